This is an optimization exercise on Yosys and OpenROAD, whose aim is small area and a short achievable clock period, not a production implementation. RTL that was checked went through simulation tests only; none was proved equivalent to the original. Runs are listed by start time; runs that overlapped did not see each other's results, and the first one shown may already differ from the original design. Some runs may be left out. An edit can pass the tests and still lose a function that they never use. No functional check of the RTL was part of runs 1 to 6.

### constraint.sdc
create_clock -name core_clock -period 14.0 [get_ports {clock}]
set_input_delay 2.8000 -clock core_clock [delete_from_list [all_inputs] [get_ports {clock}]]
set_output_delay 2.8000 -clock core_clock [all_outputs]
set_load 0.01 [all_outputs]
### run.sh
#!/bin/bash
# synth_recipe.tcl (not shown) runs the flow's synth.tcl, then flattens the netlist and writes it again
# the make line also repeats each setting of config.mk as NAME=value (left out here)
make -C /OpenROAD-flow-scripts/flow DESIGN_CONFIG=/design/flow/config.mk WORK_HOME=/design/flow/orfs CLKGATE_MAP_FILE= SYNTH_SCRIPT=/design/flow/synth_recipe.tcl finish
### design.v
module g_poker_core (
	clock,
	reset_c,
	bet_c,
	betup_c,
	betdw_c,
	start_c,
	hold_c0,
	hold_c1,
	hold_c2,
	hold_c3,
	hold_c4,
	draw_c,
	double_c,
	high_c,
	low_c,
	suit_c,
	hand_c,
	select,
	hold_o0,
	hold_o1,
	hold_o2,
	hold_o3,
	hold_o4,
	Pnum0,
	Pnum1,
	Pnum2,
	Pnum3,
	Pnum4,
	suit0,
	suit1,
	suit2,
	suit3,
	suit4,
	nnum0,
	nnum1,
	nnum2,
	nnum3,
	nnum4,
	nsuit0,
	nsuit1,
	nsuit2,
	nsuit3,
	nsuit4,
	hand_r,
	Dnum0,
	Dnum1,
	highlow,
	highlow_ro,
	wager_b,
	mih_b
);
input wire clock;
input wire reset_c;
input wire bet_c;
input wire betup_c;
input wire betdw_c;
input wire start_c;
input wire hold_c0;
input wire hold_c1;
input wire hold_c2;
input wire hold_c3;
input wire hold_c4;
input wire draw_c;
input wire double_c;
input wire high_c;
input wire low_c;
input wire suit_c;
input wire hand_c;
output wire [3:0] select;
output wire  hold_o0;
output wire  hold_o1;
output wire  hold_o2;
output wire  hold_o3;
output wire  hold_o4;
output wire [3:0] Pnum0;
output wire [3:0] Pnum1;
output wire [3:0] Pnum2;
output wire [3:0] Pnum3;
output wire [3:0] Pnum4;
output wire [2:0] suit0;
output wire [2:0] suit1;
output wire [2:0] suit2;
output wire [2:0] suit3;
output wire [2:0] suit4;
output wire [3:0] nnum0;
output wire [3:0] nnum1;
output wire [3:0] nnum2;
output wire [3:0] nnum3;
output wire [3:0] nnum4;
output wire [2:0] nsuit0;
output wire [2:0] nsuit1;
output wire [2:0] nsuit2;
output wire [2:0] nsuit3;
output wire [2:0] nsuit4;
output wire [3:0] hand_r;
output wire [3:0] Dnum0;
output wire [3:0] Dnum1;
output wire [1:0] highlow;
output wire [1:0] highlow_ro;
output wire [15:0] wager_b;
output wire [15:0] mih_b;
localparam [2:0] S0 = 3'b000, S1 = 3'b100, S2 = 3'b001,
                 S3 = 3'b101, S4 = 3'b010, S5 = 3'b011;
reg [2:0] cur, cur_n;
reg [3:0] sel_r, sel_n;
reg [4:0] hold_r, hold_n;
reg [1:0] hl_r, hl_n;
reg [1:0] updown, updown_n;
wire [1:0] game_s = cur[1:0];
wire bet_s  = (cur == S1);
wire draw_s = (cur == S3);
reg dchance1;
reg dchance2;
always @* begin
	cur_n = cur;
	sel_n = sel_r;
	hold_n = hold_r;
	hl_n = hl_r;
	updown_n = 2'b00;
	case (cur)
		S0: begin
			if (~bet_c) begin cur_n = S1; sel_n = 4'b0001; end
			else sel_n = 4'b0000;
		end
		S1: begin
			sel_n = 4'b0001;
			if (~betup_c) updown_n = 2'b01;
			else if (~betdw_c) updown_n = 2'b10;
			else if (~start_c) begin cur_n = S2; sel_n = 4'b0010; end
		end
		S2: begin
			sel_n = 4'b0010;
			if (~hold_c0) hold_n[0] = ~hold_r[0];
			else if (~hold_c1) hold_n[1] = ~hold_r[1];
			else if (~hold_c2) hold_n[2] = ~hold_r[2];
			else if (~hold_c3) hold_n[3] = ~hold_r[3];
			else if (~hold_c4) hold_n[4] = ~hold_r[4];
			else if (~suit_c) sel_n = 4'b0011;
			else if (~draw_c) begin cur_n = S3; sel_n = 4'b0100; end
		end
		S3: begin
			if (dchance1 & ~double_c) begin cur_n = S4; sel_n = 4'b0101; end
			else if (~suit_c) sel_n = 4'b1011;
			else if (~hand_c) sel_n = 4'b0110;
			else if (~bet_c) begin cur_n = S1; hold_n = 5'b0; sel_n = 4'b0001; end
			else sel_n = 4'b0100;
		end
		S4: begin
			if (~high_c) begin cur_n = S5; hl_n = 2'b01; sel_n = 4'b1101; end
			else if (~low_c) begin cur_n = S5; hl_n = 2'b10; sel_n = 4'b1101; end
			else begin hl_n = 2'b00; sel_n = 4'b0101; end
		end
		S5: begin
			if (~double_c & dchance2) begin cur_n = S4; hl_n = 2'b00; sel_n = 4'b0101; end
			else if (~double_c | ~bet_c) begin cur_n = S1; hold_n = 5'b0; hl_n = 2'b00; sel_n = 4'b0001; end
			else if (~hand_c) sel_n = 4'b0111;
			else begin hl_n = 2'b00; sel_n = 4'b1101; end
		end
		default: ;
	endcase
end
always @(posedge clock or negedge reset_c) begin
	if (~reset_c) begin
		cur <= S0;
		sel_r <= 4'b0;
		hold_r <= 5'b0;
		hl_r <= 2'b0;
		updown <= 2'b0;
	end
	else begin
		cur <= cur_n;
		sel_r <= sel_n;
		hold_r <= hold_n;
		hl_r <= hl_n;
		updown <= updown_n;
	end
end
assign select = sel_r;
assign {hold_o4, hold_o3, hold_o2, hold_o1, hold_o0} = hold_r;
assign highlow = hl_r;
reg [15:0] wager_o, mih_o;
reg [15:0] money_r;
reg [15:0] wager1;
wire        w_ge = (wager_o >= money_r);
wire [15:0] w_c  = w_ge ? money_r : wager_o;
reg  [15:0] wager_n;
always @* begin
	if (updown == 2'b01) wager_n = w_ge ? money_r : wager_o + 16'd10;
	else if (updown == 2'b10) wager_n = (w_c > 16'd10) ? w_c - 16'd10 : w_c;
	else wager_n = w_c;
end
always @(posedge clock or negedge reset_c) begin
	if (~reset_c) begin
		wager_o <= 16'd10;
		mih_o <= 16'd1000;
	end
	else if (bet_s) begin
		wager_o <= wager_n;
		mih_o <= money_r;
	end
end
reg  [3:0] hand_q;
reg  [1:0] hlr_v;        
wire [15:0] diff = mih_o - wager_o;
reg  [15:0] kw;
reg         pay, nopay;
always @* begin
	pay = 1'b1;
	nopay = 1'b0;
	case (hand_q)
		4'b0010, 4'b0011: kw = wager_o;
		4'b0100: kw = {wager_o[14:0], 1'b0};
		4'b0101: kw = {wager_o[13:0], 2'b0};
		4'b0110: kw = wager_o * 16'd5;
		4'b0111: kw = wager_o * 16'd10;
		4'b1000: kw = wager_o * 16'd15;
		4'b1010: kw = wager_o * 16'd100;
		default: begin kw = 16'd0; pay = 1'b0; nopay = (hand_q[3:1] == 3'b000); end
	endcase
end
reg [15:0] money_n, wager1_n;
always @* begin
	money_n = money_r;
	wager1_n = wager1;
	if (game_s == 2'b01) begin
		if (pay) begin wager1_n = kw; money_n = diff + kw; end
		else if (nopay) money_n = diff;
	end
	else if (game_s == 2'b11) begin
		if (hlr_v == 2'b01) begin wager1_n = {wager1[14:0], 1'b0}; money_n = diff + {wager1[14:0], 1'b0}; end
		else if (hlr_v == 2'b10) money_n = diff + wager1;
		else if (hlr_v == 2'b11) money_n = diff;
	end
end
always @(posedge clock or negedge reset_c) begin
	if (~reset_c) begin
		money_r <= 16'd1000;
		wager1 <= 16'd0;
	end
	else begin
		money_r <= money_n;
		wager1 <= wager1_n;
	end
end
function [15:0] bcd;
	input [15:0] v;
	reg [15:0] b1000, b100, b10, b1;
	begin
		b1000 = v / 16'd1000;
		b100 = v % 16'd1000 / 16'd100;
		b10 = v % 16'd100 / 16'd10;
		b1 = v % 16'd10;
		bcd = {b1000[3:0], b100[3:0], b10[3:0], b1[3:0]};
	end
endfunction
function [15:0] inc10;
	input [15:0] d;
	reg c1, c2;
	begin
		c1 = (d[7:4] == 4'd9);
		c2 = c1 & (d[11:8] == 4'd9);
		inc10[3:0] = d[3:0];
		inc10[7:4] = c1 ? 4'd0 : d[7:4] + 4'd1;
		inc10[11:8] = c2 ? 4'd0 : (c1 ? d[11:8] + 4'd1 : d[11:8]);
		inc10[15:12] = d[15:12] + {3'd0, c2};
	end
endfunction
function [15:0] dec10;
	input [15:0] d;
	reg b1, b2;
	begin
		b1 = (d[7:4] == 4'd0);
		b2 = b1 & (d[11:8] == 4'd0);
		dec10[3:0] = d[3:0];
		dec10[7:4] = b1 ? 4'd9 : d[7:4] - 4'd1;
		dec10[11:8] = b2 ? 4'd9 : (b1 ? d[11:8] - 4'd1 : d[11:8]);
		dec10[15:12] = d[15:12] - {3'd0, b2};
	end
endfunction
reg [15:0] wb_r, hb_r, wb_n;
wire [15:0] money_b = bcd(money_r);
wire [16:0] w_up = {1'b0, wager_o} + 17'd10;
wire [15:0] w_cb = w_ge ? hb_r : wb_r;
always @* begin
	if (updown == 2'b01) wb_n = w_ge ? hb_r : (w_up[16] ? {12'd0, w_up[3:0]} : inc10(wb_r));
	else if (updown == 2'b10) wb_n = (w_c > 16'd10) ? dec10(w_cb) : w_cb;
	else wb_n = w_ge ? money_b : wb_r;
end
always @(posedge clock or negedge reset_c) begin
	if (~reset_c) begin
		wb_r <= 16'h0010;
		hb_r <= 16'h1000;
	end
	else if (bet_s) begin
		wb_r <= wb_n;
		hb_r <= money_b;
	end
end
assign wager_b = wb_r;
assign mih_b = hb_r;
localparam [255:0] DIV2 = 256'h2aaaaaaaaaaaaaaaaaaaaaaaaaaaaaaaaaaaaaaaaaaaaaaaaaaaaaaaaaaaaaaa;
localparam [255:0] DIV3 = 256'h4924924924924924924924924924924924924924924924924924924924924924;
localparam [255:0] DIV5 = 256'h4210842108421084210842108421084210842108421084210842108421084210;
localparam [255:0] DIV7 = 256'h0810204081020408102040810204081020408102040810204081020408102040;
localparam [255:0] DIV11 = 256'h1002004008010020040080100200400801002004008010020040080100200400;
localparam [255:0] DIV13 = 256'h0040020010008004002001000800400200100080040020010008004002001000;
localparam [255:0] DIV17 = 256'h4000200010000800040002000100008000400020001000080004000200010000;
localparam [255:0] DIV19 = 256'h0040000800010000200004000080001000020000400008000100002000040000;
localparam [255:0] DIV23 = 256'h1000002000004000008000010000020000040000080000100000200000400000;
reg [7:0] count;
reg [39:0] rn;           
reg [19:0] rs;           
reg [19:0] Pn;           
reg [14:0] Ps;           
reg [3:0] Dn0, Dn1;
reg [1:0] d_count;
wire [9:0] adv = {DIV23[count], DIV19[count], DIV17[count], DIV13[count], DIV11[count],
                  DIV7[count], DIV5[count], DIV3[count], DIV2[count], 1'b1};
wire ld_d0 = (game_s == 2'b10) & (d_count == 2'd0) & dchance1;
wire ld_d1 = (game_s == 2'b10) & (d_count == 2'd1) & dchance2;
wire ld_d2 = (game_s == 2'b10) & (d_count == 2'd2) & dchance2;
wire tick  = (game_s != 2'b01) & ~ld_d0 & ~ld_d1 & ~ld_d2;
function [2:0] suitv;
	input [1:0] s;
	suitv = {1'b0, s} + 3'd1;
endfunction
function [3:0] inc13;
	input [3:0] n;
	inc13 = (n == 4'd13) ? 4'd1 : n + 4'd1;
endfunction
reg [39:0] rn_n;
reg [19:0] rs_n;
reg [19:0] Pn_n;
reg [14:0] Ps_n;
integer i;
always @* begin
	rn_n = rn;
	rs_n = rs;
	for (i = 0; i < 10; i = i + 1)
		if (adv[i]) begin
			rn_n[4*i +: 4] = inc13(rn[4*i +: 4]);
			rs_n[2*i +: 2] = rs[2*i +: 2] + 2'd1;
		end
	for (i = 0; i < 5; i = i + 1) begin
		Pn_n[4*i +: 4] = rn[4*i +: 4];
		Ps_n[3*i +: 3] = suitv(rs[2*i +: 2]);
	end
end
always @(posedge clock or negedge reset_c) begin
	if (~reset_c) begin
		count <= 8'd0;
		rn <= {10{4'd1}};
		rs <= 20'd0;
		Pn <= 20'd0;
		Ps <= 15'd0;
		Dn0 <= 4'd0;
		Dn1 <= 4'd0;
	end
	else begin
		if (game_s == 2'b01) begin
			Pn <= Pn_n;
			Ps <= Ps_n;
		end
		if (ld_d0) begin Dn0 <= rn[3:0]; Dn1 <= rn[7:4]; end
		if (ld_d1) begin Dn0 <= rn[11:8]; Dn1 <= rn[15:12]; end
		if (ld_d2) begin Dn0 <= rn[19:16]; Dn1 <= rn[23:20]; end
		if (tick) begin
			count <= (count == 8'd255) ? 8'd1 : count + 8'd1;
			rn <= rn_n;
			rs <= rs_n;
		end
	end
end
assign {Pnum4, Pnum3, Pnum2, Pnum1, Pnum0} = Pn;
assign {suit4, suit3, suit2, suit1, suit0} = Ps;
assign Dnum0 = Dn0;
assign Dnum1 = Dn1;
reg [19:0] nn;
reg [14:0] ns;
reg [19:0] nn_n;
reg [14:0] ns_n;
reg pjudge;
always @* begin
	for (i = 0; i < 5; i = i + 1) begin
		nn_n[4*i +: 4] = hold_r[i] ? Pn[4*i +: 4] : rn[4*(i+5) +: 4];
		ns_n[3*i +: 3] = hold_r[i] ? Ps[3*i +: 3] : suitv(rs[2*(i+5) +: 2]);
	end
end
always @(posedge clock or negedge reset_c) begin
	if (~reset_c) begin
		nn <= 20'd0;
		ns <= 15'd0;
		pjudge <= 1'b0;
	end
	else begin
		pjudge <= draw_s;
		if (draw_s) begin
			nn <= nn_n;
			ns <= ns_n;
		end
	end
end
assign {nnum4, nnum3, nnum2, nnum1, nnum0} = nn;
assign {nsuit4, nsuit3, nsuit2, nsuit1, nsuit0} = ns;
function [19:0] sort5;
	input [19:0] v;
	reg [3:0] x0, x1, x2, x3, x4, t;
	begin
		{x4, x3, x2, x1, x0} = v;
		if (x0 > x1) begin t = x0; x0 = x1; x1 = t; end
		if (x3 > x4) begin t = x3; x3 = x4; x4 = t; end
		if (x2 > x4) begin t = x2; x2 = x4; x4 = t; end
		if (x2 > x3) begin t = x2; x2 = x3; x3 = t; end
		if (x0 > x3) begin t = x0; x0 = x3; x3 = t; end
		if (x0 > x2) begin t = x0; x0 = x2; x2 = t; end
		if (x1 > x4) begin t = x1; x1 = x4; x4 = t; end
		if (x1 > x3) begin t = x1; x1 = x3; x3 = t; end
		if (x1 > x2) begin t = x1; x1 = x2; x2 = t; end
		sort5 = {x4, x3, x2, x1, x0};
	end
endfunction
wire [19:0] srt = sort5(nn);
wire [3:0] a0 = srt[3:0], a1 = srt[7:4], a2 = srt[11:8], a3 = srt[15:12], a4 = srt[19:16];
wire e01 = (a0 == a1);
wire e12 = (a1 == a2);
wire e23 = (a2 == a3);
wire e34 = (a3 == a4);
wire flush = (ns[2:0] == ns[5:3]) & (ns[2:0] == ns[8:6]) & (ns[2:0] == ns[11:9]) &
             (ns[2:0] == ns[14:12]);
wire [3:0] d20 = a2 - a0;
wire [3:0] d42 = a4 - a2;
wire [3:0] d40 = a4 - a0;
wire [3:0] d31 = a3 - a1;
wire straight = ((d20 == 4'd2) | (d42 == 4'd2)) & ((d40 == 4'd4) | (d40 == 4'd12)) &
                ((d31 == 4'd2) | (d31 == 4'd10));
wire royal = ((a0 == 4'd1) & (a1 == 4'd10)) | ((a0 == 4'd7) & (a1 == 4'd9));
reg [3:0] hand_n;
always @* begin
	if (flush) begin
		if ((e01 & e12 & e23) | (e12 & e23 & e34)) hand_n = 4'b0111;
		else if (straight) hand_n = royal ? 4'b1010 : 4'b1000;
		else hand_n = 4'b0101;
	end
	else begin
		case ({e01, e12, e23, e34})
			4'b0000: hand_n = straight ? 4'b0100 : 4'b0000;
			4'b0001, 4'b0010, 4'b0100, 4'b1000: hand_n = 4'b0001;
			4'b0101, 4'b1001, 4'b1010: hand_n = 4'b0010;
			4'b0011, 4'b0110, 4'b1100: hand_n = 4'b0011;
			4'b1011, 4'b1101: hand_n = 4'b0110;
			default: hand_n = 4'b0111;
		endcase
	end
end
always @(posedge clock or negedge reset_c) begin
	if (~reset_c) begin
		hand_q <= 4'b1111;
		dchance1 <= 1'b0;
	end
	else if (pjudge) begin
		hand_q <= hand_n;
		dchance1 <= (hand_n[3:1] != 3'b000);
	end
	else hand_q <= 4'b1111;
end
assign hand_r = hand_q;
reg [1:0] hl_ro;
reg hl_v;
wire hl_act  = (hl_r == 2'b01) | (hl_r == 2'b10);
wire hl_lose = (hl_r == 2'b01) ? (Dn0 > Dn1) : (Dn0 < Dn1);
wire hl_eq   = (Dn0 == Dn1);
wire [1:0] dc_inc = d_count + 2'd1;
always @(posedge clock or negedge reset_c) begin
	if (~reset_c) begin
		hl_ro <= 2'b00;
		hl_v <= 1'b0;
		dchance2 <= 1'b0;
		d_count <= 2'b00;
	end
	else if (~bet_c) begin
		hl_ro <= 2'b00;
		hl_v <= 1'b0;
		dchance2 <= 1'b0;
		d_count <= 2'b00;
	end
	else begin
		hl_v <= hl_act;
		if (hl_act) begin
			if (hl_lose) begin
				hl_ro <= 2'b11;
				dchance2 <= 1'b0;
				d_count <= 2'b00;
			end
			else begin
				hl_ro <= hl_eq ? 2'b10 : 2'b01;
				dchance2 <= (dc_inc != 2'b11);
				d_count <= (dc_inc == 2'b11) ? 2'b00 : dc_inc;
			end
		end
		else if (d_count == 2'b11) begin
			d_count <= 2'b00;
			dchance2 <= 1'b0;
		end
	end
end
always @* hlr_v = hl_v ? hl_ro : 2'b00;
assign highlow_ro = hl_ro;
endmodule
### config.mk
export PLATFORM = sky130hd
export DESIGN_NAME = g_poker_core
export DESIGN_NICKNAME = g_poker_core
export VERILOG_FILES = /design/flow/design.v
export SDC_FILE = /design/flow/constraint.sdc
export NUM_CORES = 8
export LEC_CHECK = 0
export ABC_AREA = 1
export CAP_MARGIN = 20
export CORE_MARGIN = 2
export CORE_UTILIZATION = 50
export SLEW_MARGIN = 20
==> impl_metrics.toml, run 1 <==
[run_status]
run_status = "complete, no violations"

[floorplan]
core_area_um2 = 57900
total_die_area_um2 = 60800
die_height_um = 247
die_w_um = 247
ios = 144
initial_utilization_pct = 50.8
floorplan.rows = 88

[placement]
detailed_placement_hpwl_um = 68800
place.detailed.instances = 5162
weighted_congestion_reported_at_the_end_of_routability_driven_placement = 0.930
port_buffers = 143

[timing]
grt_setup_unrepaired = "false"
fin_tns_setup_ns = 0
finalWorstPathRequiredPeriod_ns = 10.91
worst_slew_margin_rel_pct = 17.0
clock-skew-final_ns = 0.0307
worst-slew-pin-transition_ns = 1.23
timing_hold_violations_final = 0
hold_slack_ns = 0.486
maxClockFrequency_ghz = 0.0917
min_period_over_period_pct = 77.9
report.final.setup_viol = 0
timing_max_transition_violations_final = 0

[worst_setup_path]
setup.worst_path.start_class = "flop"
cp_num_buf_inv = 8
endpoint_kind = "flop"
critical_path.max_fanout = 22
path_common_cell = "sky130_fd_sc_hd__nand2_1"
cpPeakStageDelay_ns = 0.65
crit_path_leading_delay_family = "simple AND/OR/NAND/NOR gates"
cp_max_delay_cell = "sky130_fd_sc_hd__dfrtp_1"
arrival_ns = 11.37
critPathRequiredTime_ns = 14.46
timing_worst_setup_path_type = "reg -> reg"

[global_routing]
gr-usage-all-layers_pct = 29.2
grt_max_degree = 73
grt_pass1_wl_um = 143000
grt.overflow.total = 0
antenna_found_initial = 0
grt_pass1_vias = 26800

[drt]
drt_first_iter_violations = 2041
number_of_vias_per_cell = 5.49
drtAntennaViolNets = 0
drt_pre_antenna_iters = 8
vias = 28700
totalWireLength_um = 88500
post_drt_wl_per_cell_um = 16.9
remaining_drc_errors = 0

[layout]
post_route_cells_drive_above_1_share_pct = 8.25
antennaDiodeCount = 0
fin_util_pct = 56.2
syn_to_final_growth_pct = 10.6
final_net_count = 4718
final_cell_count_no_fill = 5225

[clock_tree]
h-tree-depth = 2
tritoncts = "built"
cts.hold.buffers_added = 0
cts_clock_pin_slew_for_the_worst_setup_and_hold_paths_ns = 0.06
setup_buffers_after_cts = 0
cts_num_sinks = 269
max_clock_buf_depth = 3
clock_latency_late_sink_ns = 0.59
clock_buffer_count_from_cts = 36
post_cts_resized = 0
clk_root_buffer_cell = "sky130_fd_sc_hd__clkbuf_16"

[synth]
synth_area_um2 = 29400
yosys_warnings = 1
async_reset_ff_share_pct = 100
yosys_register_bits = 269
synthDominantAreaCellType = "sky130_fd_sc_hd__dfrtp_1"
synth-edff-count = 0
post_synth_num_cell_types = 91
syn_nets = 4632
post-synth-top-count-cell = "sky130_fd_sc_hd__nand2_1"
synth_flop_cell = "sky130_fd_sc_hd__dfrtp_1"
post_synth.cell_area_avg_um2 = 6.76
synth.cells.most_frequent = "892 x sky130_fd_sc_hd__nand2_1, 603 x sky130_fd_sc_hd__inv_1, 474 x sky130_fd_sc_hd__o21ai_0, 436 x sky130_fd_sc_hd__nor2_1, 239 x sky130_fd_sc_hd__dfrtp_1"
yosysSeqAreaShare_pct = 23.0
netlist_top_cells_area = "sky130_fd_sc_hd__dfrtp_1 20%, sky130_fd_sc_hd__nand2_1 11%, sky130_fd_sc_hd__ha_1 9.7%"
syn-instance-count = 4349
yosysTopAreaCellShare_pct = 20.3

[job]
max_cap_viols = 0

[hold_path]
hold_class = "reg -> reg"
## routing by layer
| layer | up-vias | routed length (µm) | GRT usage (%) |
|---|---|---|---|
| li1 | 14600 | - | - |
| met1 | 13200 | 41200 | 40.4 |
| met2 | 785 | 40000 | 47.7 |
| met3 | 111 | 5400 | 4.42 |
| met4 | 0 | 1940 | 7.16 |
| met5 | - | 0 | 0 |
## per-stage QoR
stage	area (µm²)	setup slack [ns]
after global routing	32500	1.38
after floorplan	29400	4.55
after global placement	31300	3.13
final	32500	3.09
after CTS	32500	3.08
after detailed placement	31300	3.11
## worst min-delay path: stages, from the launching register on
cell and delay (ns):
sky130_fd_sc_hd__dfrtp_1 0.35, sky130_fd_sc_hd__nand2_1 0.06, sky130_fd_sc_hd__nand2_1 0.05
## cell type report
| cell class | count | area [µm²] |
|---|---|---|
| inverters | 655 | 2490 |
| clock buffers | 47 | 1010 |
| fillers | 5762 | 25400 |
| clock inverters | 16 | 185 |
| well taps | 765 | 957 |
| multi-input cells | 3312 | 19600 |
| flip-flops and latches | 269 | 6770 |
| repair buffers | 161 | 1570 |
## cell usage in the layout, fill, tap and decap left out, types with 27 or more instances in the layout
master and n:
sky130_fd_sc_hd__dfrtp_1 239, sky130_fd_sc_hd__a21oi_1 238, sky130_fd_sc_hd__ha_1 228, sky130_fd_sc_hd__inv_2 30
sky130_fd_sc_hd__o211ai_1 59, sky130_fd_sc_hd__nand2_4 29, sky130_fd_sc_hd__o21ai_0 474, sky130_fd_sc_hd__nand2_2 76
sky130_fd_sc_hd__fa_1 38, sky130_fd_sc_hd__nor3_1 72, sky130_fd_sc_hd__nor2_1 434, sky130_fd_sc_hd__nand2_1 892
sky130_fd_sc_hd__nand3_1 198, sky130_fd_sc_hd__o22ai_1 38, sky130_fd_sc_hd__inv_1 601, sky130_fd_sc_hd__dfstp_2 30
sky130_fd_sc_hd__xor2_1 94, sky130_fd_sc_hd__o31ai_1 27, sky130_fd_sc_hd__clkdlybuf4s50_1 142, sky130_fd_sc_hd__clkbuf_16 36
sky130_fd_sc_hd__xnor2_1 53, sky130_fd_sc_hd__nand4_1 44
## worst paths after layout
path                       cells past startpoint  slack (ns)        end        start
min reg2reg                                    2        0.49      rs[1]        rs[1]
max in group asynchronous                      4        8.76   count[3]      reset_c
min                                            2        0.49      rs[1]        rs[1]
max reg2reg                                   80        3.09    hb_r[4]  money_r[12]
min in group asynchronous                      1        2.21  wager1[7]      reset_c
max                                           80        3.09    hb_r[4]  money_r[12]
## state kept, by name, summed over array words and instances (netlist names), 15 cells and up
register	cells
Pn	20
nn	20
rn	40
wager_o	16
wb_r	16
mih_o	16
rs	20
ns	15
Ps	15
hb_r	15
wager1	16
money_r	16
## cell families (layout without fill, tap and decap cells)
group | count (synthesis) | count (layout) | share of synthesized area, %
AOI/OAI and AO/OA | 1011 | 1011 | 19.8
xor gates and xnor gates | 154 | 154 | 4.84
adders and majority gates | 266 | 266 | 12.3
buffers and inverters | 768 | 879 | 10.6
DFF | 269 | 269 | 23.0
muxes | 2 | 2 | 0.0681
and+or+nand+nor | 1879 | 1879 | 29.5
Power of run 1 is not shown: default switching activity piles up to over one toggle a cycle in this logic, so the estimate is an artifact.
==> run 2: changes to the inputs <==
--- a/config.mk
+++ b/config.mk
@@ -7,3 +7,2 @@
 export LEC_CHECK = 0
-export ABC_AREA = 1
 export CAP_MARGIN = 20
==> run 2 against run 1 <==
  * Clock-buffer cell count increased by 3
  * Maximum frequency decreased by 9.7%
  * Still clean on timing, DRC and antenna
  * Wire length increased by 9.0%
  * Global-route usage increased by 1.7 points
  * Register-to-register slack got worse by 1.2 ns
  * Die area increased by 1.2%
  * Area after synthesis increased by 1.3%
  * First-iteration DRC count increased by 24%
  * Highest routed layer is now met5
  * Critical endpoint is now hand_q[0]
  * Sequential share of layout area decreased by 0.20 points
  * Clock skew decreased by 0.0073 ns
  * Cell count decreased by 12%
  * Utilization decreased by 0.41 points
==> impl_metrics.toml, run 2 <==
[drt]
vias = 29000
remaining_drc_errors = 0
totalWireLength_um = 96500
drt_first_iter_violations = 2535
drt_pre_antenna_iters = 6
post_drt_wl_per_cell_um = 20.9
number_of_vias_per_cell = 6.28
drtAntennaViolNets = 0

[layout]
syn_to_final_growth_pct = 10.3
multi_input_area_um2 = 21300
max_flop_register = "rn"
antennaDiodeCount = 0
largest_register_ff_count = 40
final_net_count = 4106
sequential_cell_area_um2 = 6770
layout_commonest_cell = "sky130_fd_sc_hd__nand2_1"
post_route_cells_drive_above_1_share_pct = 7.22
layout.cells.most_common_list = "478 x sky130_fd_sc_hd__nand2_1, 320 x sky130_fd_sc_hd__o21ai_0, 312 x sky130_fd_sc_hd__a21oi_1, 294 x sky130_fd_sc_hd__nor2_1, 239 x sky130_fd_sc_hd__dfrtp_1"
layout.filler_cells = 5534

[worst_setup_path]
cp_num_buf_inv = 2
path_common_cell = "sky130_fd_sc_hd__o21ai_0"
arrival_ns = 12.56
crit_path_leading_delay_family = "compound AO/OA/AOI/OAI gates"
worst-r2r-cell-count = 54
cp_max_delay_cell = "sky130_fd_sc_hd__o21ai_1"
worst_path_depth = 54
timing_worst_setup_path_type = "reg -> reg"
cpPeakStageDelay_ns = 0.64
setup.worst_path.start_class = "flop"
critPathRequiredTime_ns = 14.47
critical_path.max_fanout = 14
endpoint_kind = "flop"

[floorplan]
ios = 144
die_height_um = 248
die_w_um = 248
core_area_um2 = 58900
initial_utilization_pct = 50.6
total_die_area_um2 = 61500
floorplan.rows = 89

[timing]
grt_setup_unrepaired = "false"
timing_hold_violations_final = 0
finalWorstPathRequiredPeriod_ns = 12.09
worst-slew-pin-transition_ns = 1.09
maxClockFrequency_ghz = 0.0827
worst_slew_margin_rel_pct = 27.1
fin_tns_setup_ns = 0
clock-skew-final_ns = 0.0234
timing_max_transition_violations_final = 0
min_period_over_period_pct = 86.3
report.final.setup_viol = 0

[clock_tree]
cts_num_sinks = 269
max_clock_buf_depth = 3
clock_buffer_count_from_cts = 36
tritoncts = "built"
clock_latency_late_sink_ns = 0.58
cts_clock_pin_slew_for_the_worst_setup_and_hold_paths_ns = 0.06
setup_buffers_after_cts = 0
clk_root_buffer_cell = "sky130_fd_sc_hd__clkbuf_16"
h-tree-depth = 2
cts.hold.buffers_added = 0
post_cts_resized = 0

[synth]
synth_top_family_by_area = "compound AO/OA/AOI/OAI gates"
yosysSeqAreaShare_pct = 22.7
post_synth_num_cell_types = 132
post_synthesis_adder_cell_area_fraction_pct = 12.3
synth-edff-count = 0
synth_xor_xnor_area_share_pct = 5.50
yosys_warnings = 1
syn-instance-count = 3824
yosys-mux-area-fraction_pct = 5.78
synth_compound_gate_area_share_pct = 28.9
synthDominantAreaCellType = "sky130_fd_sc_hd__dfrtp_1"
post_synth_and_or_nand_nor_area_fraction_pct = 18.9
synth_area_um2 = 29800
synth_flop_cell = "sky130_fd_sc_hd__dfrtp_1"
async_reset_ff_share_pct = 100
syn_nets = 4107
yosysTopAreaCellShare_pct = 20.1
post-synth-top-count-cell = "sky130_fd_sc_hd__nand2_1"
post_synth.cell_area_avg_um2 = 7.79
yosys_register_bits = 269
netlist_top_cells_area = "sky130_fd_sc_hd__dfrtp_1 20%, sky130_fd_sc_hd__ha_1 9.6%, sky130_fd_sc_hd__nand2_1 6.0%"
synth.cells.most_frequent = "480 x sky130_fd_sc_hd__nand2_1, 320 x sky130_fd_sc_hd__o21ai_0, 314 x sky130_fd_sc_hd__a21oi_1, 297 x sky130_fd_sc_hd__nor2_1, 239 x sky130_fd_sc_hd__dfrtp_1"

[global_routing]
antenna_found_initial = 1
grt.overflow.total = 0
gr-usage-all-layers_pct = 30.9
grt_pass1_vias = 27900
grt_max_degree = 187
grt_pass1_wl_um = 153000

[placement]
weighted_congestion_reported_at_the_end_of_routability_driven_placement = 0.894
port_buffers = 143
detailed_placement_hpwl_um = 71700

[hold_path]
hold_class = "reg -> reg"
timing.hold.worst_path_depth = 1

[run_status]
run_status = "complete, no violations"

[job]
max_cap_viols = 0
==> run 2: final timing paths <==
path,slack [ns],start,endpoint
setup / recovery,1.91,nn[13],hand_q[0]
hold / removal,0.48,wb_r[1],wb_r[1]
setup reg to reg,1.91,nn[13],hand_q[0]
hold reg to reg,0.48,wb_r[1],wb_r[1]
max in group asynchronous,10.17,reset_c,hb_r[11]
min in group asynchronous,2.24,reset_c,wager1[12]
==> run 2: per-layer routing <==
metal	global-route usage, %	part of all wire, %	up-vias	wire, µm
li1	-	-	13900	-
met2	52.3	47	919	45800
met4	11.3	3.8	2	3640
met5	0	0.013	-	13
met1	39.6	43	14000	41600
met3	5.05	5.7	183	5470
==> run 2: area by class of cell <==
class	count	share of cell area (%)
clock buffers	50	3.05
clock inverters	15	0.727
inverters	205	2.34
multi-input cells	3123	64.8
flip-flops and latches	269	20.6
well taps	773	2.94
repair buffers	188	5.50
==> run 2: logic make-up (layout without fill, tap and decap cells) <==
kind of cell | after synthesis | after routing
flops | 269 | 269
compound gates | 1277 | 1277
xor+xnor | 186 | 186
simple gates | 1225 | 1225
fa+ha+maj | 271 | 271
buf+inv | 432 | 458
mux | 164 | 164
==> run 2: stage by stage <==
stage                     worst slack, ns  area, µm²  util [%]  instances  hold slack [ns]
after floorplan                      3.37      29800         -       3824            0.425
after global placement               2.08      31600      53.6       4557            0.466
after detailed placement             1.96      31600      53.6       4557            0.467
after CTS                            1.95      32800      55.7       4622            0.480
after global routing                0.701      32900      55.8       4623            0.498
final                                1.91      32900      55.8       4623            0.476
Power of run 2 is left out for the same reason.
==> run 3: changes to the inputs <==
--- a/design.v
+++ b/design.v
@@ -245,11 +245,28 @@
 end
+function [3:0] add3;
+	input [3:0] x;
+	case (x)
+		4'd5: add3 = 4'd8;
+		4'd6: add3 = 4'd9;
+		4'd7: add3 = 4'd10;
+		4'd8: add3 = 4'd11;
+		4'd9: add3 = 4'd12;
+		default: add3 = x;
+	endcase
+endfunction
 function [15:0] bcd;
 	input [15:0] v;
-	reg [15:0] b1000, b100, b10, b1;
+	reg [35:0] s;
+	integer k;
 	begin
-		b1000 = v / 16'd1000;
-		b100 = v % 16'd1000 / 16'd100;
-		b10 = v % 16'd100 / 16'd10;
-		b1 = v % 16'd10;
-		bcd = {b1000[3:0], b100[3:0], b10[3:0], b1[3:0]};
+		s = {20'd0, v};
+		for (k = 0; k < 16; k = k + 1) begin
+			s[19:16] = add3(s[19:16]);
+			s[23:20] = add3(s[23:20]);
+			s[27:24] = add3(s[27:24]);
+			s[31:28] = add3(s[31:28]);
+			s = s << 1;
+		end
+		bcd[11:0] = s[27:16];
+		bcd[15:12] = ({s[34:32], 1'b0} ^ {s[32], 3'b000}) + s[31:28];
 	end
--- a/config.mk
+++ b/config.mk
@@ -7,2 +7,3 @@
 export LEC_CHECK = 0
+export ABC_AREA = 1
 export CAP_MARGIN = 20
==> run 3 against run 2 <==
  * Still clean on timing, DRC and antenna
  * Sequential share of layout area is 2.9 points higher
  * Hold slack better by 0.0051 ns
  * Area after synthesis is 14% lower
  * Cell area is 12% lower
  * Wire length is 14% lower
  * Utilization is 1.6 points higher
  * Worst setup slack better by 0.43 ns
  * Non-clock buffer count is 27 lower
  * Via count is 10% lower
  * Clock-buffer cell count is 1 higher
  * Largest cell class unchanged
  * Highest routed layer unchanged
==> impl_metrics.toml, run 3 <==
[worst_setup_path]
arrival_ns = 12.11
cp_max_delay_cell = "sky130_fd_sc_hd__a32oi_1"
critical_path.max_fanout = 16
critPathRequiredTime_ns = 14.46
endpoint_kind = "flop"
timing_worst_setup_path_type = "reg -> reg"
cpPeakStageDelay_ns = 0.79
setup.worst_path.start_class = "flop"
path_common_cell = "sky130_fd_sc_hd__inv_1"

[drt]
number_of_vias_per_cell = 5.78
vias = 26000
drt_first_iter_violations = 2040
post_drt_wl_per_cell_um = 18.4
drt_pre_antenna_iters = 6
drtAntennaViolNets = 0
remaining_drc_errors = 0
totalWireLength_um = 83000

[timing]
report.final.setup_viol = 0
worst_slew_margin_rel_pct = 27.9
fin_tns_setup_ns = 0
timing_max_transition_violations_final = 0
clock-skew-final_ns = 0.0334
hold_slack_ns = 0.481
timing_hold_violations_final = 0
grt_setup_unrepaired = "false"
min_period_over_period_pct = 83.3
maxClockFrequency_ghz = 0.0858
finalWorstPathRequiredPeriod_ns = 11.66
worst-slew-pin-transition_ns = 1.07

[global_routing]
grt_max_degree = 96
grt_pass1_vias = 25100
gr-usage-all-layers_pct = 30.9
grt.overflow.total = 0
grt_pass1_wl_um = 132000
antenna_found_initial = 7

[placement]
place.detailed.instances = 4436
port_buffers = 143
weighted_congestion_reported_at_the_end_of_routability_driven_placement = 0.946
detailed_placement_hpwl_um = 64000

[layout]
syn_to_final_growth_pct = 12.9
layout.cells.most_common_list = "767 x sky130_fd_sc_hd__nand2_1, 501 x sky130_fd_sc_hd__inv_1, 438 x sky130_fd_sc_hd__o21ai_0, 314 x sky130_fd_sc_hd__nor2_1, 239 x sky130_fd_sc_hd__dfrtp_1"
post_route_cells_drive_above_1_share_pct = 6.40
largest_register_ff_count = 40
max_flop_register = "rn"
antennaDiodeCount = 0
final_net_count = 4086
layout_commonest_cell = "sky130_fd_sc_hd__nand2_1"
final_cell_count_no_fill = 4501

[synth]
async_reset_ff_share_pct = 100
yosys_register_bits = 269
post-synth-top-count-cell = "sky130_fd_sc_hd__nand2_1"
synth-edff-count = 0
syn_nets = 3975
synth.cells.most_frequent = "767 x sky130_fd_sc_hd__nand2_1, 502 x sky130_fd_sc_hd__inv_1, 438 x sky130_fd_sc_hd__o21ai_0, 319 x sky130_fd_sc_hd__nor2_1, 239 x sky130_fd_sc_hd__dfrtp_1"
netlist_top_cells_area = "sky130_fd_sc_hd__dfrtp_1 23%, sky130_fd_sc_hd__nand2_1 11%, sky130_fd_sc_hd__ha_1 11%"
synth_flop_cell = "sky130_fd_sc_hd__dfrtp_1"
post_synth_num_cell_types = 70
yosys_warnings = 1
synthDominantAreaCellType = "sky130_fd_sc_hd__dfrtp_1"
synth_area_um2 = 25500
syn-instance-count = 3691
yosysTopAreaCellShare_pct = 23.4
yosysSeqAreaShare_pct = 26.5
post_synth.cell_area_avg_um2 = 6.92

[clock_tree]
tritoncts = "built"
clk_root_buffer_cell = "sky130_fd_sc_hd__clkbuf_16"
clock_latency_late_sink_ns = 0.56
h-tree-depth = 2
setup_buffers_after_cts = 0
cts_clock_pin_slew_for_the_worst_setup_and_hold_paths_ns = 0.06
max_clock_buf_depth = 3
cts_num_sinks = 269
post_cts_resized = 0
cts.hold.buffers_added = 0
clock_buffer_count_from_cts = 35

[floorplan]
initial_utilization_pct = 50.8
ios = 144
total_die_area_um2 = 52900
core_area_um2 = 50300
floorplan.rows = 82
die_w_um = 230
die_height_um = 230

[job]
max_cap_viols = 0

[hold_path]
hold_class = "reg -> reg"

[run_status]
run_status = "complete, no violations"
-- run 3: cell types whose count changed in the layout (fill, tap and decap cells not counted), sizes merged, moves of 43 or more --
cell	delta
a211oi	-53
a21o	-62
a21oi	-90
inv	+337
mux2i	-123
nand2	+325
nand2b	-43
nand3	+93
o21ai	+138
xnor2	-91
-- run 3: worst max-delay path, delay by kind of cell (launching register included) --
kind	cells	cell delay [ns]
AO/OA/AOI/OAI	22	5.37
flip-flops	1	0.40
adder cells (fa/ha/maj)	7	2.16
AND/OR/NAND/NOR	16	1.44
buffers and inverters	14	1.82
XOR/XNOR	2	0.38
-- run 3: worst paths after layout --
kind | start | to | slack, ns | depth (start not counted)
max in group asynchronous | reset_c | rn[7] | 9.69 | 3
worst min register to register | wb_r[0] | wb_r[0] | 0.48 | 2
worst max-delay path | nn[19] | dchance1 | 2.34 | 61
worst max register to register | nn[19] | dchance1 | 2.34 | 61
min in group asynchronous | reset_c | wager1[5] | 2.30 | 1
worst min-delay path | wb_r[0] | wb_r[0] | 0.48 | 2
-- run 3: cell type report --
class | instances | area (µm²)
fillers | 4799 | 21400
repair buffers | 161 | 1580
clock buffers | 51 | 1020
clock inverters | 13 | 159
flip-flops and latches | 269 | 6770
well taps | 672 | 841
inverters | 555 | 2080
multi-input cells | 2780 | 16400
-- run 3: cell families (layout without fill, tap and decap cells) --
family	Yosys count	in the layout	synth area share, %
AND/OR/NAND/NOR	1424	1424	23.7
AO/OA/AOI/OAI	988	988	22.7
buffers and inverters	642	780	9.46
flip-flops	269	269	26.5
adder cells (fa/ha/maj)	267	267	14.2
XOR/XNOR	99	99	3.39
multiplexers	2	2	0.0784
-- run 3: per-stage QoR --
stage,util (%),setup slack [ns],cell area (µm²)
6_report,57.4,2.34,28800
5_1_grt,57.4,0.981,28800
4_1_cts,57.3,2.58,28800
3_5_place_dp,55.0,2.66,27600
3_3_place_gp,55.0,3.26,27600
2_1_floorplan,-,4.39,25500
-- run 3: per-layer routing --
layer / track usage [%] / share of wire (%) / up-vias
met3: 5.54 / 7.3 / 166
li1: - / - / 12600
met1: 40.6 / 43 / 12300
met2: 51.3 / 46 / 915
met5: 0 / 0.11 / -
met4: 10.1 / 3.0 / 14
Power of run 3 is left out for the same reason.
==> run 4: changes to the inputs <==
--- a/design.v
+++ b/design.v
@@ -181,12 +181,35 @@
 assign highlow = hl_r;
-reg [15:0] wager_o, mih_o;
+reg [15:0] wager_o;
+reg [15:0] mih_d;
 reg [15:0] money_r;
 reg [15:0] wager1;
-wire        w_ge = (wager_o >= money_r);
-wire [15:0] w_c  = w_ge ? money_r : wager_o;
-reg  [15:0] wager_n;
+wire        w_ge  = (wager_o >= money_r);
+wire        w_gt10 = (wager_o > 16'd10);
+wire        m_gt10 = (money_r > 16'd10);
+wire [15:0] w_p10 = wager_o + 16'd10;
+wire [15:0] w_m10 = wager_o - 16'd10;
+wire [15:0] m_m10 = money_r - 16'd10;
+wire [15:0] x0    = money_r - wager_o;
+wire [15:0] x_m10 = money_r - wager_o - 16'd10;
+wire [15:0] x_p10 = money_r - wager_o + 16'd10;
+reg  [15:0] wager_n, mih_d_n;
 always @* begin
-	if (updown == 2'b01) wager_n = w_ge ? money_r : wager_o + 16'd10;
-	else if (updown == 2'b10) wager_n = (w_c > 16'd10) ? w_c - 16'd10 : w_c;
-	else wager_n = w_c;
+	if (updown == 2'b01) begin
+		wager_n = w_ge ? money_r : w_p10;
+		mih_d_n = w_ge ? 16'd0 : x_m10;
+	end
+	else if (updown == 2'b10) begin
+		if (w_ge) begin
+			wager_n = m_gt10 ? m_m10 : money_r;
+			mih_d_n = m_gt10 ? 16'd10 : 16'd0;
+		end
+		else begin
+			wager_n = w_gt10 ? w_m10 : wager_o;
+			mih_d_n = w_gt10 ? x_p10 : x0;
+		end
+	end
+	else begin
+		wager_n = w_ge ? money_r : wager_o;
+		mih_d_n = w_ge ? 16'd0 : x0;
+	end
 end
@@ -195,3 +218,3 @@
 		wager_o <= 16'd10;
-		mih_o <= 16'd1000;
+		mih_d <= 16'd990;
 	end
@@ -199,3 +222,3 @@
 		wager_o <= wager_n;
-		mih_o <= money_r;
+		mih_d <= mih_d_n;
 	end
@@ -204,6 +227,10 @@
 reg  [1:0] hlr_v;        
-wire [15:0] diff = mih_o - wager_o;
-reg  [15:0] kw;
-reg         pay, nopay;
+reg  [15:0] t1, t2, t3;
+reg         cin, pay, nopay;
+wire [15:0] w = wager_o;
 always @* begin
+	t1 = 16'd0;
+	t2 = 16'd0;
+	t3 = 16'd0;
+	cin = 1'b0;
 	pay = 1'b1;
@@ -211,26 +238,26 @@
 	case (hand_q)
-		4'b0010, 4'b0011: kw = wager_o;
-		4'b0100: kw = {wager_o[14:0], 1'b0};
-		4'b0101: kw = {wager_o[13:0], 2'b0};
-		4'b0110: kw = wager_o * 16'd5;
-		4'b0111: kw = wager_o * 16'd10;
-		4'b1000: kw = wager_o * 16'd15;
-		4'b1010: kw = wager_o * 16'd100;
-		default: begin kw = 16'd0; pay = 1'b0; nopay = (hand_q[3:1] == 3'b000); end
+		4'b0010, 4'b0011: t1 = w;
+		4'b0100: t1 = {w[14:0], 1'b0};
+		4'b0101: t1 = {w[13:0], 2'b0};
+		4'b0110: begin t1 = {w[13:0], 2'b0}; t2 = w; end
+		4'b0111: begin t1 = {w[12:0], 3'b0}; t2 = {w[14:0], 1'b0}; end
+		4'b1000: begin t1 = {w[11:0], 4'b0}; t2 = ~w; cin = 1'b1; end
+		4'b1010: begin t1 = {w[9:0], 6'b0}; t2 = {w[10:0], 5'b0}; t3 = {w[13:0], 2'b0}; end
+		default: begin pay = 1'b0; nopay = (hand_q[3:1] == 3'b000); end
 	endcase
-end
-reg [15:0] money_n, wager1_n;
-always @* begin
-	money_n = money_r;
-	wager1_n = wager1;
-	if (game_s == 2'b01) begin
-		if (pay) begin wager1_n = kw; money_n = diff + kw; end
-		else if (nopay) money_n = diff;
-	end
-	else if (game_s == 2'b11) begin
-		if (hlr_v == 2'b01) begin wager1_n = {wager1[14:0], 1'b0}; money_n = diff + {wager1[14:0], 1'b0}; end
-		else if (hlr_v == 2'b10) money_n = diff + wager1;
-		else if (hlr_v == 2'b11) money_n = diff;
+	if (game_s == 2'b11) begin
+		t1 = (hlr_v == 2'b01) ? {wager1[14:0], 1'b0} : (hlr_v == 2'b10) ? wager1 : 16'd0;
+		t2 = 16'd0;
+		t3 = 16'd0;
+		cin = 1'b0;
 	end
 end
+wire [15:0] ks = t1 ^ t2 ^ t3;
+wire [15:0] kc = (t1 & t2) | (t1 & t3) | (t2 & t3);
+wire [15:0] ms = mih_d ^ ks ^ {kc[14:0], cin};
+wire [15:0] mc = (mih_d & ks) | (mih_d & {kc[14:0], cin}) | (ks & {kc[14:0], cin});
+wire [15:0] kw = ks + {kc[14:0], cin};
+wire [15:0] msum = ms + {mc[14:0], 1'b0};
+wire m_en = ((game_s == 2'b01) & (pay | nopay)) | ((game_s == 2'b11) & (hlr_v != 2'b00));
+wire w1_en = ((game_s == 2'b01) & pay) | ((game_s == 2'b11) & (hlr_v == 2'b01));
 always @(posedge clock or negedge reset_c) begin
@@ -241,4 +268,4 @@
 	else begin
-		money_r <= money_n;
-		wager1 <= wager1_n;
+		if (m_en) money_r <= msum;
+		if (w1_en) wager1 <= kw;
 	end
@@ -303,3 +330,3 @@
 	if (updown == 2'b01) wb_n = w_ge ? hb_r : (w_up[16] ? {12'd0, w_up[3:0]} : inc10(wb_r));
-	else if (updown == 2'b10) wb_n = (w_c > 16'd10) ? dec10(w_cb) : w_cb;
+	else if (updown == 2'b10) wb_n = (w_ge ? m_gt10 : w_gt10) ? dec10(w_cb) : w_cb;
 	else wb_n = w_ge ? money_b : wb_r;
@@ -422,20 +449,37 @@
 assign {nsuit4, nsuit3, nsuit2, nsuit1, nsuit0} = ns;
-function [19:0] sort5;
-	input [19:0] v;
-	reg [3:0] x0, x1, x2, x3, x4, t;
+function lt4;
+	input [3:0] x;
+	input [3:0] y;
+	lt4 = (~x[3] & y[3]) |
+	      (~(x[3] ^ y[3]) & ((~x[2] & y[2]) |
+	       (~(x[2] ^ y[2]) & ((~x[1] & y[1]) |
+	        (~(x[1] ^ y[1]) & ~x[0] & y[0])))));
+endfunction
+wire [3:0] c0 = nn[3:0], c1 = nn[7:4], c2 = nn[11:8], c3 = nn[15:12], c4 = nn[19:16];
+wire b10 = ~lt4(c1, c0), b20 = ~lt4(c2, c0), b30 = ~lt4(c3, c0), b40 = ~lt4(c4, c0);
+wire b21 = ~lt4(c2, c1), b31 = ~lt4(c3, c1), b41 = ~lt4(c4, c1);
+wire b32 = ~lt4(c3, c2), b42 = ~lt4(c4, c2);
+wire b43 = ~lt4(c4, c3);
+wire [3:0] bf0 = {~b40, ~b30, ~b20, ~b10};
+wire [3:0] bf1 = {~b41, ~b31, ~b21, b10};
+wire [3:0] bf2 = {~b42, ~b32, b21, b20};
+wire [3:0] bf3 = {~b43, b32, b31, b30};
+wire [3:0] bf4 = {b43, b42, b41, b40};
+function [4:0] onehot_count;
+	input [3:0] x;
+	reg [2:0] n;
 	begin
-		{x4, x3, x2, x1, x0} = v;
-		if (x0 > x1) begin t = x0; x0 = x1; x1 = t; end
-		if (x3 > x4) begin t = x3; x3 = x4; x4 = t; end
-		if (x2 > x4) begin t = x2; x2 = x4; x4 = t; end
-		if (x2 > x3) begin t = x2; x2 = x3; x3 = t; end
-		if (x0 > x3) begin t = x0; x0 = x3; x3 = t; end
-		if (x0 > x2) begin t = x0; x0 = x2; x2 = t; end
-		if (x1 > x4) begin t = x1; x1 = x4; x4 = t; end
-		if (x1 > x3) begin t = x1; x1 = x3; x3 = t; end
-		if (x1 > x2) begin t = x1; x1 = x2; x2 = t; end
-		sort5 = {x4, x3, x2, x1, x0};
+		n = x[0] + x[1] + x[2] + x[3];
+		onehot_count = 5'd1 << n;
 	end
 endfunction
-wire [19:0] srt = sort5(nn);
+wire [4:0] r0 = onehot_count(bf0), r1 = onehot_count(bf1), r2 = onehot_count(bf2),
+           r3 = onehot_count(bf3), r4 = onehot_count(bf4);
+reg [19:0] srt;
+integer k;
+always @* begin
+	for (k = 0; k < 5; k = k + 1)
+		srt[4*k +: 4] = ({4{r0[k]}} & c0) | ({4{r1[k]}} & c1) | ({4{r2[k]}} & c2) |
+		                ({4{r3[k]}} & c3) | ({4{r4[k]}} & c4);
+end
 wire [3:0] a0 = srt[3:0], a1 = srt[7:4], a2 = srt[11:8], a3 = srt[15:12], a4 = srt[19:16];
--- a/config.mk
+++ b/config.mk
@@ -7,3 +7,4 @@
 export LEC_CHECK = 0
-export ABC_AREA = 1
+export ABC_AREA = 0
+export ABC_CLOCK_PERIOD_IN_PS = 4000
 export CAP_MARGIN = 20
==> run 4 against run 3 <==
  * Still clean
  * Synthesized cell count down 9.6%
  * Register-to-register slack better by 3.8 ns
  * Global-route usage down 0.099 points
  * Utilization down 1.1 points
  * Via count down 0.87%
  * Critical path depth down 38
  * Non-clock buffer count up 19
  * Wire length up 1.6%
  * Area after synthesis up 1.6%
  * Critical endpoint is now wb_r[15]
==> impl_metrics.toml, run 4 <==
[run_status]
run_status = "complete, no violations"

[timing]
timing_hold_violations_final = 0
min_period_over_period_pct = 56.3
finalWorstPathRequiredPeriod_ns = 7.88
worst_slew_margin_rel_pct = 25.2
grt_setup_unrepaired = "false"
clock-skew-final_ns = 0.0308
hold_slack_ns = 0.481
maxClockFrequency_ghz = 0.127
worst-slew-pin-transition_ns = 1.12
fin_tns_setup_ns = 0
timing_max_transition_violations_final = 0
report.final.setup_viol = 0

[clock_tree]
h-tree-depth = 2
setup_buffers_after_cts = 0
cts.hold.buffers_added = 0
clock_latency_late_sink_ns = 0.58
cts_clock_pin_slew_for_the_worst_setup_and_hold_paths_ns = 0.05
cts_num_sinks = 270
post_cts_resized = 0
tritoncts = "built"
clk_root_buffer_cell = "sky130_fd_sc_hd__clkbuf_16"
max_clock_buf_depth = 3
clock_buffer_count_from_cts = 36

[layout]
final_net_count = 3522
layout.cells.most_common_list = "502 x sky130_fd_sc_hd__nand2_1, 307 x sky130_fd_sc_hd__o21ai_0, 238 x sky130_fd_sc_hd__dfrtp_1, 231 x sky130_fd_sc_hd__nor2_1, 210 x sky130_fd_sc_hd__a21oi_1"
finish.instance_area_um2 = 28900
sequential_cell_area_um2 = 6800
largest_register_ff_count = 40
antennaDiodeCount = 0
multi_input_area_um2 = 17600
syn_to_final_growth_pct = 11.3
max_flop_register = "rn"
layout.filler_cells = 4779
layout_commonest_cell = "sky130_fd_sc_hd__nand2_1"
post_route_cells_drive_above_1_share_pct = 6.96

[synth]
post-synth-top-count-cell = "sky130_fd_sc_hd__nand2_1"
yosysTopAreaCellShare_pct = 22.9
syn-instance-count = 3338
synth-edff-count = 0
post_synth_num_cell_types = 121
async_reset_ff_share_pct = 100
yosys_warnings = 1
netlist_top_cells_area = "sky130_fd_sc_hd__dfrtp_1 23%, sky130_fd_sc_hd__nand2_1 7.3%, sky130_fd_sc_hd__ha_1 6.5%"
synth_area_um2 = 26000
yosys_register_bits = 270
syn_nets = 3526
synth_flop_cell = "sky130_fd_sc_hd__dfrtp_1"
synthDominantAreaCellType = "sky130_fd_sc_hd__dfrtp_1"
yosysSeqAreaShare_pct = 26.2
post_synth.cell_area_avg_um2 = 7.77
synth.cells.most_frequent = "504 x sky130_fd_sc_hd__nand2_1, 308 x sky130_fd_sc_hd__o21ai_0, 238 x sky130_fd_sc_hd__dfrtp_1, 233 x sky130_fd_sc_hd__nor2_1, 210 x sky130_fd_sc_hd__a21oi_1"

[placement]
weighted_congestion_reported_at_the_end_of_routability_driven_placement = 0.927
port_buffers = 143
placed_area_um2 = 27600
detailed_placement_hpwl_um = 61200

[drt]
drt_first_iter_violations = 2800
remaining_drc_errors = 0
post_drt_wl_per_cell_um = 20.9
vias = 25800
totalWireLength_um = 84300
number_of_vias_per_cell = 6.38
drtAntennaViolNets = 0
drt_pre_antenna_iters = 13

[job]
max_cap_viols = 0

[global_routing]
gr-usage-all-layers_pct = 30.8
antenna_found_initial = 0
grt.overflow.total = 0
grt_max_degree = 110
grt_pass1_wl_um = 134000
grt_pass1_vias = 24100

[worst_setup_path]
worst_r2r_startpoint = "money_r[14]"
worst-r2r-cell-count = 23
cp_max_delay_cell = "sky130_fd_sc_hd__dfrtp_1"
path_common_cell = "sky130_fd_sc_hd__nor2_1"
endpoint_kind = "flop"
timing_worst_setup_path_type = "reg -> reg"
launch_point_of_the_critical_path = "money_r[14]"
critPathRequiredTime_ns = 14.46
cpPeakStageDelay_ns = 0.91
arrival_ns = 8.34
critical_path_cell_by_cell = "clkinv_1 -> nor4b_1 -> a311oi_1 -> a31oi_2 -> a2111oi_4 -> nor2_1 -> a21boi_1 -> nor2_1 -> o21ai_0 -> a41oi_1 -> nand4_1 -> o21ai_0 -> and2_1 -> nand3_2 -> a21oi_4 -> xnor2_1 -> nor2_1 -> o31a_1 -> ha_1 -> fa_1 -> xnor2_1 -> o31ai_1 -> a311oi_1"
setup.worst_path.start_class = "flop"
critical_path.max_fanout = 29

[floorplan]
die_w_um = 232
initial_utilization_pct = 50.6
core_area_um2 = 51300
floorplan.rows = 83
die_height_um = 232
total_die_area_um2 = 53700
ios = 144

[hold_path]
timing.hold.worst_path_depth = 1
hold_class = "reg -> reg"
timing.hold.worst.start = "pjudge"
## run 4: cell type report
type,count,share of cell area [%]
inverters,170,2.21
flip-flops and latches,270,23.5
multi-input cells,2676,61.1
repair buffers,180,5.94
well taps,680,2.95
clock inverters,15,0.810
clock buffers,51,3.45
## run 4: cells by family (layout without fill, tap and decap cells)
kind of cell | after synthesis | after routing | synth area share (%)
simple gates | 1182 | 1182 | 21.5
compound gates | 1060 | 1060 | 27.3
buf+inv | 392 | 416 | 6.06
flops | 270 | 270 | 26.2
fa+ha+maj | 178 | 178 | 9.60
xor+xnor | 144 | 144 | 4.86
mux | 112 | 112 | 4.57
## run 4: worst paths after layout
kind                            slack [ns]    endpoint
worst max-delay path                  6.12    wb_r[15]
worst min-delay path                  0.48   hand_q[1]
worst max register to register        6.12    wb_r[15]
worst min register to register        0.48   hand_q[1]
max in group asynchronous            10.15  d_count[0]
min in group asynchronous             2.22    wb_r[14]
## run 4: routing by layer
| layer | vias to the layer above | track usage [%] | wire length [µm] |
|---|---|---|---|
| met1 | 12500 | 40.6 | 36100 |
| li1 | 12200 | - | - |
| met4 | 0 | 10.9 | 2600 |
| met5 | - | 0 | 0 |
| met2 | 948 | 51.2 | 40200 |
| met3 | 140 | 4.70 | 5470 |
## run 4: worst max-delay path: cells and delay by family (launching register included)
family	cells	cell delay, ns
AOI/OAI and AO/OA	11	2.68
and+or+nand+nor	7	2.58
DFF	1	0.91
adders and majority gates	2	0.59
buffers and inverters	1	0.51
xor gates and xnor gates	2	0.48
## run 4: through the flow
step / util (%) / cells / worst slack, ns
floorplan: - / 3338 / 7.99
global placement: 53.9 / 3976 / 6.48
detailed placement: 53.9 / 3976 / 6.26
CTS: 56.3 / 4042 / 6.24
global route: 56.3 / 4042 / 5.42
finish: 56.3 / 4042 / 6.12
Power of run 4 is left out for the same reason.
==> run 5: changes to the inputs <==
--- a/config.mk
+++ b/config.mk
@@ -7,4 +7,3 @@
 export LEC_CHECK = 0
-export ABC_AREA = 0
-export ABC_CLOCK_PERIOD_IN_PS = 4000
+export ABC_AREA = 1
 export CAP_MARGIN = 20
==> run 5 against run 4 <==
  * Cell area down 6.5%
  * Synthesized cell count up 4.0%
  * Highest routed layer unchanged
  * Register-to-register slack better by 1.5 ns
  * Wire length down 3.4%
==> impl_metrics.toml, run 5 <==
[layout]
max_flop_register = "rn"
layout.filler_cells = 4533
largest_register_ff_count = 40
final_net_count = 3749
layout_commonest_cell = "sky130_fd_sc_hd__nand2_1"
post_route_cells_drive_above_1_share_pct = 6.91
syn_to_final_growth_pct = 12.8
layout.cells.most_common_list = "713 x sky130_fd_sc_hd__nand2_1, 444 x sky130_fd_sc_hd__inv_1, 330 x sky130_fd_sc_hd__nor2_1, 316 x sky130_fd_sc_hd__o21ai_0, 238 x sky130_fd_sc_hd__dfrtp_1"

[synth]
post_synth_num_cell_types = 72
synth_xor_xnor_area_share_pct = 4.25
synth.cells.most_frequent = "713 x sky130_fd_sc_hd__nand2_1, 444 x sky130_fd_sc_hd__inv_1, 334 x sky130_fd_sc_hd__nor2_1, 316 x sky130_fd_sc_hd__o21ai_0, 238 x sky130_fd_sc_hd__dfrtp_1"
syn_nets = 3661
yosys_register_bits = 270
netlist_top_cells_area = "sky130_fd_sc_hd__dfrtp_1 25%, sky130_fd_sc_hd__nand2_1 11%, sky130_fd_sc_hd__ha_1 7.0%"
synth_compound_gate_area_share_pct = 21.8
synth_area_um2 = 23900
post_synth.cell_area_avg_um2 = 6.89
synthDominantAreaCellType = "sky130_fd_sc_hd__dfrtp_1"
synth_flop_cell = "sky130_fd_sc_hd__dfrtp_1"
synth_top_family_by_area = "simple AND/OR/NAND/NOR gates"
yosysSeqAreaShare_pct = 28.4
yosysTopAreaCellShare_pct = 24.9
post_synthesis_adder_cell_area_fraction_pct = 10.1
async_reset_ff_share_pct = 100
yosys-mux-area-fraction_pct = 0
post_synth_and_or_nand_nor_area_fraction_pct = 25.7
yosys_warnings = 1
post-synth-top-count-cell = "sky130_fd_sc_hd__nand2_1"
synth-edff-count = 0
syn-instance-count = 3473

[global_routing]
grt_pass1_vias = 24000
grt_max_degree = 165
grt_pass1_wl_um = 129000
grt.overflow.total = 0
gr-usage-all-layers_pct = 32.5
antenna_found_initial = 1

[worst_setup_path]
critPathRequiredTime_ns = 14.48
crit_path_leading_delay_family = "compound AO/OA/AOI/OAI gates"
arrival_ns = 6.84
endpoint_kind = "flop"
cp_max_delay_cell = "sky130_fd_sc_hd__clkinv_1"
critical_path_cell_by_cell = "nand2_1 -> clkinv_1 -> a211oi_1 -> ha_1 -> inv_1 -> fa_1 -> inv_1 -> ha_1 -> inv_1 -> fa_1 -> o31ai_1 -> inv_1 -> o21ai_0 -> nand3_1 -> nand2_1 -> nand3_1 -> nand2_1 -> a21oi_1 -> o21bai_1 -> nand2_1 -> nand2_1 -> a21oi_1 -> xor2_1 -> o21ai_0"
setup.worst_path.start_class = "flop"
cp_num_buf_inv = 5
critical_path.max_fanout = 35
timing_worst_setup_path_type = "reg -> reg"
path_common_cell = "sky130_fd_sc_hd__nand2_1"
cpPeakStageDelay_ns = 1.04

[drt]
totalWireLength_um = 81500
number_of_vias_per_cell = 5.91
drt_pre_antenna_iters = 8
vias = 24900
drtAntennaViolNets = 0
remaining_drc_errors = 0
post_drt_wl_per_cell_um = 19.4
drt_first_iter_violations = 2434

[clock_tree]
cts_num_sinks = 270
cts_clock_pin_slew_for_the_worst_setup_and_hold_paths_ns = 0.06
h-tree-depth = 2
tritoncts = "built"
clk_root_buffer_cell = "sky130_fd_sc_hd__clkbuf_16"
setup_buffers_after_cts = 0
clock_buffer_count_from_cts = 34
cts.hold.buffers_added = 0
post_cts_resized = 0
max_clock_buf_depth = 3
clock_latency_late_sink_ns = 0.57

[job]
max_cap_viols = 0

[timing]
timing_hold_violations_final = 0
grt_setup_unrepaired = "false"
min_period_over_period_pct = 45.4
worst_slew_margin_rel_pct = 34.2
timing_max_transition_violations_final = 0
clock-skew-final_ns = 0.0225
finalWorstPathRequiredPeriod_ns = 6.36
report.final.setup_viol = 0
maxClockFrequency_ghz = 0.157
fin_tns_setup_ns = 0
worst-slew-pin-transition_ns = 0.984

[floorplan]
total_die_area_um2 = 49600
die_w_um = 223
ios = 144
floorplan.rows = 80
initial_utilization_pct = 50.4
core_area_um2 = 47400
die_height_um = 223

[hold_path]
hold_class = "reg -> reg"

[placement]
detailed_placement_hpwl_um = 62200
port_buffers = 143
weighted_congestion_reported_at_the_end_of_routability_driven_placement = 0.936

[run_status]
run_status = "complete, no violations"
==> run 5: layout make-up <==
cell class              count  area (µm²)  share of cell area [%]
diodes                      1        2.50                 0.00927
clock buffers              48         943                    3.50
clock inverters            14         176                   0.654
inverters                 507        1910                    7.06
multi-input cells        2586       14800                    54.9
flip-flops and latches    270        6800                    25.2
well taps                 615         769                    2.85
repair buffers            162        1590                    5.90
==> run 5: cell families (layout without fill, tap and decap cells) <==
logic type / Yosys count / count (layout)
and+or+nand+nor: 1435 / 1435
AOI/OAI and AO/OA: 864 / 864
buffers and inverters: 617 / 731
DFF: 270 / 270
adders and majority gates: 171 / 171
xor gates and xnor gates: 116 / 116
other: 0 / 1
==> run 5: metal layers <==
layer	part of all wire, %	vias up	global-route usage (%)	wire [µm]
met2	48	1008	55.2	39000
met4	5.0	0	16.0	4090
li1	-	11900	-	-
met1	41	11700	40.6	33400
met5	0	-	0	0
met3	6.1	231	4.42	4990
==> run 5: stage by stage <==
| step | area, µm² | setup WS (ns) | std cells | hold WS [ns] | util (%) |
|---|---|---|---|---|---|
| after floorplan | 23900 | 9.12 | 3473 | 0.445 | - |
| after global placement | 25900 | 7.86 | 4140 | 0.465 | 54.5 |
| after detailed placement | 25900 | 7.67 | 4140 | 0.479 | 54.5 |
| after CTS | 27000 | 7.66 | 4202 | 0.479 | 56.9 |
| after global routing | 27000 | 7.04 | 4202 | 0.501 | 56.9 |
| final | 27000 | 7.64 | 4203 | 0.483 | 56.9 |
==> run 5: path summary, 6_finish.rpt <==
| kind | startpoint | to | slack, ns | depth (start not counted) |
|---|---|---|---|---|
| worst max-delay path | cur[0] | money_r[15] | 7.64 | 24 |
| worst min-delay path | pjudge | hand_q[1] | 0.48 | 1 |
| worst max register to register | cur[0] | money_r[15] | 7.64 | 24 |
| worst min register to register | pjudge | hand_q[1] | 0.48 | 1 |
| max in group asynchronous | reset_c | Pn[5] | 10.35 | 2 |
| min in group asynchronous | reset_c | mih_d[14] | 2.24 | 1 |
Power of run 5 is left out for the same reason.
==> run 6: changes to the inputs <==
--- a/design.v
+++ b/design.v
@@ -185,11 +185,11 @@
 reg [15:0] wager1;
-wire        w_ge  = (wager_o >= money_r);
+wire        w_ge   = (wager_o >= money_r);
 wire        w_gt10 = (wager_o > 16'd10);
 wire        m_gt10 = (money_r > 16'd10);
-wire [15:0] w_p10 = wager_o + 16'd10;
-wire [15:0] w_m10 = wager_o - 16'd10;
-wire [15:0] m_m10 = money_r - 16'd10;
-wire [15:0] x0    = money_r - wager_o;
-wire [15:0] x_m10 = money_r - wager_o - 16'd10;
-wire [15:0] x_p10 = money_r - wager_o + 16'd10;
+wire [16:0] w_up   = {1'b0, wager_o} + 17'd10;
+wire [15:0] w_m10  = wager_o - 16'd10;
+wire [15:0] m_m10  = money_r - 16'd10;
+wire [15:0] x0     = money_r - wager_o;
+wire [15:0] x_m10  = money_r - wager_o - 16'd10;
+wire [15:0] x_p10  = money_r - wager_o + 16'd10;
 reg  [15:0] wager_n, mih_d_n;
@@ -197,3 +197,3 @@
 	if (updown == 2'b01) begin
-		wager_n = w_ge ? money_r : w_p10;
+		wager_n = w_ge ? money_r : w_up[15:0];
 		mih_d_n = w_ge ? 16'd0 : x_m10;
@@ -226,38 +226,30 @@
 reg  [3:0] hand_q;
+reg  [7:0] hs;
 reg  [1:0] hlr_v;        
-reg  [15:0] t1, t2, t3;
-reg         cin, pay, nopay;
 wire [15:0] w = wager_o;
-always @* begin
-	t1 = 16'd0;
-	t2 = 16'd0;
-	t3 = 16'd0;
-	cin = 1'b0;
-	pay = 1'b1;
-	nopay = 1'b0;
-	case (hand_q)
-		4'b0010, 4'b0011: t1 = w;
-		4'b0100: t1 = {w[14:0], 1'b0};
-		4'b0101: t1 = {w[13:0], 2'b0};
-		4'b0110: begin t1 = {w[13:0], 2'b0}; t2 = w; end
-		4'b0111: begin t1 = {w[12:0], 3'b0}; t2 = {w[14:0], 1'b0}; end
-		4'b1000: begin t1 = {w[11:0], 4'b0}; t2 = ~w; cin = 1'b1; end
-		4'b1010: begin t1 = {w[9:0], 6'b0}; t2 = {w[10:0], 5'b0}; t3 = {w[13:0], 2'b0}; end
-		default: begin pay = 1'b0; nopay = (hand_q[3:1] == 3'b000); end
-	endcase
-	if (game_s == 2'b11) begin
-		t1 = (hlr_v == 2'b01) ? {wager1[14:0], 1'b0} : (hlr_v == 2'b10) ? wager1 : 16'd0;
-		t2 = 16'd0;
-		t3 = 16'd0;
-		cin = 1'b0;
-	end
-end
+wire g01 = (game_s == 2'b01);
+wire g11 = (game_s == 2'b11);
+wire [15:0] t1 = ({16{g01 & hs[0]}} & w) |
+                 ({16{g01 & hs[1]}} & {w[14:0], 1'b0}) |
+                 ({16{g01 & (hs[2] | hs[3])}} & {w[13:0], 2'b0}) |
+                 ({16{g01 & hs[4]}} & {w[12:0], 3'b0}) |
+                 ({16{g01 & hs[5]}} & {w[11:0], 4'b0}) |
+                 ({16{g01 & hs[6]}} & {w[9:0], 6'b0}) |
+                 ({16{g11 & (hlr_v == 2'b01)}} & {wager1[14:0], 1'b0}) |
+                 ({16{g11 & (hlr_v == 2'b10)}} & wager1);
+wire [15:0] t2 = ({16{g01 & hs[3]}} & w) |
+                 ({16{g01 & hs[4]}} & {w[14:0], 1'b0}) |
+                 ({16{g01 & hs[5]}} & ~w) |
+                 ({16{g01 & hs[6]}} & {w[10:0], 5'b0});
+wire [15:0] t3 = {16{g01 & hs[6]}} & {w[13:0], 2'b0};
+wire        cin = g01 & hs[5];
 wire [15:0] ks = t1 ^ t2 ^ t3;
 wire [15:0] kc = (t1 & t2) | (t1 & t3) | (t2 & t3);
-wire [15:0] ms = mih_d ^ ks ^ {kc[14:0], cin};
-wire [15:0] mc = (mih_d & ks) | (mih_d & {kc[14:0], cin}) | (ks & {kc[14:0], cin});
-wire [15:0] kw = ks + {kc[14:0], cin};
+wire [15:0] kc1 = {kc[14:0], cin};
+wire [15:0] ms = mih_d ^ ks ^ kc1;
+wire [15:0] mc = (mih_d & ks) | (mih_d & kc1) | (ks & kc1);
+wire [15:0] kw = ks + kc1;
 wire [15:0] msum = ms + {mc[14:0], 1'b0};
-wire m_en = ((game_s == 2'b01) & (pay | nopay)) | ((game_s == 2'b11) & (hlr_v != 2'b00));
-wire w1_en = ((game_s == 2'b01) & pay) | ((game_s == 2'b11) & (hlr_v == 2'b01));
+wire m_en = (g01 & (hs != 8'd0)) | (g11 & (hlr_v != 2'b00));
+wire w1_en = (g01 & (hs[6:0] != 7'd0)) | (g11 & (hlr_v == 2'b01));
 always @(posedge clock or negedge reset_c) begin
@@ -283,8 +275,8 @@
 endfunction
-function [15:0] bcd;
+function [18:0] dec5;
 	input [15:0] v;
-	reg [35:0] s;
+	reg [34:0] s;
 	integer k;
 	begin
-		s = {20'd0, v};
+		s = {19'd0, v};
 		for (k = 0; k < 16; k = k + 1) begin
@@ -296,9 +288,8 @@
 		end
-		bcd[11:0] = s[27:16];
-		bcd[15:12] = ({s[34:32], 1'b0} ^ {s[32], 3'b000}) + s[31:28];
+		dec5 = s[34:16];
 	end
 endfunction
-function [15:0] inc10;
-	input [15:0] d;
-	reg c1, c2;
+function [18:0] inc10;
+	input [18:0] d;
+	reg c1, c2, c3;
 	begin
@@ -306,2 +297,3 @@
 		c2 = c1 & (d[11:8] == 4'd9);
+		c3 = c2 & (d[15:12] == 4'd9);
 		inc10[3:0] = d[3:0];
@@ -309,8 +301,9 @@
 		inc10[11:8] = c2 ? 4'd0 : (c1 ? d[11:8] + 4'd1 : d[11:8]);
-		inc10[15:12] = d[15:12] + {3'd0, c2};
+		inc10[15:12] = c3 ? 4'd0 : (c2 ? d[15:12] + 4'd1 : d[15:12]);
+		inc10[18:16] = d[18:16] + {2'd0, c3};
 	end
 endfunction
-function [15:0] dec10;
-	input [15:0] d;
-	reg b1, b2;
+function [18:0] dec10;
+	input [18:0] d;
+	reg b1, b2, b3;
 	begin
@@ -318,2 +311,3 @@
 		b2 = b1 & (d[11:8] == 4'd0);
+		b3 = b2 & (d[15:12] == 4'd0);
 		dec10[3:0] = d[3:0];
@@ -321,13 +315,17 @@
 		dec10[11:8] = b2 ? 4'd9 : (b1 ? d[11:8] - 4'd1 : d[11:8]);
-		dec10[15:12] = d[15:12] - {3'd0, b2};
+		dec10[15:12] = b3 ? 4'd9 : (b2 ? d[15:12] - 4'd1 : d[15:12]);
+		dec10[18:16] = d[18:16] - {2'd0, b3};
 	end
 endfunction
-reg [15:0] wb_r, hb_r, wb_n;
-wire [15:0] money_b = bcd(money_r);
-wire [16:0] w_up = {1'b0, wager_o} + 17'd10;
-wire [15:0] w_cb = w_ge ? hb_r : wb_r;
+function [15:0] display;
+	input [18:0] d;
+	display = {({d[18:16], 1'b0} ^ {d[16], 3'b000}) + d[15:12], d[11:0]};
+endfunction
+reg [18:0] wd_r, hd_r, wd_n;
+wire [18:0] money_d = dec5(money_r);
+wire [18:0] w_cd = w_ge ? hd_r : wd_r;
 always @* begin
-	if (updown == 2'b01) wb_n = w_ge ? hb_r : (w_up[16] ? {12'd0, w_up[3:0]} : inc10(wb_r));
-	else if (updown == 2'b10) wb_n = (w_ge ? m_gt10 : w_gt10) ? dec10(w_cb) : w_cb;
-	else wb_n = w_ge ? money_b : wb_r;
+	if (updown == 2'b01) wd_n = w_ge ? hd_r : (w_up[16] ? {15'd0, w_up[3:0]} : inc10(wd_r));
+	else if (updown == 2'b10) wd_n = (w_ge ? m_gt10 : w_gt10) ? dec10(w_cd) : w_cd;
+	else wd_n = w_ge ? money_d : wd_r;
 end
@@ -335,12 +333,12 @@
 	if (~reset_c) begin
-		wb_r <= 16'h0010;
-		hb_r <= 16'h1000;
+		wd_r <= 19'h00010;
+		hd_r <= 19'h01000;
 	end
 	else if (bet_s) begin
-		wb_r <= wb_n;
-		hb_r <= money_b;
+		wd_r <= wd_n;
+		hd_r <= money_d;
 	end
 end
-assign wager_b = wb_r;
-assign mih_b = hb_r;
+assign wager_b = display(wd_r);
+assign mih_b = display(hd_r);
 localparam [255:0] DIV2 = 256'h2aaaaaaaaaaaaaaaaaaaaaaaaaaaaaaaaaaaaaaaaaaaaaaaaaaaaaaaaaaaaaaa;
@@ -457,3 +455,13 @@
 endfunction
-wire [3:0] c0 = nn[3:0], c1 = nn[7:4], c2 = nn[11:8], c3 = nn[15:12], c4 = nn[19:16];
+function [4:0] place;
+	input [3:0] x;
+	case (x)
+		4'b0000: place = 5'b00001;
+		4'b0001, 4'b0010, 4'b0100, 4'b1000: place = 5'b00010;
+		4'b0011, 4'b0101, 4'b0110, 4'b1001, 4'b1010, 4'b1100: place = 5'b00100;
+		4'b0111, 4'b1011, 4'b1101, 4'b1110: place = 5'b01000;
+		default: place = 5'b10000;
+	endcase
+endfunction
+wire [3:0] c0 = nn_n[3:0], c1 = nn_n[7:4], c2 = nn_n[11:8], c3 = nn_n[15:12], c4 = nn_n[19:16];
 wire b10 = ~lt4(c1, c0), b20 = ~lt4(c2, c0), b30 = ~lt4(c3, c0), b40 = ~lt4(c4, c0);
@@ -462,17 +470,8 @@
 wire b43 = ~lt4(c4, c3);
-wire [3:0] bf0 = {~b40, ~b30, ~b20, ~b10};
-wire [3:0] bf1 = {~b41, ~b31, ~b21, b10};
-wire [3:0] bf2 = {~b42, ~b32, b21, b20};
-wire [3:0] bf3 = {~b43, b32, b31, b30};
-wire [3:0] bf4 = {b43, b42, b41, b40};
-function [4:0] onehot_count;
-	input [3:0] x;
-	reg [2:0] n;
-	begin
-		n = x[0] + x[1] + x[2] + x[3];
-		onehot_count = 5'd1 << n;
-	end
-endfunction
-wire [4:0] r0 = onehot_count(bf0), r1 = onehot_count(bf1), r2 = onehot_count(bf2),
-           r3 = onehot_count(bf3), r4 = onehot_count(bf4);
+wire [4:0] r0 = place({~b40, ~b30, ~b20, ~b10});
+wire [4:0] r1 = place({~b41, ~b31, ~b21, b10});
+wire [4:0] r2 = place({~b42, ~b32, b21, b20});
+wire [4:0] r3 = place({~b43, b32, b31, b30});
+wire [4:0] r4 = place({b43, b42, b41, b40});
+reg [19:0] srt_n;
 reg [19:0] srt;
@@ -481,5 +480,7 @@
 	for (k = 0; k < 5; k = k + 1)
-		srt[4*k +: 4] = ({4{r0[k]}} & c0) | ({4{r1[k]}} & c1) | ({4{r2[k]}} & c2) |
-		                ({4{r3[k]}} & c3) | ({4{r4[k]}} & c4);
+		srt_n[4*k +: 4] = ({4{r0[k]}} & c0) | ({4{r1[k]}} & c1) | ({4{r2[k]}} & c2) |
+		                  ({4{r3[k]}} & c3) | ({4{r4[k]}} & c4);
 end
+always @(posedge clock)
+	if (draw_s) srt <= srt_n;
 wire [3:0] a0 = srt[3:0], a1 = srt[7:4], a2 = srt[11:8], a3 = srt[15:12], a4 = srt[19:16];
@@ -516,2 +517,16 @@
 end
+function [7:0] factor;
+	input [3:0] h;
+	case (h)
+		4'b0000, 4'b0001: factor = 8'b10000000;
+		4'b0010, 4'b0011: factor = 8'b00000001;
+		4'b0100: factor = 8'b00000010;
+		4'b0101: factor = 8'b00000100;
+		4'b0110: factor = 8'b00001000;
+		4'b0111: factor = 8'b00010000;
+		4'b1000: factor = 8'b00100000;
+		4'b1010: factor = 8'b01000000;
+		default: factor = 8'b00000000;
+	endcase
+endfunction
 always @(posedge clock or negedge reset_c) begin
@@ -519,2 +534,3 @@
 		hand_q <= 4'b1111;
+		hs <= 8'd0;
 		dchance1 <= 1'b0;
@@ -523,5 +539,9 @@
 		hand_q <= hand_n;
+		hs <= factor(hand_n);
 		dchance1 <= (hand_n[3:1] != 3'b000);
 	end
-	else hand_q <= 4'b1111;
+	else begin
+		hand_q <= 4'b1111;
+		hs <= 8'd0;
+	end
 end
==> run 6 against run 5 <==
  * Clock-buffer cell count increased by 5
  * First-iteration DRC count fell by 3.5%
  * Critical endpoint is now wd_r[15]
  * Highest routed layer unchanged
  * Cell count increased by 3.9%
  * Cell area increased by 5.5%
  * Synthesized cell count is 3.3% higher
  * Utilization about the same
  * Non-clock buffer count grew 6
==> impl_metrics.toml, run 6 <==
[worst_setup_path]
timing_worst_setup_path_type = "reg -> reg"
launch_point_of_the_critical_path = "wager_o[1]"
arrival_ns = 6.67
cp_num_buf_inv = 6
worst_r2r_startpoint = "wager_o[1]"
endpoint_kind = "flop"
cpPeakStageDelay_ns = 0.59
setup.worst_path.start_class = "flop"
cp_max_delay_cell = "sky130_fd_sc_hd__dfstp_2"
crit_path_leading_delay_family = "simple AND/OR/NAND/NOR gates"
critical_path.max_fanout = 72
critPathRequiredTime_ns = 14.49

[timing]
min_period_over_period_pct = 44.2
maxClockFrequency_ghz = 0.162
finalWorstPathRequiredPeriod_ns = 6.18
timing_hold_violations_final = 0
worst_slew_margin_rel_pct = 26.8
clock-skew-final_ns = 0.0219
grt_setup_unrepaired = "false"
worst-slew-pin-transition_ns = 1.09
fin_tns_setup_ns = 0
timing_max_transition_violations_final = 0
report.final.setup_viol = 0

[clock_tree]
clock_buffer_count_from_cts = 38
clock_latency_late_sink_ns = 0.58
clk_root_buffer_cell = "sky130_fd_sc_hd__clkbuf_16"
setup_buffers_after_cts = 0
cts_num_sinks = 304
tritoncts = "built"
cts_clock_pin_slew_for_the_worst_setup_and_hold_paths_ns = 0.06
h-tree-depth = 2
max_clock_buf_depth = 3
post_cts_resized = 0
cts.hold.buffers_added = 0

[layout]
syn_to_final_growth_pct = 12.7
layout_commonest_cell = "sky130_fd_sc_hd__nand2_1"
largest_register_ff_count = 40
max_flop_register = "rn"
post_route_cells_drive_above_1_share_pct = 7.47
layout.cells.most_common_list = "785 x sky130_fd_sc_hd__nand2_1, 437 x sky130_fd_sc_hd__inv_1, 346 x sky130_fd_sc_hd__o21ai_0, 300 x sky130_fd_sc_hd__nor2_1, 252 x sky130_fd_sc_hd__dfrtp_1"
finish.instance_area_um2 = 28500
final_net_count = 3856
antennaDiodeCount = 0

[floorplan]
initial_utilization_pct = 50.5
core_area_um2 = 50100
ios = 144
floorplan.rows = 82
die_height_um = 229
total_die_area_um2 = 52400
die_w_um = 229

[synth]
synth.cells.most_frequent = "786 x sky130_fd_sc_hd__nand2_1, 437 x sky130_fd_sc_hd__inv_1, 347 x sky130_fd_sc_hd__o21ai_0, 304 x sky130_fd_sc_hd__nor2_1, 252 x sky130_fd_sc_hd__dfrtp_1"
yosysTopAreaCellShare_pct = 24.9
async_reset_ff_share_pct = 93.4
post-synth-top-count-cell = "sky130_fd_sc_hd__nand2_1"
synth-edff-count = 20
yosys_warnings = 1
yosysSeqAreaShare_pct = 30.6
post_synth_num_cell_types = 77
synth_flop_cell = "sky130_fd_sc_hd__dfrtp_1"
post_synth.cell_area_avg_um2 = 7.05
netlist_top_cells_area = "sky130_fd_sc_hd__dfrtp_1 25%, sky130_fd_sc_hd__nand2_1 12%, sky130_fd_sc_hd__ha_1 6.9%"
syn-instance-count = 3586
synth_area_um2 = 25300
syn_nets = 3775
yosys_register_bits = 304
synthDominantAreaCellType = "sky130_fd_sc_hd__dfrtp_1"

[placement]
port_buffers = 143
placed_area_um2 = 27200
weighted_congestion_reported_at_the_end_of_routability_driven_placement = 0.956
detailed_placement_hpwl_um = 64100

[hold_path]
hold_class = "reg -> reg"
timing.hold.worst.start = "nn[17]"

[drt]
drt_first_iter_violations = 2348
drt_pre_antenna_iters = 6
totalWireLength_um = 85200
vias = 25400
drtAntennaViolNets = 0
number_of_vias_per_cell = 5.82
post_drt_wl_per_cell_um = 19.5
remaining_drc_errors = 0

[global_routing]
grt.overflow.total = 0
antenna_found_initial = 1
grt_pass1_vias = 24700
grt_pass1_wl_um = 136000
gr-usage-all-layers_pct = 32.3
grt_max_degree = 80

[run_status]
run_status = "complete, no violations"

[job]
max_cap_viols = 0
run 6: worst reg2reg max path: cells and delay by family (launching register included):
kind | cells | cell delay, ns
adders and majority gates | 1 | 0.49
and+or+nand+nor | 12 | 2.06
buffers and inverters | 6 | 1.71
AOI/OAI and AO/OA | 10 | 1.23
DFF | 1 | 0.59
run 6: through the flow:
step / instances / utilization, % / setup slack (ns) / hold slack (ns)
after floorplan: 3586 / - / 9.13 / 0.446
after global placement: 4298 / 54.3 / 8.26 / 0.461
after detailed placement: 4298 / 54.3 / 8.14 / 0.466
after CTS: 4367 / 56.8 / 8.03 / 0.485
after global routing: 4368 / 56.9 / 7.39 / 0.509
final: 4368 / 56.9 / 7.82 / 0.478
run 6: final timing paths:
path                                  to  slack (ns)  depth (start not counted)
worst max-delay path            wd_r[15]        7.82                         29
max in group asynchronous          rn[7]        9.59                          3
min in group asynchronous         nn[16]        2.23                          1
worst min register to register    nn[17]        0.48                          2
worst max register to register  wd_r[15]        7.82                         29
worst min-delay path              nn[17]        0.48                          2
run 6: kinds of logic (layout without fill, tap and decap cells):
family          count (synthesis)  count (layout)  synth area share, %
compound gates                882             882                 21.0
xor+xnor                      108             108                 3.74
fa+ha+maj                     172             172                 9.49
buf+inv                       625             735                 9.75
flops                         304             304                 30.6
mux                             6               6                0.242
simple gates                 1489            1489                 25.1
run 6: cell type report:
| cell class | instances | area [µm²] |
|---|---|---|
| Clock buffer | 53 | 1050 |
| Clock inverter | 16 | 233 |
| Fill cell | 4854 | 21600 |
| Inverter | 498 | 1870 |
| Multi-Input combinational cell | 2657 | 15100 |
| Sequential cell | 304 | 7750 |
| Tap cell | 672 | 841 |
| Timing Repair Buffer | 168 | 1640 |
run 6: routing by layer:
| layer | part of all wire, % | GRT usage, % | wire length (µm) |
|---|---|---|---|
| met5 | 0 | 0 | 0 |
| met4 | 3.7 | 12.7 | 3190 |
| met3 | 6.9 | 4.38 | 5920 |
| met2 | 47 | 54.4 | 39700 |
| met1 | 43 | 42.0 | 36400 |
Power of run 6 is left out for the same reason.
==> run 7: changes to the inputs <==
--- a/design.v
+++ b/design.v
@@ -195,21 +195,11 @@
 reg  [15:0] wager_n, mih_d_n;
+wire up = (updown == 2'b01);
+wire dn = (updown == 2'b10);
+wire [15:0] wager_ge = (dn & m_gt10) ? m_m10 : money_r;
+wire [15:0] mih_d_ge = (dn & m_gt10) ? 16'd10 : 16'd0;
+wire [15:0] wager_lt = up ? w_up[15:0] : (dn & w_gt10) ? w_m10 : wager_o;
+wire [15:0] mih_d_lt = up ? x_m10 : (dn & w_gt10) ? x_p10 : x0;
 always @* begin
-	if (updown == 2'b01) begin
-		wager_n = w_ge ? money_r : w_up[15:0];
-		mih_d_n = w_ge ? 16'd0 : x_m10;
-	end
-	else if (updown == 2'b10) begin
-		if (w_ge) begin
-			wager_n = m_gt10 ? m_m10 : money_r;
-			mih_d_n = m_gt10 ? 16'd10 : 16'd0;
-		end
-		else begin
-			wager_n = w_gt10 ? w_m10 : wager_o;
-			mih_d_n = w_gt10 ? x_p10 : x0;
-		end
-	end
-	else begin
-		wager_n = w_ge ? money_r : wager_o;
-		mih_d_n = w_ge ? 16'd0 : x0;
-	end
+	wager_n = w_ge ? wager_ge : wager_lt;
+	mih_d_n = w_ge ? mih_d_ge : mih_d_lt;
 end
@@ -226,21 +216,19 @@
 reg  [3:0] hand_q;
-reg  [7:0] hs;
-reg  [1:0] hlr_v;        
+reg  [7:0] ps;
+reg  [2:0] dbl;
 wire [15:0] w = wager_o;
-wire g01 = (game_s == 2'b01);
-wire g11 = (game_s == 2'b11);
-wire [15:0] t1 = ({16{g01 & hs[0]}} & w) |
-                 ({16{g01 & hs[1]}} & {w[14:0], 1'b0}) |
-                 ({16{g01 & (hs[2] | hs[3])}} & {w[13:0], 2'b0}) |
-                 ({16{g01 & hs[4]}} & {w[12:0], 3'b0}) |
-                 ({16{g01 & hs[5]}} & {w[11:0], 4'b0}) |
-                 ({16{g01 & hs[6]}} & {w[9:0], 6'b0}) |
-                 ({16{g11 & (hlr_v == 2'b01)}} & {wager1[14:0], 1'b0}) |
-                 ({16{g11 & (hlr_v == 2'b10)}} & wager1);
-wire [15:0] t2 = ({16{g01 & hs[3]}} & w) |
-                 ({16{g01 & hs[4]}} & {w[14:0], 1'b0}) |
-                 ({16{g01 & hs[5]}} & ~w) |
-                 ({16{g01 & hs[6]}} & {w[10:0], 5'b0});
-wire [15:0] t3 = {16{g01 & hs[6]}} & {w[13:0], 2'b0};
-wire        cin = g01 & hs[5];
+wire [15:0] t1 = ({16{ps[0]}} & w) |
+                 ({16{ps[1]}} & {w[14:0], 1'b0}) |
+                 ({16{ps[2] | ps[3]}} & {w[13:0], 2'b0}) |
+                 ({16{ps[4]}} & {w[12:0], 3'b0}) |
+                 ({16{ps[5]}} & {w[11:0], 4'b0}) |
+                 ({16{ps[6]}} & {w[9:0], 6'b0}) |
+                 ({16{dbl[2]}} & {wager1[14:0], 1'b0}) |
+                 ({16{dbl[1]}} & wager1);
+wire [15:0] t2 = ({16{ps[3]}} & w) |
+                 ({16{ps[4]}} & {w[14:0], 1'b0}) |
+                 ({16{ps[5]}} & ~w) |
+                 ({16{ps[6]}} & {w[10:0], 5'b0});
+wire [15:0] t3 = {16{ps[6]}} & {w[13:0], 2'b0};
+wire        cin = ps[5];
 wire [15:0] ks = t1 ^ t2 ^ t3;
@@ -252,4 +240,4 @@
 wire [15:0] msum = ms + {mc[14:0], 1'b0};
-wire m_en = (g01 & (hs != 8'd0)) | (g11 & (hlr_v != 2'b00));
-wire w1_en = (g01 & (hs[6:0] != 7'd0)) | (g11 & (hlr_v == 2'b01));
+wire m_en = (ps != 8'd0) | (dbl != 3'd0);
+wire w1_en = (ps[6:0] != 7'd0) | dbl[2];
 always @(posedge clock or negedge reset_c) begin
@@ -325,8 +313,6 @@
 wire [18:0] money_d = dec5(money_r);
-wire [18:0] w_cd = w_ge ? hd_r : wd_r;
-always @* begin
-	if (updown == 2'b01) wd_n = w_ge ? hd_r : (w_up[16] ? {15'd0, w_up[3:0]} : inc10(wd_r));
-	else if (updown == 2'b10) wd_n = (w_ge ? m_gt10 : w_gt10) ? dec10(w_cd) : w_cd;
-	else wd_n = w_ge ? money_d : wd_r;
-end
+wire [18:0] wd_ge = up ? hd_r : dn ? (m_gt10 ? dec10(hd_r) : hd_r) : money_d;
+wire [18:0] wd_lt = up ? (w_up[16] ? {15'd0, w_up[3:0]} : inc10(wd_r)) :
+                    (dn & w_gt10) ? dec10(wd_r) : wd_r;
+always @* wd_n = w_ge ? wd_ge : wd_lt;
 always @(posedge clock or negedge reset_c) begin
@@ -484,3 +470,3 @@
 always @(posedge clock)
-	if (draw_s) srt <= srt_n;
+	srt <= srt_n;
 wire [3:0] a0 = srt[3:0], a1 = srt[7:4], a2 = srt[11:8], a3 = srt[15:12], a4 = srt[19:16];
@@ -534,3 +520,3 @@
 		hand_q <= 4'b1111;
-		hs <= 8'd0;
+		ps <= 8'd0;
 		dchance1 <= 1'b0;
@@ -539,3 +525,3 @@
 		hand_q <= hand_n;
-		hs <= factor(hand_n);
+		ps <= (cur_n[1:0] == 2'b01) ? factor(hand_n) : 8'd0;
 		dchance1 <= (hand_n[3:1] != 3'b000);
@@ -544,3 +530,3 @@
 		hand_q <= 4'b1111;
-		hs <= 8'd0;
+		ps <= 8'd0;
 	end
@@ -549,3 +535,2 @@
 reg [1:0] hl_ro;
-reg hl_v;
 wire hl_act  = (hl_r == 2'b01) | (hl_r == 2'b10);
@@ -557,3 +542,2 @@
 		hl_ro <= 2'b00;
-		hl_v <= 1'b0;
 		dchance2 <= 1'b0;
@@ -563,3 +547,2 @@
 		hl_ro <= 2'b00;
-		hl_v <= 1'b0;
 		dchance2 <= 1'b0;
@@ -568,3 +551,2 @@
 	else begin
-		hl_v <= hl_act;
 		if (hl_act) begin
@@ -587,3 +569,8 @@
 end
-always @* hlr_v = hl_v ? hl_ro : 2'b00;
+wire [1:0] hlr_n = (bet_c & hl_act) ? (hl_lose ? 2'b11 : hl_eq ? 2'b10 : 2'b01) : 2'b00;
+always @(posedge clock or negedge reset_c) begin
+	if (~reset_c) dbl <= 3'd0;
+	else if (cur_n == S5) dbl <= {hlr_n == 2'b01, hlr_n == 2'b10, hlr_n == 2'b11};
+	else dbl <= 3'd0;
+end
 assign highlow_ro = hl_ro;
==> run 7 against run 6 <==
  * Still clean
  * Cell area shrank 2.2%
  * Clock-buffer cell count is 5 higher
  * Synthesized cell count fell by 3.8%
  * Critical path depth fell by 6
  * Hold slack better by 0.0022 ns
  * Register-to-register slack improved by 0.70 ns
  * Utilization increased by 0.12 points
  * Flip-flop and latch count grew 2
  * Worst setup slack better by 0.70 ns
  * Highest routed layer is now met5
==> impl_metrics.toml, run 7 <==
[synth]
yosysSeqAreaShare_pct = 30.8
post_synth_num_cell_types = 73
post_synth.cell_area_avg_um2 = 7.14
syn_nets = 3644
yosysTopAreaCellShare_pct = 25.8
post-synth-top-count-cell = "sky130_fd_sc_hd__nand2_1"
syn-instance-count = 3451
synth_flop_cell = "sky130_fd_sc_hd__dfrtp_1"
synth_area_um2 = 24700
yosys_register_bits = 306
synth.cells.most_frequent = "695 x sky130_fd_sc_hd__nand2_1, 445 x sky130_fd_sc_hd__inv_1, 363 x sky130_fd_sc_hd__o21ai_0, 285 x sky130_fd_sc_hd__nor2_1, 254 x sky130_fd_sc_hd__dfrtp_1"
yosys_warnings = 1
async_reset_ff_share_pct = 93.5
netlist_top_cells_area = "sky130_fd_sc_hd__dfrtp_1 26%, sky130_fd_sc_hd__nand2_1 11%, sky130_fd_sc_hd__o21ai_0 7.4%"
synth-edff-count = 0
synthDominantAreaCellType = "sky130_fd_sc_hd__dfrtp_1"

[floorplan]
die_w_um = 226
ios = 144
die_height_um = 226
core_area_um2 = 48800
floorplan.rows = 81
initial_utilization_pct = 50.5
total_die_area_um2 = 51100

[clock_tree]
post_cts_resized = 0
setup_buffers_after_cts = 0
max_clock_buf_depth = 3
clock_latency_late_sink_ns = 0.58
h-tree-depth = 2
clock_buffer_count_from_cts = 38
cts_clock_pin_slew_for_the_worst_setup_and_hold_paths_ns = 0.06
cts.hold.buffers_added = 0
cts_num_sinks = 306
tritoncts = "built"
clk_root_buffer_cell = "sky130_fd_sc_hd__clkbuf_16"

[run_status]
run_status = "complete, no violations"

[drt]
number_of_vias_per_cell = 5.78
drt_first_iter_violations = 2421
vias = 24400
remaining_drc_errors = 0
drtAntennaViolNets = 0
totalWireLength_um = 81200
drt_pre_antenna_iters = 7
post_drt_wl_per_cell_um = 19.2

[hold_path]
hold_class = "reg -> reg"

[timing]
grt_setup_unrepaired = "false"
worst-slew-pin-transition_ns = 0.977
clock-skew-final_ns = 0.0303
report.final.setup_viol = 0
min_period_over_period_pct = 39.2
maxClockFrequency_ghz = 0.182
fin_tns_setup_ns = 0
timing_hold_violations_final = 0
worst_slew_margin_rel_pct = 34.6
finalWorstPathRequiredPeriod_ns = 5.48
hold_slack_ns = 0.480
timing_max_transition_violations_final = 0

[worst_setup_path]
critical_path_cell_by_cell = "nor2_1 -> clkinv_1 -> a221oi_1 -> fa_1 -> inv_1 -> fa_1 -> ha_1 -> nand3_1 -> and2_1 -> o21ai_0 -> inv_1 -> nor2_1 -> o21ai_0 -> nand2_1 -> nand3_1 -> nand2_1 -> a21oi_1 -> o21bai_1 -> nand2_1 -> nand2_1 -> a21oi_1 -> or2_2 -> a31oi_1"
critPathRequiredTime_ns = 14.49
endpoint_kind = "flop"
setup.worst_path.start_class = "flop"
cp_num_buf_inv = 3
rrSetupSlack_ns = 8.52
critical_path.max_fanout = 16
crit_path_leading_delay_family = "simple AND/OR/NAND/NOR gates"
cpPeakStageDelay_ns = 0.59
arrival_ns = 5.97
timing_worst_setup_path_type = "reg -> reg"
path_common_cell = "sky130_fd_sc_hd__nand2_1"
cp_max_delay_cell = "sky130_fd_sc_hd__dfrtp_1"

[layout]
fin_util_pct = 57.0
layout.filler_cells = 4635
post_route_cells_drive_above_1_share_pct = 7.52
multi_input_area_um2 = 14600
final_net_count = 3727
max_flop_register = "rn"
sequential_cell_area_um2 = 7600
layout_commonest_cell = "sky130_fd_sc_hd__nand2_1"
final_cell_count_no_fill = 4228
layout.cells.most_common_list = "695 x sky130_fd_sc_hd__nand2_1, 445 x sky130_fd_sc_hd__inv_1, 362 x sky130_fd_sc_hd__o21ai_0, 284 x sky130_fd_sc_hd__nor2_1, 254 x sky130_fd_sc_hd__dfrtp_1"
largest_register_ff_count = 40
antennaDiodeCount = 0
syn_to_final_growth_pct = 13.0

[global_routing]
grt_max_degree = 85
gr-usage-all-layers_pct = 31.5
grt.overflow.total = 0
grt_pass1_vias = 23600
grt_pass1_wl_um = 127000
antenna_found_initial = 6

[placement]
place.detailed.instances = 4158
port_buffers = 143
detailed_placement_hpwl_um = 61900
weighted_congestion_reported_at_the_end_of_routability_driven_placement = 0.968

[job]
max_cap_viols = 0
## run 7: worst min-delay path, cell delays in order, from the launching register on
cell and delay (ns):
sky130_fd_sc_hd__dfrtp_1 0.34, sky130_fd_sc_hd__nand2_1 0.05, sky130_fd_sc_hd__nand2_1 0.05
## run 7: metal layers
| layer | part of all wire [%] | GRT usage, % |
|---|---|---|
| met2 | 47 | 52.5 |
| met4 | 3.3 | 11.0 |
| met1 | 42 | 41.1 |
| met3 | 8.0 | 5.70 |
| met5 | 0.081 | 0 |
## run 7: area by class of cell
type	instances	share of cell area [%]
multi-input cells	2531	52.5
repair buffers	169	5.86
inverters	488	6.59
clock inverters	12	0.588
clock buffers	58	4.20
well taps	664	2.98
flip-flops and latches	306	27.3
## run 7: cell families after synthesis
| family | count (synthesis) | share of synthesized area [%] |
|---|---|---|
| and+or+nand+nor | 1332 | 23.2 |
| AOI/OAI and AO/OA | 897 | 21.6 |
| buffers and inverters | 614 | 9.91 |
| DFF | 306 | 30.8 |
| adders and majority gates | 176 | 9.94 |
| xor gates and xnor gates | 119 | 4.23 |
| muxes | 7 | 0.294 |
## run 7: worst paths after layout
check / from / endpoint / depth (start not counted)
max: ps[3] / money_r[14] / 23
min: hl_ro[1] / hl_ro[1] / 2
max reg2reg: ps[3] / money_r[14] / 23
min reg2reg: hl_ro[1] / hl_ro[1] / 2
max in group asynchronous: reset_c / wd_r[15] / 2
min in group asynchronous: reset_c / rs[19] / 1
## run 7: stage by stage
stage / area (µm²) / worst slack [ns]
floorplan: 24700 / 9.55
global placement: 26500 / 8.67
detailed placement: 26500 / 8.54
CTS: 27900 / 8.54
global route: 27900 / 8.01
finish: 27900 / 8.52
Power of run 7 is not shown: the default activity estimate is doubtful for this run.
==> run 8: changes to the inputs <==
--- a/design.v
+++ b/design.v
@@ -252,11 +252,153 @@
 end
-function [3:0] add3;
-	input [3:0] x;
-	case (x)
-		4'd5: add3 = 4'd8;
-		4'd6: add3 = 4'd9;
-		4'd7: add3 = 4'd10;
-		4'd8: add3 = 4'd11;
-		4'd9: add3 = 4'd12;
-		default: add3 = x;
+function [7:0] dw0;
+	input [3:0] n;
+	case (n)
+		4'd0: dw0 = 8'h00;
+		4'd1: dw0 = 8'h01;
+		4'd2: dw0 = 8'h02;
+		4'd3: dw0 = 8'h03;
+		4'd4: dw0 = 8'h04;
+		4'd5: dw0 = 8'h05;
+		4'd6: dw0 = 8'h06;
+		4'd7: dw0 = 8'h07;
+		4'd8: dw0 = 8'h08;
+		4'd9: dw0 = 8'h09;
+		4'd10: dw0 = 8'h10;
+		4'd11: dw0 = 8'h11;
+		4'd12: dw0 = 8'h12;
+		4'd13: dw0 = 8'h13;
+		4'd14: dw0 = 8'h14;
+		4'd15: dw0 = 8'h15;
+	endcase
+endfunction
+function [11:0] dw1;
+	input [3:0] n;
+	case (n)
+		4'd0: dw1 = 12'h000;
+		4'd1: dw1 = 12'h016;
+		4'd2: dw1 = 12'h032;
+		4'd3: dw1 = 12'h048;
+		4'd4: dw1 = 12'h064;
+		4'd5: dw1 = 12'h080;
+		4'd6: dw1 = 12'h096;
+		4'd7: dw1 = 12'h112;
+		4'd8: dw1 = 12'h128;
+		4'd9: dw1 = 12'h144;
+		4'd10: dw1 = 12'h160;
+		4'd11: dw1 = 12'h176;
+		4'd12: dw1 = 12'h192;
+		4'd13: dw1 = 12'h208;
+		4'd14: dw1 = 12'h224;
+		4'd15: dw1 = 12'h240;
+	endcase
+endfunction
+function [15:0] dw2;
+	input [3:0] n;
+	case (n)
+		4'd0: dw2 = 16'h0000;
+		4'd1: dw2 = 16'h0256;
+		4'd2: dw2 = 16'h0512;
+		4'd3: dw2 = 16'h0768;
+		4'd4: dw2 = 16'h1024;
+		4'd5: dw2 = 16'h1280;
+		4'd6: dw2 = 16'h1536;
+		4'd7: dw2 = 16'h1792;
+		4'd8: dw2 = 16'h2048;
+		4'd9: dw2 = 16'h2304;
+		4'd10: dw2 = 16'h2560;
+		4'd11: dw2 = 16'h2816;
+		4'd12: dw2 = 16'h3072;
+		4'd13: dw2 = 16'h3328;
+		4'd14: dw2 = 16'h3584;
+		4'd15: dw2 = 16'h3840;
+	endcase
+endfunction
+function [19:0] dw3;
+	input [3:0] n;
+	case (n)
+		4'd0: dw3 = 20'h00000;
+		4'd1: dw3 = 20'h04096;
+		4'd2: dw3 = 20'h08192;
+		4'd3: dw3 = 20'h12288;
+		4'd4: dw3 = 20'h16384;
+		4'd5: dw3 = 20'h20480;
+		4'd6: dw3 = 20'h24576;
+		4'd7: dw3 = 20'h28672;
+		4'd8: dw3 = 20'h32768;
+		4'd9: dw3 = 20'h36864;
+		4'd10: dw3 = 20'h40960;
+		4'd11: dw3 = 20'h45056;
+		4'd12: dw3 = 20'h49152;
+		4'd13: dw3 = 20'h53248;
+		4'd14: dw3 = 20'h57344;
+		4'd15: dw3 = 20'h61440;
+	endcase
+endfunction
+function [5:0] dsplit;
+	input [5:0] s;
+	case (s)
+		6'd0: dsplit = {2'd0, 4'd0};
+		6'd1: dsplit = {2'd0, 4'd1};
+		6'd2: dsplit = {2'd0, 4'd2};
+		6'd3: dsplit = {2'd0, 4'd3};
+		6'd4: dsplit = {2'd0, 4'd4};
+		6'd5: dsplit = {2'd0, 4'd5};
+		6'd6: dsplit = {2'd0, 4'd6};
+		6'd7: dsplit = {2'd0, 4'd7};
+		6'd8: dsplit = {2'd0, 4'd8};
+		6'd9: dsplit = {2'd0, 4'd9};
+		6'd10: dsplit = {2'd1, 4'd0};
+		6'd11: dsplit = {2'd1, 4'd1};
+		6'd12: dsplit = {2'd1, 4'd2};
+		6'd13: dsplit = {2'd1, 4'd3};
+		6'd14: dsplit = {2'd1, 4'd4};
+		6'd15: dsplit = {2'd1, 4'd5};
+		6'd16: dsplit = {2'd1, 4'd6};
+		6'd17: dsplit = {2'd1, 4'd7};
+		6'd18: dsplit = {2'd1, 4'd8};
+		6'd19: dsplit = {2'd1, 4'd9};
+		6'd20: dsplit = {2'd2, 4'd0};
+		6'd21: dsplit = {2'd2, 4'd1};
+		6'd22: dsplit = {2'd2, 4'd2};
+		6'd23: dsplit = {2'd2, 4'd3};
+		6'd24: dsplit = {2'd2, 4'd4};
+		6'd25: dsplit = {2'd2, 4'd5};
+		6'd26: dsplit = {2'd2, 4'd6};
+		6'd27: dsplit = {2'd2, 4'd7};
+		6'd28: dsplit = {2'd2, 4'd8};
+		6'd29: dsplit = {2'd2, 4'd9};
+		6'd30: dsplit = {2'd3, 4'd0};
+		6'd31: dsplit = {2'd3, 4'd1};
+		6'd32: dsplit = {2'd3, 4'd2};
+		6'd33: dsplit = {2'd3, 4'd3};
+		6'd34: dsplit = {2'd3, 4'd4};
+		6'd35: dsplit = {2'd3, 4'd5};
+		6'd36: dsplit = {2'd3, 4'd6};
+		6'd37: dsplit = {2'd3, 4'd7};
+		6'd38: dsplit = {2'd3, 4'd8};
+		6'd39: dsplit = {2'd3, 4'd9};
+		6'd40: dsplit = {2'd3, 4'd0};
+		6'd41: dsplit = {2'd3, 4'd0};
+		6'd42: dsplit = {2'd3, 4'd0};
+		6'd43: dsplit = {2'd3, 4'd0};
+		6'd44: dsplit = {2'd3, 4'd0};
+		6'd45: dsplit = {2'd3, 4'd0};
+		6'd46: dsplit = {2'd3, 4'd0};
+		6'd47: dsplit = {2'd3, 4'd0};
+		6'd48: dsplit = {2'd3, 4'd0};
+		6'd49: dsplit = {2'd3, 4'd0};
+		6'd50: dsplit = {2'd3, 4'd0};
+		6'd51: dsplit = {2'd3, 4'd0};
+		6'd52: dsplit = {2'd3, 4'd0};
+		6'd53: dsplit = {2'd3, 4'd0};
+		6'd54: dsplit = {2'd3, 4'd0};
+		6'd55: dsplit = {2'd3, 4'd0};
+		6'd56: dsplit = {2'd3, 4'd0};
+		6'd57: dsplit = {2'd3, 4'd0};
+		6'd58: dsplit = {2'd3, 4'd0};
+		6'd59: dsplit = {2'd3, 4'd0};
+		6'd60: dsplit = {2'd3, 4'd0};
+		6'd61: dsplit = {2'd3, 4'd0};
+		6'd62: dsplit = {2'd3, 4'd0};
+		6'd63: dsplit = {2'd3, 4'd0};
 	endcase
@@ -265,14 +407,36 @@
 	input [15:0] v;
-	reg [34:0] s;
-	integer k;
+	reg [19:0] t3;
+	reg [15:0] t2;
+	reg [11:0] t1;
+	reg [7:0] t0;
+	reg [5:0] s0, s1, s2, s3;
+	reg [5:0] p0, p1, p2, p3;
+	reg [3:0] a1, a2, a3, a4;
+	reg c2, c3, c4;
+	reg [3:0] d1, d2, d3, d4;
 	begin
-		s = {19'd0, v};
-		for (k = 0; k < 16; k = k + 1) begin
-			s[19:16] = add3(s[19:16]);
-			s[23:20] = add3(s[23:20]);
-			s[27:24] = add3(s[27:24]);
-			s[31:28] = add3(s[31:28]);
-			s = s << 1;
-		end
-		dec5 = s[34:16];
+		t0 = dw0(v[3:0]);
+		t1 = dw1(v[7:4]);
+		t2 = dw2(v[11:8]);
+		t3 = dw3(v[15:12]);
+		s0 = t0[3:0] + t1[3:0] + t2[3:0] + t3[3:0];
+		s1 = t0[7:4] + t1[7:4] + t2[7:4] + t3[7:4];
+		s2 = t1[11:8] + t2[11:8] + t3[11:8];
+		s3 = t2[15:12] + t3[15:12];
+		p0 = dsplit(s0);
+		p1 = dsplit(s1);
+		p2 = dsplit(s2);
+		p3 = dsplit(s3);
+		a1 = p1[3:0] + p0[5:4];
+		a2 = p2[3:0] + p1[5:4];
+		a3 = p3[3:0] + p2[5:4];
+		a4 = t3[19:16] + p3[5:4];
+		c2 = (a1 >= 4'd10);
+		c3 = (a2 >= 4'd10) | ((a2 == 4'd9) & c2);
+		c4 = (a3 >= 4'd10) | ((a3 == 4'd9) & c3);
+		d1 = (a1 >= 4'd10) ? a1 - 4'd10 : a1;
+		d2 = (a2 + c2 >= 4'd10) ? a2 + c2 - 4'd10 : a2 + c2;
+		d3 = (a3 + c3 >= 4'd10) ? a3 + c3 - 4'd10 : a3 + c3;
+		d4 = a4 + c4;
+		dec5 = {d4[2:0], d3, d2, d1, p0[3:0]};
 	end
@@ -307,5 +471,138 @@
 endfunction
+function [3:0] top16;
+	input [6:0] x;     
+	case (x)
+		7'h00: top16 = 4'd0;
+		7'h01: top16 = 4'd1;
+		7'h02: top16 = 4'd2;
+		7'h03: top16 = 4'd3;
+		7'h04: top16 = 4'd4;
+		7'h05: top16 = 4'd5;
+		7'h06: top16 = 4'd6;
+		7'h07: top16 = 4'd7;
+		7'h08: top16 = 4'd8;
+		7'h09: top16 = 4'd9;
+		7'h0a: top16 = 4'd10;
+		7'h0b: top16 = 4'd11;
+		7'h0c: top16 = 4'd12;
+		7'h0d: top16 = 4'd13;
+		7'h0e: top16 = 4'd14;
+		7'h0f: top16 = 4'd15;
+		7'h10: top16 = 4'd10;
+		7'h11: top16 = 4'd11;
+		7'h12: top16 = 4'd12;
+		7'h13: top16 = 4'd13;
+		7'h14: top16 = 4'd14;
+		7'h15: top16 = 4'd15;
+		7'h16: top16 = 4'd0;
+		7'h17: top16 = 4'd1;
+		7'h18: top16 = 4'd2;
+		7'h19: top16 = 4'd3;
+		7'h1a: top16 = 4'd4;
+		7'h1b: top16 = 4'd5;
+		7'h1c: top16 = 4'd6;
+		7'h1d: top16 = 4'd7;
+		7'h1e: top16 = 4'd8;
+		7'h1f: top16 = 4'd9;
+		7'h20: top16 = 4'd4;
+		7'h21: top16 = 4'd5;
+		7'h22: top16 = 4'd6;
+		7'h23: top16 = 4'd7;
+		7'h24: top16 = 4'd8;
+		7'h25: top16 = 4'd9;
+		7'h26: top16 = 4'd10;
+		7'h27: top16 = 4'd11;
+		7'h28: top16 = 4'd12;
+		7'h29: top16 = 4'd13;
+		7'h2a: top16 = 4'd14;
+		7'h2b: top16 = 4'd15;
+		7'h2c: top16 = 4'd0;
+		7'h2d: top16 = 4'd1;
+		7'h2e: top16 = 4'd2;
+		7'h2f: top16 = 4'd3;
+		7'h30: top16 = 4'd14;
+		7'h31: top16 = 4'd15;
+		7'h32: top16 = 4'd0;
+		7'h33: top16 = 4'd1;
+		7'h34: top16 = 4'd2;
+		7'h35: top16 = 4'd3;
+		7'h36: top16 = 4'd4;
+		7'h37: top16 = 4'd5;
+		7'h38: top16 = 4'd6;
+		7'h39: top16 = 4'd7;
+		7'h3a: top16 = 4'd8;
+		7'h3b: top16 = 4'd9;
+		7'h3c: top16 = 4'd10;
+		7'h3d: top16 = 4'd11;
+		7'h3e: top16 = 4'd12;
+		7'h3f: top16 = 4'd13;
+		7'h40: top16 = 4'd8;
+		7'h41: top16 = 4'd9;
+		7'h42: top16 = 4'd10;
+		7'h43: top16 = 4'd11;
+		7'h44: top16 = 4'd12;
+		7'h45: top16 = 4'd13;
+		7'h46: top16 = 4'd14;
+		7'h47: top16 = 4'd15;
+		7'h48: top16 = 4'd0;
+		7'h49: top16 = 4'd1;
+		7'h4a: top16 = 4'd2;
+		7'h4b: top16 = 4'd3;
+		7'h4c: top16 = 4'd4;
+		7'h4d: top16 = 4'd5;
+		7'h4e: top16 = 4'd6;
+		7'h4f: top16 = 4'd7;
+		7'h50: top16 = 4'd2;
+		7'h51: top16 = 4'd3;
+		7'h52: top16 = 4'd4;
+		7'h53: top16 = 4'd5;
+		7'h54: top16 = 4'd6;
+		7'h55: top16 = 4'd7;
+		7'h56: top16 = 4'd8;
+		7'h57: top16 = 4'd9;
+		7'h58: top16 = 4'd10;
+		7'h59: top16 = 4'd11;
+		7'h5a: top16 = 4'd12;
+		7'h5b: top16 = 4'd13;
+		7'h5c: top16 = 4'd14;
+		7'h5d: top16 = 4'd15;
+		7'h5e: top16 = 4'd0;
+		7'h5f: top16 = 4'd1;
+		7'h60: top16 = 4'd12;
+		7'h61: top16 = 4'd13;
+		7'h62: top16 = 4'd14;
+		7'h63: top16 = 4'd15;
+		7'h64: top16 = 4'd0;
+		7'h65: top16 = 4'd1;
+		7'h66: top16 = 4'd2;
+		7'h67: top16 = 4'd3;
+		7'h68: top16 = 4'd4;
+		7'h69: top16 = 4'd5;
+		7'h6a: top16 = 4'd6;
+		7'h6b: top16 = 4'd7;
+		7'h6c: top16 = 4'd8;
+		7'h6d: top16 = 4'd9;
+		7'h6e: top16 = 4'd10;
+		7'h6f: top16 = 4'd11;
+		7'h70: top16 = 4'd6;
+		7'h71: top16 = 4'd7;
+		7'h72: top16 = 4'd8;
+		7'h73: top16 = 4'd9;
+		7'h74: top16 = 4'd10;
+		7'h75: top16 = 4'd11;
+		7'h76: top16 = 4'd12;
+		7'h77: top16 = 4'd13;
+		7'h78: top16 = 4'd14;
+		7'h79: top16 = 4'd15;
+		7'h7a: top16 = 4'd0;
+		7'h7b: top16 = 4'd1;
+		7'h7c: top16 = 4'd2;
+		7'h7d: top16 = 4'd3;
+		7'h7e: top16 = 4'd4;
+		7'h7f: top16 = 4'd5;
+	endcase
+endfunction
 function [15:0] display;
 	input [18:0] d;
-	display = {({d[18:16], 1'b0} ^ {d[16], 3'b000}) + d[15:12], d[11:0]};
+	display = {top16(d[18:12]), d[11:0]};
 endfunction
==> flow/run.sh (new file) <==
#!/bin/bash
set -euo pipefail
bash standard.sh ADDER_MAP_FILE= SETUP_SLACK_MARGIN=9.3 finish > standard.log 2>&1
==> standard.sh (new file) <==
#!/bin/bash
# synth_recipe.tcl (not shown) runs the flow's synth.tcl, then flattens the netlist and writes it again
# the make line also repeats each setting of config.mk as NAME=value (left out here)
make -C /OpenROAD-flow-scripts/flow DESIGN_CONFIG=/design/flow/config.mk WORK_HOME=/design/flow/orfs CLKGATE_MAP_FILE= SYNTH_SCRIPT=/design/flow/synth_recipe.tcl "${@:-finish}"
removed: run.sh
==> run 8 against run 7 <==
  * Die area decreased by 1.0%
  * Worst setup slack better by 0.83 ns
  * Sequential share of layout area is 0.44 points higher
  * Cell area down 1.4%
  * Non-clock buffer count rose by 7
  * Cell count is 5.3% higher
  * Critical path depth fell by 20
==> impl_metrics.toml, run 8 <==
[layout]
layout_commonest_cell = "sky130_fd_sc_hd__nand2_1"
final_net_count = 3826
final_cell_count_no_fill = 4454
syn_to_final_growth_pct = 12.6
layout.filler_cells = 4670
layout.cells.most_common_list = "938 x sky130_fd_sc_hd__nand2_1, 456 x sky130_fd_sc_hd__inv_1, 398 x sky130_fd_sc_hd__nor2_1, 351 x sky130_fd_sc_hd__o21ai_0, 244 x sky130_fd_sc_hd__dfrtp_1"
largest_register_ff_count = 40
max_flop_register = "rn"
post_route_cells_drive_above_1_share_pct = 8.18

[synth]
synth_top_family_by_area = "simple AND/OR/NAND/NOR gates"
syn_nets = 3750
synth_flop_cell = "sky130_fd_sc_hd__dfrtp_1"
post_synth.cell_area_avg_um2 = 6.54
synth.cells.most_frequent = "938 x sky130_fd_sc_hd__nand2_1, 460 x sky130_fd_sc_hd__inv_1, 404 x sky130_fd_sc_hd__nor2_1, 354 x sky130_fd_sc_hd__o21ai_0, 254 x sky130_fd_sc_hd__dfrtp_1"
post_synth_and_or_nand_nor_area_fraction_pct = 31.0
netlist_top_cells_area = "sky130_fd_sc_hd__dfrtp_1 26%, sky130_fd_sc_hd__nand2_1 14%, sky130_fd_sc_hd__o21ai_0 7.3%"
post_synth_num_cell_types = 74
synth_xor_xnor_area_share_pct = 5.60
yosysTopAreaCellShare_pct = 26.1
syn-instance-count = 3733
synth-edff-count = 0
synthDominantAreaCellType = "sky130_fd_sc_hd__dfrtp_1"
synth_compound_gate_area_share_pct = 21.5
synth_area_um2 = 24400
yosys_warnings = 1
yosys_register_bits = 306
post-synth-top-count-cell = "sky130_fd_sc_hd__nand2_1"
post_synthesis_adder_cell_area_fraction_pct = 0
yosys-mux-area-fraction_pct = 0.0410
yosysSeqAreaShare_pct = 31.1
async_reset_ff_share_pct = 93.5

[drt]
post_drt_wl_per_cell_um = 18.7
totalWireLength_um = 83400
number_of_vias_per_cell = 5.80
drt_pre_antenna_iters = 6
drt_first_iter_violations = 2402
vias = 25800
drtAntennaViolNets = 0
remaining_drc_errors = 0

[clock_tree]
cts_clock_pin_slew_for_the_worst_setup_and_hold_paths_ns = 0.06
tritoncts = "built"
max_clock_buf_depth = 3
clk_root_buffer_cell = "sky130_fd_sc_hd__clkbuf_16"
clock_latency_late_sink_ns = 0.57
cts_num_sinks = 306
h-tree-depth = 2
clock_buffer_count_from_cts = 38
cts.hold.buffers_added = 0

[placement]
weighted_congestion_reported_at_the_end_of_routability_driven_placement = 0.992
port_buffers = 143
place.detailed.instances = 4376
detailed_placement_hpwl_um = 63100

[global_routing]
grt.overflow.total = 0
grt_pass1_vias = 24900
grt_max_degree = 78
antenna_found_initial = 4
gr-usage-all-layers_pct = 32.7
grt_pass1_wl_um = 132000

[timing]
grt_setup_unrepaired = "true"
clock-skew-final_ns = 0.0203
maxClockFrequency_ghz = 0.215
report.final.setup_viol = 0
timing_max_transition_violations_final = 0
worst-slew-pin-transition_ns = 1.07
worst_slew_margin_rel_pct = 28.1
fin_tns_setup_ns = 0
finalWorstPathRequiredPeriod_ns = 4.65
min_period_over_period_pct = 33.2
timing_hold_violations_final = 0

[worst_setup_path]
arrival_ns = 1.85
setup.worst_path.start_class = "flop"
endpoint_kind = "primary output"
timing_worst_setup_path_type = "reg -> out"
critical_path.max_fanout = 5
critPathRequiredTime_ns = 11.20

[floorplan]
ios = 144
total_die_area_um2 = 50600
floorplan.rows = 80
core_area_um2 = 47900
initial_utilization_pct = 50.9
die_height_um = 225
die_w_um = 225

[run_status]
run_status = "complete, no violations"

[hold_path]
hold_class = "reg -> reg"

[job]
max_cap_viols = 0
[run 8: cell types whose count changed after synthesis, sizes merged, moves of 33 or more]
cell,delta
a21oi,-33
ha,-143
nand2,+252
nand3,+66
fa,-33
nor2,+118
[run 8: final timing paths]
path                           from           to  slack [ns]  cells after the start
min                           nn[4]        nn[4]        0.48                      2
max in group asynchronous   reset_c     hd_r[14]       10.34                      2
max reg2reg                   ps[3]  money_r[11]        9.61                     22
min reg2reg                   nn[4]        nn[4]        0.48                      2
min in group asynchronous   reset_c  money_r[12]        2.20                      1
max                        hd_r[13]    mih_b[13]        9.35                      3
[run 8: cell families (layout without fill, tap and decap cells)]
| logic type | count (synthesis) | in the layout |
|---|---|---|
| xor gates and xnor gates | 155 | 155 |
| muxes | 1 | 1 |
| and+or+nand+nor | 1756 | 1756 |
| buffers and inverters | 640 | 744 |
| other | 0 | 2 |
| DFF | 306 | 306 |
| AOI/OAI and AO/OA | 875 | 875 |
[run 8: final cells by class]
cell class / count / area [µm²] / area share [%]
tap: 615 / 769 / 2.80
timing repair inverter: 1 / 7.51 / 0.0273
timing repair buffer: 176 / 1700 / 6.17
clock buffer: 52 / 1080 / 3.95
clock inverter: 16 / 151 / 0.551
sequential: 306 / 7610 / 27.7
inverter: 499 / 1890 / 6.89
multi-input combinational: 2787 / 14200 / 51.9
antenna: 2 / 5.00 / 0.0182
[run 8: metrics by stage]
step	hold slack (ns)	util (%)	area, µm²	setup WS (ns)
final	0.484	57.3	27500	9.35
after detailed placement	0.472	54.4	26100	8.72
after floorplan	0.460	-	24400	9.76
after global placement	0.470	54.4	26100	8.78
after CTS	0.487	57.0	27300	9.17
after global routing	0.513	57.3	27500	9.25
[run 8: critical path, cell delays in order, from the launching register on]
cell and delay (ns):
sky130_fd_sc_hd__dfrtp_2 0.45, sky130_fd_sc_hd__buf_4 0.15, sky130_fd_sc_hd__xor2_1 0.15, sky130_fd_sc_hd__clkdlybuf4s50_1 0.55
[run 8: layer usage]
metal / part of all wire, % / GRT usage (%)
met1: 41 / 40.9
met2: 47 / 54.8
met3: 7.1 / 6.08
met4: 5.1 / 15.1
met5: 0.038 / 0
[run 8: repair_timing]
action / 4_1_cts / 5_1_grt
resized for setup: 17 / 27
pin swaps: 1 / 5
buffers inserted: 1 / 6
cloned: 0 / 1
endpoints found under the setup margin: 26 / 47
Power of run 8 is not shown: the default activity estimate is doubtful for this run.
==> run 9: changes to the inputs <==
--- a/design.v
+++ b/design.v
@@ -185,11 +185,75 @@
 reg [15:0] wager1;
-wire        w_ge   = (wager_o >= money_r);
+function [16:0] add16;
+	input [15:0] x;
+	input [15:0] y;
+	input ci;
+	reg [15:0] g, p, gg, pp, g2, p2;
+	reg [16:0] c;
+	integer ai, al, aj;
+	begin
+		g = x & y;
+		p = x ^ y;
+		gg = g;
+		pp = p;
+		for (al = 0; al < 4; al = al + 1) begin
+			g2 = gg;
+			p2 = pp;
+			for (ai = 0; ai < 16; ai = ai + 1)
+				if ((ai >> al) & 1) begin
+					aj = ((ai >> al) << al) - 1;
+					g2[ai] = gg[ai] | (pp[ai] & gg[aj]);
+					p2[ai] = pp[ai] & pp[aj];
+				end
+			gg = g2;
+			pp = p2;
+		end
+		c[0] = ci;
+		for (ai = 0; ai < 16; ai = ai + 1)
+			c[ai+1] = gg[ai] | (pp[ai] & ci);
+		add16 = {c[16], p ^ c[15:0]};
+	end
+endfunction
+function ge16;
+	input [15:0] x;
+	input [15:0] y;
+	reg [15:0] g, e, g2, e2;
+	integer ci2, cl;
+	begin
+		g = x & ~y;
+		e = ~(x ^ y);
+		for (cl = 0; cl < 4; cl = cl + 1) begin
+			g2 = g;
+			e2 = e;
+			for (ci2 = 0; ci2 < 8; ci2 = ci2 + 1)
+				if (ci2 < (8 >> cl)) begin
+					g2[ci2] = g[2*ci2+1] | (e[2*ci2+1] & g[2*ci2]);
+					e2[ci2] = e[2*ci2+1] & e[2*ci2];
+				end
+			g = g2;
+			e = e2;
+		end
+		ge16 = g[0] | e[0];
+	end
+endfunction
+function [15:0] add3x16;
+	input [15:0] x;
+	input [15:0] y;
+	input [15:0] z;
+	input ci;
+	reg [15:0] s, c;
+	begin
+		s = x ^ y ^ z;
+		c = (x & y) | (x & z) | (y & z);
+		add3x16 = add16(s, {c[14:0], 1'b0}, ci);
+	end
+endfunction
+wire        w_ge   = ge16(wager_o, money_r);
 wire        w_gt10 = (wager_o > 16'd10);
 wire        m_gt10 = (money_r > 16'd10);
-wire [16:0] w_up   = {1'b0, wager_o} + 17'd10;
-wire [15:0] w_m10  = wager_o - 16'd10;
-wire [15:0] m_m10  = money_r - 16'd10;
-wire [15:0] x0     = money_r - wager_o;
-wire [15:0] x_m10  = money_r - wager_o - 16'd10;
-wire [15:0] x_p10  = money_r - wager_o + 16'd10;
+wire [16:0] w_up   = add16(wager_o, 16'd10, 1'b0);
+wire [15:0] w_m10  = add16(wager_o, 16'hfff5, 1'b1);
+wire [15:0] m_m10  = add16(money_r, 16'hfff5, 1'b1);
+wire [15:0] x0     = add16(money_r, ~wager_o, 1'b1);
+wire [15:0] x_m10  = add3x16(money_r, ~wager_o, 16'hfff6, 1'b1);
+wire [15:0] x_p10  = add3x16(money_r, ~wager_o, 16'd10, 1'b1);
 reg  [15:0] wager_n, mih_d_n;
@@ -238,4 +302,4 @@
 wire [15:0] mc = (mih_d & ks) | (mih_d & kc1) | (ks & kc1);
-wire [15:0] kw = ks + kc1;
-wire [15:0] msum = ms + {mc[14:0], 1'b0};
+wire [15:0] kw = add16(ks, kc1, 1'b0);
+wire [15:0] msum = add16(ms, {mc[14:0], 1'b0}, 1'b0);
 wire m_en = (ps != 8'd0) | (dbl != 3'd0);
@@ -336,2 +400,23 @@
 endfunction
+function [3:0] th3;
+	input [3:0] n;
+	case (n)
+		4'd0: th3 = 4'd0;
+		4'd1: th3 = 4'd4;
+		4'd2: th3 = 4'd8;
+		4'd3: th3 = 4'd12;
+		4'd4: th3 = 4'd0;
+		4'd5: th3 = 4'd4;
+		4'd6: th3 = 4'd8;
+		4'd7: th3 = 4'd12;
+		4'd8: th3 = 4'd0;
+		4'd9: th3 = 4'd4;
+		4'd10: th3 = 4'd8;
+		4'd11: th3 = 4'd13;
+		4'd12: th3 = 4'd1;
+		4'd13: th3 = 4'd5;
+		4'd14: th3 = 4'd9;
+		4'd15: th3 = 4'd13;
+	endcase
+endfunction
 function [5:0] dsplit;
@@ -405,3 +490,3 @@
 endfunction
-function [18:0] dec5;
+function [15:0] disp;
 	input [15:0] v;
@@ -411,7 +496,7 @@
 	reg [7:0] t0;
-	reg [5:0] s0, s1, s2, s3;
-	reg [5:0] p0, p1, p2, p3;
-	reg [3:0] a1, a2, a3, a4;
-	reg c2, c3, c4;
-	reg [3:0] d1, d2, d3, d4;
+	reg [5:0] s0, s1, s2;
+	reg [5:0] p0, p1, p2;
+	reg [3:0] a1, a2, x;
+	reg c2, c3;
+	reg [3:0] d1, d2;
 	begin
@@ -424,3 +509,2 @@
 		s2 = t1[11:8] + t2[11:8] + t3[11:8];
-		s3 = t2[15:12] + t3[15:12];
 		p0 = dsplit(s0);
@@ -428,20 +512,15 @@
 		p2 = dsplit(s2);
-		p3 = dsplit(s3);
 		a1 = p1[3:0] + p0[5:4];
 		a2 = p2[3:0] + p1[5:4];
-		a3 = p3[3:0] + p2[5:4];
-		a4 = t3[19:16] + p3[5:4];
 		c2 = (a1 >= 4'd10);
 		c3 = (a2 >= 4'd10) | ((a2 == 4'd9) & c2);
-		c4 = (a3 >= 4'd10) | ((a3 == 4'd9) & c3);
 		d1 = (a1 >= 4'd10) ? a1 - 4'd10 : a1;
 		d2 = (a2 + c2 >= 4'd10) ? a2 + c2 - 4'd10 : a2 + c2;
-		d3 = (a3 + c3 >= 4'd10) ? a3 + c3 - 4'd10 : a3 + c3;
-		d4 = a4 + c4;
-		dec5 = {d4[2:0], d3, d2, d1, p0[3:0]};
+		x = th3(v[15:12]) + t2[15:12] + p2[5:4];
+		disp = {x + c3, d2, d1, p0[3:0]};
 	end
 endfunction
-function [18:0] inc10;
-	input [18:0] d;
-	reg c1, c2, c3;
+function [15:0] inc10;
+	input [15:0] d;
+	reg c1, c2;
 	begin
@@ -449,3 +528,2 @@
 		c2 = c1 & (d[11:8] == 4'd9);
-		c3 = c2 & (d[15:12] == 4'd9);
 		inc10[3:0] = d[3:0];
@@ -453,9 +531,8 @@
 		inc10[11:8] = c2 ? 4'd0 : (c1 ? d[11:8] + 4'd1 : d[11:8]);
-		inc10[15:12] = c3 ? 4'd0 : (c2 ? d[15:12] + 4'd1 : d[15:12]);
-		inc10[18:16] = d[18:16] + {2'd0, c3};
+		inc10[15:12] = d[15:12] + {3'd0, c2};
 	end
 endfunction
-function [18:0] dec10;
-	input [18:0] d;
-	reg b1, b2, b3;
+function [15:0] dec10;
+	input [15:0] d;
+	reg b1, b2;
 	begin
@@ -463,3 +540,2 @@
 		b2 = b1 & (d[11:8] == 4'd0);
-		b3 = b2 & (d[15:12] == 4'd0);
 		dec10[3:0] = d[3:0];
@@ -467,153 +543,16 @@
 		dec10[11:8] = b2 ? 4'd9 : (b1 ? d[11:8] - 4'd1 : d[11:8]);
-		dec10[15:12] = b3 ? 4'd9 : (b2 ? d[15:12] - 4'd1 : d[15:12]);
-		dec10[18:16] = d[18:16] - {2'd0, b3};
+		dec10[15:12] = d[15:12] - {3'd0, b2};
 	end
 endfunction
-function [3:0] top16;
-	input [6:0] x;     
-	case (x)
-		7'h00: top16 = 4'd0;
-		7'h01: top16 = 4'd1;
-		7'h02: top16 = 4'd2;
-		7'h03: top16 = 4'd3;
-		7'h04: top16 = 4'd4;
-		7'h05: top16 = 4'd5;
-		7'h06: top16 = 4'd6;
-		7'h07: top16 = 4'd7;
-		7'h08: top16 = 4'd8;
-		7'h09: top16 = 4'd9;
-		7'h0a: top16 = 4'd10;
-		7'h0b: top16 = 4'd11;
-		7'h0c: top16 = 4'd12;
-		7'h0d: top16 = 4'd13;
-		7'h0e: top16 = 4'd14;
-		7'h0f: top16 = 4'd15;
-		7'h10: top16 = 4'd10;
-		7'h11: top16 = 4'd11;
-		7'h12: top16 = 4'd12;
-		7'h13: top16 = 4'd13;
-		7'h14: top16 = 4'd14;
-		7'h15: top16 = 4'd15;
-		7'h16: top16 = 4'd0;
-		7'h17: top16 = 4'd1;
-		7'h18: top16 = 4'd2;
-		7'h19: top16 = 4'd3;
-		7'h1a: top16 = 4'd4;
-		7'h1b: top16 = 4'd5;
-		7'h1c: top16 = 4'd6;
-		7'h1d: top16 = 4'd7;
-		7'h1e: top16 = 4'd8;
-		7'h1f: top16 = 4'd9;
-		7'h20: top16 = 4'd4;
-		7'h21: top16 = 4'd5;
-		7'h22: top16 = 4'd6;
-		7'h23: top16 = 4'd7;
-		7'h24: top16 = 4'd8;
-		7'h25: top16 = 4'd9;
-		7'h26: top16 = 4'd10;
-		7'h27: top16 = 4'd11;
-		7'h28: top16 = 4'd12;
-		7'h29: top16 = 4'd13;
-		7'h2a: top16 = 4'd14;
-		7'h2b: top16 = 4'd15;
-		7'h2c: top16 = 4'd0;
-		7'h2d: top16 = 4'd1;
-		7'h2e: top16 = 4'd2;
-		7'h2f: top16 = 4'd3;
-		7'h30: top16 = 4'd14;
-		7'h31: top16 = 4'd15;
-		7'h32: top16 = 4'd0;
-		7'h33: top16 = 4'd1;
-		7'h34: top16 = 4'd2;
-		7'h35: top16 = 4'd3;
-		7'h36: top16 = 4'd4;
-		7'h37: top16 = 4'd5;
-		7'h38: top16 = 4'd6;
-		7'h39: top16 = 4'd7;
-		7'h3a: top16 = 4'd8;
-		7'h3b: top16 = 4'd9;
-		7'h3c: top16 = 4'd10;
-		7'h3d: top16 = 4'd11;
-		7'h3e: top16 = 4'd12;
-		7'h3f: top16 = 4'd13;
-		7'h40: top16 = 4'd8;
-		7'h41: top16 = 4'd9;
-		7'h42: top16 = 4'd10;
-		7'h43: top16 = 4'd11;
-		7'h44: top16 = 4'd12;
-		7'h45: top16 = 4'd13;
-		7'h46: top16 = 4'd14;
-		7'h47: top16 = 4'd15;
-		7'h48: top16 = 4'd0;
-		7'h49: top16 = 4'd1;
-		7'h4a: top16 = 4'd2;
-		7'h4b: top16 = 4'd3;
-		7'h4c: top16 = 4'd4;
-		7'h4d: top16 = 4'd5;
-		7'h4e: top16 = 4'd6;
-		7'h4f: top16 = 4'd7;
-		7'h50: top16 = 4'd2;
-		7'h51: top16 = 4'd3;
-		7'h52: top16 = 4'd4;
-		7'h53: top16 = 4'd5;
-		7'h54: top16 = 4'd6;
-		7'h55: top16 = 4'd7;
-		7'h56: top16 = 4'd8;
-		7'h57: top16 = 4'd9;
-		7'h58: top16 = 4'd10;
-		7'h59: top16 = 4'd11;
-		7'h5a: top16 = 4'd12;
-		7'h5b: top16 = 4'd13;
-		7'h5c: top16 = 4'd14;
-		7'h5d: top16 = 4'd15;
-		7'h5e: top16 = 4'd0;
-		7'h5f: top16 = 4'd1;
-		7'h60: top16 = 4'd12;
-		7'h61: top16 = 4'd13;
-		7'h62: top16 = 4'd14;
-		7'h63: top16 = 4'd15;
-		7'h64: top16 = 4'd0;
-		7'h65: top16 = 4'd1;
-		7'h66: top16 = 4'd2;
-		7'h67: top16 = 4'd3;
-		7'h68: top16 = 4'd4;
-		7'h69: top16 = 4'd5;
-		7'h6a: top16 = 4'd6;
-		7'h6b: top16 = 4'd7;
-		7'h6c: top16 = 4'd8;
-		7'h6d: top16 = 4'd9;
-		7'h6e: top16 = 4'd10;
-		7'h6f: top16 = 4'd11;
-		7'h70: top16 = 4'd6;
-		7'h71: top16 = 4'd7;
-		7'h72: top16 = 4'd8;
-		7'h73: top16 = 4'd9;
-		7'h74: top16 = 4'd10;
-		7'h75: top16 = 4'd11;
-		7'h76: top16 = 4'd12;
-		7'h77: top16 = 4'd13;
-		7'h78: top16 = 4'd14;
-		7'h79: top16 = 4'd15;
-		7'h7a: top16 = 4'd0;
-		7'h7b: top16 = 4'd1;
-		7'h7c: top16 = 4'd2;
-		7'h7d: top16 = 4'd3;
-		7'h7e: top16 = 4'd4;
-		7'h7f: top16 = 4'd5;
-	endcase
-endfunction
-function [15:0] display;
-	input [18:0] d;
-	display = {top16(d[18:12]), d[11:0]};
-endfunction
-reg [18:0] wd_r, hd_r, wd_n;
-wire [18:0] money_d = dec5(money_r);
-wire [18:0] wd_ge = up ? hd_r : dn ? (m_gt10 ? dec10(hd_r) : hd_r) : money_d;
-wire [18:0] wd_lt = up ? (w_up[16] ? {15'd0, w_up[3:0]} : inc10(wd_r)) :
+reg [15:0] wd_r, hd_r, wd_n;
+wire [15:0] money_d = disp(money_r);
+wire [15:0] wd_ge = (dn & m_gt10) ? dec10(hd_r) : hd_r;
+wire [15:0] wd_lt = up ? (w_up[16] ? {12'd0, w_up[3:0]} : inc10(wd_r)) :
                     (dn & w_gt10) ? dec10(wd_r) : wd_r;
-always @* wd_n = w_ge ? wd_ge : wd_lt;
+wire [15:0] wd_mv = w_ge ? wd_ge : wd_lt;
+always @* wd_n = (w_ge & ~up & ~dn) ? money_d : wd_mv;
 always @(posedge clock or negedge reset_c) begin
 	if (~reset_c) begin
-		wd_r <= 19'h00010;
-		hd_r <= 19'h01000;
+		wd_r <= 16'h0010;
+		hd_r <= 16'h1000;
 	end
@@ -624,4 +563,4 @@
 end
-assign wager_b = display(wd_r);
-assign mih_b = display(hd_r);
+assign wager_b = wd_r;
+assign mih_b = hd_r;
 localparam [255:0] DIV2 = 256'h2aaaaaaaaaaaaaaaaaaaaaaaaaaaaaaaaaaaaaaaaaaaaaaaaaaaaaaaaaaaaaaa;
==> flow/run.sh (replaced) <==
#!/bin/bash
set -euo pipefail
bash standard.sh ADDER_MAP_FILE= SETUP_SLACK_MARGIN=9.3 \
  "BUFFER_PORTS_ARGS=-buffer_cell sky130_fd_sc_hd__buf_4" finish > standard.log 2>&1
==> run 9 against run 8 <==
  * Sequential share of layout area down 0.36 points
  * Synthesized cell count up 2.3%
  * Flip-flop and latch count decreased by 6
  * Worst setup slack better by 0.16 ns
  * Critical path depth is 11 higher
  * Utilization decreased by 0.48 points
  * Register-to-register slack got worse by 0.098 ns
  * First-iteration DRC count rose by 5.5%
  * Wire length grew 3.2%
  * Area after synthesis is 0.21% lower
  * Cell area is 0.84% lower
  * Hold slack got worse by 0.0067 ns
==> impl_metrics.toml, run 9 <==
[layout]
max_flop_register = "rn"
layout_commonest_cell = "sky130_fd_sc_hd__nand2_1"
syn_to_final_growth_pct = 11.8
final_net_count = 3936
antennaDiodeCount = 0
layout.cells.most_common_list = "1039 x sky130_fd_sc_hd__nand2_1, 480 x sky130_fd_sc_hd__inv_1, 416 x sky130_fd_sc_hd__nor2_1, 346 x sky130_fd_sc_hd__o21ai_0, 248 x sky130_fd_sc_hd__dfrtp_1"
largest_register_ff_count = 40
post_route_cells_drive_above_1_share_pct = 10.7

[drt]
drt_first_iter_violations = 2533
number_of_vias_per_cell = 5.79
remaining_drc_errors = 0
totalWireLength_um = 86100
post_drt_wl_per_cell_um = 18.9
drtAntennaViolNets = 0
drt_pre_antenna_iters = 6
vias = 26400

[placement]
detailed_placement_hpwl_um = 65900
port_buffers = 143
weighted_congestion_reported_at_the_end_of_routability_driven_placement = 1.00

[timing]
timing_max_transition_violations_final = 0
min_period_over_period_pct = 32.1
timing_hold_violations_final = 0
maxClockFrequency_ghz = 0.223
report.final.setup_viol = 0
fin_tns_setup_ns = 0
worst-slew-pin-transition_ns = 1.10
grt_setup_unrepaired = "false"
worst_slew_margin_rel_pct = 25.9
finalWorstPathRequiredPeriod_ns = 4.49
clock-skew-final_ns = 0.0372

[synth]
syn_nets = 3836
synth.cells.most_frequent = "1039 x sky130_fd_sc_hd__nand2_1, 481 x sky130_fd_sc_hd__inv_1, 418 x sky130_fd_sc_hd__nor2_1, 348 x sky130_fd_sc_hd__o21ai_0, 248 x sky130_fd_sc_hd__dfrtp_1"
synth_flop_cell = "sky130_fd_sc_hd__dfrtp_1"
synth-edff-count = 0
post-synth-top-count-cell = "sky130_fd_sc_hd__nand2_1"
async_reset_ff_share_pct = 93.3
synthDominantAreaCellType = "sky130_fd_sc_hd__dfrtp_1"
yosysTopAreaCellShare_pct = 25.5
yosys_warnings = 1
netlist_top_cells_area = "sky130_fd_sc_hd__dfrtp_1 25%, sky130_fd_sc_hd__nand2_1 16%, sky130_fd_sc_hd__inv_1 7.4%"
yosysSeqAreaShare_pct = 30.6
synth_area_um2 = 24300
post_synth.cell_area_avg_um2 = 6.37
yosys_register_bits = 300
post_synth_num_cell_types = 73
syn-instance-count = 3819

[floorplan]
die_height_um = 225
total_die_area_um2 = 50500
ios = 144
initial_utilization_pct = 50.8
die_w_um = 225
core_area_um2 = 47900
floorplan.rows = 80

[job]
max_cap_viols = 0

[clock_tree]
cts_num_sinks = 300
max_clock_buf_depth = 3
clock_latency_late_sink_ns = 0.59
clk_root_buffer_cell = "sky130_fd_sc_hd__clkbuf_16"
cts_clock_pin_slew_for_the_worst_setup_and_hold_paths_ns = 0.06
cts.hold.buffers_added = 0
clock_buffer_count_from_cts = 37
setup_buffers_after_cts = 0
h-tree-depth = 2
tritoncts = "built"

[worst_setup_path]
arrival_ns = 4.92
timing_worst_setup_path_type = "reg -> reg"
endpoint_kind = "flop"
cp_max_delay_cell = "sky130_fd_sc_hd__dfrtp_1"
cpPeakStageDelay_ns = 0.76
critical_path_cell_by_cell = "clkinvlp_2 -> o2111ai_1 -> xnor2_1 -> xor2_1 -> nand2_1 -> nand2_1 -> xor2_1 -> nand3_1 -> a21boi_0 -> o211ai_2 -> nand3_1 -> a21oi_1 -> nand3b_1 -> o21ai_0"
critPathRequiredTime_ns = 14.43
critical_path.max_fanout = 12
setup.worst_path.start_class = "flop"

[global_routing]
grt_pass1_wl_um = 134000
antenna_found_initial = 2
grt_pass1_vias = 25100
grt.overflow.total = 0
gr-usage-all-layers_pct = 33.3
grt_max_degree = 87

[run_status]
run_status = "complete, no violations"

[hold_path]
hold_class = "reg -> reg"
## run 9: per-stage QoR
step / instances / utilization (%) / hold WS [ns] / worst slack, ns / cell area [µm²]
after floorplan: 3819 / - / 0.449 / 9.94 / 24300
after CTS: 4562 / 56.7 / 0.478 / 9.62 / 27200
final: 4563 / 56.8 / 0.478 / 9.51 / 27200
after global routing: 4563 / 56.8 / 0.510 / 9.31 / 27200
after detailed placement: 4494 / 54.1 / 0.464 / 9.33 / 25900
after global placement: 4494 / 54.1 / 0.458 / 9.34 / 25900
## run 9: cell families after synthesis
group                     Yosys count  share of synthesized area [%]
AOI/OAI and AO/OA                 853                           21.0
xor gates and xnor gates          146                           5.25
buffers and inverters             633                           10.1
DFF                               300                           30.6
muxes                               1                         0.0411
and+or+nand+nor                  1886                           33.0
## run 9: routing by layer
layer	up-vias	track usage [%]	share of wire, %
li1	12800	-	-
met5	-	0	0.016
met3	205	5.04	7.3
met4	2	14.9	4.5
met2	1120	56.6	47
met1	12300	42.0	41
## run 9: final cells by class
cell class                      count  area, µm²
Clock buffer                       55       1060
Timing Repair Buffer              174       1330
Multi-Input combinational cell   2886      14400
Sequential cell                   300       7450
Fill cell                        4695      20700
Tap cell                          615        769
Clock inverter                     13        216
Timing Repair inverter              1       5.00
Inverter                          519       1960
## run 9: worst paths after layout
path / start / to / slack, ns / cells after the start
worst min-delay path: nn[1] / nn[1] / 0.48 / 2
worst max register to register: ps[5] / money_r[13] / 9.51 / 14
worst max-delay path: ps[5] / money_r[13] / 9.51 / 14
worst min register to register: nn[1] / nn[1] / 0.48 / 2
min in group asynchronous: reset_c / mih_d[12] / 2.14 / 1
max in group asynchronous: reset_c / nn[1] / 10.44 / 2
## run 9: timing repair
item	4_1_cts	5_1_grt
endpoints found under the hold margin	0	0
setup endpoints to repair	0	7
resized for setup	0	3
## run 9: worst max-delay path: cells and delay by family (launching register included)
| family | cells | cell delay, ns |
|---|---|---|
| AOI/OAI and AO/OA | 5 | 1.51 |
| xor gates and xnor gates | 3 | 0.55 |
| buffers and inverters | 1 | 0.69 |
| DFF | 1 | 0.76 |
| and+or+nand+nor | 5 | 0.80 |
Power of run 9 is not shown: the default activity estimate is doubtful for this run.
==> run 10: changes to the inputs <==
--- a/design.v
+++ b/design.v
@@ -249,11 +249,2 @@
 endfunction
-wire        w_ge   = ge16(wager_o, money_r);
-wire        w_gt10 = (wager_o > 16'd10);
-wire        m_gt10 = (money_r > 16'd10);
-wire [16:0] w_up   = add16(wager_o, 16'd10, 1'b0);
-wire [15:0] w_m10  = add16(wager_o, 16'hfff5, 1'b1);
-wire [15:0] m_m10  = add16(money_r, 16'hfff5, 1'b1);
-wire [15:0] x0     = add16(money_r, ~wager_o, 1'b1);
-wire [15:0] x_m10  = add3x16(money_r, ~wager_o, 16'hfff6, 1'b1);
-wire [15:0] x_p10  = add3x16(money_r, ~wager_o, 16'd10, 1'b1);
 reg  [15:0] wager_n, mih_d_n;
@@ -261,10 +252,24 @@
 wire dn = (updown == 2'b10);
-wire [15:0] wager_ge = (dn & m_gt10) ? m_m10 : money_r;
-wire [15:0] mih_d_ge = (dn & m_gt10) ? 16'd10 : 16'd0;
-wire [15:0] wager_lt = up ? w_up[15:0] : (dn & w_gt10) ? w_m10 : wager_o;
-wire [15:0] mih_d_lt = up ? x_m10 : (dn & w_gt10) ? x_p10 : x0;
+wire none = ~up & ~dn;
+wire        w_ge   = ge16(wager_o, money_r);
+reg         ge_r;
+wire        w_gt10 = (wager_o > 16'd10);
+wire        m_gt10 = (money_r > 16'd10);
+wire [16:0] w_pm   = add16(wager_o, up ? 16'd10 : 16'hfff6, 1'b0);   
+wire [15:0] m_m10  = add16(money_r, 16'hfff6, 1'b0);
+wire [15:0] kd     = up ? 16'hfff6 : (dn & w_gt10) ? 16'd10 : 16'd0;
+wire [15:0] x_k    = add3x16(money_r, ~wager_o, kd, 1'b1);   
+wire        ge_up  = ge16(w_pm[15:0], money_r);
+wire        ge_mv  = ge_r & ~none;
+wire        cut    = none & w_ge;
+wire [15:0] wager_mv = ge_mv ? ((dn & m_gt10) ? m_m10 : money_r) :
+                       (up | (dn & w_gt10)) ? w_pm[15:0] : wager_o;
+wire [15:0] mih_d_mv = ge_mv ? ((dn & m_gt10) ? 16'd10 : 16'd0) : x_k;
 always @* begin
-	wager_n = w_ge ? wager_ge : wager_lt;
-	mih_d_n = w_ge ? mih_d_ge : mih_d_lt;
+	wager_n = cut ? money_r : wager_mv;
+	mih_d_n = cut ? 16'd0 : mih_d_mv;
 end
+wire ge_n = w_ge ? ~(dn & m_gt10) : (up & ge_up);
+always @(posedge clock)
+	ge_r <= ge_n;
 always @(posedge clock or negedge reset_c) begin
@@ -549,6 +554,6 @@
 wire [15:0] wd_ge = (dn & m_gt10) ? dec10(hd_r) : hd_r;
-wire [15:0] wd_lt = up ? (w_up[16] ? {12'd0, w_up[3:0]} : inc10(wd_r)) :
+wire [15:0] wd_lt = up ? (w_pm[16] ? {12'd0, w_pm[3:0]} : inc10(wd_r)) :
                     (dn & w_gt10) ? dec10(wd_r) : wd_r;
-wire [15:0] wd_mv = w_ge ? wd_ge : wd_lt;
-always @* wd_n = (w_ge & ~up & ~dn) ? money_d : wd_mv;
+wire [15:0] wd_mv = ge_mv ? wd_ge : wd_lt;
+always @* wd_n = cut ? money_d : wd_mv;
 always @(posedge clock or negedge reset_c) begin
==> run 10 against run 9 <==
  * Flip-flop and latch count up 1
  * Non-clock buffer count down 1
  * Maximum frequency up 5.3%
  * Cell count down 1.3%
==> impl_metrics.toml, run 10 <==
[run_status]
run_status = "complete, no violations"

[timing]
worst-slew-pin-transition_ns = 1.02
grt_setup_unrepaired = "false"
report.final.setup_viol = 0
hold_slack_ns = 0.483
timing_max_transition_violations_final = 0
finalWorstPathRequiredPeriod_ns = 4.26
maxClockFrequency_ghz = 0.235
worst_slew_margin_rel_pct = 31.7
timing_hold_violations_final = 0
fin_tns_setup_ns = 0
min_period_over_period_pct = 30.4
clock-skew-final_ns = 0.0268

[clock_tree]
tritoncts = "built"
cts_num_sinks = 301
cts_clock_pin_slew_for_the_worst_setup_and_hold_paths_ns = 0.06
post_cts_resized = 0
clk_root_buffer_cell = "sky130_fd_sc_hd__clkbuf_16"
cts.hold.buffers_added = 0
clock_latency_late_sink_ns = 0.58
setup_buffers_after_cts = 0
clock_buffer_count_from_cts = 37
max_clock_buf_depth = 3
h-tree-depth = 2

[global_routing]
grt.overflow.total = 0
grt_max_degree = 83
antenna_found_initial = 1
grt_pass1_vias = 25000
gr-usage-all-layers_pct = 34.1
grt_pass1_wl_um = 135000

[drt]
post_drt_wl_per_cell_um = 19.1
number_of_vias_per_cell = 5.84
remaining_drc_errors = 0
vias = 26300
drt_first_iter_violations = 2592
drtAntennaViolNets = 0
drt_pre_antenna_iters = 12
totalWireLength_um = 85900

[layout]
antennaDiodeCount = 0
max_flop_register = "rn"
post_route_cells_drive_above_1_share_pct = 10.5
largest_register_ff_count = 40
layout_commonest_cell = "sky130_fd_sc_hd__nand2_1"
fin_util_pct = 56.5
finish.instance_area_um2 = 26900
layout.filler_cells = 4733
final_net_count = 3877
syn_to_final_growth_pct = 12.2
layout.cells.most_common_list = "1019 x sky130_fd_sc_hd__nand2_1, 472 x sky130_fd_sc_hd__inv_1, 398 x sky130_fd_sc_hd__nor2_1, 345 x sky130_fd_sc_hd__o21ai_0, 248 x sky130_fd_sc_hd__dfrtp_1"

[worst_setup_path]
critical_path.max_fanout = 13
timing_worst_setup_path_type = "reg -> reg"
critPathRequiredTime_ns = 14.43
setup.worst_path.start_class = "flop"
arrival_ns = 4.69
rrSetupSlack_ns = 9.74
endpoint_kind = "flop"

[floorplan]
core_area_um2 = 47500
die_w_um = 223
initial_utilization_pct = 50.4
die_height_um = 223
ios = 144
floorplan.rows = 80
total_die_area_um2 = 49700

[synth]
synth_area_um2 = 23900
netlist_top_cells_area = "sky130_fd_sc_hd__dfrtp_1 26%, sky130_fd_sc_hd__nand2_1 16%, sky130_fd_sc_hd__inv_1 7.4%"
synthDominantAreaCellType = "sky130_fd_sc_hd__dfrtp_1"
async_reset_ff_share_pct = 93.0
post_synth.cell_area_avg_um2 = 6.36
yosysSeqAreaShare_pct = 31.2
yosysTopAreaCellShare_pct = 25.9
synth-edff-count = 0
post_synth_num_cell_types = 75
syn_nets = 3783
synth_flop_cell = "sky130_fd_sc_hd__dfrtp_1"
yosys_register_bits = 301
synth.cells.most_frequent = "1019 x sky130_fd_sc_hd__nand2_1, 474 x sky130_fd_sc_hd__inv_1, 400 x sky130_fd_sc_hd__nor2_1, 346 x sky130_fd_sc_hd__o21ai_0, 248 x sky130_fd_sc_hd__dfrtp_1"
post-synth-top-count-cell = "sky130_fd_sc_hd__nand2_1"
syn-instance-count = 3766
yosys_warnings = 1

[placement]
port_buffers = 143
detailed_placement_hpwl_um = 65200
placed_area_um2 = 25500
weighted_congestion_reported_at_the_end_of_routability_driven_placement = 0.999

[hold_path]
hold_class = "reg -> reg"

[job]
max_cap_viols = 0
-- run 10: routing by layer --
layer	global-route usage, %	wire length (µm)
met1	42.1	34700
met2	57.1	40200
met3	5.89	6250
met4	18.4	4740
met5	0	12
-- run 10: metrics by stage --
stage	setup WS [ns]	instances
after floorplan	10.16	3766
after global placement	9.63	4435
after detailed placement	9.60	4435
after CTS	9.58	4503
after global routing	9.37	4504
final	9.74	4504
-- run 10: cells by family (layout without fill, tap and decap cells) --
group | count (synthesis) | in the layout | synth area share [%]
mux | 3 | 3 | 0.136
buf+inv | 626 | 749 | 10.2
xor+xnor | 142 | 142 | 5.22
simple gates | 1860 | 1860 | 32.8
flops | 301 | 301 | 31.2
compound gates | 834 | 834 | 20.5
-- run 10: worst max-delay path, stage by stage (launching register included) --
cell                       delay (ns)
sky130_fd_sc_hd__dfrtp_1         0.56
sky130_fd_sc_hd__nor2_1          0.27
sky130_fd_sc_hd__nand4_1         0.15
sky130_fd_sc_hd__o21ai_2         0.26
sky130_fd_sc_hd__nand2_1         0.23
sky130_fd_sc_hd__o21ai_0         0.28
sky130_fd_sc_hd__or2_2           0.19
sky130_fd_sc_hd__nand2_1         0.09
sky130_fd_sc_hd__nor2_1          0.16
sky130_fd_sc_hd__nand3b_1        0.14
sky130_fd_sc_hd__o211ai_1        0.20
sky130_fd_sc_hd__nand2_1         0.10
sky130_fd_sc_hd__nand3_1         0.15
sky130_fd_sc_hd__nand2_1         0.17
sky130_fd_sc_hd__inv_1           0.17
sky130_fd_sc_hd__nand3_1         0.15
sky130_fd_sc_hd__o21ai_2         0.24
sky130_fd_sc_hd__a21oi_1         0.11
sky130_fd_sc_hd__or2_2           0.28
sky130_fd_sc_hd__nand3_1         0.11
sky130_fd_sc_hd__o21ai_0         0.11
-- run 10: path summary, 6_finish.rpt --
kind,depth (start not counted),from,to
setup / recovery,20,wager_o[12],mih_d[13]
hold / removal,2,nn[7],nn[7]
setup reg to reg,20,wager_o[12],mih_d[13]
hold reg to reg,2,nn[7],nn[7]
max in group asynchronous,2,reset_c,wd_r[3]
min in group asynchronous,1,reset_c,mih_d[14]
-- run 10: final cells by class --
| class | instances | area [µm²] | area share, % |
|---|---|---|---|
| inverter | 507 | 1910 | 7.11 |
| timing repair inverter | 1 | 7.51 | 0.0279 |
| clock inverter | 17 | 244 | 0.908 |
| tap | 615 | 769 | 2.86 |
| sequential | 301 | 7470 | 27.8 |
| multi-input combinational | 2839 | 14100 | 52.4 |
| timing repair buffer | 173 | 1310 | 4.86 |
| clock buffer | 51 | 1090 | 4.06 |
Power of run 10 is not shown: the default activity estimate is doubtful for this run.
==> run 11: changes to the inputs <==
--- a/design.v
+++ b/design.v
@@ -257,4 +257,3 @@
 wire        m_gt10 = (money_r > 16'd10);
-wire [16:0] w_pm   = add16(wager_o, up ? 16'd10 : 16'hfff6, 1'b0);   
-wire [15:0] m_m10  = add16(money_r, 16'hfff6, 1'b0);
+wire [16:0] w_pm   = add16((ge_r & dn) ? money_r : wager_o, up ? 16'd10 : 16'hfff6, 1'b0);
 wire [15:0] kd     = up ? 16'hfff6 : (dn & w_gt10) ? 16'd10 : 16'd0;
@@ -264,3 +263,3 @@
 wire        cut    = none & w_ge;
-wire [15:0] wager_mv = ge_mv ? ((dn & m_gt10) ? m_m10 : money_r) :
+wire [15:0] wager_mv = ge_mv ? ((dn & m_gt10) ? w_pm[15:0] : money_r) :
                        (up | (dn & w_gt10)) ? w_pm[15:0] : wager_o;
==> flow/run.sh (replaced) <==
#!/bin/bash
set -euo pipefail
bash standard.sh ADDER_MAP_FILE= SETUP_SLACK_MARGIN=9.6 \
  "BUFFER_PORTS_ARGS=-buffer_cell sky130_fd_sc_hd__buf_4" finish > standard.log 2>&1
==> run 11 against run 10 <==
  * Critical path type is now reg -> out
  * Via count decreased by 2.1%
  * Critical path depth decreased by 19
  * Still clean
  * Worst setup slack improved by 0.10 ns
  * Cell area decreased by 0.80%
  * Maximum frequency increased by 2.4%
  * Critical endpoint is now hold_o0
  * Wire length decreased by 0.72%
==> impl_metrics.toml, run 11 <==
[drt]
remaining_drc_errors = 0
vias = 25700
drt_pre_antenna_iters = 6
drtAntennaViolNets = 0
totalWireLength_um = 85300
drt_first_iter_violations = 2355
number_of_vias_per_cell = 5.81
post_drt_wl_per_cell_um = 19.3

[global_routing]
antenna_found_initial = 2
grt_pass1_wl_um = 133000
grt_max_degree = 79
grt.overflow.total = 0
grt_pass1_vias = 24600
gr-usage-all-layers_pct = 34.1

[clock_tree]
clock_buffer_count_from_cts = 37
tritoncts = "built"
clock_latency_late_sink_ns = 0.56
cts_clock_pin_slew_for_the_worst_setup_and_hold_paths_ns = 0.06
clk_root_buffer_cell = "sky130_fd_sc_hd__clkbuf_16"
max_clock_buf_depth = 3
cts.hold.buffers_added = 0
cts_num_sinks = 301
h-tree-depth = 2

[timing]
report.final.setup_viol = 0
maxClockFrequency_ghz = 0.240
timing_max_transition_violations_final = 0
min_period_over_period_pct = 29.7
clock-skew-final_ns = 0.0227
layout_setup_ws_ns = 9.84
grt_setup_unrepaired = "false"
worst_slew_margin_rel_pct = 30.1
timing_hold_violations_final = 0
worst-slew-pin-transition_ns = 1.02
finalWorstPathRequiredPeriod_ns = 4.16
fin_tns_setup_ns = 0

[floorplan]
total_die_area_um2 = 49000
die_w_um = 221
floorplan.rows = 79
core_area_um2 = 46700
die_height_um = 221
initial_utilization_pct = 50.7
ios = 144

[synth]
syn_nets = 3708
synth_area_um2 = 23600
post-synth-top-count-cell = "sky130_fd_sc_hd__nand2_1"
async_reset_ff_share_pct = 93.0
syn-instance-count = 3691
post_synth_num_cell_types = 73
post_synth.cell_area_avg_um2 = 6.40
synthDominantAreaCellType = "sky130_fd_sc_hd__dfrtp_1"
netlist_top_cells_area = "sky130_fd_sc_hd__dfrtp_1 26%, sky130_fd_sc_hd__nand2_1 16%, sky130_fd_sc_hd__o21ai_0 7.1%"
synth_flop_cell = "sky130_fd_sc_hd__dfrtp_1"
yosys_register_bits = 301
yosysTopAreaCellShare_pct = 26.3
yosys_warnings = 1
yosysSeqAreaShare_pct = 31.6
synth.cells.most_frequent = "1025 x sky130_fd_sc_hd__nand2_1, 448 x sky130_fd_sc_hd__inv_1, 390 x sky130_fd_sc_hd__nor2_1, 337 x sky130_fd_sc_hd__o21ai_0, 248 x sky130_fd_sc_hd__dfrtp_1"
synth-edff-count = 0

[worst_setup_path]
worst_r2r_startpoint = "ps[3]"
endpoint_kind = "primary output"
worst_path_depth = 1
cpPeakStageDelay_ns = 0.60
critical_path_cell_by_cell = "buf_4"
worst-r2r-cell-count = 22
arrival_ns = 1.36
cp_num_buf_inv = 1
crit_end = "hold_o0"
rrSetupSlack_ns = 9.88
setup.worst_path.start_class = "flop"
crit_path_leading_delay_family = "flip-flops"
launch_point_of_the_critical_path = "hold_r[0]"
cp_max_delay_cell = "sky130_fd_sc_hd__dfrtp_1"
timing_worst_setup_path_type = "reg -> out"
critPathRequiredTime_ns = 11.20
critical_path.max_fanout = 8
rr_endpoint = "money_r[14]"

[layout]
final_net_count = 3810
post_route_cells_drive_above_1_share_pct = 11.1
antennaDiodeCount = 0
max_flop_register = "rn"
largest_register_ff_count = 40
layout_commonest_cell = "sky130_fd_sc_hd__nand2_1"
layout.cells.most_common_list = "1022 x sky130_fd_sc_hd__nand2_1, 445 x sky130_fd_sc_hd__inv_1, 387 x sky130_fd_sc_hd__nor2_1, 335 x sky130_fd_sc_hd__o21ai_0, 244 x sky130_fd_sc_hd__dfrtp_1"
syn_to_final_growth_pct = 12.8

[run_status]
run_status = "complete, no violations"

[placement]
detailed_placement_hpwl_um = 65100
dpl_worst_slack_ns = 8.86
weighted_congestion_reported_at_the_end_of_routability_driven_placement = 1.06
port_buffers = 143

[job]
max_cap_viols = 0

[hold_path]
hold_class = "reg -> reg"
==> run 11: cell types whose count changed after synthesis, sizes merged, moves of 6 or more <==
cell / delta
clkbuf: -8
a21oi: +17
a22oi: -10
xor2: -9
nand4: +6
a21boi: +7
nand2: +18
o21ai: -25
inv: -31
nor4: +6
nor3: -9
nand3: -47
==> run 11: final cells by class <==
type | instances | area, µm²
Timing Repair Buffer | 176 | 1370
Clock buffer | 46 | 1030
Inverter | 481 | 1830
Tap cell | 607 | 759
Fill cell | 4630 | 20000
Multi-Input combinational cell | 2796 | 13900
Clock inverter | 22 | 264
Sequential cell | 301 | 7470
==> run 11: how the worst min path moves through the flow <==
stage          cells past startpoint  slack (ns)   endpoint   start
4_1_cts                            1        0.48     rn[19]  rn[18]
3_5_place_dp                       2        0.47     nn[12]  nn[12]
2_1_floorplan                      1        0.44  hand_q[2]  pjudge
5_1_grt                            2        0.51     nn[18]  nn[18]
3_3_place_gp                       1        0.46     rn[19]  rn[18]
6_report                           1        0.48     rn[19]  rn[18]
==> run 11: routing by layer <==
layer / up-vias / wire length (µm) / global-route usage, % / part of all wire, %
met5: - / 21 / 0 / 0.025
met4: 4 / 5160 / 18.8 / 6.1
met3: 286 / 5650 / 5.52 / 6.6
met2: 1088 / 40400 / 58.0 / 47
met1: 12000 / 34000 / 41.2 / 40
li1: 12400 / - / - / -
==> run 11: cells by family after synthesis <==
kind of cell | share of synthesized area, %
xor gates and xnor gates | 4.97
buffers and inverters | 9.80
muxes | 0.0423
DFF | 31.6
adders and majority gates | 0.212
and+or+nand+nor | 32.3
AOI/OAI and AO/OA | 21.1
==> run 11: per-stage QoR <==
stage               hold slack, ns  utilization [%]  instances  cell area, µm²
detailed placement           0.472             53.9       4348           25200
CTS                          0.482             56.7       4416           26500
finish                       0.482             57.1       4429           26700
floorplan                    0.436                -       3691           23600
global route                 0.509             57.1       4429           26700
global placement             0.460             53.8       4347           25100
==> run 11: repair_timing <==
item | in CTS | in global routing
cloned | 0 | 0
gates resized for setup | 6 | 30
hold endpoints to repair | 0 | 0
endpoints found under the setup margin | 172 | 133
setup buffers | 0 | 12
pin swaps | 0 | 1
Power of run 11 is not shown: the default activity estimate is doubtful for this run.
==> run 12: changes to the inputs <==
--- a/design.v
+++ b/design.v
@@ -168,3 +168,2 @@
 		hl_r <= 2'b0;
-		updown <= 2'b0;
 	end
@@ -175,5 +174,6 @@
 		hl_r <= hl_n;
-		updown <= updown_n;
 	end
 end
+always @(posedge clock)
+	updown <= updown_n;
 assign select = sel_r;
@@ -274,11 +274,7 @@
 always @(posedge clock or negedge reset_c) begin
-	if (~reset_c) begin
-		wager_o <= 16'd10;
-		mih_d <= 16'd990;
-	end
-	else if (bet_s) begin
-		wager_o <= wager_n;
-		mih_d <= mih_d_n;
-	end
+	if (~reset_c) wager_o <= 16'd10;
+	else if (bet_s) wager_o <= wager_n;
 end
+always @(posedge clock)
+	if (bet_s) mih_d <= mih_d_n;
 reg  [3:0] hand_q;
==> flow/run.sh (replaced) <==
#!/bin/bash
set -euo pipefail
bash standard.sh ADDER_MAP_FILE= SETUP_SLACK_MARGIN=9.6 \
  "BUFFER_PORTS_ARGS=-buffer_cell sky130_fd_sc_hd__buf_1" finish > standard.log 2>&1
==> run 12 against run 11 <==
  * Still clean on timing, DRC and antenna
  * Utilization shrank 1.4 points
  * Clock skew shrank 0.0015 ns
  * Hold slack gained 0.0038 ns
  * First-iteration DRC count grew 11%
  * Die area grew 1.1%
  * Sequential share of layout area grew 0.48 points
  * Critical path type unchanged
==> impl_metrics.toml, run 12 <==
[run_status]
run_status = "complete, no violations"

[worst_setup_path]
arrival_ns = 1.38
critical_path.max_fanout = 8
cp_max_delay_cell = "sky130_fd_sc_hd__dfrtp_1"
setup.worst_path.start_class = "flop"
critPathRequiredTime_ns = 11.20
cp_num_buf_inv = 1
endpoint_kind = "primary output"
cpPeakStageDelay_ns = 0.61
critical_path_cell_by_cell = "buf_1"
crit_path_leading_delay_family = "flip-flops"
rrSetupSlack_ns = 9.90
timing_worst_setup_path_type = "reg -> out"

[synth]
yosysTopAreaCellShare_pct = 24.9
yosysSeqAreaShare_pct = 31.5
syn-instance-count = 3730
syn_nets = 3747
synth.cells.most_frequent = "1010 x sky130_fd_sc_hd__nand2_1, 469 x sky130_fd_sc_hd__inv_1, 375 x sky130_fd_sc_hd__nor2_1, 345 x sky130_fd_sc_hd__o21ai_0, 238 x sky130_fd_sc_hd__dfrtp_1"
synth-edff-count = 16
yosys_warnings = 1
synth_area_um2 = 23900
yosys_register_bits = 301
post_synth_num_cell_types = 74
post_synth.cell_area_avg_um2 = 6.41
post-synth-top-count-cell = "sky130_fd_sc_hd__nand2_1"
synthDominantAreaCellType = "sky130_fd_sc_hd__dfrtp_1"
async_reset_ff_share_pct = 87.0
synth_flop_cell = "sky130_fd_sc_hd__dfrtp_1"
netlist_top_cells_area = "sky130_fd_sc_hd__dfrtp_1 25%, sky130_fd_sc_hd__nand2_1 16%, sky130_fd_sc_hd__inv_1 7.4%"

[clock_tree]
cts_num_sinks = 301
clk_root_buffer_cell = "sky130_fd_sc_hd__clkbuf_16"
clock_latency_late_sink_ns = 0.57
max_clock_buf_depth = 3
clock_buffer_count_from_cts = 38
cts.hold.buffers_added = 0
h-tree-depth = 2
cts_clock_pin_slew_for_the_worst_setup_and_hold_paths_ns = 0.06
tritoncts = "built"

[global_routing]
gr-usage-all-layers_pct = 33.2
grt_pass1_wl_um = 132000
antenna_found_initial = 0
grt_max_degree = 63
grt_pass1_vias = 24500
grt.overflow.total = 0

[drt]
remaining_drc_errors = 0
vias = 26200
drtAntennaViolNets = 0
drt_pre_antenna_iters = 9
totalWireLength_um = 84200
number_of_vias_per_cell = 5.85
drt_first_iter_violations = 2623
post_drt_wl_per_cell_um = 18.8

[layout]
layout.cells.most_common_list = "1008 x sky130_fd_sc_hd__nand2_1, 468 x sky130_fd_sc_hd__inv_1, 371 x sky130_fd_sc_hd__nor2_1, 343 x sky130_fd_sc_hd__o21ai_0, 232 x sky130_fd_sc_hd__dfrtp_1"
layout_commonest_cell = "sky130_fd_sc_hd__nand2_1"
fin_util_pct = 55.7
multi_input_area_um2 = 14000
sequential_cell_area_um2 = 7530
max_flop_register = "rn"
antennaDiodeCount = 0
post_route_cells_drive_above_1_share_pct = 7.45
final_net_count = 3853
syn_to_final_growth_pct = 10.5
largest_register_ff_count = 40
layout.filler_cells = 4679

[floorplan]
die_w_um = 223
floorplan.rows = 80
initial_utilization_pct = 50.4
ios = 144
total_die_area_um2 = 49600
core_area_um2 = 47400
die_height_um = 223

[timing]
layout_setup_ws_ns = 9.82
worst-slew-pin-transition_ns = 0.993
timing_max_transition_violations_final = 0
timing_hold_violations_final = 0
maxClockFrequency_ghz = 0.239
fin_tns_setup_ns = 0
report.final.setup_viol = 0
finalWorstPathRequiredPeriod_ns = 4.18
clock-skew-final_ns = 0.0212
grt_setup_unrepaired = "true"
worst_slew_margin_rel_pct = 33.7
min_period_over_period_pct = 29.9

[placement]
detailed_placement_hpwl_um = 64200
weighted_congestion_reported_at_the_end_of_routability_driven_placement = 0.983
dpl_worst_slack_ns = 8.29
port_buffers = 143

[hold_path]
hold_class = "reg -> reg"

[job]
max_cap_viols = 0
## run 12: routing by layer
layer | track usage, % | vias to the layer above | part of all wire (%)
met3 | 4.23 | 231 | 6.8
met1 | 41.5 | 12300 | 40
li1 | - | 12500 | -
met4 | 14.8 | 0 | 4.6
met5 | 0 | - | 0
met2 | 57.4 | 1137 | 48
## run 12: final timing paths
check	start	endpoint	cells past startpoint
max	hold_r[3]	hold_o3	1
min	nn[15]	nn[15]	2
max reg2reg	updown[0]	mih_d[15]	21
min reg2reg	nn[15]	nn[15]	2
max in group asynchronous	reset_c	rn[36]	4
min in group asynchronous	reset_c	wager1[13]	1
## run 12: kinds of logic (layout without fill, tap and decap cells)
family / Yosys count / after routing / synth area share [%]
xor gates and xnor gates: 135 / 135 / 4.95
muxes: 2 / 2 / 0.0890
adders and majority gates: 1 / 1 / 0.0419
DFF: 301 / 301 / 31.5
and+or+nand+nor: 1814 / 1814 / 32.1
AOI/OAI and AO/OA: 854 / 854 / 21.2
buffers and inverters: 623 / 758 / 10.1
## run 12: stage by stage
step	hold WS [ns]	instance area, µm²	cells
2_1_floorplan	0.454	23900	3730
5_1_grt	0.513	26400	4480
4_1_cts	0.491	26300	4475
6_report	0.486	26400	4480
3_5_place_dp	0.474	24900	4406
3_3_place_gp	0.467	24900	4406
## run 12: final cells by class
type	count	share of cell area [%]
inverters	516	7.38
repair inverters	1	0.0189
clock inverters	16	0.976
flip-flops and latches	301	28.5
clock buffers	53	4.12
well taps	615	2.91
multi-input cells	2806	53.1
repair buffers	172	2.96
## run 12: what timing repair did
item	in CTS	in global routing
gates resized for setup	12	22
pin swaps	0	1
buffers inserted	0	4
setup endpoints to repair	102	113
cloned	0	1
hold endpoints to repair	0	0
## run 12: worst reg2reg max path, delay by kind of cell, from the launching register on
kind / cells / cell delay (ns)
buffers and inverters: 6 / 1.25
xor gates and xnor gates: 1 / 0.16
and+or+nand+nor: 9 / 1.25
DFF: 1 / 0.38
AOI/OAI and AO/OA: 5 / 0.80
Power of run 12 is not shown: the default activity estimate is doubtful for this run.

## static timing again, ports no longer ideal
The results above use ideal ports. As a check the final layouts listed here were re-extracted and re-timed, cells and wires unchanged.
Step 1, drivers: a clkbuf_16 drives clock and a buf_2 each remaining input, both assumed.
Step 2 also shifts input and output timing later by t, the mid clock arrival at the registers, as if the neighbouring blocks saw the same clock.
Three values: ideal ports, drivers, drivers and shift; two values: the first two.
run	t, ns	setup WS [ns]	cell pins on the clock port's net
run 1	0.625	3.091 / 3.091 / 3.091	1
run 2	0.622	1.914 / 1.914 / 1.914	1
run 3	0.609	2.343 / 2.343 / 2.343	1
run 4	0.629	6.118 / 6.118 / 6.118	1
run 5	0.613	7.640 / 7.640 / 7.640	1
run 6	0.635	7.819 / 7.819 / 7.819	1
run 7	0.624	8.517 / 8.517 / 8.517	1
run 8	0.618	9.349 / 9.294 / 8.987	1
run 9	0.625	9.512 / 9.512 / 9.283	1
run 10	0.623	9.739 / 9.739 / 9.593	1
run 11	0.611	9.839 / 9.780 / 9.459	1
run 12	0.615	9.817 / 9.763 / 9.311	1
After both steps every run listed still meets setup and hold. The setup slack of run 12, which loses most, moves by -0.054 ns with the drivers and by -0.506 ns with both steps. The worst setup slack also covers recovery checks on asynchronous resets.
